From an optimization exercise on the open Yosys and OpenROAD flow, aimed at small area, a short achievable clock period and few clock cycles; shortcuts taken in it are not production practice. Where RTL was checked, it was by simulation tests only, not by an equivalence proof against the original. The runs stand in the order in which they began. Some may have run side by side, so a run need not build on the results above it, and the first need not be the original design. Some runs may be left out. An edit can pass the tests and still lose a function that they never use. The RTL of run 2 was laid out without a check of its function. No activity file was given, so power comes from the tool's default toggle rates.

===== design/flow/run.sh =====
#!/bin/bash
# synth_recipe.tcl (not shown) runs the flow's synth.tcl, then flattens the netlist and writes it again
# the make line also repeats each setting of config.mk as NAME=value (left out here)
make -C /OpenROAD-flow-scripts/flow DESIGN_CONFIG=/design/flow/config.mk WORK_HOME=/design/flow/orfs CLKGATE_MAP_FILE= SYNTH_SCRIPT=/design/flow/synth_recipe.tcl finish

===== design/flow/config.mk =====
export PLATFORM = sky130hd
export DESIGN_NAME = One_Core_CPU_Mips_Top
export DESIGN_NICKNAME = One_Core_CPU_Mips_Top
export VERILOG_FILES = /design/flow/design.v
export SDC_FILE = /design/flow/constraint.sdc
export NUM_CORES = 4
export LEC_CHECK = 0
export CAP_MARGIN = 20
export CORE_MARGIN = 2
export CORE_UTILIZATION = 40
export SLEW_MARGIN = 20

===== design/flow/constraint.sdc =====
create_clock -name core_clock -period 11.0 [get_ports {Clk}]
set_input_delay 2.2000 -clock core_clock [delete_from_list [all_inputs] [get_ports {Clk}]]
set_output_delay 2.2000 -clock core_clock [all_outputs]
set_load 0.01 [all_outputs]

===== design/flow/design.v =====
`timescale 1ns / 1ps
module ALU32Bit(
    input  wire [31:0] A, B,
    input  wire [3:0]  ALUControl,
    output reg  [31:0] ALUResult
);
    wire signed [31:0] sA = $signed(A);
    wire signed [31:0] sB = $signed(B);
    wire signed [63:0] MulResult = sA * sB;
    always @(*) begin
        case (ALUControl)
            4'h0: ALUResult = A + B;                         
            4'h1: ALUResult = A - B;                         
            4'h2: ALUResult = MulResult[31:0];               
            4'h3: ALUResult = A | B;                         
            4'h4: ALUResult = A ^ B;                         
            4'h5: ALUResult = ~(A | B);                      
            4'h6: ALUResult = A & B;                         
            4'h7: ALUResult = A << B[4:0];                   
            4'h8: ALUResult = A >> B[4:0];                   
            4'h9: ALUResult = (sA < sB) ? 32'd1 : 32'd0;     
            default: ALUResult = 32'd0;
        endcase
    end
endmodule
`timescale 1ns / 1ps
module ALUControlUnit(
    input  wire [1:0] ALUOp,
    input  wire [5:0] funct,
    input  wire [5:0] OpCode,
    output reg  [3:0] ALUControl
);
    always @* begin
        ALUControl = 4'hF;  
        case (ALUOp)
            2'b00: begin
                ALUControl = 4'h0;
            end
            2'b01: begin
                ALUControl = 4'h2;   
            end
            2'b10: begin
                case (funct)
                    6'h20: ALUControl = 4'h0;  
                    6'h22: ALUControl = 4'h1;  
                    6'h25: ALUControl = 4'h3;  
                    6'h26: ALUControl = 4'h4;  
                    6'h27: ALUControl = 4'h5;  
                    6'h24: ALUControl = 4'h6;  
                    6'h00: ALUControl = 4'h7;  
                    6'h02: ALUControl = 4'h8;  
                    6'h2a: ALUControl = 4'h9;  
                    default: ALUControl = 4'hF;  
                endcase
            end
            2'b11: begin
                case(OpCode)
                    6'b001100: ALUControl = 4'h6;      
                    6'b001101: ALUControl = 4'h3;      
                    6'b001110: ALUControl = 4'h4;      
                    6'b001010: ALUControl = 4'h9;      
                    default:    ALUControl = 4'hF;
                endcase
            end
            default: begin
                ALUControl = 4'hF;  
            end
        endcase
    end
endmodule
`timescale 1ns / 1ps
module BranchLogic(
    input  wire [31:0] A,           
    input  wire [31:0] B,           
    input  wire        Branch,      
    input  wire [2:0]  BranchType,  
    output reg         BranchTaken  
);
    localparam BEQ     = 3'b000,
               BNE     = 3'b001,
               BGEZ    = 3'b010,
               BGTZ    = 3'b011,
               BLEZ    = 3'b100,
               BLTZ    = 3'b101,
               BR_NONE = 3'b111;
    wire signed [31:0] sA = A;
    wire signed [31:0] sB = B;
    wire eq   = (sA == sB);
    wire neq  = ~eq;
    wire ltz  = (sA <  0);
    wire gtz  = (sA >  0);
    wire lez  = (sA <= 0);
    wire gez  = (sA >= 0);
    reg cond_match;
    always @* begin
        cond_match  = 1'b0;
        BranchTaken = 1'b0;
        case (BranchType)
            BEQ:     cond_match = eq;
            BNE:     cond_match = neq;
            BGEZ:    cond_match = gez;
            BGTZ:    cond_match = gtz;
            BLEZ:    cond_match = lez;
            BLTZ:    cond_match = ltz;
            default: cond_match = 1'b0;  
        endcase
        BranchTaken = Branch & cond_match;
    end
endmodule
`timescale 1ns / 1ps
module Controller(
  input  wire [31:0] instruction,
  output reg  [1:0]  RegDst, MemToReg,
  output reg         RegWrite, ALUSrc, Branch, extOp,
  output reg  [1:0]  ALUOp,                          
  output reg         MemRead, MemWrite,
  output reg  [2:0]  branchType,
  output reg  [1:0]  loadWidth,
  output reg         loadUnsigned,
  output reg  [1:0]  storeWidth,
  output reg         DoJump,
  output reg         DoJR,
  output reg         IsShift,
  output reg         UsesRs,
  output reg         UsesRt
);
  localparam OP_RTYPE = 6'b000000,
             OP_LW    = 6'b100011,
             OP_SW    = 6'b101011,
             OP_BEQ   = 6'b000100,
             OP_BNE   = 6'b000101,
             OP_ADDI  = 6'b001000,
             OP_ANDI  = 6'b001100,
             OP_ORI   = 6'b001101,
             OP_SLTI  = 6'b001010,
             OP_J     = 6'b000010,
             OP_JAL   = 6'b000011,
             OP_LB    = 6'b100000,
             OP_LH    = 6'b100001,
             OP_SB    = 6'b101000,
             OP_SH    = 6'b101001,
             OP_BLEZ  = 6'b000110,
             OP_BGTZ  = 6'b000111,
             OP_REGI  = 6'b000001,
             OP_XORI  = 6'b001110,
             OP_MUL   = 6'b011100;
  localparam FUNCT_JR   = 6'b001000,
             FUNCT_SLL  = 6'b000000,
             FUNCT_SRL  = 6'b000010;
  localparam BEQ     = 3'b000,
             BNE     = 3'b001,
             BGEZ    = 3'b010,
             BGTZ    = 3'b011,
             BLEZ    = 3'b100,
             BLTZ    = 3'b101,
             BR_NONE = 3'b111;
  localparam M2R_MEM = 2'b01,                 
             M2R_ALU = 2'b00,
             M2R_PC8 = 2'b10,
             M2R_ZERO = 2'b11;           
  localparam RD_RT = 2'b00,
             RD_RD = 2'b01,
             RD_RA = 2'b10;
  wire [5:0] opcode = instruction[31:26];
  wire [4:0] rt     = instruction[20:16];
  wire [5:0] funct  = instruction[5:0];
  wire [4:0] rs     = instruction[25:21];
  always @* begin
    RegDst       = RD_RT;
    RegWrite     = 1'b0;
    ALUSrc       = 1'b0;
    ALUOp        = 2'b00;
    MemRead      = 1'b0;
    MemWrite     = 1'b0;
    MemToReg     = M2R_ZERO;
    Branch       = 1'b0;
    branchType   = BR_NONE;
    loadWidth    = 2'b00;
    loadUnsigned = 1'b0;
    storeWidth   = 2'b00;
    extOp        = 1'b1;               
    DoJump       = 1'b0;
    DoJR         = 1'b0;
    IsShift      = 1'b0;
    UsesRs       = 1'b0;
    UsesRt       = 1'b0;
   if(instruction == 32'h0000_0000) begin    
    end
    else case (opcode)
      OP_RTYPE: begin
        if (funct == FUNCT_JR) begin
          DoJR = 1'b1;
          UsesRs = 1'b1;
        end
        else if ((funct == FUNCT_SLL || funct == FUNCT_SRL) && (rs == 5'b0)) begin     
            IsShift = 1'b1;
            RegDst   = RD_RD;
            RegWrite = 1'b1;
            ALUOp    = 2'b10;
            UsesRt   = 1'b1;
            MemToReg = M2R_ALU;
        end
        else begin                       
          RegDst   = RD_RD;
          RegWrite = 1'b1;
          ALUOp    = 2'b10;
          UsesRs   = 1'b1;
          UsesRt   = 1'b1;
          MemToReg = M2R_ALU;
        end
      end
      OP_MUL: begin
         RegDst   = RD_RD;
         RegWrite = 1'b1;
         ALUOp    = 2'b01;      
         UsesRs   = 1'b1;
         UsesRt   = 1'b1;
         MemToReg = M2R_ALU;
      end
      OP_BEQ: begin
        Branch     = 1'b1;
        branchType = BEQ;
        UsesRs     = 1'b1;
        UsesRt     = 1'b1;
      end
      OP_BNE: begin
        Branch     = 1'b1;
        branchType = BNE;
        UsesRs     = 1'b1;
        UsesRt     = 1'b1;
      end
      OP_BLEZ: begin
        Branch     = 1'b1;
        branchType = BLEZ;
        UsesRs     = 1'b1;
      end
      OP_BGTZ: begin
        Branch     = 1'b1;
        branchType = BGTZ;
        UsesRs     = 1'b1;
      end
      OP_REGI: begin
        Branch = 1'b1;
        UsesRs = 1'b1;
        case (rt)
          5'b00000: begin
             branchType = BLTZ;
          end
          5'b00001:begin
             branchType = BGEZ;
          end
        default:  branchType = BR_NONE;
       endcase
      end
      OP_J: begin
        DoJump = 1'b1;
      end
      OP_JAL: begin
        DoJump = 1'b1;         
        RegWrite = 1'b1;       
        RegDst   = RD_RA;      
        MemToReg = M2R_PC8;    
      end
      OP_ADDI: begin
        RegWrite = 1'b1;
        ALUSrc   = 1'b1;
        ALUOp    = 2'b00;
        UsesRs   = 1'b1;
        MemToReg = M2R_ALU;
      end
      OP_ANDI: begin
        RegWrite = 1'b1;
        ALUSrc   = 1'b1;
        ALUOp    = 2'b11;
        extOp    = 1'b0;
        UsesRs   = 1'b1;
        MemToReg = M2R_ALU;
      end
      OP_ORI: begin
        RegWrite = 1'b1;
        ALUSrc   = 1'b1;
        ALUOp    = 2'b11;
        extOp    = 1'b0;
        UsesRs   = 1'b1;
        MemToReg = M2R_ALU;
      end
      OP_XORI: begin
        RegWrite = 1'b1;
        ALUSrc   = 1'b1;
        ALUOp    = 2'b11;
        extOp    = 1'b0;
        UsesRs   = 1'b1;
        MemToReg = M2R_ALU;
      end
      OP_SLTI: begin
        RegWrite = 1'b1;
        ALUSrc   = 1'b1;
        ALUOp    = 2'b11;
        UsesRs   = 1'b1;
        MemToReg = M2R_ALU;
      end
      OP_LW: begin
        RegWrite   = 1'b1;
        ALUSrc     = 1'b1;
        MemRead    = 1'b1;
        MemToReg   = M2R_MEM;
        loadWidth  = 2'b00;
        UsesRs     = 1'b1;
      end
      OP_LB: begin
        RegWrite   = 1'b1;
        ALUSrc     = 1'b1;
        MemRead    = 1'b1;
        MemToReg   = M2R_MEM;
        loadWidth  = 2'b10;
        loadUnsigned = 1'b0;
        UsesRs       = 1'b1;
      end
      OP_LH: begin
        RegWrite   = 1'b1;
        ALUSrc     = 1'b1;
        MemRead    = 1'b1;
        MemToReg   = M2R_MEM;
        loadWidth  = 2'b01;
        loadUnsigned = 1'b0;
        UsesRs       = 1'b1;
      end
      OP_SW: begin
        ALUSrc    = 1'b1;
        MemWrite  = 1'b1;
        storeWidth = 2'b00;
        UsesRs     = 1'b1;
        UsesRt     = 1'b1;
      end
      OP_SB: begin
        ALUSrc    = 1'b1;
        MemWrite  = 1'b1;
        storeWidth = 2'b10;
        UsesRs     = 1'b1;
        UsesRt     = 1'b1;
      end
      OP_SH: begin
        ALUSrc    = 1'b1;
        MemWrite  = 1'b1;
        storeWidth = 2'b01;
        UsesRs     = 1'b1;
        UsesRt     = 1'b1;
      end
      default: begin
      end
    endcase
  end
endmodule
`timescale 1ns / 1ps
module EX_MEM (
    input  wire        clk,
    input  wire        reset,           
    input  wire        enable,          
    input  wire        flush,           
    input  wire [1:0]  MemToReg_in,
    input  wire        RegWrite_in,
    input  wire        MemRead_in,
    input  wire        MemWrite_in,
    input  wire [1:0]  loadWidth_in,     
    input  wire        loadUnsigned_in,  
    input  wire [1:0]  storeWidth_in,    
    input  wire [31:0] ALUResult_in,     
    input  wire [31:0] WriteData_in,     
    input  wire [4:0]  WriteReg_in,      
    input  wire [31:0] PCPlus8_in, PCPlus4_in,
    output wire [1:0]  MemToReg_out,
    output wire        RegWrite_out,
    output wire        MemRead_out,
    output wire        MemWrite_out,
    output wire [1:0]  loadWidth_out,
    output wire        loadUnsigned_out,
    output wire [1:0]  storeWidth_out,
    output wire [31:0] ALUResult_out,
    output wire [31:0] WriteData_out,
    output wire [4:0]  WriteReg_out,
    output  wire [31:0] PCPlus8_out, PCPlus4_out
);
    reg [1:0]  MemToReg_q;
    reg        RegWrite_q, MemRead_q, MemWrite_q;
    reg [1:0]  loadWidth_q, storeWidth_q;
    reg        loadUnsigned_q;
    reg [31:0] ALUResult_q, WriteData_q;
    reg [4:0]  WriteReg_q;
    reg [31:0] PCPlus8_q, PCPlus4_q;
    localparam [1:0]  Z2 = 2'b00;
    localparam [2:0]  Z3 = 3'b000;
    localparam [4:0]  Z5 = 5'b00000;
    localparam [31:0] Z32 = 32'h0000_0000;
    always @(posedge clk or posedge reset) begin
        if (reset) begin
            MemToReg_q      <= Z2;
            RegWrite_q      <= 1'b0;
            MemRead_q       <= 1'b0;
            MemWrite_q      <= 1'b0;
            loadWidth_q     <= Z2;
            loadUnsigned_q  <= 1'b0;
            storeWidth_q    <= Z2;
            ALUResult_q     <= Z32;
            WriteData_q     <= Z32;
            WriteReg_q      <= Z5;
            PCPlus8_q       <= Z32;  
            PCPlus4_q       <= Z32;
        end else if (enable) begin
            if (flush) begin
                MemToReg_q      <= Z2;
                RegWrite_q      <= 1'b0;
                MemRead_q       <= 1'b0;
                MemWrite_q      <= 1'b0;
                loadWidth_q     <= Z2;
                loadUnsigned_q  <= 1'b0;
                storeWidth_q    <= Z2;
                ALUResult_q     <= Z32;
                WriteData_q     <= Z32;
                WriteReg_q      <= Z5;
                PCPlus8_q       <= Z32;  
                PCPlus4_q       <= Z32;
            end
            else begin
                MemToReg_q      <= MemToReg_in;
                RegWrite_q      <= RegWrite_in;
                MemRead_q       <= MemRead_in;
                MemWrite_q      <= MemWrite_in;
                loadWidth_q     <= loadWidth_in;
                loadUnsigned_q  <= loadUnsigned_in;
                storeWidth_q    <= storeWidth_in;
                ALUResult_q     <= ALUResult_in;
                WriteData_q     <= WriteData_in;
                WriteReg_q      <= WriteReg_in;
                PCPlus8_q       <= PCPlus8_in; 
                PCPlus4_q       <= PCPlus4_in;
            end
        end
    end
    assign MemToReg_out     = MemToReg_q;
    assign RegWrite_out     = RegWrite_q;
    assign MemRead_out      = MemRead_q;
    assign MemWrite_out     = MemWrite_q;
    assign loadWidth_out    = loadWidth_q;
    assign loadUnsigned_out = loadUnsigned_q;
    assign storeWidth_out   = storeWidth_q;
    assign ALUResult_out    = ALUResult_q;
    assign WriteData_out    = WriteData_q;
    assign WriteReg_out     = WriteReg_q;
    assign PCPlus8_out      = PCPlus8_q; 
    assign PCPlus4_out      = PCPlus4_q;
endmodule
`timescale 1ns / 1ps
module ExecutionAdder(PCAddResult, LeftShiftResult, ExecutionAddResult);
    input [31:0] LeftShiftResult;
    input [31:0] PCAddResult;
    output reg [31:0] ExecutionAddResult;
    always@(*) begin
        ExecutionAddResult = LeftShiftResult + PCAddResult;
    end
endmodule
`timescale 1ns / 1ps
module HDU(
    input wire [4:0] ID_Rs, ID_Rt,
    input wire ID_UsesRs,                
    input wire ID_UsesRt,
    input wire EX_RegWrite,
    input wire [4:0] EX_WriteRegister,
    input wire MEM_RegWrite,
    input wire [4:0] MEM_WriteRegister,
    output reg PCWrite,
    output reg IF_ID_Write,
    output reg ID_EX_FlushCtrl
    );
   wire Haz_EX_Rs = (ID_UsesRs && EX_RegWrite && (EX_WriteRegister != 5'b0) && (EX_WriteRegister == ID_Rs));
   wire Haz_EX_Rt = (ID_UsesRt && EX_RegWrite && (EX_WriteRegister != 5'b0) && (EX_WriteRegister == ID_Rt));
   wire Haz_MEM_Rs = (ID_UsesRs && MEM_RegWrite && (MEM_WriteRegister != 5'b0) && (MEM_WriteRegister == ID_Rs));
   wire Haz_MEM_Rt = (ID_UsesRt && MEM_RegWrite && (MEM_WriteRegister != 5'b0) && (MEM_WriteRegister == ID_Rt));
   wire DataHazard = Haz_EX_Rs | Haz_EX_Rt | Haz_MEM_Rs | Haz_MEM_Rt;
   always @* begin
        if (DataHazard) begin
            PCWrite = 1'b0;                  
            IF_ID_Write = 1'b0;              
            ID_EX_FlushCtrl = 1'b1;          
        end else begin
            PCWrite = 1'b1;
            IF_ID_Write = 1'b1;
            ID_EX_FlushCtrl = 1'b0; 
       end
    end
endmodule
`timescale 1ns / 1ps
module ID_EX (
    input clk,
    input reset,         
    input enable,        
    input flush,         
    input  [1:0]       RegDst_in, MemToReg_in,
    input              RegWrite_in, ALUSrc_in, extOp_in,
    input  [1:0]       ALUOp_in,
    input              MemRead_in, MemWrite_in,
    input  [1:0]       loadWidth_in,
    input              loadUnsigned_in,
    input  [1:0]       storeWidth_in,
    input              IsShift_in,
    input      [31:0]  ReadData1_in,
    input      [31:0]  ReadData2_in,
    input      [31:0]  SignExtend_in,  
    input      [5:0]   OpCode_in,
    input      [4:0]   Rt_in,
    input      [4:0]   Rd_in,
    input      [5:0]   Funct_in,
    input      [31:0]  PC_in,          
    input      [31:0]  PCPlus8_in,
    input      [31:0]  Shamt_in,
    output wire   [1:0]       RegDst_out, MemToReg_out,
    output wire               RegWrite_out, ALUSrc_out, extOp_out,
    output wire   [1:0]       ALUOp_out,
    output wire               MemRead_out, MemWrite_out,
    output wire   [1:0]       loadWidth_out,
    output wire               loadUnsigned_out,
    output wire   [1:0]       storeWidth_out,
    output wire               IsShift_out,
    output wire [31:0] ReadData1_out,
    output wire [31:0] ReadData2_out,
    output wire [31:0] SignExtend_out,
    output wire  [5:0] OpCode_out,
    output wire  [4:0] Rt_out,
    output wire  [4:0] Rd_out,
    output wire  [5:0] Funct_out,
    output wire [31:0] PC_out,
    output wire [31:0] PCPlus8_out,
    output wire [31:0] Shamt_out
);
    reg [1:0]   RegDst_q, MemToReg_q;
    reg         RegWrite_q, ALUSrc_q, extOp_q;
    reg [1:0]   ALUOp_q;
    reg         MemRead_q, MemWrite_q;
    reg [1:0]   loadWidth_q;
    reg         loadUnsigned_q;
    reg [1:0]   storeWidth_q;  
    reg         IsShift_q;
    reg [31:0] ReadData1_q, ReadData2_q, SignExtend_q, PC_q;
    reg [5:0]  OpCode_q;
    reg [4:0]  Rt_q, Rd_q;
    reg [5:0]  Funct_q;
    reg [31:0] PCPlus8_q;
    reg [5:0]  Shamt_q;
    assign RegDst_out           =   RegDst_q;
    assign MemToReg_out         =   MemToReg_q;
    assign MemWrite_out         =   MemWrite_q;
    assign RegWrite_out         =   RegWrite_q;
    assign ALUSrc_out           =   ALUSrc_q;
    assign extOp_out            =   extOp_q;
    assign ALUOp_out            =   ALUOp_q;
    assign MemRead_out          =   MemRead_q;
    assign loadWidth_out        =   loadWidth_q;
    assign loadUnsigned_out     =   loadUnsigned_q;
    assign storeWidth_out       =   storeWidth_q;
    assign PCPlus8_out          =   PCPlus8_q;
    assign IsShift_out          =   IsShift_q;
    assign Shamt_out            =   Shamt_q;
    assign OpCode_out           =   OpCode_q;
    assign Rt_out               =   Rt_q;
    assign Rd_out               =   Rd_q;
    assign Funct_out            =   Funct_q;
    assign PC_out               =   PC_q;
    assign ReadData1_out        =   ReadData1_q;
    assign ReadData2_out        =   ReadData2_q;
    assign SignExtend_out       =   SignExtend_q;
    always @(posedge clk or posedge reset) begin
        if (reset)
         begin
            RegWrite_q   <= 1'b0;
            ALUSrc_q     <= 1'b0;
            MemWrite_q   <= 1'b0;
            MemRead_q    <= 1'b0;
            ALUOp_q      <= 2'b00;
            RegDst_q     <= 2'b00;
            MemToReg_q   <= 2'b00;
            loadWidth_q  <= 2'b00;
            loadUnsigned_q <= 1'b0;
            storeWidth_q <= 2'b00;
            extOp_q      <= 1'b0;
            IsShift_q    <= 1'b0;
            ReadData1_q  <= 32'b0;
            ReadData2_q  <= 32'b0;
            SignExtend_q <= 32'b0;
            OpCode_q     <= 6'b0;
            Rt_q         <= 5'b0;
            Rd_q         <= 5'b0;
            Funct_q      <= 6'b0;
            PC_q         <= 32'b0;
            PCPlus8_q    <= 32'b0;
            Shamt_q      <= 32'b0;
        end 
        else if (enable) begin
            if (flush)
            begin
                RegWrite_q   <= 1'b0;
                ALUSrc_q     <= 1'b0;
                MemWrite_q   <= 1'b0;
                MemRead_q    <= 1'b0;
                ALUOp_q      <= 2'b00;
                RegDst_q     <= 2'b00;
                MemToReg_q   <= 2'b00;
                loadWidth_q  <= 2'b00;
                loadUnsigned_q <= 1'b0;
                storeWidth_q <= 2'b00;
                extOp_q      <= 1'b0;
                IsShift_q    <= 1'b0;
                ReadData1_q  <= 32'b0;
                ReadData2_q  <= 32'b0;
                SignExtend_q <= 32'b0;
                OpCode_q     <= 6'b0;
                Rt_q         <= 5'b0;
                Rd_q         <= 5'b0;
                Funct_q      <= 6'b0;
                PC_q         <= 32'b0;
                PCPlus8_q    <= PCPlus8_in;
                Shamt_q      <= 32'b0;
            end 
            else begin
                RegDst_q            <= RegDst_in;       
                MemToReg_q          <= MemToReg_in;
                RegWrite_q          <= RegWrite_in;
                ALUSrc_q            <= ALUSrc_in;
                extOp_q             <= extOp_in;
                ALUOp_q             <= ALUOp_in;
                MemRead_q           <= MemRead_in;
                MemWrite_q          <= MemWrite_in;
                loadWidth_q         <= loadWidth_in;
                loadUnsigned_q      <= loadUnsigned_in;
                storeWidth_q        <= storeWidth_in;  
                IsShift_q           <= IsShift_in;
                ReadData1_q  <= ReadData1_in;
                ReadData2_q  <= ReadData2_in;
                SignExtend_q <= SignExtend_in;
                OpCode_q     <= OpCode_in;
                Rt_q         <= Rt_in;
                Rd_q         <= Rd_in;
                Funct_q      <= Funct_in;
                PC_q         <= PC_in;
                PCPlus8_q    <= PCPlus8_in;
                Shamt_q      <= Shamt_in;
            end
        end
    end
endmodule
`timescale 1ns / 1ps
module IF_ID (
    input         clk,
    input         reset,          
    input         enable,         
    input         flush,          
    input  [31:0] PC_in,          
    input  [31:0] Instruction_in,
    output wire [31:0] PC_out,
    output wire [31:0] Instruction_out
);
    reg [31:0] PC_q;
    reg [31:0] Instruction_q;
    assign PC_out         = PC_q;
    assign Instruction_out= Instruction_q;
    always @(posedge clk or posedge reset) begin
        if (reset) begin
            PC_q         <= 32'b0;
            Instruction_q<= 32'b0;
        end else if (enable) begin
            if (flush) begin
                PC_q          <= PC_in;
                Instruction_q <= 32'b0;
            end else begin
                PC_q          <= PC_in;
                Instruction_q <= Instruction_in;
            end
        end
    end
endmodule
`timescale 1ns / 1ps
module LeftShifter(LeftShiftInput, LeftShiftOutput);
    input [31:0] LeftShiftInput;
    output reg [31:0] LeftShiftOutput;
    always @(*) begin
        LeftShiftOutput = LeftShiftInput << 2;
    end
endmodule
`timescale 1ns / 1ps
module MEM_WB (
    input              clk,
    input              reset,               
    input              enable,              
    input              flush,               
    input              RegWrite_in,
    input       [1:0]  MemToReg_in,
    input      [31:0]  ReadDataMem_in,      
    input      [31:0]  ALUResult_in,        
    input       [4:0]  RegDestination_in,   
    input       [31:0] PCPlus8_in,
    output wire        RegWrite_out,
    output wire  [1:0] MemToReg_out,
    output wire [31:0] ReadDataMem_out,
    output wire [31:0] ALUResult_out,
    output wire  [4:0] RegDestination_out,
    output wire [31:0] PCPlus8_out
);
    reg        RegWrite_q; 
    reg  [1:0] MemToReg_q;
    reg [31:0] ReadDataMem_q, ALUResult_q;
    reg  [4:0] RegDestination_q;
    reg [31:0] PCPlus8_q;
    always @(posedge clk or posedge reset) begin
        if (reset) begin
            RegWrite_q        <= 1'b0;
            MemToReg_q        <= 2'b00;
            ReadDataMem_q     <= 32'b0;
            ALUResult_q       <= 32'b0;
            RegDestination_q  <= 5'b0;
            PCPlus8_q         <= 32'b0;
        end else if (enable) begin
            if (flush) begin
                RegWrite_q        <= 1'b0;
                MemToReg_q        <= 2'b00;
                ReadDataMem_q     <= 32'b0;
                ALUResult_q       <= 32'b0;
                RegDestination_q  <= 5'b0;
                PCPlus8_q         <= 32'b0;
            end else begin
                RegWrite_q        <= RegWrite_in;
                MemToReg_q        <= MemToReg_in;
                ReadDataMem_q     <= ReadDataMem_in;
                ALUResult_q       <= ALUResult_in;
                RegDestination_q  <= RegDestination_in;
                PCPlus8_q         <= PCPlus8_in;
            end
        end
    end
    assign RegWrite_out       = RegWrite_q;
    assign MemToReg_out       = MemToReg_q;
    assign ReadDataMem_out    = ReadDataMem_q;
    assign ALUResult_out      = ALUResult_q;
    assign RegDestination_out = RegDestination_q;
    assign PCPlus8_out        = PCPlus8_q;
endmodule
`timescale 1ns / 1ps
module Mux32Bit2To1(
    input  [31:0] inA,
    input  [31:0] inB,
    input         sel,
    output reg [31:0] out
);
always @(*) begin
    if (sel)
        out = inB;
    else
        out = inA;
end
endmodule
`timescale 1ns / 1ps
module PCAdder(PCResult, PCAddResult);
    input [31:0] PCResult;
    output [31:0] PCAddResult;
    reg [31:0] PCAddResult;
   always@ (PCResult)begin
        PCAddResult <= PCResult + 4;
    end
endmodule
`timescale 1ns / 1ps
module ProgramCounter(Address, Reset, PCWrite, Clk, PCResult);
	input [31:0] Address;
	input Reset, PCWrite, Clk;
	output reg [31:0] PCResult;
    always @(posedge Clk) begin
       if (Reset)begin
          PCResult <= 32'h00000000;
       end else if (PCWrite) begin
          PCResult <= Address;
       end
       else begin
       end
    end
endmodule
`timescale 1ns / 1ps
module RegisterFile(ReadRegister1, ReadRegister2, WriteRegister, WriteData, RegWrite, Clk, ReadData1, ReadData2);
    input [4:0] ReadRegister1;   
    input [4:0] ReadRegister2;   
    input [4:0] WriteRegister;   
    input [31:0] WriteData;
    input RegWrite;
    input Clk;
    output reg [31:0] ReadData1;
    output reg [31:0] ReadData2;
    reg [31:0] registers [31:0];
    always @(posedge Clk)
    begin
       if(RegWrite == 1 && (WriteRegister != 0))
           registers[WriteRegister] <= WriteData;
    end
    always @(*)
    begin
       if (ReadRegister1 == 5'd0)
           ReadData1 = 32'd0;
       else if (RegWrite && (WriteRegister == ReadRegister1))
           ReadData1 = WriteData;
       else
           ReadData1 = registers[ReadRegister1];
       if (ReadRegister2 == 5'd0)
           ReadData2 = 32'd0;
       else if (RegWrite && (WriteRegister == ReadRegister2))
           ReadData2 = WriteData;
       else
           ReadData2 = registers[ReadRegister2];
    end
endmodule
`timescale 1ns / 1ps
module SignExtension (
    input  [15:0] in,
    input         extOp,
    output reg [31:0] out
);
    always @(*) begin
        if (extOp)
            out = {{16{in[15]}}, in};   
        else
            out = {16'b0, in};          
    end
endmodule
 `timescale 1ns / 1ps
 module One_Core_CPU_Mips_Top(Clk, Reset, PCAddDisplay, WriteDataDisplay,
                              IMemAddr, IMemData,
                              DMemAddr, DMemWriteData, DMemByteEnable, DMemWrite, DMemReadData);
    input Clk, Reset;
    output [31:0] PCAddDisplay;
    output [31:0] WriteDataDisplay;
    output [9:0]  IMemAddr;
    input  [31:0] IMemData;
    output [9:0]  DMemAddr;
    output [31:0] DMemWriteData;
    output [3:0]  DMemByteEnable;
    output        DMemWrite;
    input  [31:0] DMemReadData;
    wire [31:0] IF_Instruction;
    wire [31:0] IF_PCResult;
    wire [31:0] IF_PCAddResult;
    wire IF_ID_Enable;
    wire IF_ID_Flush;
    wire ID_EX_Enable;       
    assign ID_EX_Enable = 1'b1;       
    wire ID_EX_Flush;
    wire ID_PCWrite;                         
    wire [31:0] ID_Instruction;
    wire [31:0] ID_InstSignExtOut;
    wire [31:0] ID_PCAddResult;
    wire [31:0] ID_ReadData1; 
    wire [31:0] ID_ReadData2;
    wire [31:0] ID_JumpTarget; 
    wire [31:0] ID_JRTarget;
    wire [31:0] ID_PCPlus8;         
    wire [31:0] ID_Shamt;
    wire [4:0]  ID_Rs;
    wire [4:0]  ID_Rt;
    wire [4:0]  ID_Rd;
    wire [5:0]  ID_Funct;
    wire [5:0]  ID_OpCode;
    wire        ID_BranchTaken;
    wire [31:0] ID_BranchTarget;
    wire [31:0] ID_NextPC;
    wire [31:0] EX_ReadData1;
    wire [31:0] EX_ReadData2;
    wire [31:0] EX_InstSignExtOut;
    wire [31:0] EX_LeftShiftOut;
    wire [31:0] EX_ExecutionAdderResult;
    wire [4:0]  EX_WriteRegister;
    wire [3:0]  EX_ALUControl;
    wire [31:0] EX_ALUResult;
    wire [31:0] EX_ALUInputA;
    wire [31:0] EX_ALUInputB;
    wire [31:0] EX_RdInstMuxOut;
    wire [31:0] EX_PCAddResult;
    wire [31:0] EX_PCPlus8;         
    wire [31:0] EX_PCPlus4;         
    wire [31:0] EX_Shamt;
    wire [4:0]  EX_Rt, EX_Rd;
    wire [5:0]  EX_Funct;
    wire [5:0]  EX_OpCode;
    wire [31:0] MEM_MemReadData;
    wire [31:0] MEM_ALUResult;
    wire [31:0] MEM_ReadData2;
    wire [4:0]  MEM_WriteRegister;
    wire [31:0] MEM_ExecutionAdderResult;
    wire [31:0] MEM_PCPlus8, MEM_PCPlus4;                     
    wire [31:0] MEM_StoreData;
    wire [31:0] WB_ALUResult;
    wire [31:0] WB_MemReadData;
    wire [4:0]  WB_WriteRegister;
    wire [31:0] WB_WriteData;
    wire [31:0] WB_PCPlus8;
  wire  [1:0]  ID_RegDst, ID_MemToReg;
  wire         ID_RegWrite, ID_ALUSrc, ID_Branch, ID_ExtOp;
  wire  [1:0]  ID_ALUOp;
  wire         ID_MemRead, ID_MemWrite;
  wire  [2:0]  ID_BranchType;
  wire  [1:0]  ID_LoadWidth;
  wire         ID_LoadUnsigned;
  wire  [1:0]  ID_StoreWidth;
  wire         ID_DoJump, ID_DoJR;
  wire         ID_IsShift;
  wire         ID_UsesRs;
  wire         ID_UsesRt;
  wire  [1:0]  EX_RegDst, EX_MemToReg;
  wire         EX_RegWrite, EX_ALUSrc, EX_ExtOp;
  wire  [1:0]  EX_ALUOp;
  wire         EX_MemRead, EX_MemWrite;
  wire  [1:0]  EX_LoadWidth;
  wire         EX_LoadUnsigned;
  wire  [1:0]  EX_StoreWidth;
  wire         EX_IsShift;
  wire  [1:0]  MEM_MemToReg;
  wire         MEM_RegWrite;
  wire         MEM_MemRead, MEM_MemWrite;
  wire  [1:0]  MEM_LoadWidth;
  wire         MEM_LoadUnsigned;
  wire  [1:0]  MEM_StoreWidth;
  wire [1:0]   a;                                    
  wire [3:0]   MEM_ByteEnable;                       
  wire  [1:0]  WB_MemToReg;
  wire         WB_RegWrite; 
  localparam BEQ     = 3'b000,
             BNE     = 3'b001,
             BGEZ    = 3'b010,
             BGTZ    = 3'b011,
             BLEZ    = 3'b100,
             BLTZ    = 3'b101,
             BR_NONE = 3'b111;
    ProgramCounter ProgramCounter_1(ID_NextPC, Reset, ID_PCWrite, Clk, IF_PCResult);
    PCAdder PCAdder_1(IF_PCResult, IF_PCAddResult);
    assign IMemAddr       = IF_PCResult[11:2];
    assign IF_Instruction = IMemData;
    IF_ID IF_ID_1(
        .clk           (Clk),
        .reset         (Reset),
        .enable        (IF_ID_Enable),              
        .flush         (IF_ID_Flush),               
        .PC_in         (IF_PCAddResult),            
        .Instruction_in(IF_Instruction),
        .PC_out        (ID_PCAddResult),
        .Instruction_out(ID_Instruction)
    );                 
    RegisterFile RegisterFile_1(ID_Instruction[25:21], ID_Instruction[20:16], WB_WriteRegister, WB_WriteData, WB_RegWrite, Clk, ID_ReadData1, ID_ReadData2);
    SignExtension SignExtension_1(ID_Instruction[15:0], ID_ExtOp, ID_InstSignExtOut);
    HDU HDU_1(
        .ID_Rs(ID_Rs),
        .ID_Rt(ID_Rt),
        .ID_UsesRs(ID_UsesRs),
        .ID_UsesRt(ID_UsesRt),
        .EX_RegWrite(EX_RegWrite),
        .EX_WriteRegister(EX_WriteRegister),
        .MEM_RegWrite(MEM_RegWrite),
        .MEM_WriteRegister(MEM_WriteRegister),
        .PCWrite(ID_PCWrite),
        .IF_ID_Write(IF_ID_Enable),
        .ID_EX_FlushCtrl(ID_EX_Flush)
        );
    BranchLogic BranchLogic1(ID_ReadData1, ID_ReadData2, ID_Branch, ID_BranchType, ID_BranchTaken); 
    assign ID_BranchTarget = {ID_InstSignExtOut << 2} + ID_PCAddResult;
    assign ID_JumpTarget  = { ID_PCAddResult[31:28], ID_Instruction[25:0], 2'b00};    
    assign ID_JRTarget    = ID_ReadData1;                  
    assign IF_ID_Flush    = (ID_BranchTaken | ID_DoJump | ID_DoJR) & ID_PCWrite;              
    reg [31:0] next_pc;
    always @* begin
        if(ID_DoJR) begin
            next_pc = ID_JRTarget;
        end
        else if(ID_DoJump) begin
            next_pc = ID_JumpTarget;
        end
        else if(ID_BranchTaken)begin
            next_pc = ID_BranchTarget;
        end
        else begin
            next_pc = IF_PCAddResult;                      
        end
     end 
     assign ID_NextPC = next_pc;
    assign ID_PCPlus8    = ID_PCAddResult + 32'd4;                                   
    assign ID_Shamt      = {27'b0, ID_Instruction[10:6]};
    assign ID_OpCode     = ID_Instruction[31:26];
    assign ID_Rs         = ID_Instruction[25:21];
    assign ID_Rt         = ID_Instruction[20:16];
    assign ID_Rd         = ID_Instruction[15:11];
    assign ID_Funct      = ID_Instruction[5:0];
    Controller Controller_1(
          .instruction(ID_Instruction),
          .RegDst(ID_RegDst),
          .MemToReg(ID_MemToReg),
          .RegWrite(ID_RegWrite),
          .ALUSrc(ID_ALUSrc),
          .Branch(ID_Branch),
          .extOp(ID_ExtOp),
          .ALUOp(ID_ALUOp),
          .MemRead(ID_MemRead),
          .MemWrite(ID_MemWrite),
          .branchType(ID_BranchType),
          .loadWidth(ID_LoadWidth),
          .loadUnsigned(ID_LoadUnsigned),
          .storeWidth(ID_StoreWidth),
          .DoJump(ID_DoJump),
          .DoJR(ID_DoJR),
          .IsShift(ID_IsShift),
          .UsesRs(ID_UsesRs),
          .UsesRt(ID_UsesRt)
        );
    ID_EX ID_EX_1(
        .clk(Clk),
        .reset(Reset),
        .enable(ID_EX_Enable),
        .flush(ID_EX_Flush),
        .RegDst_in(ID_RegDst),
        .MemToReg_in(ID_MemToReg),
        .RegWrite_in(ID_RegWrite),
        .ALUSrc_in(ID_ALUSrc),
        .extOp_in(ID_ExtOp),
        .ALUOp_in(ID_ALUOp),
        .MemRead_in(ID_MemRead),
        .MemWrite_in(ID_MemWrite),
        .loadWidth_in(ID_LoadWidth),
        .loadUnsigned_in(ID_LoadUnsigned),
        .storeWidth_in(ID_StoreWidth),
        .IsShift_in(ID_IsShift),
        .ReadData1_in(ID_ReadData1),
        .ReadData2_in(ID_ReadData2),
        .SignExtend_in(ID_InstSignExtOut),
        .OpCode_in(ID_OpCode),
        .Rt_in(ID_Rt),
        .Rd_in(ID_Rd),
        .Funct_in(ID_Funct),
        .PC_in(ID_PCAddResult),
        .PCPlus8_in(ID_PCPlus8),
        .Shamt_in(ID_Shamt),
        .RegDst_out(EX_RegDst),
        .MemToReg_out(EX_MemToReg),
        .RegWrite_out(EX_RegWrite),
        .ALUSrc_out(EX_ALUSrc),
        .extOp_out(EX_ExtOp),
        .ALUOp_out(EX_ALUOp),
        .MemRead_out(EX_MemRead),
        .MemWrite_out(EX_MemWrite),
        .loadWidth_out(EX_LoadWidth),
        .loadUnsigned_out(EX_LoadUnsigned),
        .storeWidth_out(EX_StoreWidth),
        .IsShift_out(EX_IsShift),
        .ReadData1_out(EX_ReadData1),
        .ReadData2_out(EX_ReadData2),
        .SignExtend_out(EX_InstSignExtOut),
        .OpCode_out(EX_OpCode),
        .Rt_out(EX_Rt),
        .Rd_out(EX_Rd),
        .Funct_out(EX_Funct),
        .PC_out(EX_PCAddResult),
        .PCPlus8_out(EX_PCPlus8),
        .Shamt_out(EX_Shamt)
);                
    ExecutionAdder ExecutionAdder_1(EX_PCAddResult, EX_LeftShiftOut, EX_ExecutionAdderResult);
    LeftShifter LeftShifter_1(EX_InstSignExtOut, EX_LeftShiftOut);
    Mux32Bit2To1 MuxToALUInputA(EX_ReadData1, EX_ReadData2, EX_IsShift, EX_ALUInputA);                   
    Mux32Bit2To1 RdInstMux(EX_ReadData2, EX_InstSignExtOut, EX_ALUSrc, EX_RdInstMuxOut);                 
    Mux32Bit2To1 MuxToALUInputB(EX_RdInstMuxOut, EX_Shamt, EX_IsShift, EX_ALUInputB);                    
    ALUControlUnit ALUControlUnit_1 (EX_ALUOp, EX_Funct, EX_OpCode, EX_ALUControl);
    ALU32Bit ALU32Bit_1(EX_ALUInputA, EX_ALUInputB, EX_ALUControl, EX_ALUResult);
    assign EX_PCPlus4     = EX_PCAddResult;  
    assign EX_WriteRegister = 
        (EX_RegDst == 2'b00)? EX_Rt :    
        (EX_RegDst == 2'b01)? EX_Rd :    
                                5'd31;                   
EX_MEM EX_MEM_1 (
    .clk(Clk),
    .reset(Reset),
    .enable(1'b1),
    .flush(1'b0),
    .MemToReg_in(EX_MemToReg),
    .RegWrite_in(EX_RegWrite),
    .MemRead_in(EX_MemRead),
    .MemWrite_in(EX_MemWrite),
    .loadWidth_in(EX_LoadWidth),
    .loadUnsigned_in(EX_LoadUnsigned),
    .storeWidth_in(EX_StoreWidth),
    .ALUResult_in(EX_ALUResult),
    .WriteData_in(EX_ReadData2),
    .WriteReg_in(EX_WriteRegister),
    .PCPlus8_in(EX_PCPlus8),
    .PCPlus4_in(EX_PCPlus4),
    .MemToReg_out(MEM_MemToReg),
    .RegWrite_out(MEM_RegWrite),
    .MemRead_out(MEM_MemRead),
    .MemWrite_out(MEM_MemWrite),
    .loadWidth_out(MEM_LoadWidth),
    .loadUnsigned_out(MEM_LoadUnsigned),
    .storeWidth_out(MEM_StoreWidth),
    .ALUResult_out(MEM_ALUResult),
    .WriteData_out(MEM_ReadData2),
    .WriteReg_out(MEM_WriteRegister),
    .PCPlus8_out(MEM_PCPlus8),
    .PCPlus4_out(MEM_PCPlus4)
);
    assign DMemAddr        = MEM_ALUResult[11:2];
    assign DMemWriteData   = MEM_StoreData;
    assign DMemByteEnable  = MEM_ByteEnable;
    assign DMemWrite       = MEM_MemWrite & (MEM_ByteEnable != 4'b0000);
    assign MEM_MemReadData = MEM_MemRead ? DMemReadData : 32'h0000_0000;
    assign a = MEM_ALUResult[1:0];    
    reg  [31:0] raw;           
    wire [31:0] MEM_LoadData;  
    always @* begin
      raw = 32'b0;
      case (MEM_LoadWidth)
        2'b00: begin
          raw = MEM_MemReadData;
        end
        2'b01: begin
          raw = (a[1] == 1'b0) ? {16'b0, MEM_MemReadData[15:0]}
                               : {16'b0, MEM_MemReadData[31:16]};
        end
        2'b10: begin
          case (a)
            2'b00: raw = {24'b0, MEM_MemReadData[7:0]};
            2'b01: raw = {24'b0, MEM_MemReadData[15:8]};
            2'b10: raw = {24'b0, MEM_MemReadData[23:16]};
            2'b11: raw = {24'b0, MEM_MemReadData[31:24]};
            default: raw = 32'b0;
          endcase
        end
        default: raw = 32'b0;
      endcase
    end
    assign MEM_LoadData =
      (MEM_LoadWidth == 2'b01) ? (MEM_LoadUnsigned ? raw
                                                   : {{16{raw[15]}}, raw[15:0]}) :
      (MEM_LoadWidth == 2'b10) ? (MEM_LoadUnsigned ? raw
                                                   : {{24{raw[7]}},  raw[7:0]})  :
                                 raw;  
    reg[31:0] rt_raw;
    reg [3:0] byte_enable;
    always @* begin
        rt_raw = 32'b0;             
        byte_enable = 4'b0000; 
        case(MEM_StoreWidth)
            2'b00: begin
                 rt_raw = MEM_ReadData2; 
                 byte_enable = 4'b1111;
            end
            2'b01: begin
                if(a[1] == 1'b0)begin
                    rt_raw = {16'b0, MEM_ReadData2[15:0]};
                    byte_enable = 4'b0011;
                end
                else begin
                    rt_raw = {MEM_ReadData2[15:0], 16'b0};
                    byte_enable = 4'b1100;
                end
            end
            2'b10: 
                case(a)
                    2'b00: begin
                         rt_raw = {24'b0, MEM_ReadData2[7:0]};
                         byte_enable = 4'b0001;
                    end
                    2'b01: begin
                        rt_raw = {16'b0, MEM_ReadData2[7:0], 8'b0};
                        byte_enable = 4'b0010;
                    end 
                    2'b10: begin
                        rt_raw = {8'b0, MEM_ReadData2[7:0], 16'b0};
                        byte_enable = 4'b0100;
                    end
                    2'b11: begin
                        rt_raw = {MEM_ReadData2[7:0], 24'b0};
                        byte_enable = 4'b1000;
                    end
                    default: begin 
                        rt_raw = 32'b0;
                        byte_enable = 4'b0000;
                    end
                   endcase
            default: begin
            end
        endcase
      end
      assign MEM_StoreData = rt_raw;
      assign MEM_ByteEnable = byte_enable;
    MEM_WB MEM_WB_1(
        .clk(Clk),
        .reset(Reset),
        .enable(1'b1),
        .flush(1'b0),
        .RegWrite_in(MEM_RegWrite),
        .MemToReg_in(MEM_MemToReg),
        .ReadDataMem_in(MEM_LoadData),                   
        .ALUResult_in(MEM_ALUResult),
        .RegDestination_in(MEM_WriteRegister),          
        .PCPlus8_in(MEM_PCPlus8),
        .RegWrite_out(WB_RegWrite),
        .MemToReg_out(WB_MemToReg),
        .ReadDataMem_out(WB_MemReadData),
        .ALUResult_out(WB_ALUResult),
        .RegDestination_out(WB_WriteRegister),
        .PCPlus8_out(WB_PCPlus8)          
        );
    assign WB_WriteData =
        (WB_MemToReg == 2'b00)? WB_ALUResult :
        (WB_MemToReg == 2'b01)? WB_MemReadData  :
        (WB_MemToReg == 2'b10)?(WB_PCPlus8-4) :
                               32'b0 ;          
   reg [31:0] v0_shadow, v1_shadow;               
   always @(posedge Clk or posedge Reset) begin
        if(Reset) begin
            v0_shadow <= 32'd0;     
            v1_shadow <= 32'd0;
        end
        else if(WB_RegWrite) begin                             
            if(WB_WriteRegister == 5'd2)begin
                v0_shadow <= WB_WriteData;
            end
            if (WB_WriteRegister == 5'd3) begin
                v1_shadow <= WB_WriteData;
            end
        end
    end
   assign PCAddDisplay      = v0_shadow;     
   assign WriteDataDisplay  = v1_shadow;     
endmodule

==> results of run 1 <==
final cells by class:
class	instances	area, um2	share of cell area
multi-input cells	5330	48000	0.448
flip-flops and latches	1537	43500	0.405
clock buffers	202	4450	0.0415
well taps	3167	3960	0.0370
repair buffers	435	3830	0.0357
inverters	590	2230	0.0208
clock inverters	106	1220	0.0114
diodes	15	37.5	0.000350
kinds of logic (layout without fill, tap and decap cells):
group                    count (synthesis)  after routing  share of synthesized area
adder cells (fa/ha/maj)                692            692                      0.123
flip-flops                            1537           1537                      0.455
multiplexers                           819            819                      0.149
buffers and inverters                 1089           1333                     0.0489
XOR/XNOR                               227            227                     0.0208
other                                    1             47                  0.0000393
AND/OR/NAND/NOR                       2118           2118                      0.101
AO/OA/AOI/OAI                         1442           1442                      0.103
routing by layer:
layer	part of all wire	vias to the layer above
met2	0.47	4568
met3	0.090	1290
li1	-	29400
met4	0.099	12
met5	0.00017	-
met1	0.34	37200
stage by stage:
step                      setup WS (ns)  area (um2)
after floorplan                    1.65       95600
after global placement             1.33      101000
after detailed placement           1.41      101000
after CTS                          1.38      107000
after global routing              0.763      107000
final                              1.16      107000
registers in the layout, indices dropped and copies added, names as in the netlist, 6 cells and up:
signal and flops:
ID_EX_1.SignExtend_q 13, ID_EX_1.OpCode_q 6, IF_ID_1.PC_q 32, ID_EX_1.ReadData1_q 32, ID_EX_1.PCPlus8_q 32, EX_MEM_1.WriteData_q 32
EX_MEM_1.ALUResult_q 32, MEM_WB_1.ReadDataMem_q 32, MEM_WB_1.PCPlus8_q 32, ID_EX_1.ReadData2_q 32, ProgramCounter_1.PCResult 32, RegisterFile_1.registers 1024
IF_ID_1.Instruction_q 32, MEM_WB_1.ALUResult_q 32, v1_shadow 32, v0_shadow 32, EX_MEM_1.PCPlus8_q 32
final timing paths:
path / from / endpoint / slack (ns) / cells after the start
max: ID_EX_1.IsShift_q / EX_MEM_1.ALUResult_q[31] / 1.16 / 24
min: ID_EX_1.PCPlus8_q[9] / EX_MEM_1.PCPlus8_q[9] / 0.32 / 0
max reg2reg: ID_EX_1.IsShift_q / EX_MEM_1.ALUResult_q[31] / 1.16 / 24
min reg2reg: ID_EX_1.PCPlus8_q[9] / EX_MEM_1.PCPlus8_q[9] / 0.32 / 0
max in group asynchronous: Reset / EX_MEM_1.ALUResult_q[1] / 6.85 / 5
min in group asynchronous: Reset / IF_ID_1.Instruction_q[24] / 1.69 / 3
layout by cell type (no fill, tap or decap), drive strengths merged, types with 60 or more instances in the layout:
cell / Yosys / layout
nor3: 121 / 121
mux2: 82 / 82
a22oi: 109 / 109
a211oi: 63 / 63
ha: 279 / 279
a21o: 64 / 64
o21ai: 321 / 321
o22ai: 73 / 73
mux2i: 266 / 266
dfrtp: 481 / 481
nor2: 788 / 788
inv: 575 / 579
fa: 411 / 411
nand3: 121 / 121
nand2: 613 / 613
xor2: 60 / 60
mux4: 471 / 471
nor2b: 96 / 96
and2: 73 / 73
xnor2: 167 / 167
clkbuf: 274 / 203
edfxtp: 1024 / 1024
a21oi: 303 / 303
clkdlybuf4s50: 0 / 185
clkinv: 15 / 86
buf: 225 / 249
==> impl_summary.txt, run 1 <==
----------------------------------------------------
[Status]
  Result of the run ... complete, no violations

[Worst setup path]
  Critical path's top delay family ... adder cells
  Crit path arrival time ... 10.51 ns
  Worst path most repeated cell ... fa_1
  Kind of end point of the critical path ... register
  Startpoint-to-endpoint class of the critical path ... reg2reg
  Slowest cell on the critical path ... clkinv_1
  Cells traversed along the worst timing path ... nor2_1, clkinv_1, nor2_1, fa_1, fa_1, fa_1, inv_1, fa_1, inv_1, fa_1, inv_1, fa_1, inv_1, fa_1, fa_1, ha_1, a2111oi_0, nor4_1, o31a_1, a211oi_1, o21ai_0, a21oi_1, xnor2_1, a221o_1
  Startpoint kind of the worst setup timing path ... register
  Required time of the worst setup path ... 11.67 ns
  Number of buffer and inverter instances along the worst setup path ... 5
  Critical path fanouts, max ... 46
  Largest incremental delay on the critical path ... 0.96 ns

[Flow run]
  Maximum Capacitance Violations ... 0

[Layout]
  Growth of design area from synthesis to finish ... 12.3%
  Core utilization of the finished layout ... 0.451
  Filler instances ... 21,500
  Total number of nets in the final design ... 8,816
  Layout cells sized above 1 ... 0.149
  Non-Filler Instances ... 11,400

[Drt]
  Antenna viol nets, final ... 0
  Residual DRC count ... 0
  Drt pass-1 iters ... 10
  Number of DRC violations after detailed-routing iteration 0 ... 9,851
  Vias after detailed routing ... 72,400
  Number of vias per cell after detailed routing ... 6.36
  Post-detailed-routing wire length ... 421 mm
  Wire per inst ... 37.0 um

[Timing]
  Tightest Pin Transition ... 1.30 ns
  Final hold viol count ... 0
  Worst slack on hold paths ... 0.324 ns
  Max-slew violation count ... 0
  Portion of the clock cycle consumed by the worst path in the final layout ... 0.894
  Setup tns final ... 0 ns
  Final critical path time including I/O delays and setup ... 9.84 ns
  Setup Viol. Count Final ... 0
  RSZ-0062 raised after global routing ... no
  Worst-case clock skew ... 0.0701 ns
  Max frequency ... 102 MHz
  Remaining max-slew budget at the tightest pin ... 0.135

[Clocking]
  Root Driver ... clkbuf_16
  H-Tree Depth ... 4
  Number of buffers inserted to repair setup after CTS ... 0
  Clock transition time at the flip-flop clock pins of the worst setup and hold paths ... 0.07 ns
  Post-CTS Hold Fix Bufs ... 0
  Number of buffers inserted during clock tree synthesis ... 166
  Number of gates given a new drive strength after cts ... 0
  Clock sink count ... 1,537
  Clock latency at the later pin of the worst-skew pair ... 0.85 ns
  Clock tree from TritonCTS ... built
  Deepest clock path buffer count ... 3

[Hold path]
  Class of the tightest hold or removal check ... reg2reg

[Die]
  Full die area ... 243,000 um2
  Standard-cell rows ... 179
  Core Box Area ... 238,000 um2
  Horizontal extent of the die ... 493 um
  Starting density of the core ... 0.402
  Die height ... 493 um
  I/O pin total ... 187

[Global route]
  First-pass GRT wire length ... 581 mm
  Initial antenna violation count ... 23
  Met3 Resource Use GR ... 0.0722
  Met1 track utilization from global routing ... 0.400
  Combined global-route utilization of all metal layers ... 0.343
  Met2 track demand over resource in global routing ... 0.549
  Maximum number of pins on one net before global-route repair ... 125
  Vias in the first global route ... 72,500
  Peak-usage layer in the global routing report ... met2
  GR Overflow Total ... 0

[Yosys]
  Dominant cells by area after synthesis ... edfxtp_1, dfrtp_1, mux4_2
  Share of flip-flops with an asynchronous set or reset ... 0.313
  Count of flip-flops with a built-in enable after synthesis ... 1,024
  Synthesized area divided by synthesized cell count ... 12.1 um2
  Library cell with the largest summed area after synthesis ... edfxtp_1
  Yosys Warn Count ... 17
  Count of mapped cells out of synthesis ... 7,925
  Sequential share of the synthesized area ... 0.455
  Synthesis-stage register bit count ... 1,537
  Count of distinct cell types in the synthesized netlist ... 113
  Cell area after synthesis ... 95,500 um2
  Cell types with the highest counts after synthesis ... edfxtp_1, nor2_1, nand2_1
  Most common cell in the netlist ... edfxtp_1
  Area fraction of the dominant cell type after synthesis ... 0.322
  Most frequently used flop master after synthesis ... edfxtp_1

[Place]
  Post-DP HPWL ... 306 mm
  Input/output buffers ... 186
  Cell Count Post-Placement ... 11,100
  Routability-driven placement congestion ratio ... 1.02

----------------------------------------------------
Testbench counts, summed over its fixed seeds: cycles 112,579.
Power of run 1 is left out: the tool's default activity adds up to more than one toggle a clock period on the data nets, which glitch-free logic cannot reach.
==> inputs of run 2 (changes only) <==
==> design/flow/design.v (replaced) <==
module MulTree(input wire [31:0] a, input wire [31:0] b, output wire [31:0] r0, output wire [31:0] r1, output wire [31:0] r2, output wire [31:0] r3);
    wire [32:0] bx = {b, 1'b0};
    wire neg0 = bx[2];
    wire one0 = bx[1] ^ bx[0];
    wire two0 = (bx[2] & ~bx[1] & ~bx[0]) | (~bx[2] & bx[1] & bx[0]);
    wire p0_0 = (one0 & a[0]) ^ neg0;
    wire p0_1 = ((one0 & a[1]) | (two0 & a[0])) ^ neg0;
    wire p0_2 = ((one0 & a[2]) | (two0 & a[1])) ^ neg0;
    wire p0_3 = ((one0 & a[3]) | (two0 & a[2])) ^ neg0;
    wire p0_4 = ((one0 & a[4]) | (two0 & a[3])) ^ neg0;
    wire p0_5 = ((one0 & a[5]) | (two0 & a[4])) ^ neg0;
    wire p0_6 = ((one0 & a[6]) | (two0 & a[5])) ^ neg0;
    wire p0_7 = ((one0 & a[7]) | (two0 & a[6])) ^ neg0;
    wire p0_8 = ((one0 & a[8]) | (two0 & a[7])) ^ neg0;
    wire p0_9 = ((one0 & a[9]) | (two0 & a[8])) ^ neg0;
    wire p0_10 = ((one0 & a[10]) | (two0 & a[9])) ^ neg0;
    wire p0_11 = ((one0 & a[11]) | (two0 & a[10])) ^ neg0;
    wire p0_12 = ((one0 & a[12]) | (two0 & a[11])) ^ neg0;
    wire p0_13 = ((one0 & a[13]) | (two0 & a[12])) ^ neg0;
    wire p0_14 = ((one0 & a[14]) | (two0 & a[13])) ^ neg0;
    wire p0_15 = ((one0 & a[15]) | (two0 & a[14])) ^ neg0;
    wire p0_16 = ((one0 & a[16]) | (two0 & a[15])) ^ neg0;
    wire p0_17 = ((one0 & a[17]) | (two0 & a[16])) ^ neg0;
    wire p0_18 = ((one0 & a[18]) | (two0 & a[17])) ^ neg0;
    wire p0_19 = ((one0 & a[19]) | (two0 & a[18])) ^ neg0;
    wire p0_20 = ((one0 & a[20]) | (two0 & a[19])) ^ neg0;
    wire p0_21 = ((one0 & a[21]) | (two0 & a[20])) ^ neg0;
    wire p0_22 = ((one0 & a[22]) | (two0 & a[21])) ^ neg0;
    wire p0_23 = ((one0 & a[23]) | (two0 & a[22])) ^ neg0;
    wire p0_24 = ((one0 & a[24]) | (two0 & a[23])) ^ neg0;
    wire p0_25 = ((one0 & a[25]) | (two0 & a[24])) ^ neg0;
    wire p0_26 = ((one0 & a[26]) | (two0 & a[25])) ^ neg0;
    wire p0_27 = ((one0 & a[27]) | (two0 & a[26])) ^ neg0;
    wire p0_28 = ((one0 & a[28]) | (two0 & a[27])) ^ neg0;
    wire p0_29 = ((one0 & a[29]) | (two0 & a[28])) ^ neg0;
    wire p0_30 = ((one0 & a[30]) | (two0 & a[29])) ^ neg0;
    wire p0_31 = ((one0 & a[31]) | (two0 & a[30])) ^ neg0;
    wire neg1 = bx[4];
    wire one1 = bx[3] ^ bx[2];
    wire two1 = (bx[4] & ~bx[3] & ~bx[2]) | (~bx[4] & bx[3] & bx[2]);
    wire p1_0 = (one1 & a[0]) ^ neg1;
    wire p1_1 = ((one1 & a[1]) | (two1 & a[0])) ^ neg1;
    wire p1_2 = ((one1 & a[2]) | (two1 & a[1])) ^ neg1;
    wire p1_3 = ((one1 & a[3]) | (two1 & a[2])) ^ neg1;
    wire p1_4 = ((one1 & a[4]) | (two1 & a[3])) ^ neg1;
    wire p1_5 = ((one1 & a[5]) | (two1 & a[4])) ^ neg1;
    wire p1_6 = ((one1 & a[6]) | (two1 & a[5])) ^ neg1;
    wire p1_7 = ((one1 & a[7]) | (two1 & a[6])) ^ neg1;
    wire p1_8 = ((one1 & a[8]) | (two1 & a[7])) ^ neg1;
    wire p1_9 = ((one1 & a[9]) | (two1 & a[8])) ^ neg1;
    wire p1_10 = ((one1 & a[10]) | (two1 & a[9])) ^ neg1;
    wire p1_11 = ((one1 & a[11]) | (two1 & a[10])) ^ neg1;
    wire p1_12 = ((one1 & a[12]) | (two1 & a[11])) ^ neg1;
    wire p1_13 = ((one1 & a[13]) | (two1 & a[12])) ^ neg1;
    wire p1_14 = ((one1 & a[14]) | (two1 & a[13])) ^ neg1;
    wire p1_15 = ((one1 & a[15]) | (two1 & a[14])) ^ neg1;
    wire p1_16 = ((one1 & a[16]) | (two1 & a[15])) ^ neg1;
    wire p1_17 = ((one1 & a[17]) | (two1 & a[16])) ^ neg1;
    wire p1_18 = ((one1 & a[18]) | (two1 & a[17])) ^ neg1;
    wire p1_19 = ((one1 & a[19]) | (two1 & a[18])) ^ neg1;
    wire p1_20 = ((one1 & a[20]) | (two1 & a[19])) ^ neg1;
    wire p1_21 = ((one1 & a[21]) | (two1 & a[20])) ^ neg1;
    wire p1_22 = ((one1 & a[22]) | (two1 & a[21])) ^ neg1;
    wire p1_23 = ((one1 & a[23]) | (two1 & a[22])) ^ neg1;
    wire p1_24 = ((one1 & a[24]) | (two1 & a[23])) ^ neg1;
    wire p1_25 = ((one1 & a[25]) | (two1 & a[24])) ^ neg1;
    wire p1_26 = ((one1 & a[26]) | (two1 & a[25])) ^ neg1;
    wire p1_27 = ((one1 & a[27]) | (two1 & a[26])) ^ neg1;
    wire p1_28 = ((one1 & a[28]) | (two1 & a[27])) ^ neg1;
    wire p1_29 = ((one1 & a[29]) | (two1 & a[28])) ^ neg1;
    wire neg2 = bx[6];
    wire one2 = bx[5] ^ bx[4];
    wire two2 = (bx[6] & ~bx[5] & ~bx[4]) | (~bx[6] & bx[5] & bx[4]);
    wire p2_0 = (one2 & a[0]) ^ neg2;
    wire p2_1 = ((one2 & a[1]) | (two2 & a[0])) ^ neg2;
    wire p2_2 = ((one2 & a[2]) | (two2 & a[1])) ^ neg2;
    wire p2_3 = ((one2 & a[3]) | (two2 & a[2])) ^ neg2;
    wire p2_4 = ((one2 & a[4]) | (two2 & a[3])) ^ neg2;
    wire p2_5 = ((one2 & a[5]) | (two2 & a[4])) ^ neg2;
    wire p2_6 = ((one2 & a[6]) | (two2 & a[5])) ^ neg2;
    wire p2_7 = ((one2 & a[7]) | (two2 & a[6])) ^ neg2;
    wire p2_8 = ((one2 & a[8]) | (two2 & a[7])) ^ neg2;
    wire p2_9 = ((one2 & a[9]) | (two2 & a[8])) ^ neg2;
    wire p2_10 = ((one2 & a[10]) | (two2 & a[9])) ^ neg2;
    wire p2_11 = ((one2 & a[11]) | (two2 & a[10])) ^ neg2;
    wire p2_12 = ((one2 & a[12]) | (two2 & a[11])) ^ neg2;
    wire p2_13 = ((one2 & a[13]) | (two2 & a[12])) ^ neg2;
    wire p2_14 = ((one2 & a[14]) | (two2 & a[13])) ^ neg2;
    wire p2_15 = ((one2 & a[15]) | (two2 & a[14])) ^ neg2;
    wire p2_16 = ((one2 & a[16]) | (two2 & a[15])) ^ neg2;
    wire p2_17 = ((one2 & a[17]) | (two2 & a[16])) ^ neg2;
    wire p2_18 = ((one2 & a[18]) | (two2 & a[17])) ^ neg2;
    wire p2_19 = ((one2 & a[19]) | (two2 & a[18])) ^ neg2;
    wire p2_20 = ((one2 & a[20]) | (two2 & a[19])) ^ neg2;
    wire p2_21 = ((one2 & a[21]) | (two2 & a[20])) ^ neg2;
    wire p2_22 = ((one2 & a[22]) | (two2 & a[21])) ^ neg2;
    wire p2_23 = ((one2 & a[23]) | (two2 & a[22])) ^ neg2;
    wire p2_24 = ((one2 & a[24]) | (two2 & a[23])) ^ neg2;
    wire p2_25 = ((one2 & a[25]) | (two2 & a[24])) ^ neg2;
    wire p2_26 = ((one2 & a[26]) | (two2 & a[25])) ^ neg2;
    wire p2_27 = ((one2 & a[27]) | (two2 & a[26])) ^ neg2;
    wire neg3 = bx[8];
    wire one3 = bx[7] ^ bx[6];
    wire two3 = (bx[8] & ~bx[7] & ~bx[6]) | (~bx[8] & bx[7] & bx[6]);
    wire p3_0 = (one3 & a[0]) ^ neg3;
    wire p3_1 = ((one3 & a[1]) | (two3 & a[0])) ^ neg3;
    wire p3_2 = ((one3 & a[2]) | (two3 & a[1])) ^ neg3;
    wire p3_3 = ((one3 & a[3]) | (two3 & a[2])) ^ neg3;
    wire p3_4 = ((one3 & a[4]) | (two3 & a[3])) ^ neg3;
    wire p3_5 = ((one3 & a[5]) | (two3 & a[4])) ^ neg3;
    wire p3_6 = ((one3 & a[6]) | (two3 & a[5])) ^ neg3;
    wire p3_7 = ((one3 & a[7]) | (two3 & a[6])) ^ neg3;
    wire p3_8 = ((one3 & a[8]) | (two3 & a[7])) ^ neg3;
    wire p3_9 = ((one3 & a[9]) | (two3 & a[8])) ^ neg3;
    wire p3_10 = ((one3 & a[10]) | (two3 & a[9])) ^ neg3;
    wire p3_11 = ((one3 & a[11]) | (two3 & a[10])) ^ neg3;
    wire p3_12 = ((one3 & a[12]) | (two3 & a[11])) ^ neg3;
    wire p3_13 = ((one3 & a[13]) | (two3 & a[12])) ^ neg3;
    wire p3_14 = ((one3 & a[14]) | (two3 & a[13])) ^ neg3;
    wire p3_15 = ((one3 & a[15]) | (two3 & a[14])) ^ neg3;
    wire p3_16 = ((one3 & a[16]) | (two3 & a[15])) ^ neg3;
    wire p3_17 = ((one3 & a[17]) | (two3 & a[16])) ^ neg3;
    wire p3_18 = ((one3 & a[18]) | (two3 & a[17])) ^ neg3;
    wire p3_19 = ((one3 & a[19]) | (two3 & a[18])) ^ neg3;
    wire p3_20 = ((one3 & a[20]) | (two3 & a[19])) ^ neg3;
    wire p3_21 = ((one3 & a[21]) | (two3 & a[20])) ^ neg3;
    wire p3_22 = ((one3 & a[22]) | (two3 & a[21])) ^ neg3;
    wire p3_23 = ((one3 & a[23]) | (two3 & a[22])) ^ neg3;
    wire p3_24 = ((one3 & a[24]) | (two3 & a[23])) ^ neg3;
    wire p3_25 = ((one3 & a[25]) | (two3 & a[24])) ^ neg3;
    wire neg4 = bx[10];
    wire one4 = bx[9] ^ bx[8];
    wire two4 = (bx[10] & ~bx[9] & ~bx[8]) | (~bx[10] & bx[9] & bx[8]);
    wire p4_0 = (one4 & a[0]) ^ neg4;
    wire p4_1 = ((one4 & a[1]) | (two4 & a[0])) ^ neg4;
    wire p4_2 = ((one4 & a[2]) | (two4 & a[1])) ^ neg4;
    wire p4_3 = ((one4 & a[3]) | (two4 & a[2])) ^ neg4;
    wire p4_4 = ((one4 & a[4]) | (two4 & a[3])) ^ neg4;
    wire p4_5 = ((one4 & a[5]) | (two4 & a[4])) ^ neg4;
    wire p4_6 = ((one4 & a[6]) | (two4 & a[5])) ^ neg4;
    wire p4_7 = ((one4 & a[7]) | (two4 & a[6])) ^ neg4;
    wire p4_8 = ((one4 & a[8]) | (two4 & a[7])) ^ neg4;
    wire p4_9 = ((one4 & a[9]) | (two4 & a[8])) ^ neg4;
    wire p4_10 = ((one4 & a[10]) | (two4 & a[9])) ^ neg4;
    wire p4_11 = ((one4 & a[11]) | (two4 & a[10])) ^ neg4;
    wire p4_12 = ((one4 & a[12]) | (two4 & a[11])) ^ neg4;
    wire p4_13 = ((one4 & a[13]) | (two4 & a[12])) ^ neg4;
    wire p4_14 = ((one4 & a[14]) | (two4 & a[13])) ^ neg4;
    wire p4_15 = ((one4 & a[15]) | (two4 & a[14])) ^ neg4;
    wire p4_16 = ((one4 & a[16]) | (two4 & a[15])) ^ neg4;
    wire p4_17 = ((one4 & a[17]) | (two4 & a[16])) ^ neg4;
    wire p4_18 = ((one4 & a[18]) | (two4 & a[17])) ^ neg4;
    wire p4_19 = ((one4 & a[19]) | (two4 & a[18])) ^ neg4;
    wire p4_20 = ((one4 & a[20]) | (two4 & a[19])) ^ neg4;
    wire p4_21 = ((one4 & a[21]) | (two4 & a[20])) ^ neg4;
    wire p4_22 = ((one4 & a[22]) | (two4 & a[21])) ^ neg4;
    wire p4_23 = ((one4 & a[23]) | (two4 & a[22])) ^ neg4;
    wire neg5 = bx[12];
    wire one5 = bx[11] ^ bx[10];
    wire two5 = (bx[12] & ~bx[11] & ~bx[10]) | (~bx[12] & bx[11] & bx[10]);
    wire p5_0 = (one5 & a[0]) ^ neg5;
    wire p5_1 = ((one5 & a[1]) | (two5 & a[0])) ^ neg5;
    wire p5_2 = ((one5 & a[2]) | (two5 & a[1])) ^ neg5;
    wire p5_3 = ((one5 & a[3]) | (two5 & a[2])) ^ neg5;
    wire p5_4 = ((one5 & a[4]) | (two5 & a[3])) ^ neg5;
    wire p5_5 = ((one5 & a[5]) | (two5 & a[4])) ^ neg5;
    wire p5_6 = ((one5 & a[6]) | (two5 & a[5])) ^ neg5;
    wire p5_7 = ((one5 & a[7]) | (two5 & a[6])) ^ neg5;
    wire p5_8 = ((one5 & a[8]) | (two5 & a[7])) ^ neg5;
    wire p5_9 = ((one5 & a[9]) | (two5 & a[8])) ^ neg5;
    wire p5_10 = ((one5 & a[10]) | (two5 & a[9])) ^ neg5;
    wire p5_11 = ((one5 & a[11]) | (two5 & a[10])) ^ neg5;
    wire p5_12 = ((one5 & a[12]) | (two5 & a[11])) ^ neg5;
    wire p5_13 = ((one5 & a[13]) | (two5 & a[12])) ^ neg5;
    wire p5_14 = ((one5 & a[14]) | (two5 & a[13])) ^ neg5;
    wire p5_15 = ((one5 & a[15]) | (two5 & a[14])) ^ neg5;
    wire p5_16 = ((one5 & a[16]) | (two5 & a[15])) ^ neg5;
    wire p5_17 = ((one5 & a[17]) | (two5 & a[16])) ^ neg5;
    wire p5_18 = ((one5 & a[18]) | (two5 & a[17])) ^ neg5;
    wire p5_19 = ((one5 & a[19]) | (two5 & a[18])) ^ neg5;
    wire p5_20 = ((one5 & a[20]) | (two5 & a[19])) ^ neg5;
    wire p5_21 = ((one5 & a[21]) | (two5 & a[20])) ^ neg5;
    wire neg6 = bx[14];
    wire one6 = bx[13] ^ bx[12];
    wire two6 = (bx[14] & ~bx[13] & ~bx[12]) | (~bx[14] & bx[13] & bx[12]);
    wire p6_0 = (one6 & a[0]) ^ neg6;
    wire p6_1 = ((one6 & a[1]) | (two6 & a[0])) ^ neg6;
    wire p6_2 = ((one6 & a[2]) | (two6 & a[1])) ^ neg6;
    wire p6_3 = ((one6 & a[3]) | (two6 & a[2])) ^ neg6;
    wire p6_4 = ((one6 & a[4]) | (two6 & a[3])) ^ neg6;
    wire p6_5 = ((one6 & a[5]) | (two6 & a[4])) ^ neg6;
    wire p6_6 = ((one6 & a[6]) | (two6 & a[5])) ^ neg6;
    wire p6_7 = ((one6 & a[7]) | (two6 & a[6])) ^ neg6;
    wire p6_8 = ((one6 & a[8]) | (two6 & a[7])) ^ neg6;
    wire p6_9 = ((one6 & a[9]) | (two6 & a[8])) ^ neg6;
    wire p6_10 = ((one6 & a[10]) | (two6 & a[9])) ^ neg6;
    wire p6_11 = ((one6 & a[11]) | (two6 & a[10])) ^ neg6;
    wire p6_12 = ((one6 & a[12]) | (two6 & a[11])) ^ neg6;
    wire p6_13 = ((one6 & a[13]) | (two6 & a[12])) ^ neg6;
    wire p6_14 = ((one6 & a[14]) | (two6 & a[13])) ^ neg6;
    wire p6_15 = ((one6 & a[15]) | (two6 & a[14])) ^ neg6;
    wire p6_16 = ((one6 & a[16]) | (two6 & a[15])) ^ neg6;
    wire p6_17 = ((one6 & a[17]) | (two6 & a[16])) ^ neg6;
    wire p6_18 = ((one6 & a[18]) | (two6 & a[17])) ^ neg6;
    wire p6_19 = ((one6 & a[19]) | (two6 & a[18])) ^ neg6;
    wire neg7 = bx[16];
    wire one7 = bx[15] ^ bx[14];
    wire two7 = (bx[16] & ~bx[15] & ~bx[14]) | (~bx[16] & bx[15] & bx[14]);
    wire p7_0 = (one7 & a[0]) ^ neg7;
    wire p7_1 = ((one7 & a[1]) | (two7 & a[0])) ^ neg7;
    wire p7_2 = ((one7 & a[2]) | (two7 & a[1])) ^ neg7;
    wire p7_3 = ((one7 & a[3]) | (two7 & a[2])) ^ neg7;
    wire p7_4 = ((one7 & a[4]) | (two7 & a[3])) ^ neg7;
    wire p7_5 = ((one7 & a[5]) | (two7 & a[4])) ^ neg7;
    wire p7_6 = ((one7 & a[6]) | (two7 & a[5])) ^ neg7;
    wire p7_7 = ((one7 & a[7]) | (two7 & a[6])) ^ neg7;
    wire p7_8 = ((one7 & a[8]) | (two7 & a[7])) ^ neg7;
    wire p7_9 = ((one7 & a[9]) | (two7 & a[8])) ^ neg7;
    wire p7_10 = ((one7 & a[10]) | (two7 & a[9])) ^ neg7;
    wire p7_11 = ((one7 & a[11]) | (two7 & a[10])) ^ neg7;
    wire p7_12 = ((one7 & a[12]) | (two7 & a[11])) ^ neg7;
    wire p7_13 = ((one7 & a[13]) | (two7 & a[12])) ^ neg7;
    wire p7_14 = ((one7 & a[14]) | (two7 & a[13])) ^ neg7;
    wire p7_15 = ((one7 & a[15]) | (two7 & a[14])) ^ neg7;
    wire p7_16 = ((one7 & a[16]) | (two7 & a[15])) ^ neg7;
    wire p7_17 = ((one7 & a[17]) | (two7 & a[16])) ^ neg7;
    wire neg8 = bx[18];
    wire one8 = bx[17] ^ bx[16];
    wire two8 = (bx[18] & ~bx[17] & ~bx[16]) | (~bx[18] & bx[17] & bx[16]);
    wire p8_0 = (one8 & a[0]) ^ neg8;
    wire p8_1 = ((one8 & a[1]) | (two8 & a[0])) ^ neg8;
    wire p8_2 = ((one8 & a[2]) | (two8 & a[1])) ^ neg8;
    wire p8_3 = ((one8 & a[3]) | (two8 & a[2])) ^ neg8;
    wire p8_4 = ((one8 & a[4]) | (two8 & a[3])) ^ neg8;
    wire p8_5 = ((one8 & a[5]) | (two8 & a[4])) ^ neg8;
    wire p8_6 = ((one8 & a[6]) | (two8 & a[5])) ^ neg8;
    wire p8_7 = ((one8 & a[7]) | (two8 & a[6])) ^ neg8;
    wire p8_8 = ((one8 & a[8]) | (two8 & a[7])) ^ neg8;
    wire p8_9 = ((one8 & a[9]) | (two8 & a[8])) ^ neg8;
    wire p8_10 = ((one8 & a[10]) | (two8 & a[9])) ^ neg8;
    wire p8_11 = ((one8 & a[11]) | (two8 & a[10])) ^ neg8;
    wire p8_12 = ((one8 & a[12]) | (two8 & a[11])) ^ neg8;
    wire p8_13 = ((one8 & a[13]) | (two8 & a[12])) ^ neg8;
    wire p8_14 = ((one8 & a[14]) | (two8 & a[13])) ^ neg8;
    wire p8_15 = ((one8 & a[15]) | (two8 & a[14])) ^ neg8;
    wire neg9 = bx[20];
    wire one9 = bx[19] ^ bx[18];
    wire two9 = (bx[20] & ~bx[19] & ~bx[18]) | (~bx[20] & bx[19] & bx[18]);
    wire p9_0 = (one9 & a[0]) ^ neg9;
    wire p9_1 = ((one9 & a[1]) | (two9 & a[0])) ^ neg9;
    wire p9_2 = ((one9 & a[2]) | (two9 & a[1])) ^ neg9;
    wire p9_3 = ((one9 & a[3]) | (two9 & a[2])) ^ neg9;
    wire p9_4 = ((one9 & a[4]) | (two9 & a[3])) ^ neg9;
    wire p9_5 = ((one9 & a[5]) | (two9 & a[4])) ^ neg9;
    wire p9_6 = ((one9 & a[6]) | (two9 & a[5])) ^ neg9;
    wire p9_7 = ((one9 & a[7]) | (two9 & a[6])) ^ neg9;
    wire p9_8 = ((one9 & a[8]) | (two9 & a[7])) ^ neg9;
    wire p9_9 = ((one9 & a[9]) | (two9 & a[8])) ^ neg9;
    wire p9_10 = ((one9 & a[10]) | (two9 & a[9])) ^ neg9;
    wire p9_11 = ((one9 & a[11]) | (two9 & a[10])) ^ neg9;
    wire p9_12 = ((one9 & a[12]) | (two9 & a[11])) ^ neg9;
    wire p9_13 = ((one9 & a[13]) | (two9 & a[12])) ^ neg9;
    wire neg10 = bx[22];
    wire one10 = bx[21] ^ bx[20];
    wire two10 = (bx[22] & ~bx[21] & ~bx[20]) | (~bx[22] & bx[21] & bx[20]);
    wire p10_0 = (one10 & a[0]) ^ neg10;
    wire p10_1 = ((one10 & a[1]) | (two10 & a[0])) ^ neg10;
    wire p10_2 = ((one10 & a[2]) | (two10 & a[1])) ^ neg10;
    wire p10_3 = ((one10 & a[3]) | (two10 & a[2])) ^ neg10;
    wire p10_4 = ((one10 & a[4]) | (two10 & a[3])) ^ neg10;
    wire p10_5 = ((one10 & a[5]) | (two10 & a[4])) ^ neg10;
    wire p10_6 = ((one10 & a[6]) | (two10 & a[5])) ^ neg10;
    wire p10_7 = ((one10 & a[7]) | (two10 & a[6])) ^ neg10;
    wire p10_8 = ((one10 & a[8]) | (two10 & a[7])) ^ neg10;
    wire p10_9 = ((one10 & a[9]) | (two10 & a[8])) ^ neg10;
    wire p10_10 = ((one10 & a[10]) | (two10 & a[9])) ^ neg10;
    wire p10_11 = ((one10 & a[11]) | (two10 & a[10])) ^ neg10;
    wire neg11 = bx[24];
    wire one11 = bx[23] ^ bx[22];
    wire two11 = (bx[24] & ~bx[23] & ~bx[22]) | (~bx[24] & bx[23] & bx[22]);
    wire p11_0 = (one11 & a[0]) ^ neg11;
    wire p11_1 = ((one11 & a[1]) | (two11 & a[0])) ^ neg11;
    wire p11_2 = ((one11 & a[2]) | (two11 & a[1])) ^ neg11;
    wire p11_3 = ((one11 & a[3]) | (two11 & a[2])) ^ neg11;
    wire p11_4 = ((one11 & a[4]) | (two11 & a[3])) ^ neg11;
    wire p11_5 = ((one11 & a[5]) | (two11 & a[4])) ^ neg11;
    wire p11_6 = ((one11 & a[6]) | (two11 & a[5])) ^ neg11;
    wire p11_7 = ((one11 & a[7]) | (two11 & a[6])) ^ neg11;
    wire p11_8 = ((one11 & a[8]) | (two11 & a[7])) ^ neg11;
    wire p11_9 = ((one11 & a[9]) | (two11 & a[8])) ^ neg11;
    wire neg12 = bx[26];
    wire one12 = bx[25] ^ bx[24];
    wire two12 = (bx[26] & ~bx[25] & ~bx[24]) | (~bx[26] & bx[25] & bx[24]);
    wire p12_0 = (one12 & a[0]) ^ neg12;
    wire p12_1 = ((one12 & a[1]) | (two12 & a[0])) ^ neg12;
    wire p12_2 = ((one12 & a[2]) | (two12 & a[1])) ^ neg12;
    wire p12_3 = ((one12 & a[3]) | (two12 & a[2])) ^ neg12;
    wire p12_4 = ((one12 & a[4]) | (two12 & a[3])) ^ neg12;
    wire p12_5 = ((one12 & a[5]) | (two12 & a[4])) ^ neg12;
    wire p12_6 = ((one12 & a[6]) | (two12 & a[5])) ^ neg12;
    wire p12_7 = ((one12 & a[7]) | (two12 & a[6])) ^ neg12;
    wire neg13 = bx[28];
    wire one13 = bx[27] ^ bx[26];
    wire two13 = (bx[28] & ~bx[27] & ~bx[26]) | (~bx[28] & bx[27] & bx[26]);
    wire p13_0 = (one13 & a[0]) ^ neg13;
    wire p13_1 = ((one13 & a[1]) | (two13 & a[0])) ^ neg13;
    wire p13_2 = ((one13 & a[2]) | (two13 & a[1])) ^ neg13;
    wire p13_3 = ((one13 & a[3]) | (two13 & a[2])) ^ neg13;
    wire p13_4 = ((one13 & a[4]) | (two13 & a[3])) ^ neg13;
    wire p13_5 = ((one13 & a[5]) | (two13 & a[4])) ^ neg13;
    wire neg14 = bx[30];
    wire one14 = bx[29] ^ bx[28];
    wire two14 = (bx[30] & ~bx[29] & ~bx[28]) | (~bx[30] & bx[29] & bx[28]);
    wire p14_0 = (one14 & a[0]) ^ neg14;
    wire p14_1 = ((one14 & a[1]) | (two14 & a[0])) ^ neg14;
    wire p14_2 = ((one14 & a[2]) | (two14 & a[1])) ^ neg14;
    wire p14_3 = ((one14 & a[3]) | (two14 & a[2])) ^ neg14;
    wire neg15 = bx[32];
    wire one15 = bx[31] ^ bx[30];
    wire two15 = (bx[32] & ~bx[31] & ~bx[30]) | (~bx[32] & bx[31] & bx[30]);
    wire p15_0 = (one15 & a[0]) ^ neg15;
    wire p15_1 = ((one15 & a[1]) | (two15 & a[0])) ^ neg15;
    wire s0 = p0_24 ^ p1_22;
    wire c0 = p0_24 & p1_22;
    wire s1 = p0_25 ^ p1_23;
    wire c1 = p0_25 & p1_23;
    wire s2 = p0_26 ^ p1_24 ^ p2_22;
    wire c2 = (p0_26 & p1_24) | (p0_26 & p2_22) | (p1_24 & p2_22);
    wire s3 = p3_20 ^ p4_18;
    wire c3 = p3_20 & p4_18;
    wire s4 = p0_27 ^ p1_25 ^ p2_23;
    wire c4 = (p0_27 & p1_25) | (p0_27 & p2_23) | (p1_25 & p2_23);
    wire s5 = p3_21 ^ p4_19;
    wire c5 = p3_21 & p4_19;
    wire s6 = p0_28 ^ p1_26 ^ p2_24;
    wire c6 = (p0_28 & p1_26) | (p0_28 & p2_24) | (p1_26 & p2_24);
    wire s7 = p3_22 ^ p4_20 ^ p5_18;
    wire c7 = (p3_22 & p4_20) | (p3_22 & p5_18) | (p4_20 & p5_18);
    wire s8 = p6_16 ^ p7_14;
    wire c8 = p6_16 & p7_14;
    wire s9 = p0_29 ^ p1_27 ^ p2_25;
    wire c9 = (p0_29 & p1_27) | (p0_29 & p2_25) | (p1_27 & p2_25);
    wire s10 = p3_23 ^ p4_21 ^ p5_19;
    wire c10 = (p3_23 & p4_21) | (p3_23 & p5_19) | (p4_21 & p5_19);
    wire s11 = p6_17 ^ p7_15;
    wire c11 = p6_17 & p7_15;
    wire s12 = p0_30 ^ p1_28 ^ p2_26;
    wire c12 = (p0_30 & p1_28) | (p0_30 & p2_26) | (p1_28 & p2_26);
    wire s13 = p3_24 ^ p4_22 ^ p5_20;
    wire c13 = (p3_24 & p4_22) | (p3_24 & p5_20) | (p4_22 & p5_20);
    wire s14 = p6_18 ^ p7_16 ^ p8_14;
    wire c14 = (p6_18 & p7_16) | (p6_18 & p8_14) | (p7_16 & p8_14);
    wire s15 = p9_12 ^ p10_10;
    wire c15 = p9_12 & p10_10;
    wire s16 = p0_31 ^ p1_29 ^ p2_27;
    wire c16 = (p0_31 & p1_29) | (p0_31 & p2_27) | (p1_29 & p2_27);
    wire s17 = p3_25 ^ p4_23 ^ p5_21;
    wire c17 = (p3_25 & p4_23) | (p3_25 & p5_21) | (p4_23 & p5_21);
    wire s18 = p6_19 ^ p7_17 ^ p8_15;
    wire c18 = (p6_19 & p7_17) | (p6_19 & p8_15) | (p7_17 & p8_15);
    wire s19 = p9_13 ^ p10_11;
    wire c19 = p9_13 & p10_11;
    wire s20 = p0_16 ^ p1_14;
    wire c20 = p0_16 & p1_14;
    wire s21 = p0_17 ^ p1_15;
    wire c21 = p0_17 & p1_15;
    wire s22 = p0_18 ^ p1_16 ^ p2_14;
    wire c22 = (p0_18 & p1_16) | (p0_18 & p2_14) | (p1_16 & p2_14);
    wire s23 = p3_12 ^ p4_10;
    wire c23 = p3_12 & p4_10;
    wire s24 = p0_19 ^ p1_17 ^ p2_15;
    wire c24 = (p0_19 & p1_17) | (p0_19 & p2_15) | (p1_17 & p2_15);
    wire s25 = p3_13 ^ p4_11;
    wire c25 = p3_13 & p4_11;
    wire s26 = p0_20 ^ p1_18 ^ p2_16;
    wire c26 = (p0_20 & p1_18) | (p0_20 & p2_16) | (p1_18 & p2_16);
    wire s27 = p3_14 ^ p4_12 ^ p5_10;
    wire c27 = (p3_14 & p4_12) | (p3_14 & p5_10) | (p4_12 & p5_10);
    wire s28 = p6_8 ^ p7_6;
    wire c28 = p6_8 & p7_6;
    wire s29 = p0_21 ^ p1_19 ^ p2_17;
    wire c29 = (p0_21 & p1_19) | (p0_21 & p2_17) | (p1_19 & p2_17);
    wire s30 = p3_15 ^ p4_13 ^ p5_11;
    wire c30 = (p3_15 & p4_13) | (p3_15 & p5_11) | (p4_13 & p5_11);
    wire s31 = p6_9 ^ p7_7;
    wire c31 = p6_9 & p7_7;
    wire s32 = p0_22 ^ p1_20 ^ p2_18;
    wire c32 = (p0_22 & p1_20) | (p0_22 & p2_18) | (p1_20 & p2_18);
    wire s33 = p3_16 ^ p4_14 ^ p5_12;
    wire c33 = (p3_16 & p4_14) | (p3_16 & p5_12) | (p4_14 & p5_12);
    wire s34 = p6_10 ^ p7_8 ^ p8_6;
    wire c34 = (p6_10 & p7_8) | (p6_10 & p8_6) | (p7_8 & p8_6);
    wire s35 = p9_4 ^ p10_2;
    wire c35 = p9_4 & p10_2;
    wire s36 = p0_23 ^ p1_21 ^ p2_19;
    wire c36 = (p0_23 & p1_21) | (p0_23 & p2_19) | (p1_21 & p2_19);
    wire s37 = p3_17 ^ p4_15 ^ p5_13;
    wire c37 = (p3_17 & p4_15) | (p3_17 & p5_13) | (p4_15 & p5_13);
    wire s38 = p6_11 ^ p7_9 ^ p8_7;
    wire c38 = (p6_11 & p7_9) | (p6_11 & p8_7) | (p7_9 & p8_7);
    wire s39 = p9_5 ^ p10_3;
    wire c39 = p9_5 & p10_3;
    wire s40 = s0 ^ p2_20 ^ p3_18;
    wire c40 = (s0 & p2_20) | (s0 & p3_18) | (p2_20 & p3_18);
    wire s41 = p4_16 ^ p5_14 ^ p6_12;
    wire c41 = (p4_16 & p5_14) | (p4_16 & p6_12) | (p5_14 & p6_12);
    wire s42 = p7_10 ^ p8_8 ^ p9_6;
    wire c42 = (p7_10 & p8_8) | (p7_10 & p9_6) | (p8_8 & p9_6);
    wire s43 = p10_4 ^ p11_2 ^ p12_0;
    wire c43 = (p10_4 & p11_2) | (p10_4 & p12_0) | (p11_2 & p12_0);
    wire s44 = s1 ^ p2_21 ^ p3_19;
    wire c44 = (s1 & p2_21) | (s1 & p3_19) | (p2_21 & p3_19);
    wire s45 = p4_17 ^ p5_15 ^ p6_13;
    wire c45 = (p4_17 & p5_15) | (p4_17 & p6_13) | (p5_15 & p6_13);
    wire s46 = p7_11 ^ p8_9 ^ p9_7;
    wire c46 = (p7_11 & p8_9) | (p7_11 & p9_7) | (p8_9 & p9_7);
    wire s47 = p10_5 ^ p11_3 ^ p12_1;
    wire c47 = (p10_5 & p11_3) | (p10_5 & p12_1) | (p11_3 & p12_1);
    wire s48 = s2 ^ s3 ^ p5_16;
    wire c48 = (s2 & s3) | (s2 & p5_16) | (s3 & p5_16);
    wire s49 = p6_14 ^ p7_12 ^ p8_10;
    wire c49 = (p6_14 & p7_12) | (p6_14 & p8_10) | (p7_12 & p8_10);
    wire s50 = p9_8 ^ p10_6 ^ p11_4;
    wire c50 = (p9_8 & p10_6) | (p9_8 & p11_4) | (p10_6 & p11_4);
    wire s51 = p12_2 ^ p13_0 ^ neg13;
    wire c51 = (p12_2 & p13_0) | (p12_2 & neg13) | (p13_0 & neg13);
    wire s52 = s4 ^ s5 ^ p5_17;
    wire c52 = (s4 & s5) | (s4 & p5_17) | (s5 & p5_17);
    wire s53 = p6_15 ^ p7_13 ^ p8_11;
    wire c53 = (p6_15 & p7_13) | (p6_15 & p8_11) | (p7_13 & p8_11);
    wire s54 = p9_9 ^ p10_7 ^ p11_5;
    wire c54 = (p9_9 & p10_7) | (p9_9 & p11_5) | (p10_7 & p11_5);
    wire s55 = p12_3 ^ p13_1 ^ c2;
    wire c55 = (p12_3 & p13_1) | (p12_3 & c2) | (p13_1 & c2);
    wire s56 = s6 ^ s7 ^ s8;
    wire c56 = (s6 & s7) | (s6 & s8) | (s7 & s8);
    wire s57 = p8_12 ^ p9_10 ^ p10_8;
    wire c57 = (p8_12 & p9_10) | (p8_12 & p10_8) | (p9_10 & p10_8);
    wire s58 = p11_6 ^ p12_4 ^ p13_2;
    wire c58 = (p11_6 & p12_4) | (p11_6 & p13_2) | (p12_4 & p13_2);
    wire s59 = p14_0 ^ neg14 ^ c4;
    wire c59 = (p14_0 & neg14) | (p14_0 & c4) | (neg14 & c4);
    wire s60 = s9 ^ s10 ^ s11;
    wire c60 = (s9 & s10) | (s9 & s11) | (s10 & s11);
    wire s61 = p8_13 ^ p9_11 ^ p10_9;
    wire c61 = (p8_13 & p9_11) | (p8_13 & p10_9) | (p9_11 & p10_9);
    wire s62 = p11_7 ^ p12_5 ^ p13_3;
    wire c62 = (p11_7 & p12_5) | (p11_7 & p13_3) | (p12_5 & p13_3);
    wire s63 = p14_1 ^ c6 ^ c7;
    wire c63 = (p14_1 & c6) | (p14_1 & c7) | (c6 & c7);
    wire s64 = s12 ^ s13 ^ s14;
    wire c64 = (s12 & s13) | (s12 & s14) | (s13 & s14);
    wire s65 = s15 ^ p11_8 ^ p12_6;
    wire c65 = (s15 & p11_8) | (s15 & p12_6) | (p11_8 & p12_6);
    wire s66 = p13_4 ^ p14_2 ^ p15_0;
    wire c66 = (p13_4 & p14_2) | (p13_4 & p15_0) | (p14_2 & p15_0);
    wire s67 = neg15 ^ c9 ^ c10;
    wire c67 = (neg15 & c9) | (neg15 & c10) | (c9 & c10);
    wire s68 = s16 ^ s17 ^ s18;
    wire c68 = (s16 & s17) | (s16 & s18) | (s17 & s18);
    wire s69 = s19 ^ p11_9 ^ p12_7;
    wire c69 = (s19 & p11_9) | (s19 & p12_7) | (p11_9 & p12_7);
    wire s70 = p13_5 ^ p14_3 ^ p15_1;
    wire c70 = (p13_5 & p14_3) | (p13_5 & p15_1) | (p14_3 & p15_1);
    wire s71 = c12 ^ c13 ^ c14;
    wire c71 = (c12 & c13) | (c12 & c14) | (c13 & c14);
    wire s72 = p0_10 ^ p1_8;
    wire c72 = p0_10 & p1_8;
    wire s73 = p0_11 ^ p1_9;
    wire c73 = p0_11 & p1_9;
    wire s74 = p0_12 ^ p1_10 ^ p2_8;
    wire c74 = (p0_12 & p1_10) | (p0_12 & p2_8) | (p1_10 & p2_8);
    wire s75 = p3_6 ^ p4_4;
    wire c75 = p3_6 & p4_4;
    wire s76 = p0_13 ^ p1_11 ^ p2_9;
    wire c76 = (p0_13 & p1_11) | (p0_13 & p2_9) | (p1_11 & p2_9);
    wire s77 = p3_7 ^ p4_5;
    wire c77 = p3_7 & p4_5;
    wire s78 = p0_14 ^ p1_12 ^ p2_10;
    wire c78 = (p0_14 & p1_12) | (p0_14 & p2_10) | (p1_12 & p2_10);
    wire s79 = p3_8 ^ p4_6 ^ p5_4;
    wire c79 = (p3_8 & p4_6) | (p3_8 & p5_4) | (p4_6 & p5_4);
    wire s80 = p6_2 ^ p7_0;
    wire c80 = p6_2 & p7_0;
    wire s81 = p0_15 ^ p1_13 ^ p2_11;
    wire c81 = (p0_15 & p1_13) | (p0_15 & p2_11) | (p1_13 & p2_11);
    wire s82 = p3_9 ^ p4_7 ^ p5_5;
    wire c82 = (p3_9 & p4_7) | (p3_9 & p5_5) | (p4_7 & p5_5);
    wire s83 = p6_3 ^ p7_1;
    wire c83 = p6_3 & p7_1;
    wire s84 = s20 ^ p2_12 ^ p3_10;
    wire c84 = (s20 & p2_12) | (s20 & p3_10) | (p2_12 & p3_10);
    wire s85 = p4_8 ^ p5_6 ^ p6_4;
    wire c85 = (p4_8 & p5_6) | (p4_8 & p6_4) | (p5_6 & p6_4);
    wire s86 = p7_2 ^ p8_0 ^ neg8;
    wire c86 = (p7_2 & p8_0) | (p7_2 & neg8) | (p8_0 & neg8);
    wire s87 = s21 ^ p2_13 ^ p3_11;
    wire c87 = (s21 & p2_13) | (s21 & p3_11) | (p2_13 & p3_11);
    wire s88 = p4_9 ^ p5_7 ^ p6_5;
    wire c88 = (p4_9 & p5_7) | (p4_9 & p6_5) | (p5_7 & p6_5);
    wire s89 = p7_3 ^ p8_1 ^ c20;
    wire c89 = (p7_3 & p8_1) | (p7_3 & c20) | (p8_1 & c20);
    wire s90 = s22 ^ s23 ^ p5_8;
    wire c90 = (s22 & s23) | (s22 & p5_8) | (s23 & p5_8);
    wire s91 = p6_6 ^ p7_4 ^ p8_2;
    wire c91 = (p6_6 & p7_4) | (p6_6 & p8_2) | (p7_4 & p8_2);
    wire s92 = p9_0 ^ neg9 ^ c21;
    wire c92 = (p9_0 & neg9) | (p9_0 & c21) | (neg9 & c21);
    wire s93 = s24 ^ s25 ^ p5_9;
    wire c93 = (s24 & s25) | (s24 & p5_9) | (s25 & p5_9);
    wire s94 = p6_7 ^ p7_5 ^ p8_3;
    wire c94 = (p6_7 & p7_5) | (p6_7 & p8_3) | (p7_5 & p8_3);
    wire s95 = p9_1 ^ c22 ^ c23;
    wire c95 = (p9_1 & c22) | (p9_1 & c23) | (c22 & c23);
    wire s96 = s26 ^ s27 ^ s28;
    wire c96 = (s26 & s27) | (s26 & s28) | (s27 & s28);
    wire s97 = p8_4 ^ p9_2 ^ p10_0;
    wire c97 = (p8_4 & p9_2) | (p8_4 & p10_0) | (p9_2 & p10_0);
    wire s98 = neg10 ^ c24 ^ c25;
    wire c98 = (neg10 & c24) | (neg10 & c25) | (c24 & c25);
    wire s99 = s29 ^ s30 ^ s31;
    wire c99 = (s29 & s30) | (s29 & s31) | (s30 & s31);
    wire s100 = p8_5 ^ p9_3 ^ p10_1;
    wire c100 = (p8_5 & p9_3) | (p8_5 & p10_1) | (p9_3 & p10_1);
    wire s101 = c26 ^ c27 ^ c28;
    wire c101 = (c26 & c27) | (c26 & c28) | (c27 & c28);
    wire s102 = s32 ^ s33 ^ s34;
    wire c102 = (s32 & s33) | (s32 & s34) | (s33 & s34);
    wire s103 = s35 ^ p11_0 ^ neg11;
    wire c103 = (s35 & p11_0) | (s35 & neg11) | (p11_0 & neg11);
    wire s104 = c29 ^ c30 ^ c31;
    wire c104 = (c29 & c30) | (c29 & c31) | (c30 & c31);
    wire s105 = s36 ^ s37 ^ s38;
    wire c105 = (s36 & s37) | (s36 & s38) | (s37 & s38);
    wire s106 = s39 ^ p11_1 ^ c32;
    wire c106 = (s39 & p11_1) | (s39 & c32) | (p11_1 & c32);
    wire s107 = c33 ^ c34 ^ c35;
    wire c107 = (c33 & c34) | (c33 & c35) | (c34 & c35);
    wire s108 = s40 ^ s41 ^ s42;
    wire c108 = (s40 & s41) | (s40 & s42) | (s41 & s42);
    wire s109 = s43 ^ neg12 ^ c36;
    wire c109 = (s43 & neg12) | (s43 & c36) | (neg12 & c36);
    wire s110 = c37 ^ c38 ^ c39;
    wire c110 = (c37 & c38) | (c37 & c39) | (c38 & c39);
    wire s111 = s44 ^ s45 ^ s46;
    wire c111 = (s44 & s45) | (s44 & s46) | (s45 & s46);
    wire s112 = s47 ^ c0 ^ c40;
    wire c112 = (s47 & c0) | (s47 & c40) | (c0 & c40);
    wire s113 = c41 ^ c42 ^ c43;
    wire c113 = (c41 & c42) | (c41 & c43) | (c42 & c43);
    wire s114 = s48 ^ s49 ^ s50;
    wire c114 = (s48 & s49) | (s48 & s50) | (s49 & s50);
    wire s115 = s51 ^ c1 ^ c44;
    wire c115 = (s51 & c1) | (s51 & c44) | (c1 & c44);
    wire s116 = c45 ^ c46 ^ c47;
    wire c116 = (c45 & c46) | (c45 & c47) | (c46 & c47);
    wire s117 = s52 ^ s53 ^ s54;
    wire c117 = (s52 & s53) | (s52 & s54) | (s53 & s54);
    wire s118 = s55 ^ c3 ^ c48;
    wire c118 = (s55 & c3) | (s55 & c48) | (c3 & c48);
    wire s119 = c49 ^ c50 ^ c51;
    wire c119 = (c49 & c50) | (c49 & c51) | (c50 & c51);
    wire s120 = s56 ^ s57 ^ s58;
    wire c120 = (s56 & s57) | (s56 & s58) | (s57 & s58);
    wire s121 = s59 ^ c5 ^ c52;
    wire c121 = (s59 & c5) | (s59 & c52) | (c5 & c52);
    wire s122 = c53 ^ c54 ^ c55;
    wire c122 = (c53 & c54) | (c53 & c55) | (c54 & c55);
    wire s123 = s60 ^ s61 ^ s62;
    wire c123 = (s60 & s61) | (s60 & s62) | (s61 & s62);
    wire s124 = s63 ^ c8 ^ c56;
    wire c124 = (s63 & c8) | (s63 & c56) | (c8 & c56);
    wire s125 = c57 ^ c58 ^ c59;
    wire c125 = (c57 & c58) | (c57 & c59) | (c58 & c59);
    wire s126 = s64 ^ s65 ^ s66;
    wire c126 = (s64 & s65) | (s64 & s66) | (s65 & s66);
    wire s127 = s67 ^ c11 ^ c60;
    wire c127 = (s67 & c11) | (s67 & c60) | (c11 & c60);
    wire s128 = c61 ^ c62 ^ c63;
    wire c128 = (c61 & c62) | (c61 & c63) | (c62 & c63);
    wire s129 = s68 ^ s69 ^ s70;
    wire c129 = (s68 & s69) | (s68 & s70) | (s69 & s70);
    wire s130 = s71 ^ c15 ^ c64;
    wire c130 = (s71 & c15) | (s71 & c64) | (c15 & c64);
    wire s131 = c65 ^ c66 ^ c67;
    wire c131 = (c65 & c66) | (c65 & c67) | (c66 & c67);
    wire s132 = p0_6 ^ p1_4;
    wire c132 = p0_6 & p1_4;
    wire s133 = p0_7 ^ p1_5;
    wire c133 = p0_7 & p1_5;
    wire s134 = p0_8 ^ p1_6 ^ p2_4;
    wire c134 = (p0_8 & p1_6) | (p0_8 & p2_4) | (p1_6 & p2_4);
    wire s135 = p3_2 ^ p4_0;
    wire c135 = p3_2 & p4_0;
    wire s136 = p0_9 ^ p1_7 ^ p2_5;
    wire c136 = (p0_9 & p1_7) | (p0_9 & p2_5) | (p1_7 & p2_5);
    wire s137 = p3_3 ^ p4_1;
    wire c137 = p3_3 & p4_1;
    wire s138 = s72 ^ p2_6 ^ p3_4;
    wire c138 = (s72 & p2_6) | (s72 & p3_4) | (p2_6 & p3_4);
    wire s139 = p4_2 ^ p5_0 ^ neg5;
    wire c139 = (p4_2 & p5_0) | (p4_2 & neg5) | (p5_0 & neg5);
    wire s140 = s73 ^ p2_7 ^ p3_5;
    wire c140 = (s73 & p2_7) | (s73 & p3_5) | (p2_7 & p3_5);
    wire s141 = p4_3 ^ p5_1 ^ c72;
    wire c141 = (p4_3 & p5_1) | (p4_3 & c72) | (p5_1 & c72);
    wire s142 = s74 ^ s75 ^ p5_2;
    wire c142 = (s74 & s75) | (s74 & p5_2) | (s75 & p5_2);
    wire s143 = p6_0 ^ neg6 ^ c73;
    wire c143 = (p6_0 & neg6) | (p6_0 & c73) | (neg6 & c73);
    wire s144 = s76 ^ s77 ^ p5_3;
    wire c144 = (s76 & s77) | (s76 & p5_3) | (s77 & p5_3);
    wire s145 = p6_1 ^ c74 ^ c75;
    wire c145 = (p6_1 & c74) | (p6_1 & c75) | (c74 & c75);
    wire s146 = s78 ^ s79 ^ s80;
    wire c146 = (s78 & s79) | (s78 & s80) | (s79 & s80);
    wire s147 = neg7 ^ c76 ^ c77;
    wire c147 = (neg7 & c76) | (neg7 & c77) | (c76 & c77);
    wire s148 = s81 ^ s82 ^ s83;
    wire c148 = (s81 & s82) | (s81 & s83) | (s82 & s83);
    wire s149 = c78 ^ c79 ^ c80;
    wire c149 = (c78 & c79) | (c78 & c80) | (c79 & c80);
    wire s150 = s84 ^ s85 ^ s86;
    wire c150 = (s84 & s85) | (s84 & s86) | (s85 & s86);
    wire s151 = c81 ^ c82 ^ c83;
    wire c151 = (c81 & c82) | (c81 & c83) | (c82 & c83);
    wire s152 = s87 ^ s88 ^ s89;
    wire c152 = (s87 & s88) | (s87 & s89) | (s88 & s89);
    wire s153 = c84 ^ c85 ^ c86;
    wire c153 = (c84 & c85) | (c84 & c86) | (c85 & c86);
    wire s154 = s90 ^ s91 ^ s92;
    wire c154 = (s90 & s91) | (s90 & s92) | (s91 & s92);
    wire s155 = c87 ^ c88 ^ c89;
    wire c155 = (c87 & c88) | (c87 & c89) | (c88 & c89);
    wire s156 = s93 ^ s94 ^ s95;
    wire c156 = (s93 & s94) | (s93 & s95) | (s94 & s95);
    wire s157 = c90 ^ c91 ^ c92;
    wire c157 = (c90 & c91) | (c90 & c92) | (c91 & c92);
    wire s158 = s96 ^ s97 ^ s98;
    wire c158 = (s96 & s97) | (s96 & s98) | (s97 & s98);
    wire s159 = c93 ^ c94 ^ c95;
    wire c159 = (c93 & c94) | (c93 & c95) | (c94 & c95);
    wire s160 = s99 ^ s100 ^ s101;
    wire c160 = (s99 & s100) | (s99 & s101) | (s100 & s101);
    wire s161 = c96 ^ c97 ^ c98;
    wire c161 = (c96 & c97) | (c96 & c98) | (c97 & c98);
    wire s162 = s102 ^ s103 ^ s104;
    wire c162 = (s102 & s103) | (s102 & s104) | (s103 & s104);
    wire s163 = c99 ^ c100 ^ c101;
    wire c163 = (c99 & c100) | (c99 & c101) | (c100 & c101);
    wire s164 = s105 ^ s106 ^ s107;
    wire c164 = (s105 & s106) | (s105 & s107) | (s106 & s107);
    wire s165 = c102 ^ c103 ^ c104;
    wire c165 = (c102 & c103) | (c102 & c104) | (c103 & c104);
    wire s166 = s108 ^ s109 ^ s110;
    wire c166 = (s108 & s109) | (s108 & s110) | (s109 & s110);
    wire s167 = c105 ^ c106 ^ c107;
    wire c167 = (c105 & c106) | (c105 & c107) | (c106 & c107);
    wire s168 = s111 ^ s112 ^ s113;
    wire c168 = (s111 & s112) | (s111 & s113) | (s112 & s113);
    wire s169 = c108 ^ c109 ^ c110;
    wire c169 = (c108 & c109) | (c108 & c110) | (c109 & c110);
    wire s170 = s114 ^ s115 ^ s116;
    wire c170 = (s114 & s115) | (s114 & s116) | (s115 & s116);
    wire s171 = c111 ^ c112 ^ c113;
    wire c171 = (c111 & c112) | (c111 & c113) | (c112 & c113);
    wire s172 = s117 ^ s118 ^ s119;
    wire c172 = (s117 & s118) | (s117 & s119) | (s118 & s119);
    wire s173 = c114 ^ c115 ^ c116;
    wire c173 = (c114 & c115) | (c114 & c116) | (c115 & c116);
    wire s174 = s120 ^ s121 ^ s122;
    wire c174 = (s120 & s121) | (s120 & s122) | (s121 & s122);
    wire s175 = c117 ^ c118 ^ c119;
    wire c175 = (c117 & c118) | (c117 & c119) | (c118 & c119);
    wire s176 = s123 ^ s124 ^ s125;
    wire c176 = (s123 & s124) | (s123 & s125) | (s124 & s125);
    wire s177 = c120 ^ c121 ^ c122;
    wire c177 = (c120 & c121) | (c120 & c122) | (c121 & c122);
    wire s178 = s126 ^ s127 ^ s128;
    wire c178 = (s126 & s127) | (s126 & s128) | (s127 & s128);
    wire s179 = c123 ^ c124 ^ c125;
    wire c179 = (c123 & c124) | (c123 & c125) | (c124 & c125);
    wire s180 = s129 ^ s130 ^ s131;
    wire c180 = (s129 & s130) | (s129 & s131) | (s130 & s131);
    wire s181 = c126 ^ c127 ^ c128;
    wire c181 = (c126 & c127) | (c126 & c128) | (c127 & c128);
    assign r0 = {s180, s178, s176, s174, s172, s170, s168, s166, s164, s162, s160, s158, s156, s154, s152, s150, s148, s146, s144, s142, s140, s138, s136, s134, s133, s132, p0_5, p0_4, p0_3, p0_2, p0_1, p0_0};
    assign r1 = {s181, s179, s177, s175, s173, s171, s169, s167, s165, s163, s161, s159, s157, s155, s153, s151, s149, s147, s145, s143, s141, s139, s137, s135, p2_3, p2_2, p1_3, p1_2, p1_1, p1_0, 1'b0, neg0};
    assign r2 = {c178, c176, c174, c172, c170, c168, c166, c164, c162, c160, c158, c156, c154, c152, c150, c148, c146, c144, c142, c140, c138, c136, c134, neg4, p3_1, p3_0, p2_1, p2_0, 1'b0, neg1, 1'b0, 1'b0};
    assign r3 = {c179, c177, c175, c173, c171, c169, c167, c165, c163, c161, c159, c157, c155, c153, c151, c149, c147, c145, c143, c141, c139, c137, c135, c133, c132, neg3, 1'b0, neg2, 1'b0, 1'b0, 1'b0, 1'b0};
endmodule
`timescale 1ns / 1ps
module RegisterFile(
    input  wire        Clk, Reset,
    input  wire [3:0]  ra_hi, rb_hi,
    input  wire [7:0]  ra_lo, rb_lo,
    input  wire        we,
    input  wire [4:0]  wa,
    input  wire [31:0] wd,
    output wire [31:0] qa, qb,
    output wire [31:0] r2, r3
);
    wire [31:0] rv [0:31];
    assign rv[0] = 32'd0;
    genvar i, g;
    generate
        for (i = 1; i < 32; i = i + 1) begin : R
            reg [31:0] q;
            if (i == 2 || i == 3) begin : rst
                always @(posedge Clk or posedge Reset)
                    if (Reset) q <= 32'd0;
                    else if (we && wa == i) q <= wd;
            end else begin : nrst
                always @(posedge Clk)
                    if (we && wa == i) q <= wd;
            end
            assign rv[i] = q;
        end
    endgenerate
    wire [31:0] ga [0:3];
    wire [31:0] gb [0:3];
    generate
        for (g = 0; g < 4; g = g + 1) begin : G
            assign ga[g] = ({32{ra_lo[0]}} & rv[8*g+0]) | ({32{ra_lo[1]}} & rv[8*g+1]) |
                           ({32{ra_lo[2]}} & rv[8*g+2]) | ({32{ra_lo[3]}} & rv[8*g+3]) |
                           ({32{ra_lo[4]}} & rv[8*g+4]) | ({32{ra_lo[5]}} & rv[8*g+5]) |
                           ({32{ra_lo[6]}} & rv[8*g+6]) | ({32{ra_lo[7]}} & rv[8*g+7]);
            assign gb[g] = ({32{rb_lo[0]}} & rv[8*g+0]) | ({32{rb_lo[1]}} & rv[8*g+1]) |
                           ({32{rb_lo[2]}} & rv[8*g+2]) | ({32{rb_lo[3]}} & rv[8*g+3]) |
                           ({32{rb_lo[4]}} & rv[8*g+4]) | ({32{rb_lo[5]}} & rv[8*g+5]) |
                           ({32{rb_lo[6]}} & rv[8*g+6]) | ({32{rb_lo[7]}} & rv[8*g+7]);
        end
    endgenerate
    assign qa = ({32{ra_hi[0]}} & ga[0]) | ({32{ra_hi[1]}} & ga[1]) |
                ({32{ra_hi[2]}} & ga[2]) | ({32{ra_hi[3]}} & ga[3]);
    assign qb = ({32{rb_hi[0]}} & gb[0]) | ({32{rb_hi[1]}} & gb[1]) |
                ({32{rb_hi[2]}} & gb[2]) | ({32{rb_hi[3]}} & gb[3]);
    assign r2 = rv[2];
    assign r3 = rv[3];
endmodule
`timescale 1ns / 1ps
module One_Core_CPU_Mips_Top(Clk, Reset, PCAddDisplay, WriteDataDisplay,
                             IMemAddr, IMemData,
                             DMemAddr, DMemWriteData, DMemByteEnable, DMemWrite, DMemReadData);
    input Clk, Reset;
    output [31:0] PCAddDisplay;
    output [31:0] WriteDataDisplay;
    output [9:0]  IMemAddr;
    input  [31:0] IMemData;
    output [9:0]  DMemAddr;
    output [31:0] DMemWriteData;
    output [3:0]  DMemByteEnable;
    output        DMemWrite;
    input  [31:0] DMemReadData;
    reg  [31:0] pc;
    wire [31:0] pc4 = pc + 32'd4;
    assign IMemAddr = pc[11:2];
    wire        if_jump    = (IMemData[31:27] == 5'b00001);           
    wire [31:0] if_jtarget = {pc4[31:28], IMemData[25:0], 2'b00};
    wire [5:0] f_op = IMemData[31:26];
    wire [5:0] f_fn = IMemData[5:0];
    wire f_r      = (f_op == 6'h00);
    wire f_jr     = f_r & (f_fn == 6'h08);
    wire f_shift  = f_r & ((f_fn == 6'h00) | (f_fn == 6'h02)) & (IMemData[25:21] == 5'd0);
    wire f_ralu   = f_r & ~f_jr & ~f_shift;
    wire f_mul    = (f_op == 6'h1c);
    wire f_br     = (f_op == 6'h04) | (f_op == 6'h05) | (f_op == 6'h06) | (f_op == 6'h07) | (f_op == 6'h01);
    wire f_immalu = (f_op == 6'h08) | (f_op == 6'h0a) | (f_op == 6'h0c) | (f_op == 6'h0d) | (f_op == 6'h0e);
    wire f_load   = (f_op == 6'h23) | (f_op == 6'h21) | (f_op == 6'h20);
    wire f_store  = (f_op == 6'h2b) | (f_op == 6'h29) | (f_op == 6'h28);
    wire f_jal    = (f_op == 6'h03);
    wire f_uses_rs = f_ralu | f_mul | f_br | f_jr | f_immalu | f_load | f_store;
    wire f_uses_rt = f_ralu | f_mul | f_shift | (f_op == 6'h04) | (f_op == 6'h05) | f_store;
    wire [4:0] f_dest = f_jal ? 5'd31 : (f_immalu | f_load) ? IMemData[20:16] : IMemData[15:11];
    wire f_wr = (f_ralu | f_shift | f_mul | f_immalu | f_load | f_jal) & (f_dest != 5'd0);
    reg         d_valid;
    reg         d_uses_rs, d_uses_rt, d_needs_id, d_wrp;
    reg  [4:0]  d_destp;
    reg  [31:0] d_instr;
    reg  [3:0]  d_rs_hi, d_rt_hi;      
    reg  [7:0]  d_rs_lo, d_rt_lo;
    wire [5:0]  d_op    = d_instr[31:26];
    wire [4:0]  d_rs    = d_instr[25:21];
    wire [4:0]  d_rt    = d_instr[20:16];
    wire [4:0]  d_rdf   = d_instr[15:11];
    wire [5:0]  d_funct = d_instr[5:0];
    wire [15:0] d_imm   = d_instr[15:0];
    wire op_r    = (d_op == 6'h00);
    wire op_mul  = (d_op == 6'h1c);
    wire op_beq  = (d_op == 6'h04);
    wire op_bne  = (d_op == 6'h05);
    wire op_blez = (d_op == 6'h06);
    wire op_bgtz = (d_op == 6'h07);
    wire op_regi = (d_op == 6'h01);
    wire op_jal  = (d_op == 6'h03);
    wire op_addi = (d_op == 6'h08);
    wire op_slti = (d_op == 6'h0a);
    wire op_andi = (d_op == 6'h0c);
    wire op_ori  = (d_op == 6'h0d);
    wire op_xori = (d_op == 6'h0e);
    wire op_lw   = (d_op == 6'h23);
    wire op_lh   = (d_op == 6'h21);
    wire op_lb   = (d_op == 6'h20);
    wire op_sw   = (d_op == 6'h2b);
    wire op_sh   = (d_op == 6'h29);
    wire op_sb   = (d_op == 6'h28);
    wire is_jr    = op_r & (d_funct == 6'h08);
    wire is_shift = op_r & ((d_funct == 6'h00) | (d_funct == 6'h02)) & (d_rs == 5'd0);
    wire is_ralu  = op_r & ~is_jr & ~is_shift;
    wire is_branch = op_beq | op_bne | op_blez | op_bgtz | op_regi;
    wire is_immalu = op_addi | op_slti | op_andi | op_ori | op_xori;
    wire is_load  = op_lw | op_lh | op_lb;
    wire is_store = op_sw | op_sh | op_sb;
    wire uses_rs = d_uses_rs;
    wire uses_rt = d_uses_rt;
    wire [4:0] d_dest = d_destp;
    wire d_wr = d_valid & d_wrp;
    reg         e_wr, e_load, e_store, e_mul;
    reg  [4:0]  e_rd;
    reg  [31:0] e_a, e_b;
    reg  [15:0] e_imm;
    reg         e_fa, e_fb, e_useimm, e_sext;
    reg         e_add, e_sub, e_slt, e_and, e_or, e_xor, e_nor, e_sll, e_srl, e_pass;
    reg  [1:0]  e_width;
    reg         m_wr, m_load, m_store, m_mul;
    reg  [4:0]  m_rd;
    reg  [31:0] m_res, m_c1, m_c2, m_c3, m_sdata;
    reg  [1:0]  m_width;
    wire e_late = e_load | e_mul;
    wire m_late = m_load | m_mul;
    wire hit_e_rs = uses_rs & e_wr & (e_rd == d_rs);
    wire hit_e_rt = uses_rt & e_wr & (e_rd == d_rt);
    wire m_is_rs  = m_wr & (m_rd == d_rs);
    wire m_is_rt  = m_wr & (m_rd == d_rt);
    wire needs_id = d_needs_id;
    wire stall = d_valid & (((hit_e_rs | hit_e_rt) & (needs_id | e_late)) |
                            (((m_is_rs & uses_rs) | (m_is_rt & uses_rt)) & needs_id & m_late));
    wire [31:0] m_wdata;
    wire [31:0] rf_rs, rf_rt;
    RegisterFile RegisterFile_1(.Clk(Clk), .Reset(Reset),
                                .ra_hi(d_rs_hi), .ra_lo(d_rs_lo), .rb_hi(d_rt_hi), .rb_lo(d_rt_lo),
                                .we(m_wr), .wa(m_rd), .wd(m_wdata),
                                .qa(rf_rs), .qb(rf_rt), .r2(PCAddDisplay), .r3(WriteDataDisplay));
    wire [31:0] byp_rs = m_is_rs ? m_wdata : rf_rs;    
    wire [31:0] byp_rt = m_is_rt ? m_wdata : rf_rt;
    wire [31:0] cmp_rs = m_is_rs ? m_res : rf_rs;      
    wire [31:0] cmp_rt = m_is_rt ? m_res : rf_rt;
    wire eq   = (cmp_rs == cmp_rt);
    wire ltz  = cmp_rs[31];
    wire zero = (cmp_rs == 32'd0);
    wire cond = (op_beq & eq) | (op_bne & ~eq) | (op_blez & (ltz | zero)) |
                (op_bgtz & ~ltz & ~zero) |
                (op_regi & (d_rt == 5'd0) & ltz) | (op_regi & (d_rt == 5'd1) & ~ltz);
    wire redirect = d_valid & ~stall & (cond | is_jr);
    wire [31:0] br_target = pc + {{14{d_imm[15]}}, d_imm, 2'b00};
    wire [31:0] jal_link  = {pc[31:28], d_instr[25:0], 2'b00};
    wire [31:0] target = is_jr ? cmp_rs : br_target;
    always @(posedge Clk or posedge Reset) begin
        if (Reset) begin
            pc      <= 32'd0;
            d_valid <= 1'b0;
        end else begin
            if (redirect)      pc <= target;
            else if (!stall)   pc <= if_jump ? if_jtarget : pc4;
            if (redirect)      d_valid <= 1'b0;
            else if (!stall)   d_valid <= 1'b1;
        end
    end
    always @(posedge Clk) begin
        if (!stall) begin
            d_instr <= f_jal ? {IMemData[31:26], pc4[27:2]} : IMemData;
            d_uses_rs  <= f_uses_rs;
            d_uses_rt  <= f_uses_rt;
            d_needs_id <= f_br | f_jr;
            d_wrp      <= f_wr;
            d_destp    <= f_dest;
            d_rs_hi <= 4'b0001 << IMemData[25:24];
            d_rs_lo <= 8'b00000001 << IMemData[23:21];
            d_rt_hi <= 4'b0001 << IMemData[20:19];
            d_rt_lo <= 8'b00000001 << IMemData[18:16];
        end
    end
    wire go = ~stall;
    always @(posedge Clk or posedge Reset) begin
        if (Reset) begin
            e_wr <= 1'b0; e_load <= 1'b0; e_store <= 1'b0; e_mul <= 1'b0;
        end else begin
            e_wr    <= d_wr & go;
            e_load  <= d_valid & is_load & go;
            e_store <= d_valid & is_store & go;
            e_mul   <= d_valid & op_mul & go;
        end
    end
    always @(posedge Clk) begin
        e_rd    <= d_dest;
        e_a     <= op_jal ? jal_link : byp_rs;
        e_b     <= byp_rt;
        e_imm   <= d_imm;
        e_fa    <= hit_e_rs;
        e_fb    <= hit_e_rt;
        e_useimm <= is_immalu | is_load | is_store;
        e_sext  <= ~(op_andi | op_ori | op_xori);
        e_add   <= (is_ralu & (d_funct == 6'h20)) | op_addi | is_load | is_store;
        e_sub   <= is_ralu & (d_funct == 6'h22);
        e_slt   <= (is_ralu & (d_funct == 6'h2a)) | op_slti;
        e_and   <= (is_ralu & (d_funct == 6'h24)) | op_andi;
        e_or    <= (is_ralu & (d_funct == 6'h25)) | op_ori;
        e_xor   <= (is_ralu & (d_funct == 6'h26)) | op_xori;
        e_nor   <= is_ralu & (d_funct == 6'h27);
        e_sll   <= is_shift & (d_funct == 6'h00);
        e_srl   <= is_shift & (d_funct == 6'h02);
        e_pass  <= op_jal;
        e_width <= (op_lh | op_sh) ? 2'd1 : (op_lb | op_sb) ? 2'd2 : 2'd0;
    end
    wire [31:0] ex_a = e_fa ? m_res : e_a;
    wire [31:0] ex_b = e_fb ? m_res : e_b;
    wire [31:0] immx = {e_sext ? {16{e_imm[15]}} : 16'h0000, e_imm};
    wire [31:0] opb  = e_useimm ? immx : ex_b;
    wire        inv  = e_sub | e_slt;
    wire [31:0] sum  = ex_a + (opb ^ {32{inv}}) + {31'd0, inv};
    wire        lt   = (ex_a[31] ^ opb[31]) ? ex_a[31] : sum[31];
    wire [4:0]  shamt = e_imm[10:6];
    wire [31:0] alu =
        ({32{e_add | e_sub}} & sum) |
        ({32{e_slt}} & {31'd0, lt}) |
        ({32{e_and}} & (ex_a & opb)) |
        ({32{e_or}}  & (ex_a | opb)) |
        ({32{e_xor}} & (ex_a ^ opb)) |
        ({32{e_nor}} & ~(ex_a | opb)) |
        ({32{e_sll}} & (ex_b << shamt)) |
        ({32{e_srl}} & (ex_b >> shamt)) |
        ({32{e_pass}} & ex_a);
    wire [31:0] mr0, mr1, mr2, mr3;
    MulTree MulTree_1(.a(ex_a), .b(ex_b), .r0(mr0), .r1(mr1), .r2(mr2), .r3(mr3));
    always @(posedge Clk or posedge Reset) begin
        if (Reset) begin
            m_wr <= 1'b0; m_load <= 1'b0; m_store <= 1'b0; m_mul <= 1'b0;
        end else begin
            m_wr <= e_wr; m_load <= e_load; m_store <= e_store; m_mul <= e_mul;
        end
    end
    always @(posedge Clk) begin
        m_rd    <= e_rd;
        m_res   <= e_mul ? mr0 : alu;
        m_c1    <= mr1;
        m_c2    <= mr2;
        m_c3    <= mr3;
        m_sdata <= ex_b;
        m_width <= e_width;
    end
    wire [1:0] ab = m_res[1:0];
    assign DMemAddr  = m_res[11:2];
    assign DMemWrite = m_store;
    assign DMemByteEnable = (m_width == 2'd0) ? 4'b1111 :
                            (m_width == 2'd1) ? (ab[1] ? 4'b1100 : 4'b0011) :
                            (4'b0001 << ab);
    assign DMemWriteData  = (m_width == 2'd0) ? m_sdata :
                            (m_width == 2'd1) ? {2{m_sdata[15:0]}} : {4{m_sdata[7:0]}};
    wire [15:0] lhalf = ab[1] ? DMemReadData[31:16] : DMemReadData[15:0];
    wire [7:0]  lbyte = ab[0] ? lhalf[15:8] : lhalf[7:0];
    wire [31:0] ldata = (m_width == 2'd0) ? DMemReadData :
                        (m_width == 2'd1) ? {{16{lhalf[15]}}, lhalf} : {{24{lbyte[7]}}, lbyte};
    wire [31:0] cs1_s = m_res ^ m_c1 ^ m_c2;
    wire [31:0] cs1_c = {(m_res[30:0] & m_c1[30:0]) | (m_res[30:0] & m_c2[30:0]) | (m_c1[30:0] & m_c2[30:0]), 1'b0};
    wire [31:0] cs2_s = cs1_s ^ cs1_c ^ m_c3;
    wire [31:0] cs2_c = {(cs1_s[30:0] & cs1_c[30:0]) | (cs1_s[30:0] & m_c3[30:0]) | (cs1_c[30:0] & m_c3[30:0]), 1'b0};
    wire [31:0] mprod = cs2_s + cs2_c;
    assign m_wdata = m_load ? ldata : m_mul ? mprod : m_res;
endmodule
==> design/flow/flow/run.sh (new file) <==
#!/bin/bash
set -o pipefail
bash standard.sh SETUP_SLACK_MARGIN=7 \
  "CTS_ARGS=-sink_clustering_enable -repair_clock_nets -dont_use_dummy_load" \
  finish > standard_flow.log 2>&1
==> design/flow/standard.sh (new file) <==
#!/bin/bash
# synth_recipe.tcl (not shown) runs the flow's synth.tcl, then flattens the netlist and writes it again
# the make line also repeats each setting of config.mk as NAME=value (left out here)
make -C /OpenROAD-flow-scripts/flow DESIGN_CONFIG=/design/flow/config.mk WORK_HOME=/design/flow/orfs CLKGATE_MAP_FILE= SYNTH_SCRIPT=/design/flow/synth_recipe.tcl "${@:-finish}"
--- a/design/flow/config.mk
+++ b/design/flow/config.mk
@@ -7,5 +7,5 @@
 export LEC_CHECK = 0
 export CAP_MARGIN = 20
 export CORE_MARGIN = 2
-export CORE_UTILIZATION = 40
+export CORE_UTILIZATION = 60
 export SLEW_MARGIN = 20
removed: design/flow/run.sh
==> run 2 against run 1 <==
  * The flow now stops in 5_1_grt
  * Synthesized cell count down 1.2%
  * Synthesized area fell by 16%
==> impl_summary.txt, run 2 <==
----------------------------------------------------
[Yosys]
  Area fraction of the dominant cell type after synthesis ... 0.370
  Count of flip-flops with a built-in enable after synthesis ... 993
  Library cell with the largest summed area after synthesis ... edfxtp_1
  Cell area after synthesis ... 80,600 um2
  Sequential share of the synthesized area ... 0.465
  Most common cell in the netlist ... a22oi_1
  Cell types with the highest counts after synthesis ... a22oi_1, edfxtp_1, clkbuf_1
  Synthesis-stage register bit count ... 1,350
  Yosys Warn Count ... 2
  Most frequently used flop master after synthesis ... edfxtp_1
  Share of flip-flops with an asynchronous set or reset ... 0.0763
  Count of distinct cell types in the synthesized netlist ... 85
  Dominant cells by area after synthesis ... edfxtp_1, a22oi_1, dfxtp_1
  Synthesized area divided by synthesized cell count ... 10.3 um2
  Count of mapped cells out of synthesis ... 7,832

[Clocking]
  Clock sink count ... 1,350
  H-Tree Depth ... 4
  Deepest clock path buffer count ... 3
  Number of buffers inserted during clock tree synthesis ... 144
  Post-CTS Hold Fix Bufs ... 0
  Root Driver ... clkbuf_16

[Status]
  Result of the run ... aborted with a tool error
  Last step reached ... 5_1_grt
  First reported error ... [ERROR GRT-0232] Routing congestion too high. Check the congestion heatmap in the GUI.

[Die]
  Horizontal extent of the die ... 371 um
  Starting density of the core ... 0.604
  I/O pin total ... 187
  Die height ... 371 um
  Standard-cell rows ... 134

[Global route]
  GR Overflow Total ... 1
  Combined global-route utilization of all metal layers ... 0.714
  Maximum number of pins on one net before global-route repair ... 110

[Place]
  Cell Count Post-Placement ... 9,287
  Post-DP HPWL ... 251 mm
  Input/output buffers ... 186
  Routability-driven placement congestion ratio ... 1.11

----------------------------------------------------
run 2: logic make-up after synthesis:
family	share of synthesized area
fa+ha+maj	0.0763
compound gates	0.256
flops	0.465
xor+xnor	0.0275
mux	0.0388
buf+inv	0.0498
simple gates	0.0865
run 2: timing repair:
| item | in CTS |
|---|---|
| endpoints found under the setup margin | 1110 |
| pin swaps | 270 |
| setup buffers | 441 |
| resized for setup | 1422 |
| cloned | 124 |
run 2: how the worst max path moves through the flow:
stage                            to  cells past startpoint
after floorplan             e_a[24]                     13
after global placement        pc[5]                     14
after detailed placement  m_res[26]                     15
after CTS                   e_b[28]                     19
run 2: per-stage QoR:
step / setup WS [ns] / cell area [um2]
after detailed placement: 5.02 / 84700
after global placement: 4.93 / 84600
after CTS: 6.36 / 99700
after floorplan: 6.59 / 81300
run 2: layer usage:
metal / overflow / track usage
met5: 0 / 0.329
met2: 1 / 0.869
met3: 0 / 0.556
met1: 0 / 0.743
met4: 0 / 0.655
==> inputs of run 3 (changes only) <==
--- a/design/flow/design.v
+++ b/design/flow/design.v
@@ -769,11 +769,15 @@
     wire f_load   = (f_op == 6'h23) | (f_op == 6'h21) | (f_op == 6'h20);
     wire f_store  = (f_op == 6'h2b) | (f_op == 6'h29) | (f_op == 6'h28);
     wire f_jal    = (f_op == 6'h03);
+    wire f_ret    = f_jr & (IMemData[25:21] == 5'd31);     
     wire f_uses_rs = f_ralu | f_mul | f_br | f_jr | f_immalu | f_load | f_store;
     wire f_uses_rt = f_ralu | f_mul | f_shift | (f_op == 6'h04) | (f_op == 6'h05) | f_store;
     wire [4:0] f_dest = f_jal ? 5'd31 : (f_immalu | f_load) ? IMemData[20:16] : IMemData[15:11];
     wire f_wr = (f_ralu | f_shift | f_mul | f_immalu | f_load | f_jal) & (f_dest != 5'd0);
     reg         d_valid;
+    reg         d_pred;            
+    reg  [31:0] ras;               
+    reg         ras_v;
     reg         d_uses_rs, d_uses_rt, d_needs_id, d_wrp;
     reg  [4:0]  d_destp;
     reg  [31:0] d_instr;
@@ -819,12 +823,15 @@
     reg  [4:0]  e_rd;
     reg  [31:0] e_a, e_b;
     reg  [15:0] e_imm;
-    reg         e_fa, e_fb, e_useimm, e_sext;
+    reg         e_fa, e_fb, e_wa, e_wb, e_useimm, e_sext;
     reg         e_add, e_sub, e_slt, e_and, e_or, e_xor, e_nor, e_sll, e_srl, e_pass;
     reg  [1:0]  e_width;
     reg         m_wr, m_load, m_store, m_mul;
     reg  [4:0]  m_rd;
     reg  [31:0] m_res, m_c1, m_c2, m_c3, m_sdata;
+    reg         w_wr;
+    reg  [4:0]  w_rd;
+    reg  [31:0] w_data;
     reg  [1:0]  m_width;
     wire e_late = e_load | e_mul;
     wire m_late = m_load | m_mul;
@@ -832,6 +839,8 @@
     wire hit_e_rt = uses_rt & e_wr & (e_rd == d_rt);
     wire m_is_rs  = m_wr & (m_rd == d_rs);
     wire m_is_rt  = m_wr & (m_rd == d_rt);
+    wire w_is_rs  = w_wr & (w_rd == d_rs);
+    wire w_is_rt  = w_wr & (w_rd == d_rt);
     wire needs_id = d_needs_id;
     wire stall = d_valid & (((hit_e_rs | hit_e_rt) & (needs_id | e_late)) |
                             (((m_is_rs & uses_rs) | (m_is_rt & uses_rt)) & needs_id & m_late));
@@ -839,19 +848,20 @@
     wire [31:0] rf_rs, rf_rt;
     RegisterFile RegisterFile_1(.Clk(Clk), .Reset(Reset),
                                 .ra_hi(d_rs_hi), .ra_lo(d_rs_lo), .rb_hi(d_rt_hi), .rb_lo(d_rt_lo),
-                                .we(m_wr), .wa(m_rd), .wd(m_wdata),
+                                .we(w_wr), .wa(w_rd), .wd(w_data),
                                 .qa(rf_rs), .qb(rf_rt), .r2(PCAddDisplay), .r3(WriteDataDisplay));
-    wire [31:0] byp_rs = m_is_rs ? m_wdata : rf_rs;    
-    wire [31:0] byp_rt = m_is_rt ? m_wdata : rf_rt;
-    wire [31:0] cmp_rs = m_is_rs ? m_res : rf_rs;      
-    wire [31:0] cmp_rt = m_is_rt ? m_res : rf_rt;
+    wire [31:0] byp_rs = w_is_rs ? w_data : rf_rs;     
+    wire [31:0] byp_rt = w_is_rt ? w_data : rf_rt;
+    wire [31:0] cmp_rs = m_is_rs ? m_res : byp_rs;     
+    wire [31:0] cmp_rt = m_is_rt ? m_res : byp_rt;
     wire eq   = (cmp_rs == cmp_rt);
     wire ltz  = cmp_rs[31];
     wire zero = (cmp_rs == 32'd0);
     wire cond = (op_beq & eq) | (op_bne & ~eq) | (op_blez & (ltz | zero)) |
                 (op_bgtz & ~ltz & ~zero) |
                 (op_regi & (d_rt == 5'd0) & ltz) | (op_regi & (d_rt == 5'd1) & ~ltz);
-    wire redirect = d_valid & ~stall & (cond | is_jr);
+    wire jr_ok    = d_pred & (cmp_rs == pc);     
+    wire redirect = d_valid & ~stall & (cond | (is_jr & ~jr_ok));
     wire [31:0] br_target = pc + {{14{d_imm[15]}}, d_imm, 2'b00};
     wire [31:0] jal_link  = {pc[31:28], d_instr[25:0], 2'b00};
     wire [31:0] target = is_jr ? cmp_rs : br_target;
@@ -859,15 +869,19 @@
         if (Reset) begin
             pc      <= 32'd0;
             d_valid <= 1'b0;
+            ras_v   <= 1'b0;
         end else begin
             if (redirect)      pc <= target;
-            else if (!stall)   pc <= if_jump ? if_jtarget : pc4;
+            else if (!stall)   pc <= if_jump ? if_jtarget : (f_ret & ras_v) ? ras : pc4;
             if (redirect)      d_valid <= 1'b0;
             else if (!stall)   d_valid <= 1'b1;
+            if (!redirect && !stall && f_jal) ras_v <= 1'b1;
         end
     end
     always @(posedge Clk) begin
+        if (!redirect && !stall && f_jal) ras <= pc4;
         if (!stall) begin
+            d_pred  <= f_ret & ras_v;
             d_instr <= f_jal ? {IMemData[31:26], pc4[27:2]} : IMemData;
             d_uses_rs  <= f_uses_rs;
             d_uses_rt  <= f_uses_rt;
@@ -898,6 +912,8 @@
         e_imm   <= d_imm;
         e_fa    <= hit_e_rs;
         e_fb    <= hit_e_rt;
+        e_wa    <= m_is_rs & uses_rs;
+        e_wb    <= m_is_rt & uses_rt;
         e_useimm <= is_immalu | is_load | is_store;
         e_sext  <= ~(op_andi | op_ori | op_xori);
         e_add   <= (is_ralu & (d_funct == 6'h20)) | op_addi | is_load | is_store;
@@ -912,8 +928,8 @@
         e_pass  <= op_jal;
         e_width <= (op_lh | op_sh) ? 2'd1 : (op_lb | op_sb) ? 2'd2 : 2'd0;
     end
-    wire [31:0] ex_a = e_fa ? m_res : e_a;
-    wire [31:0] ex_b = e_fb ? m_res : e_b;
+    wire [31:0] ex_a = e_fa ? m_res : e_wa ? w_data : e_a;
+    wire [31:0] ex_b = e_fb ? m_res : e_wb ? w_data : e_b;
     wire [31:0] immx = {e_sext ? {16{e_imm[15]}} : 16'h0000, e_imm};
     wire [31:0] opb  = e_useimm ? immx : ex_b;
     wire        inv  = e_sub | e_slt;
@@ -960,10 +976,21 @@
     wire [7:0]  lbyte = ab[0] ? lhalf[15:8] : lhalf[7:0];
     wire [31:0] ldata = (m_width == 2'd0) ? DMemReadData :
                         (m_width == 2'd1) ? {{16{lhalf[15]}}, lhalf} : {{24{lbyte[7]}}, lbyte};
-    wire [31:0] cs1_s = m_res ^ m_c1 ^ m_c2;
-    wire [31:0] cs1_c = {(m_res[30:0] & m_c1[30:0]) | (m_res[30:0] & m_c2[30:0]) | (m_c1[30:0] & m_c2[30:0]), 1'b0};
-    wire [31:0] cs2_s = cs1_s ^ cs1_c ^ m_c3;
-    wire [31:0] cs2_c = {(cs1_s[30:0] & cs1_c[30:0]) | (cs1_s[30:0] & m_c3[30:0]) | (cs1_c[30:0] & m_c3[30:0]), 1'b0};
-    wire [31:0] mprod = cs2_s + cs2_c;
+    wire [31:0] csa_s, csa_c, csb_s, csb_c;
+    CSA32 CSA_a(.x(m_res), .y(m_c1),  .z(m_c2), .s(csa_s), .c(csa_c));
+    CSA32 CSA_b(.x(csa_s), .y(csa_c), .z(m_c3), .s(csb_s), .c(csb_c));
+    wire [31:0] mprod = csb_s + csb_c;
     assign m_wdata = m_load ? ldata : m_mul ? mprod : m_res;
+    always @(posedge Clk or posedge Reset) begin
+        if (Reset) w_wr <= 1'b0;
+        else       w_wr <= m_wr;
+    end
+    always @(posedge Clk) begin
+        w_rd   <= m_rd;
+        w_data <= m_wdata;
+    end
+endmodule
+module CSA32(input wire [31:0] x, y, z, output wire [31:0] s, c);
+    assign s = x ^ y ^ z;
+    assign c = {(x[30:0] & y[30:0]) | (x[30:0] & z[30:0]) | (y[30:0] & z[30:0]), 1'b0};
 endmodule
==> design/flow/flow/run.sh (replaced) <==
#!/bin/bash
set -o pipefail
bash standard.sh SETUP_SLACK_MARGIN=6.6 \
  "CTS_ARGS=-sink_clustering_enable -repair_clock_nets -dont_use_dummy_load -buf_list sky130_fd_sc_hd__clkbuf_8 -root_buf sky130_fd_sc_hd__clkbuf_16" \
  finish > standard_flow.log 2>&1
--- a/design/flow/config.mk
+++ b/design/flow/config.mk
@@ -7,5 +7,5 @@
 export LEC_CHECK = 0
 export CAP_MARGIN = 20
 export CORE_MARGIN = 2
-export CORE_UTILIZATION = 60
+export CORE_UTILIZATION = 50
 export SLEW_MARGIN = 20
==> run 3 against run 2 <==
  * Synthesized area up 5.8%
  * Synthesized cell count up 3.0%
  * Now clean on timing, DRC and antenna
==> impl_summary.txt, run 3 <==
----------------------------------------------------
[Clocking]
  Root Driver ... clkbuf_16
  Clock latency at the later pin of the worst-skew pair ... 0.92 ns
  Number of buffers inserted during clock tree synthesis ... 238
  Post-CTS Hold Fix Bufs ... 0
  H-Tree Depth ... 4
  Clock transition time at the flip-flop clock pins of the worst setup and hold paths ... 0.06 ns
  Clock tree from TritonCTS ... built
  Clock sink count ... 1,426
  Deepest clock path buffer count ... 3

[Power]
  Maximum ir drop on the vdd rail ... 0.000272 V
  PwrDens ... 212 nW/um2
  Leakage power of the design ... 35.2 nW

[Yosys]
  Share of synthesized area spent on multiplexers ... 0.0468
  Area fraction in and, or, nand and nor cells after synthesis ... 0.0680
  Count of distinct cell types in the synthesized netlist ... 96
  Sequential share of the synthesized area ... 0.462
  Xor and xnor area share after synthesis ... 0.0298
  Area fraction of the dominant cell type after synthesis ... 0.361
  Synthesis-stage register bit count ... 1,426
  Count of mapped cells out of synthesis ... 8,069
  Count of flip-flops with a built-in enable after synthesis ... 1,026
  Share of flip-flops with an asynchronous set or reset ... 0.0750
  Yosys Warn Count ... 2
  Cell area after synthesis ... 85,200 um2
  Dominant cells by area after synthesis ... edfxtp_1, a22oi_1, dfxtp_1
  Fraction of the mapped netlist area in compound gates ... 0.267
  Synthesized area divided by synthesized cell count ... 10.6 um2
  Dominant combinational cell family by area after synthesis ... compound AO/OA/AOI/OAI gates
  Adder and majority gate portion of the synthesized area ... 0.0722
  Most common cell in the netlist ... edfxtp_1
  Cell types with the highest counts after synthesis ... edfxtp_1, a22oi_1, clkbuf_1
  Most frequently used flop master after synthesis ... edfxtp_1
  Library cell with the largest summed area after synthesis ... edfxtp_1

[Layout]
  Layout cells sized above 1 ... 0.201
  Total number of nets in the final design ... 8,804
  Growth of design area from synthesis to finish ... 19.1%
  Filler instances ... 13,800
  Final Cell Area ... 102,000 um2
  Most frequent standard cell in the layout excluding fill and tap cells ... edfxtp_1
  Non-Filler Instances ... 10,600
  Number of flip-flops in the largest register ... 992
  Highest-count cells in the layout ignoring fill and taps ... edfxtp_1, a22oi_1, a21oi_1
  Register name with the most flops ... RegisterFile_1.R.q

[Drt]
  Number of DRC violations after detailed-routing iteration 0 ... 15,400
  Wire per inst ... 41.5 um
  Post-detailed-routing wire length ... 440 mm
  Number of vias per cell after detailed routing ... 7.80
  Antenna viol nets, final ... 0
  Vias after detailed routing ... 82,700
  Residual DRC count ... 0
  Drt pass-1 iters ... 14

[Die]
  Full die area ... 174,000 um2
  Die height ... 417 um
  Horizontal extent of the die ... 417 um
  Starting density of the core ... 0.504
  Standard-cell rows ... 151
  I/O pin total ... 187
  Core Box Area ... 169,000 um2

[Global route]
  Maximum number of pins on one net before global-route repair ... 102
  GR Overflow Total ... 0
  Vias in the first global route ... 77,100
  Combined global-route utilization of all metal layers ... 0.481
  Initial antenna violation count ... 30
  First-pass GRT wire length ... 594 mm

[Worst setup path]
  Largest incremental delay on the critical path ... 0.67 ns
  Number of buffer and inverter instances along the worst setup path ... 5
  Required time of the worst setup path ... 11.49 ns
  Startpoint kind of the worst setup timing path ... register
  Startpoint-to-endpoint class of the critical path ... reg2reg
  R2R depth ... 18
  Critical path's top delay family ... simple AND/OR/NAND/NOR gates
  Kind of end point of the critical path ... register
  Number of logic stages on the critical path including buffering ... 18
  Cells traversed along the worst timing path ... buf_12, a22oi_1, a41oi_2, or4_4, mux2_4, o221a_1, o22ai_2, nand4_1, nor4_4, a22o_1, a211oi_2, buf_4, o21ai_4, buf_12, and2_4, buf_6, nor2b_4, buf_6
  Slowest cell on the critical path ... or4_4
  Critical path fanouts, max ... 96
  Crit path arrival time ... 5.86 ns

[Place]
  Routability-driven placement congestion ratio ... 1.05
  Input/output buffers ... 186
  Post-DP HPWL ... 256 mm
  Area after DPL ... 89,000 um2
  Cell Count Post-Placement ... 9,907

[Timing]
  Portion of the clock cycle consumed by the worst path in the final layout ... 0.488
  Max frequency ... 186 MHz
  Remaining max-slew budget at the tightest pin ... 0.167
  Setup Viol. Count Final ... 0
  Final hold viol count ... 0
  Worst slack on hold paths ... 0.338 ns
  Tightest Pin Transition ... 1.24 ns
  RSZ-0062 raised after global routing ... yes
  Max-slew violation count ... 0
  Worst-case clock skew ... 0.215 ns
  Setup tns final ... 0 ns
  Final critical path time including I/O delays and setup ... 5.37 ns

[Flow run]
  Maximum Capacitance Violations ... 0

[Status]
  Result of the run ... complete, no violations

[Hold path]
  Class of the tightest hold or removal check ... reg2reg
  Number of instances on the worst hold path ... 0

----------------------------------------------------
run 3: changes by cell type after synthesis, sizes merged, moves of 58 or more:
| cell | previous run | this run |
|---|---|---|
| a41oi | 35 | 193 |
| nand4 | 187 | 30 |
| nand3 | 202 | 59 |
| a221oi | 88 | 216 |
| mux2i | 196 | 291 |
| o21ai | 538 | 444 |
| a21oi | 546 | 464 |
| buf | 157 | 239 |
| o21a | 21 | 81 |
| inv | 245 | 303 |
run 3: final cells by class:
| type | count | area (um2) | share of cell area |
|---|---|---|---|
| antenna | 22 | 55.1 | 0.000542 |
| clock buffer | 238 | 3290 | 0.0324 |
| inverter | 313 | 1400 | 0.0138 |
| multi-input combinational | 5506 | 44600 | 0.439 |
| sequential | 1426 | 39500 | 0.389 |
| tap | 2218 | 2780 | 0.0273 |
| timing repair buffer | 872 | 9990 | 0.0983 |
| timing repair inverter | 5 | 33.8 | 0.000333 |
run 3: power breakdown:
part	total, mW	internal [mW]	switching (mW)
combinational	10.8	3.94	6.85
clock	3.93	1.89	2.04
sequential	6.80	6.27	0.528
run 3: worst paths after layout:
| check | slack (ns) | end | start |
|---|---|---|---|
| worst max-delay path | 5.63 | ras[18] | d_rs_lo[0] |
| worst min-delay path | 0.34 | e_rd[3] | d_destp[3] |
| worst max register to register | 5.63 | ras[18] | d_rs_lo[0] |
| worst min register to register | 0.34 | e_rd[3] | d_destp[3] |
| max in group asynchronous | 7.53 | RegisterFile_1.R[3].q[12] | Reset |
| min in group asynchronous | 1.75 | pc[24] | Reset |
run 3: logic make-up (layout without fill, tap and decap cells):
kind of cell	Yosys count	in the layout
compound gates	3206	3206
xor+xnor	290	290
fa+ha+maj	376	376
buf+inv	1145	1428
flops	1426	1426
mux	368	368
other cells	0	22
simple gates	1258	1266
run 3: metal layers:
metal | part of all wire | vias up | GRT usage
li1 | - | 32200 | -
met1 | 0.33 | 39900 | 0.582
met5 | 0.00075 | - | 0.0117
met4 | 0.11 | 20 | 0.396
met3 | 0.15 | 2463 | 0.164
met2 | 0.41 | 8116 | 0.694
run 3: per-stage QoR:
| step | util | power, mW | setup WS (ns) |
|---|---|---|---|
| floorplan | - | 11.8 | 6.35 |
| global placement | 0.526 | 15.3 | 3.92 |
| detailed placement | 0.526 | 15.3 | 3.87 |
| CTS | 0.583 | 20.3 | 5.85 |
| global route | 0.600 | 22.0 | 5.75 |
| finish | 0.600 | 21.5 | 5.63 |
run 3: what timing repair did:
item                                    CTS  global route
pin swaps                               135           139
gates cloned                             50            22
endpoints found under the setup margin  231           170
buffers inserted                        251           109
resized for setup                       752           336
endpoints found under the hold margin     0             0
Testbench counts for the RTL of run 3, summed over its fixed seeds: cycles 77,796.
==> inputs of run 4 (changes only) <==
--- a/design/flow/design.v
+++ b/design/flow/design.v
@@ -769,15 +769,12 @@
     wire f_load   = (f_op == 6'h23) | (f_op == 6'h21) | (f_op == 6'h20);
     wire f_store  = (f_op == 6'h2b) | (f_op == 6'h29) | (f_op == 6'h28);
     wire f_jal    = (f_op == 6'h03);
-    wire f_ret    = f_jr & (IMemData[25:21] == 5'd31);     
     wire f_uses_rs = f_ralu | f_mul | f_br | f_jr | f_immalu | f_load | f_store;
     wire f_uses_rt = f_ralu | f_mul | f_shift | (f_op == 6'h04) | (f_op == 6'h05) | f_store;
     wire [4:0] f_dest = f_jal ? 5'd31 : (f_immalu | f_load) ? IMemData[20:16] : IMemData[15:11];
-    wire f_wr = (f_ralu | f_shift | f_mul | f_immalu | f_load | f_jal) & (f_dest != 5'd0);
+    wire f_wr = ((f_ralu | f_shift | f_mul) & (IMemData[15:11] != 5'd0)) |
+                ((f_immalu | f_load) & (IMemData[20:16] != 5'd0)) | f_jal;
     reg         d_valid;
-    reg         d_pred;            
-    reg  [31:0] ras;               
-    reg         ras_v;
     reg         d_uses_rs, d_uses_rt, d_needs_id, d_wrp;
     reg  [4:0]  d_destp;
     reg  [31:0] d_instr;
@@ -823,12 +820,14 @@
     reg  [4:0]  e_rd;
     reg  [31:0] e_a, e_b;
     reg  [15:0] e_imm;
-    reg         e_fa, e_fb, e_wa, e_wb, e_useimm, e_sext;
+    reg         e_fb, e_wb, e_immhi;
+    reg         e_am, e_aw, e_ar, e_bm, e_bw, e_bi, e_br;      
     reg         e_add, e_sub, e_slt, e_and, e_or, e_xor, e_nor, e_sll, e_srl, e_pass;
     reg  [1:0]  e_width;
     reg         m_wr, m_load, m_store, m_mul;
     reg  [4:0]  m_rd;
     reg  [31:0] m_res, m_c1, m_c2, m_c3, m_sdata;
+    reg  [3:0]  m_be;
     reg         w_wr;
     reg  [4:0]  w_rd;
     reg  [31:0] w_data;
@@ -860,8 +859,7 @@
     wire cond = (op_beq & eq) | (op_bne & ~eq) | (op_blez & (ltz | zero)) |
                 (op_bgtz & ~ltz & ~zero) |
                 (op_regi & (d_rt == 5'd0) & ltz) | (op_regi & (d_rt == 5'd1) & ~ltz);
-    wire jr_ok    = d_pred & (cmp_rs == pc);     
-    wire redirect = d_valid & ~stall & (cond | (is_jr & ~jr_ok));
+    wire redirect = d_valid & ~stall & (cond | is_jr);
     wire [31:0] br_target = pc + {{14{d_imm[15]}}, d_imm, 2'b00};
     wire [31:0] jal_link  = {pc[31:28], d_instr[25:0], 2'b00};
     wire [31:0] target = is_jr ? cmp_rs : br_target;
@@ -869,19 +867,15 @@
         if (Reset) begin
             pc      <= 32'd0;
             d_valid <= 1'b0;
-            ras_v   <= 1'b0;
         end else begin
             if (redirect)      pc <= target;
-            else if (!stall)   pc <= if_jump ? if_jtarget : (f_ret & ras_v) ? ras : pc4;
+            else if (!stall)   pc <= if_jump ? if_jtarget : pc4;
             if (redirect)      d_valid <= 1'b0;
             else if (!stall)   d_valid <= 1'b1;
-            if (!redirect && !stall && f_jal) ras_v <= 1'b1;
         end
     end
     always @(posedge Clk) begin
-        if (!redirect && !stall && f_jal) ras <= pc4;
         if (!stall) begin
-            d_pred  <= f_ret & ras_v;
             d_instr <= f_jal ? {IMemData[31:26], pc4[27:2]} : IMemData;
             d_uses_rs  <= f_uses_rs;
             d_uses_rt  <= f_uses_rt;
@@ -895,6 +889,7 @@
         end
     end
     wire go = ~stall;
+    wire d_useimm = is_immalu | is_load | is_store;
     always @(posedge Clk or posedge Reset) begin
         if (Reset) begin
             e_wr <= 1'b0; e_load <= 1'b0; e_store <= 1'b0; e_mul <= 1'b0;
@@ -910,12 +905,16 @@
         e_a     <= op_jal ? jal_link : byp_rs;
         e_b     <= byp_rt;
         e_imm   <= d_imm;
-        e_fa    <= hit_e_rs;
         e_fb    <= hit_e_rt;
-        e_wa    <= m_is_rs & uses_rs;
         e_wb    <= m_is_rt & uses_rt;
-        e_useimm <= is_immalu | is_load | is_store;
-        e_sext  <= ~(op_andi | op_ori | op_xori);
+        e_am    <= hit_e_rs;
+        e_aw    <= ~hit_e_rs & m_is_rs & uses_rs;
+        e_ar    <= ~hit_e_rs & ~(m_is_rs & uses_rs);
+        e_bi    <= d_useimm;
+        e_bm    <= ~d_useimm & hit_e_rt;
+        e_bw    <= ~d_useimm & ~hit_e_rt & m_is_rt & uses_rt;
+        e_br    <= ~d_useimm & ~hit_e_rt & ~(m_is_rt & uses_rt);
+        e_immhi <= ~(op_andi | op_ori | op_xori) & d_imm[15];
         e_add   <= (is_ralu & (d_funct == 6'h20)) | op_addi | is_load | is_store;
         e_sub   <= is_ralu & (d_funct == 6'h22);
         e_slt   <= (is_ralu & (d_funct == 6'h2a)) | op_slti;
@@ -928,10 +927,11 @@
         e_pass  <= op_jal;
         e_width <= (op_lh | op_sh) ? 2'd1 : (op_lb | op_sb) ? 2'd2 : 2'd0;
     end
-    wire [31:0] ex_a = e_fa ? m_res : e_wa ? w_data : e_a;
-    wire [31:0] ex_b = e_fb ? m_res : e_wb ? w_data : e_b;
-    wire [31:0] immx = {e_sext ? {16{e_imm[15]}} : 16'h0000, e_imm};
-    wire [31:0] opb  = e_useimm ? immx : ex_b;
+    wire [31:0] ex_a = ({32{e_am}} & m_res) | ({32{e_aw}} & w_data) | ({32{e_ar}} & e_a);
+    wire [31:0] ex_b = e_fb ? m_res : e_wb ? w_data : e_b;          
+    wire [31:0] immx = {{16{e_immhi}}, e_imm};
+    wire [31:0] opb  = ({32{e_bm}} & m_res) | ({32{e_bw}} & w_data) |
+                       ({32{e_bi}} & immx)  | ({32{e_br}} & e_b);
     wire        inv  = e_sub | e_slt;
     wire [31:0] sum  = ex_a + (opb ^ {32{inv}}) + {31'd0, inv};
     wire        lt   = (ex_a[31] ^ opb[31]) ? ex_a[31] : sum[31];
@@ -961,17 +961,18 @@
         m_c1    <= mr1;
         m_c2    <= mr2;
         m_c3    <= mr3;
-        m_sdata <= ex_b;
+        m_sdata <= (e_width == 2'd0) ? ex_b :
+                   (e_width == 2'd1) ? {2{ex_b[15:0]}} : {4{ex_b[7:0]}};
+        m_be    <= (e_width == 2'd0) ? 4'b1111 :
+                   (e_width == 2'd1) ? (sum[1] ? 4'b1100 : 4'b0011) :
+                   (4'b0001 << sum[1:0]);
         m_width <= e_width;
     end
     wire [1:0] ab = m_res[1:0];
     assign DMemAddr  = m_res[11:2];
     assign DMemWrite = m_store;
-    assign DMemByteEnable = (m_width == 2'd0) ? 4'b1111 :
-                            (m_width == 2'd1) ? (ab[1] ? 4'b1100 : 4'b0011) :
-                            (4'b0001 << ab);
-    assign DMemWriteData  = (m_width == 2'd0) ? m_sdata :
-                            (m_width == 2'd1) ? {2{m_sdata[15:0]}} : {4{m_sdata[7:0]}};
+    assign DMemByteEnable = m_be;
+    assign DMemWriteData  = m_sdata;
     wire [15:0] lhalf = ab[1] ? DMemReadData[31:16] : DMemReadData[15:0];
     wire [7:0]  lbyte = ab[0] ? lhalf[15:8] : lhalf[7:0];
     wire [31:0] ldata = (m_width == 2'd0) ? DMemReadData :
==> design/flow/flow/run.sh (replaced) <==
#!/bin/bash
set -o pipefail
bash standard.sh SETUP_SLACK_MARGIN=7 TNS_END_PERCENT=10 \
  "CTS_ARGS=-sink_clustering_enable -repair_clock_nets -dont_use_dummy_load -buf_list sky130_fd_sc_hd__clkbuf_8 -root_buf sky130_fd_sc_hd__clkbuf_16" \
  "BUFFER_PORTS_ARGS=-buffer_cell sky130_fd_sc_hd__buf_2" \
  finish > standard_flow.log 2>&1
==> run 4 against run 3 <==
  * Critical path type unchanged
  * Sequential share of layout area about the same
  * Cell count is 0.69% lower
  * Critical endpoint is now pc[5]
  * Core utilization up 0.12 points
  * Wire length increased by 4.4%
  * Synthesized cell count decreased by 0.66%
==> impl_summary.txt, run 4 <==
----------------------------------------------------
[Yosys]
  Most common cell in the netlist ... edfxtp_1
  Cell area after synthesis ... 83,500 um2
  Synthesis-stage register bit count ... 1,399
  Area fraction of the dominant cell type after synthesis ... 0.357
  Cell types with the highest counts after synthesis ... edfxtp_1, a22oi_1, clkbuf_1
  Synthesized area divided by synthesized cell count ... 10.4 um2
  Sequential share of the synthesized area ... 0.461
  Most frequently used flop master after synthesis ... edfxtp_1
  Library cell with the largest summed area after synthesis ... edfxtp_1
  Count of flip-flops with a built-in enable after synthesis ... 993
  Yosys Warn Count ... 2
  Share of flip-flops with an asynchronous set or reset ... 0.0743
  Count of mapped cells out of synthesis ... 8,016
  Dominant cells by area after synthesis ... edfxtp_1, a22oi_1, dfxtp_1
  Count of distinct cell types in the synthesized netlist ... 89

[Power]
  Part of the power in registers ... 0.308
  Share of power burned in the clock network ... 0.178
  Leakage power of the design ... 35.0 nW
  Maximum ir drop on the vdd rail ... 0.000297 V
  PwrDens ... 215 nW/um2
  P_int ... 11.9 mW
  Net switching component of the power ... 9.56 mW
  Part of the power in combinational logic ... 0.514
  Switching share of total power ... 0.447
  Total power ... 21.4 mW

[Die]
  Horizontal extent of the die ... 413 um
  Core Box Area ... 165,000 um2
  Standard-cell rows ... 149
  I/O pin total ... 187
  Full die area ... 170,000 um2
  Starting density of the core ... 0.505
  Die height ... 413 um

[Worst setup path]
  Critical path's top delay family ... simple AND/OR/NAND/NOR gates
  Endpoint of the lowest-slack register-to-register path ... pc[5]
  Startpoint kind of the worst setup timing path ... register
  Slowest cell on the critical path ... or4_4
  R2R depth ... 18
  Number of buffer and inverter instances along the worst setup path ... 6
  Worst reg2reg startpoint ... d_rs_lo[7]
  Largest incremental delay on the critical path ... 0.61 ns
  Required time of the worst setup path ... 11.64 ns
  Critical path fanouts, max ... 47
  Setup slack, reg-to-reg ... 6.06 ns
  Cells traversed along the worst timing path ... buf_4, buf_12, clkbuf_16, a22oi_1, a41oi_1, or4_4, mux2i_4, a221oi_1, o221ai_1, nand4_1, or4_4, o41ai_4, buf_4, o21bai_4, buf_12, clkbuf_16, o2111ai_2, o311ai_2
  Crit path arrival time ... 5.59 ns
  Startpoint-to-endpoint class of the critical path ... reg2reg
  Kind of end point of the critical path ... register

[Timing]
  Final critical path time including I/O delays and setup ... 4.94 ns
  Portion of the clock cycle consumed by the worst path in the final layout ... 0.449
  Setup tns final ... 0 ns
  Remaining max-slew budget at the tightest pin ... 0.0843
  Final hold viol count ... 0
  Max-slew violation count ... 0
  Setup Viol. Count Final ... 0
  Worst-case clock skew ... 0.189 ns
  Tightest Pin Transition ... 1.37 ns
  Max frequency ... 202 MHz
  RSZ-0062 raised after global routing ... yes

[Drt]
  Vias after detailed routing ... 83,500
  Number of DRC violations after detailed-routing iteration 0 ... 18,000
  Number of vias per cell after detailed routing ... 7.93
  Antenna viol nets, final ... 0
  Drt pass-1 iters ... 11
  Wire per inst ... 43.7 um
  Post-detailed-routing wire length ... 460 mm
  Residual DRC count ... 0

[Clocking]
  Clock sink count ... 1,399
  H-Tree Depth ... 4
  Number of buffers inserted during clock tree synthesis ... 227
  Clock latency at the later pin of the worst-skew pair ... 0.93 ns
  Clock transition time at the flip-flop clock pins of the worst setup and hold paths ... 0.06 ns
  Clock tree from TritonCTS ... built
  Deepest clock path buffer count ... 3
  Root Driver ... clkbuf_16

[Layout]
  Footprint of the flip-flops and latches ... 38,600 um2
  Layout cells sized above 1 ... 0.210
  Area of the multi-input gates ... 43,500 um2
  Number of flip-flops in the largest register ... 992
  Total number of nets in the final design ... 8,752
  Filler instances ... 13,500
  Register name with the most flops ... RegisterFile_1.R.q
  Most frequent standard cell in the layout excluding fill and tap cells ... edfxtp_1
  Growth of design area from synthesis to finish ... 19.0%
  Highest-count cells in the layout ignoring fill and taps ... edfxtp_1, a22oi_1, a21oi_1

[Hold path]
  Worst hold path startpoint ... d_destp[2]
  Number of instances on the worst hold path ... 0
  Class of the tightest hold or removal check ... reg2reg
  End of the worst hold path ... e_rd[2]

[Place]
  Post-DP HPWL ... 256 mm
  Routability-driven placement congestion ratio ... 1.04
  Input/output buffers ... 186

[Global route]
  Initial antenna violation count ... 28
  First-pass GRT wire length ... 600 mm
  Combined global-route utilization of all metal layers ... 0.503
  Maximum number of pins on one net before global-route repair ... 97
  GR Overflow Total ... 0
  Vias in the first global route ... 75,800

[Flow run]
  Maximum Capacitance Violations ... 0

[Status]
  Result of the run ... complete, no violations

----------------------------------------------------
[run 4: timing repair]
item,in CTS,in global routing
gates resized for setup,524,415
hold buffers,0,0
pin swaps,54,174
setup buffers,151,188
gates cloned,67,50
setup endpoints to repair,194,194
[run 4: metrics by stage]
stage | worst slack [ns] | hold WS (ns) | instance area (um2) | utilization | std cells
final | 6.06 | 0.337 | 99400 | 0.601 | 10500
after global routing | 6.01 | 0.353 | 99400 | 0.601 | 10500
after global placement | 4.91 | 0.326 | 86200 | 0.521 | 9814
after detailed placement | 4.92 | 0.328 | 86200 | 0.521 | 9814
after CTS | 6.21 | 0.335 | 94800 | 0.573 | 10300
after floorplan | 6.35 | 0.323 | 83900 | - | 8016
[run 4: power by group through the flow]
stage / registers (mW) / clock network (mW) / logic (mW)
finish: 6.60 / 3.81 / 11.0
global route: 6.62 / 3.97 / 11.2
CTS: 6.59 / 3.77 / 9.45
detailed placement: 6.74 / 0 / 8.78
global placement: 6.74 / 0 / 8.75
floorplan: 6.57 / 0 / 5.14
[run 4: layer usage]
layer / track usage / wire length, um / vias to the layer above
met5: 0.00113 / 230 / -
met4: 0.423 / 53600 / 16
met3: 0.207 / 76100 / 2781
met2: 0.703 / 179000 / 8786
met1: 0.602 / 150000 / 39900
li1: - / - / 32000
[run 4: logic make-up after synthesis]
family | Yosys count | synth area share
AND/OR/NAND/NOR | 1282 | 0.0693
AO/OA/AOI/OAI | 3301 | 0.275
buffers and inverters | 1099 | 0.0549
flip-flops | 1399 | 0.461
XOR/XNOR | 263 | 0.0276
adder cells (fa/ha/maj) | 377 | 0.0738
multiplexers | 295 | 0.0391
[run 4: worst max path at each step]
stage / depth (start not counted) / startpoint / slack, ns / to
after floorplan: 15 / d_instr[16] / 6.35 / pc[11]
after global placement: 22 / e_wb / 4.91 / m_res[31]
final: 18 / d_rs_lo[7] / 6.06 / pc[5]
after CTS: 18 / m_res[4] / 6.21 / w_data[29]
after detailed placement: 22 / e_wb / 4.92 / m_res[31]
after global routing: 19 / d_rs_lo[2] / 6.01 / pc[5]
[run 4: final cells by class]
cell class | instances | share of cell area
Antenna cell | 30 | 0.000755
Sequential cell | 1399 | 0.388
Timing Repair inverter | 5 | 0.000466
Inverter | 266 | 0.0119
Timing Repair Buffer | 884 | 0.102
Clock buffer | 227 | 0.0315
Multi-Input combinational cell | 5527 | 0.437
Tap cell | 2189 | 0.0276
Testbench counts for the RTL of run 4, summed over its fixed seeds: cycles 79,147.
==> inputs of run 5 (changes only) <==
--- a/design/flow/design.v
+++ b/design/flow/design.v
@@ -859,17 +859,20 @@
     wire cond = (op_beq & eq) | (op_bne & ~eq) | (op_blez & (ltz | zero)) |
                 (op_bgtz & ~ltz & ~zero) |
                 (op_regi & (d_rt == 5'd0) & ltz) | (op_regi & (d_rt == 5'd1) & ~ltz);
-    wire redirect = d_valid & ~stall & (cond | is_jr);
+    wire id_go    = d_valid & ~stall;
+    wire br_take  = id_go & cond;                  
+    wire jr_take  = id_go & is_jr;
+    wire redirect = br_take | jr_take;
     wire [31:0] br_target = pc + {{14{d_imm[15]}}, d_imm, 2'b00};
     wire [31:0] jal_link  = {pc[31:28], d_instr[25:0], 2'b00};
-    wire [31:0] target = is_jr ? cmp_rs : br_target;
+    wire [31:0] pc_alt = jr_take ? cmp_rs : stall ? pc : if_jump ? if_jtarget : pc4;
+    wire [31:0] pc_nxt = br_take ? br_target : pc_alt;
     always @(posedge Clk or posedge Reset) begin
         if (Reset) begin
             pc      <= 32'd0;
             d_valid <= 1'b0;
         end else begin
-            if (redirect)      pc <= target;
-            else if (!stall)   pc <= if_jump ? if_jtarget : pc4;
+            pc <= pc_nxt;
             if (redirect)      d_valid <= 1'b0;
             else if (!stall)   d_valid <= 1'b1;
         end
==> run 5 against run 4 <==
  * Count of clock-buffer cells in the layout up 6
  * Design area down 3.7%
  * Synthesized area up 0.52%
  * Clock power up 2%
  * Wire length down 5.6%
  * Register-to-register slack worse by 0.20 ns
  * Non-clock buffer count down 201
  * Core utilization down 2.8 points
  * Sequential cell count unchanged
  * Critical path type unchanged
  * Sequential share of layout area up 1.5 points
  * Still clean on timing, DRC and antenna
  * Largest power group unchanged
==> impl_summary.txt, run 5 <==
----------------------------------------------------
[Status]
  Result of the run ... complete, no violations

[Timing]
  Portion of the clock cycle consumed by the worst path in the final layout ... 0.467
  Slack of the critical path ... 5.86 ns
  Setup tns final ... 0 ns
  Setup Viol. Count Final ... 0
  Worst-case clock skew ... 0.176 ns
  Final critical path time including I/O delays and setup ... 5.14 ns
  Final hold viol count ... 0
  Remaining max-slew budget at the tightest pin ... 0.238
  Worst slack on hold paths ... 0.341 ns
  RSZ-0062 raised after global routing ... yes
  Tightest Pin Transition ... 1.14 ns
  Max-slew violation count ... 0
  Max frequency ... 194 MHz

[Worst setup path]
  Startpoint-to-endpoint class of the critical path ... reg2reg
  Endpoint of the lowest-slack register-to-register path ... pc[16]
  Crit path arrival time ... 5.82 ns
  Setup slack, reg-to-reg ... 5.86 ns
  Startpoint kind of the worst setup timing path ... register
  Required time of the worst setup path ... 11.68 ns
  R2R depth ... 16
  Worst reg2reg startpoint ... d_rs_lo[0]
  Critical path fanouts, max ... 33
  Kind of end point of the critical path ... register

[Die]
  Horizontal extent of the die ... 414 um
  Die height ... 414 um
  Core Box Area ... 167,000 um2
  Starting density of the core ... 0.503
  Full die area ... 171,000 um2
  Standard-cell rows ... 150
  I/O pin total ... 187

[Yosys]
  Share of flip-flops with an asynchronous set or reset ... 0.0743
  Sequential share of the synthesized area ... 0.458
  Dominant cells by area after synthesis ... edfxtp_1, a22oi_1, dfxtp_1
  Cell types with the highest counts after synthesis ... a22oi_1, edfxtp_1, a21oi_1
  Most frequently used flop master after synthesis ... edfxtp_1
  Yosys Warn Count ... 2
  Synthesis-stage register bit count ... 1,399
  Count of distinct cell types in the synthesized netlist ... 95
  Area fraction of the dominant cell type after synthesis ... 0.355
  Count of flip-flops with a built-in enable after synthesis ... 993
  Count of mapped cells out of synthesis ... 8,028
  Library cell with the largest summed area after synthesis ... edfxtp_1
  Cell area after synthesis ... 84,000 um2
  Synthesized area divided by synthesized cell count ... 10.5 um2
  Most common cell in the netlist ... a22oi_1

[Clocking]
  Root Driver ... clkbuf_16
  Clock sink count ... 1,399
  Clock tree from TritonCTS ... built
  Post-CTS Hold Fix Bufs ... 0
  Deepest clock path buffer count ... 3
  Clock transition time at the flip-flop clock pins of the worst setup and hold paths ... 0.06 ns
  Clock latency at the later pin of the worst-skew pair ... 0.91 ns
  H-Tree Depth ... 4
  Number of buffers inserted during clock tree synthesis ... 233

[Place]
  Setup Slack @ Placement ... 4.25 ns
  Input/output buffers ... 186
  Routability-driven placement congestion ratio ... 1.06
  Post-DP HPWL ... 257 mm

[Global route]
  Vias in the first global route ... 73,400
  Combined global-route utilization of all metal layers ... 0.482
  Initial antenna violation count ... 27
  Maximum number of pins on one net before global-route repair ... 97
  GR Overflow Total ... 0
  First-pass GRT wire length ... 577 mm

[Layout]
  Register name with the most flops ... RegisterFile_1.R.q
  Number of flip-flops in the largest register ... 992
  Layout cells sized above 1 ... 0.175
  Highest-count cells in the layout ignoring fill and taps ... a22oi_1, edfxtp_1, a21oi_1
  Growth of design area from synthesis to finish ... 14.0%
  Most frequent standard cell in the layout excluding fill and tap cells ... a22oi_1
  Total number of nets in the final design ... 8,575
  Filler instances ... 14,200

[Drt]
  Post-detailed-routing wire length ... 434 mm
  Residual DRC count ... 0
  Number of DRC violations after detailed-routing iteration 0 ... 14,800
  Number of vias per cell after detailed routing ... 7.72
  Wire per inst ... 41.9 um
  Vias after detailed routing ... 79,800
  Antenna viol nets, final ... 0
  Drt pass-1 iters ... 10

[Power]
  Total power ... 19.9 mW
  Leakage power of the design ... 33.8 nW
  Maximum ir drop on the vdd rail ... 0.000290 V
  PwrDens ... 208 nW/um2

[Hold path]
  Class of the tightest hold or removal check ... reg2reg
  Number of instances on the worst hold path ... 0
  Worst hold path startpoint ... d_destp[1]
  End of the worst hold path ... e_rd[1]

[Flow run]
  Maximum Capacitance Violations ... 0

----------------------------------------------------
run 5: per-layer routing:
metal	vias to the layer above	GRT usage	share of wire
li1	31600	-	-
met1	38400	0.580	0.33
met2	7626	0.687	0.41
met3	2106	0.184	0.15
met4	38	0.386	0.11
met5	-	0.00283	0.00084
run 5: worst max-delay path by stage:
stage | cells after the start | startpoint | slack (ns) | to
2_1_floorplan | 12 | d_instr[23] | 6.43 | d_destp[0]
3_3_place_gp | 21 | e_fb | 4.25 | m_res[31]
3_5_place_dp | 21 | e_fb | 4.25 | m_res[31]
4_1_cts | 17 | d_rs_lo[1] | 6.01 | pc[24]
5_1_grt | 17 | d_rs_lo[1] | 5.92 | pc[17]
6_report | 16 | d_rs_lo[0] | 5.86 | pc[16]
run 5: where the power goes:
part	internal, mW	switching (mW)	total [mW]
Sequential	6.15	0.456	6.60
Clock	1.85	2.03	3.88
Combinational	3.47	6.00	9.46
Total	11.5	8.48	19.9
run 5: final cells by class:
type | count | area [um2] | area share
Multi-Input combinational cell | 5547 | 42800 | 0.448
Sequential cell | 1399 | 38600 | 0.403
Timing Repair Buffer | 683 | 7160 | 0.0748
Clock buffer | 233 | 3220 | 0.0336
Tap cell | 2204 | 2760 | 0.0288
Inverter | 267 | 1100 | 0.0115
Antenna cell | 12 | 30.0 | 0.000314
Timing Repair inverter | 2 | 10.0 | 0.000105
run 5: cell families (layout without fill, tap and decap cells):
| logic type | Yosys count | in the layout | share of synthesized area |
|---|---|---|---|
| buffers and inverters | 1088 | 1185 | 0.0554 |
| other | 0 | 12 | 0 |
| adders and majority gates | 383 | 383 | 0.0741 |
| and+or+nand+nor | 1306 | 1309 | 0.0720 |
| xor gates and xnor gates | 266 | 266 | 0.0277 |
| muxes | 324 | 324 | 0.0431 |
| DFF | 1399 | 1399 | 0.458 |
| AOI/OAI and AO/OA | 3262 | 3265 | 0.269 |
run 5: timing repair:
| item | 4_1_cts | 5_1_grt |
|---|---|---|
| setup buffers | 85 | 63 |
| hold endpoints to repair | 0 | 0 |
| endpoints found under the setup margin | 177 | 157 |
| gates cloned | 42 | 29 |
| pin swaps | 43 | 74 |
| resized for setup | 414 | 137 |
run 5: worst max-delay path, cell delays in order (launching register included):
cell	delay [ns]
edfxtp_1	0.49
buf_6	0.25
buf_8	0.27
a22oi_1	0.25
a41oi_1	0.18
or4_4	0.62
mux2i_4	0.33
a221oi_1	0.15
o221ai_1	0.18
nand4_1	0.18
nor4_2	0.29
nand4b_1	0.44
mux2_4	0.45
a31o_4	0.26
clkbuf_16	0.19
mux2i_1	0.11
mux2_2	0.26
run 5: stage by stage:
step           instance area, um2  cells  utilization
6_report                    95700  10300        0.573
5_1_grt                     95700  10300        0.573
4_1_cts                     93900  10200        0.562
3_5_place_dp                86900   9883        0.520
3_3_place_gp                86900   9881        0.520
2_1_floorplan               84500   8028            -
Testbench counts for the RTL of run 5, summed over its fixed seeds: cycles 79,147.
==> inputs of run 6 (changes only) <==
--- a/design/flow/design.v
+++ b/design/flow/design.v
@@ -821,7 +821,8 @@
     reg  [31:0] e_a, e_b;
     reg  [15:0] e_imm;
     reg         e_fb, e_wb, e_immhi;
-    reg         e_am, e_aw, e_ar, e_bm, e_bw, e_bi, e_br;      
+    reg         e_am, e_aw, e_ar, e_bm, e_bmi, e_bw, e_bwi, e_bi, e_br;    
+    reg         e_binv;        
     reg         e_add, e_sub, e_slt, e_and, e_or, e_xor, e_nor, e_sll, e_srl, e_pass;
     reg  [1:0]  e_width;
     reg         m_wr, m_load, m_store, m_mul;
@@ -893,6 +894,7 @@
     end
     wire go = ~stall;
     wire d_useimm = is_immalu | is_load | is_store;
+    wire d_binv   = (is_ralu & ((d_funct == 6'h22) | (d_funct == 6'h2a))) | op_slti;
     always @(posedge Clk or posedge Reset) begin
         if (Reset) begin
             e_wr <= 1'b0; e_load <= 1'b0; e_store <= 1'b0; e_mul <= 1'b0;
@@ -906,18 +908,21 @@
     always @(posedge Clk) begin
         e_rd    <= d_dest;
         e_a     <= op_jal ? jal_link : byp_rs;
-        e_b     <= byp_rt;
-        e_imm   <= d_imm;
+        e_b     <= d_binv ? ~byp_rt : byp_rt;
+        e_imm   <= op_slti ? ~d_imm : d_imm;
+        e_binv  <= d_binv;
         e_fb    <= hit_e_rt;
         e_wb    <= m_is_rt & uses_rt;
         e_am    <= hit_e_rs;
         e_aw    <= ~hit_e_rs & m_is_rs & uses_rs;
         e_ar    <= ~hit_e_rs & ~(m_is_rs & uses_rs);
         e_bi    <= d_useimm;
-        e_bm    <= ~d_useimm & hit_e_rt;
-        e_bw    <= ~d_useimm & ~hit_e_rt & m_is_rt & uses_rt;
+        e_bm    <= ~d_useimm & hit_e_rt & ~d_binv;
+        e_bmi   <= ~d_useimm & hit_e_rt & d_binv;
+        e_bw    <= ~d_useimm & ~hit_e_rt & m_is_rt & uses_rt & ~d_binv;
+        e_bwi   <= ~d_useimm & ~hit_e_rt & m_is_rt & uses_rt & d_binv;
         e_br    <= ~d_useimm & ~hit_e_rt & ~(m_is_rt & uses_rt);
-        e_immhi <= ~(op_andi | op_ori | op_xori) & d_imm[15];
+        e_immhi <= op_slti ? ~d_imm[15] : ~(op_andi | op_ori | op_xori) & d_imm[15];
         e_add   <= (is_ralu & (d_funct == 6'h20)) | op_addi | is_load | is_store;
         e_sub   <= is_ralu & (d_funct == 6'h22);
         e_slt   <= (is_ralu & (d_funct == 6'h2a)) | op_slti;
@@ -933,11 +938,11 @@
     wire [31:0] ex_a = ({32{e_am}} & m_res) | ({32{e_aw}} & w_data) | ({32{e_ar}} & e_a);
     wire [31:0] ex_b = e_fb ? m_res : e_wb ? w_data : e_b;          
     wire [31:0] immx = {{16{e_immhi}}, e_imm};
-    wire [31:0] opb  = ({32{e_bm}} & m_res) | ({32{e_bw}} & w_data) |
-                       ({32{e_bi}} & immx)  | ({32{e_br}} & e_b);
-    wire        inv  = e_sub | e_slt;
-    wire [31:0] sum  = ex_a + (opb ^ {32{inv}}) + {31'd0, inv};
-    wire        lt   = (ex_a[31] ^ opb[31]) ? ex_a[31] : sum[31];
+    wire [31:0] opb  = ({32{e_bm}} & m_res)  | ({32{e_bmi}} & ~m_res) |
+                       ({32{e_bw}} & w_data) | ({32{e_bwi}} & ~w_data) |
+                       ({32{e_bi}} & immx)   | ({32{e_br}} & e_b);
+    wire [31:0] sum  = ex_a + opb + {31'd0, e_binv};
+    wire        lt   = (ex_a[31] ^ ~opb[31]) ? ex_a[31] : sum[31];
     wire [4:0]  shamt = e_imm[10:6];
     wire [31:0] alu =
         ({32{e_add | e_sub}} & sum) |
--- a/design/flow/config.mk
+++ b/design/flow/config.mk
@@ -7,5 +7,5 @@
 export LEC_CHECK = 0
 export CAP_MARGIN = 20
 export CORE_MARGIN = 2
-export CORE_UTILIZATION = 50
+export CORE_UTILIZATION = 55
 export SLEW_MARGIN = 20
==> run 6 against run 5 <==
  * Still clean on timing, DRC and antenna
  * Maximum frequency down 1.8%
  * First-iteration DRC count up 27%
  * Clock skew down 0.019 ns
==> impl_summary.txt, run 6 <==
----------------------------------------------------
[Worst setup path]
  Startpoint kind of the worst setup timing path ... register
  R2R depth ... 15
  Largest incremental delay on the critical path ... 0.55 ns
  Worst path most repeated cell ... fa_1
  Required time of the worst setup path ... 11.61 ns
  Critical path's top delay family ... adder cells
  Cells traversed along the worst timing path ... buf_12, a22oi_1, nand2_4, clkinvlp_4, buf_4, o311ai_0, o21ai_0, o21ai_0, fa_2, inv_1, fa_1, fa_1, fa_1, inv_1, a21oi_1
  Endpoint of the lowest-slack register-to-register path ... m_res[26]
  Setup slack, reg-to-reg ... 5.76 ns
  Startpoint-to-endpoint class of the critical path ... reg2reg
  Crit path arrival time ... 5.85 ns
  Slowest cell on the critical path ... fa_1
  Kind of end point of the critical path ... register
  Number of buffer and inverter instances along the worst setup path ... 5
  Critical path fanouts, max ... 32
  Worst reg2reg startpoint ... e_am

[Yosys]
  Count of flip-flops with a built-in enable after synthesis ... 993
  Synthesis-stage register bit count ... 1,402
  Library cell with the largest summed area after synthesis ... edfxtp_1
  Most frequently used flop master after synthesis ... edfxtp_1
  Area fraction of the dominant cell type after synthesis ... 0.357
  Yosys Warn Count ... 2
  Synthesized area divided by synthesized cell count ... 10.4 um2
  Sequential share of the synthesized area ... 0.462
  Most common cell in the netlist ... edfxtp_1
  Cell area after synthesis ... 83,400 um2
  Cell types with the highest counts after synthesis ... edfxtp_1, a22oi_1, clkbuf_1
  Dominant cells by area after synthesis ... edfxtp_1, a22oi_1, dfxtp_1
  Count of mapped cells out of synthesis ... 8,001
  Count of distinct cell types in the synthesized netlist ... 85
  Share of flip-flops with an asynchronous set or reset ... 0.0742

[Global route]
  First-pass GRT wire length ... 606 mm
  Initial antenna violation count ... 45
  Combined global-route utilization of all metal layers ... 0.555
  Maximum number of pins on one net before global-route repair ... 105
  Vias in the first global route ... 77,300
  GR Overflow Total ... 0

[Layout]
  Register name with the most flops ... RegisterFile_1.R.q
  Total number of nets in the final design ... 8,678
  Layout cells sized above 1 ... 0.207
  Filler instances ... 11,500
  Non-Filler Instances ... 10,300
  Number of flip-flops in the largest register ... 992
  Growth of design area from synthesis to finish ... 18.7%
  Final Cell Area ... 99,000 um2
  Most frequent standard cell in the layout excluding fill and tap cells ... edfxtp_1
  Highest-count cells in the layout ignoring fill and taps ... edfxtp_1, a22oi_1, a21oi_1

[Drt]
  Residual DRC count ... 0
  Vias after detailed routing ... 84,400
  Drt pass-1 iters ... 14
  Antenna viol nets, final ... 0
  Number of DRC violations after detailed-routing iteration 0 ... 18,800
  Post-detailed-routing wire length ... 456 mm
  Wire per inst ... 44.2 um
  Number of vias per cell after detailed routing ... 8.20

[Timing]
  Setup tns final ... 0 ns
  RSZ-0062 raised after global routing ... yes
  Max-slew violation count ... 0
  Setup Viol. Count Final ... 0
  Worst-case clock skew ... 0.157 ns
  Portion of the clock cycle consumed by the worst path in the final layout ... 0.476
  Remaining max-slew budget at the tightest pin ... 0.0572
  Tightest Pin Transition ... 1.41 ns
  Final hold viol count ... 0
  Final critical path time including I/O delays and setup ... 5.24 ns
  Max frequency ... 191 MHz

[Place]
  Area after DPL ... 86,100 um2
  Input/output buffers ... 186
  Cell Count Post-Placement ... 9,626
  Routability-driven placement congestion ratio ... 1.04
  Post-DP HPWL ... 251 mm

[Clocking]
  H-Tree Depth ... 4
  Number of buffers inserted during clock tree synthesis ... 230
  Clock transition time at the flip-flop clock pins of the worst setup and hold paths ... 0.06 ns
  Clock latency at the later pin of the worst-skew pair ... 0.89 ns
  Clock tree from TritonCTS ... built
  Deepest clock path buffer count ... 3
  Clock sink count ... 1,402
  Root Driver ... clkbuf_16

[Hold path]
  Class of the tightest hold or removal check ... reg2reg
  End of the worst hold path ... e_rd[2]
  Worst hold path startpoint ... d_destp[2]
  Number of instances on the worst hold path ... 0

[Die]
  Standard-cell rows ... 142
  Starting density of the core ... 0.556
  Die height ... 393 um
  Horizontal extent of the die ... 393 um
  Core Box Area ... 150,000 um2
  I/O pin total ... 187
  Full die area ... 155,000 um2

[Power]
  Switching share of total power ... 0.457
  Leakage power of the design ... 34.8 nW
  Total power ... 22.1 mW
  P_int ... 12.0 mW
  Maximum ir drop on the vdd rail ... 0.000464 V
  Share of power burned in the clock network ... 0.175
  Net switching component of the power ... 10.1 mW
  Part of the power in registers ... 0.303
  PwrDens ... 223 nW/um2
  Part of the power in combinational logic ... 0.521

[Flow run]
  Maximum Capacitance Violations ... 0

[Status]
  Result of the run ... complete, no violations

----------------------------------------------------
## run 6: changes by cell type in the layout (fill, tap and decap cells not counted), moves of 20 or more
cell       before  now
buf_4         315  430
a22oi_1      1024  961
inv_1         229  169
nand2_1       452  401
mux2i_1       193  241
bufbuf_16      27   63
o22ai_1       186  220
ha_1          179  149
buf_12         34   63
a221oi_1      112   85
mux2i_4        40   60
nor2_1        317  297
## run 6: through the flow
step / utilization / setup WS, ns / hold slack (ns)
after floorplan: - / 6.41 / 0.323
after global placement: 0.573 / 4.20 / 0.326
after detailed placement: 0.574 / 4.17 / 0.329
after CTS: 0.641 / 6.11 / 0.338
after global routing: 0.659 / 5.81 / 0.346
final: 0.659 / 5.76 / 0.334
## run 6: how the worst max path moves through the flow
stage          from   endpoint  slack, ns  cells past startpoint
2_1_floorplan  e_ar   m_res[0]       6.41                     25
3_5_place_dp   e_wb  m_res[31]       4.17                     22
4_1_cts        e_wb  m_res[31]       6.11                     22
5_1_grt        e_am  m_res[26]       5.81                     15
3_3_place_gp   e_wb  m_res[31]       4.20                     22
6_report       e_am  m_res[26]       5.76                     15
## run 6: layer usage
metal,global-route usage,part of all wire,vias up,wire length [um]
met1,0.652,0.31,39900,143000
li1,-,-,31900,-
met4,0.476,0.12,44,53800
met2,0.748,0.38,9561,173000
met5,0.0108,0.00081,-,367
met3,0.275,0.19,3053,85500
## run 6: area by class of cell
class                      count  area [um2]  area share
antenna                       25        62.6    0.000632
timing repair inverter         2        25.0    0.000253
tap                         2016        2520      0.0255
timing repair buffer         878       10200       0.103
clock buffer                 230        3180      0.0321
inverter                     215         932     0.00942
sequential                  1402       38700       0.391
multi-input combinational   5535       43300       0.438
## run 6: what timing repair did
item | in CTS | in global routing
pin swaps | 109 | 114
hold buffers | 0 | 0
buffers inserted | 175 | 130
cloned | 93 | 24
endpoints found under the setup margin | 182 | 155
resized for setup | 616 | 242
## run 6: power by group through the flow
stage,Combinational [mW],Sequential [mW],Clock [mW]
2_1_floorplan,5.14,6.59,0
3_3_place_gp,8.89,6.76,0
3_5_place_dp,8.94,6.77,0
4_1_cts,9.87,6.66,3.80
5_1_grt,11.5,6.70,4.02
6_report,11.5,6.69,3.86
## run 6: logic make-up after synthesis
kind of cell	count (synthesis)	share of synthesized area
xor+xnor	281	0.0295
simple gates	1277	0.0710
flops	1402	0.462
compound gates	3236	0.268
fa+ha+maj	349	0.0699
buf+inv	1068	0.0505
mux	388	0.0489
Testbench counts for the RTL of run 6, summed over its fixed seeds: cycles 79,147.
==> inputs of run 7 (changes only) <==
==> design/flow/design.v: back to that of run 4 <==
==> design/flow/run.sh (new file) <==
#!/bin/bash
# synth_recipe.tcl (not shown) runs the flow's synth.tcl, then flattens the netlist and writes it again
# the make line also repeats each setting of config.mk as NAME=value (left out here)
make -C /OpenROAD-flow-scripts/flow DESIGN_CONFIG=/design/flow/config.mk WORK_HOME=/design/flow/orfs CLKGATE_MAP_FILE= SYNTH_SCRIPT=/design/flow/synth_recipe.tcl finish
--- a/design/flow/config.mk
+++ b/design/flow/config.mk
@@ -7,5 +7,8 @@
 export LEC_CHECK = 0
 export CAP_MARGIN = 20
 export CORE_MARGIN = 2
-export CORE_UTILIZATION = 55
+export CORE_UTILIZATION = 50
+export CTS_BUF_LIST = sky130_fd_sc_hd__clkbuf_8
+export SETUP_SLACK_MARGIN = 5
 export SLEW_MARGIN = 20
+export TNS_END_PERCENT = 10
removed: design/flow/flow/run.sh
removed: design/flow/standard.sh
==> run 7 against run 6 <==
  * First-iteration DRC count is 18% lower
  * Still clean on timing, DRC and antenna
  * Via count is 7.4% lower
  * Combinational power is 18% lower
  * Highest routed layer unchanged
==> impl_summary.txt, run 7 <==
----------------------------------------------------
[Layout]
  Total number of nets in the final design ... 8,322
  Growth of design area from synthesis to finish ... 10.6%
  Footprint of the flip-flops and latches ... 38,500 um2
  Final Cell Area ... 92,300 um2
  Filler instances ... 14,300
  Highest-count cells in the layout ignoring fill and taps ... edfxtp_1, a22oi_1, o21ai_0
  Area of the multi-input gates ... 41,000 um2
  Most frequent standard cell in the layout excluding fill and tap cells ... edfxtp_1
  Number of flip-flops in the largest register ... 992
  Register name with the most flops ... RegisterFile_1.R.q
  Layout cells sized above 1 ... 0.105

[Worst setup path]
  Startpoint kind of the worst setup timing path ... register
  Critical path fanouts, max ... 21
  Kind of end point of the critical path ... register
  Crit path arrival time ... 7.07 ns
  Required time of the worst setup path ... 11.98 ns
  Startpoint-to-endpoint class of the critical path ... reg2reg

[Drt]
  Residual DRC count ... 0
  Post-detailed-routing wire length ... 412 mm
  Vias after detailed routing ... 78,200
  Drt pass-1 iters ... 14
  Wire per inst ... 40.0 um
  Number of DRC violations after detailed-routing iteration 0 ... 15,500
  Antenna viol nets, final ... 0
  Number of vias per cell after detailed routing ... 7.59

[Yosys]
  Synthesis-stage register bit count ... 1,399
  Synthesized area divided by synthesized cell count ... 10.4 um2
  Dominant cells by area after synthesis ... edfxtp_1, a22oi_1, dfxtp_1
  Cell area after synthesis ... 83,500 um2
  Cell types with the highest counts after synthesis ... edfxtp_1, a22oi_1, clkbuf_1
  Most frequently used flop master after synthesis ... edfxtp_1
  Share of flip-flops with an asynchronous set or reset ... 0.0743
  Library cell with the largest summed area after synthesis ... edfxtp_1
  Yosys Warn Count ... 2
  Count of distinct cell types in the synthesized netlist ... 89
  Count of mapped cells out of synthesis ... 8,016
  Most common cell in the netlist ... edfxtp_1
  Count of flip-flops with a built-in enable after synthesis ... 993
  Area fraction of the dominant cell type after synthesis ... 0.357
  Sequential share of the synthesized area ... 0.461

[Place]
  Routability-driven placement congestion ratio ... 1.05
  Input/output buffers ... 186
  Area after DPL ... 87,200 um2
  Post-DP HPWL ... 260 mm

[Global route]
  Maximum number of pins on one net before global-route repair ... 118
  First-pass GRT wire length ... 566 mm
  Vias in the first global route ... 72,300
  GR Overflow Total ... 0
  Initial antenna violation count ... 34
  Combined global-route utilization of all metal layers ... 0.470

[Die]
  I/O pin total ... 187
  Die height ... 413 um
  Full die area ... 170,000 um2
  Core Box Area ... 165,000 um2
  Starting density of the core ... 0.505
  Horizontal extent of the die ... 413 um
  Standard-cell rows ... 149

[Timing]
  Max frequency ... 164 MHz
  RSZ-0062 raised after global routing ... yes
  Worst slack on hold paths ... 0.353 ns
  Setup tns final ... 0 ns
  Final hold viol count ... 0
  Max-slew violation count ... 0
  Setup Viol. Count Final ... 0
  Worst-case clock skew ... 0.130 ns
  Remaining max-slew budget at the tightest pin ... 0.0805
  Portion of the clock cycle consumed by the worst path in the final layout ... 0.554
  Final critical path time including I/O delays and setup ... 6.09 ns
  Tightest Pin Transition ... 1.37 ns

[Power]
  Net switching component of the power ... 9.02 mW
  Part of the power in combinational logic ... 0.448
  Maximum ir drop on the vdd rail ... 0.000256 V
  Switching share of total power ... 0.430
  Leakage power of the design ... 32.0 nW
  P_int ... 12.0 mW
  Part of the power in registers ... 0.313
  PwrDens ... 227 nW/um2
  Share of power burned in the clock network ... 0.239
  Total power ... 21.0 mW

[Hold path]
  Class of the tightest hold or removal check ... reg2reg

[Clocking]
  Clock sink count ... 1,399
  Number of buffers inserted during clock tree synthesis ... 232
  Clock tree from TritonCTS ... built
  Clock latency at the later pin of the worst-skew pair ... 1.08 ns
  Deepest clock path buffer count ... 3
  H-Tree Depth ... 4
  Clock transition time at the flip-flop clock pins of the worst setup and hold paths ... 0.07 ns
  Root Driver ... clkbuf_8

[Status]
  Result of the run ... complete, no violations

[Flow run]
  Maximum Capacitance Violations ... 0

----------------------------------------------------
[run 7: changes by cell type after synthesis, moves of 26 or more]
cell	previous run	this run
clkbuf_1	663	541
buf_2	52	151
mux2i_1	305	206
nand2_1	433	505
inv_1	201	250
a21oi_1	542	501
nor4_1	25	59
o21ai_0	474	505
ha_1	153	183
or4_1	64	34
o221ai_1	174	203
nand3_1	108	82
[run 7: what timing repair did]
| item | in CTS | in global routing |
|---|---|---|
| endpoints found under the setup margin | 32 | 43 |
| hold buffers | 0 | 0 |
| setup buffers | 0 | 3 |
| pin swaps | 0 | 3 |
| gates cloned | 0 | 1 |
| gates resized for setup | 11 | 18 |
[run 7: worst max-delay path, stage by stage (launching register included)]
cell and delay, ns:
dfxtp_1 0.87, buf_4 0.41, nand2_1 0.08, nand2_1 0.09, buf_4 0.33, clkinv_1 0.61
buf_4 0.48, a222oi_1 0.37, nor2_1 0.07, a221oi_1 0.54, ha_1 0.36, fa_1 0.48
fa_1 1.08, o22a_1 0.22
[run 7: area by class of cell]
| cell class | instances | area share |
|---|---|---|
| antenna | 19 | 0.000515 |
| clock buffer | 249 | 0.0371 |
| clock inverter | 189 | 0.0165 |
| inverter | 266 | 0.0109 |
| multi-input combinational | 5519 | 0.443 |
| sequential | 1399 | 0.417 |
| tap | 2189 | 0.0297 |
| timing repair buffer | 462 | 0.0451 |
[run 7: kinds of logic after synthesis]
kind of cell    Yosys count  synth area share
compound gates         3301             0.275
xor+xnor                263            0.0276
fa+ha+maj               377            0.0738
buf+inv                1099            0.0549
flops                  1399             0.461
mux                     295            0.0391
simple gates           1282            0.0693
[run 7: layer usage]
metal	share of wire	track usage	wire length (um)
met5	0.00092	0.00480	379
met4	0.086	0.323	35600
met3	0.15	0.176	61100
met2	0.41	0.669	170000
met1	0.35	0.589	145000
[run 7: metrics by stage]
| stage | setup slack, ns | utilization | cells |
|---|---|---|---|
| after floorplan | 5.69 | - | 8016 |
| after global placement | 4.55 | 0.527 | 9826 |
| after detailed placement | 4.50 | 0.527 | 9831 |
| after CTS | 4.96 | 0.558 | 10300 |
| after global routing | 4.97 | 0.558 | 10300 |
| final | 4.91 | 0.558 | 10300 |
[run 7: worst paths after layout]
| path | start | to | slack [ns] | cells after the start |
|---|---|---|---|---|
| hold reg to reg | d_destp[4] | e_rd[4] | 0.35 | 0 |
| min in group asynchronous | Reset | pc[4] | 1.65 | 2 |
| setup / recovery | m_res[10] | m_res[18] | 4.91 | 13 |
| hold / removal | d_destp[4] | e_rd[4] | 0.35 | 0 |
| max in group asynchronous | Reset | RegisterFile_1.R[3].q[24] | 7.75 | 3 |
| setup reg to reg | m_res[10] | m_res[18] | 4.91 | 13 |
[run 7: power groups by stage]
stage | registers [mW] | clock network (mW) | logic, mW
global route | 6.57 | 5.24 | 9.77
finish | 6.56 | 5.02 | 9.40
detailed placement | 6.64 | 0 | 8.78
global placement | 6.64 | 0 | 8.74
floorplan | 6.57 | 0 | 5.10
CTS | 6.53 | 5.01 | 8.84
Testbench counts for the RTL of run 7, summed over its fixed seeds: cycles 79,147.

## static timing again, ports no longer ideal
In the flow no input, the clock included, has a driving cell. The finished layouts below were timed again as built, in two steps. Step 1 assumes that a clkbuf_16 drives the clock port and a buf_2 every other input. Step 2, shift: input delay + t, output delay - t, t = (earliest + latest rising clock arrival at the registers) / 2. This alone moves slack from input paths to output paths. Slacks: no drivers / after step 1 / after step 2; pairs: no drivers / after step 1.
run	shift t [ns]	setup WS [ns]	hold slack, ns	worst setup path after step 2	cell pins on the clock port's net
run 1	0.903	1.164 / 1.164 / 1.164	0.324 / 0.324 / 0.324	register to register	1
run 3	0.903	5.627 / 5.627 / 5.576	0.338 / 0.338 / 0.338	input to register	1
run 4	0.936	6.059 / 6.059 / 5.896	0.337 / 0.337 / 0.337	input to register	1
run 5	0.916	5.858 / 5.858 / 5.858	0.341 / 0.341 / 0.341	register to register	1
run 6	0.907	5.762 / 5.762 / 5.672	0.334 / 0.334 / 0.334	input to register	1
run 7	1.103	4.910 / 4.910 / 4.910	0.353 / 0.353 / 0.353	register to register	1
After both steps setup and hold are still met in every run listed. The setup slack of run 4, which loses most, moves by 0.000 ns with the drivers and by -0.163 ns with both steps.
